Source: an optimization exercise on an open RTL-to-GDS flow (aim: small area, a short achievable clock period and few clock cycles per item). Production flows keep margins and buffers that such runs may drop.
RTL that was checked went through simulation tests only; none was proved equivalent to the original.
The runs stand in the order in which they began. Some may have run side by side, so a run need not build on the results above it, and the first need not be the original design.
The series may have gaps, and a smaller design here may also do less where the tests do not look.
The RTL of run 1 was laid out without a check of its function.

===== flow/run.sh =====
#!/bin/bash
# synth_recipe.tcl (not shown) runs the flow's synth.tcl, then flattens the netlist and writes it again
# the make line also repeats each setting of config.mk as NAME=value (left out here)
make -C /OpenROAD-flow-scripts/flow DESIGN_CONFIG=/design/flow/config.mk WORK_HOME=/design/flow/orfs CLKGATE_MAP_FILE= SYNTH_SCRIPT=/design/flow/synth_recipe.tcl finish

===== flow/config.mk =====
export PLATFORM = sky130hd
export DESIGN_NAME = llnn_wrapper
export DESIGN_NICKNAME = llnn_wrapper
export VERILOG_FILES = /design/flow/design.v
export SDC_FILE = /design/flow/constraint.sdc
export NUM_CORES = 4
export LEC_CHECK = 0
export CAP_MARGIN = 20
export CORE_MARGIN = 2
export CORE_UTILIZATION = 40
export SLEW_MARGIN = 20

===== flow/constraint.sdc =====
create_clock -name core_clock -period 20.0 [get_ports {clk}]
set_input_delay 4.0000 -clock core_clock [delete_from_list [all_inputs] [get_ports {clk}]]
set_output_delay 4.0000 -clock core_clock [all_outputs]
set_load 0.01 [all_outputs]

===== flow/design.v =====
module SoftLUT5 (
    input logic clk,
    input  logic [4:0] lut_in,
    output logic       lut_out,
    input  logic cfg_ce,
    input  logic cfg_data,
    output logic cfg_out
);
  logic [31:0] init_reg;
  assign lut_out = init_reg[lut_in];
  assign cfg_out = init_reg[31];
  always_ff @(posedge clk) begin
    if (cfg_ce) begin
      init_reg <= {init_reg[30:0], cfg_data};
    end
  end
endmodule
module axi_lut_ctrl #(
    parameter TOTAL_GATES = 1512,
    parameter NET_INPUTS = 400,
    parameter NET_OUTPUTS = 4,
    parameter ADDR_W = 16,
    parameter DATA_W = 32,
    parameter GATE_SEL_W = (TOTAL_GATES > 1) ? $clog2(TOTAL_GATES) : 1
) (
    input logic S_AXI_ACLK,
    input logic S_AXI_ARESETN,
    input  logic [ADDR_W-1:0] S_AXI_AWADDR,
    input  logic S_AXI_AWVALID,
    output logic S_AXI_AWREADY,
    input  logic [DATA_W-1:0] S_AXI_WDATA,
    input  logic [3:0] S_AXI_WSTRB,
    input  logic S_AXI_WVALID,
    output logic S_AXI_WREADY,
    output logic [1:0] S_AXI_BRESP,
    output logic S_AXI_BVALID,
    input  logic S_AXI_BREADY,
    input  logic [ADDR_W-1:0] S_AXI_ARADDR,
    input  logic S_AXI_ARVALID,
    output logic S_AXI_ARREADY,
    output logic [DATA_W-1:0] S_AXI_RDATA,
    output logic [1:0] S_AXI_RRESP,
    output logic S_AXI_RVALID,
    input  logic S_AXI_RREADY,
    output logic [GATE_SEL_W-1:0] cfg_gate_sel,
    output logic cfg_ce,
    output logic cfg_data,
    output logic [NET_INPUTS-1:0] net_i,
    input  logic [NET_OUTPUTS-1:0] net_o
);
  localparam NUM_INPUT_WORDS = (NET_INPUTS + 31) / 32;
  localparam [ADDR_W-1:0] ADDR_INPUT_BASE = ADDR_W'(16'h9000);
  localparam [ADDR_W-1:0] ADDR_OUTPUT     = ADDR_INPUT_BASE + ADDR_W'(NUM_INPUT_WORDS * 4);
  logic [DATA_W-1:0] input_regs [NUM_INPUT_WORDS];
  genvar gi;
  generate
    for (gi = 0; gi < NUM_INPUT_WORDS; gi++) begin : pack_input
      if ((gi + 1) * 32 <= NET_INPUTS) begin
        assign net_i[gi*32+:32] = input_regs[gi];
      end else begin
        assign net_i[NET_INPUTS-1 : gi*32] = input_regs[gi][NET_INPUTS-1-gi*32:0];
      end
    end
  endgenerate
  typedef enum logic [1:0] { IDLE, SHIFTING, RESPOND } cfg_state_t;
  cfg_state_t cfg_state;
  logic [DATA_W-1:0] shift_reg;
  logic [5:0] bit_cnt;
  logic [GATE_SEL_W-1:0] gate_sel_r;
  assign cfg_gate_sel = gate_sel_r;
  assign cfg_data     = shift_reg[31];             
  assign cfg_ce       = (cfg_state == SHIFTING);
  logic s_axi_awready_reg;
  logic s_axi_wready_reg;
  logic s_axi_bvalid_reg;
  logic aw_captured;
  logic w_captured;
  logic [ADDR_W-1:0] aw_addr_latched;
  logic [DATA_W-1:0] w_data_latched;
  assign S_AXI_AWREADY = s_axi_awready_reg;
  assign S_AXI_WREADY  = s_axi_wready_reg;
  assign S_AXI_BRESP   = 2'b00;
  assign S_AXI_BVALID  = s_axi_bvalid_reg;
  wire wr_addr_is_gate  = (aw_addr_latched < ADDR_W'(16'h8000));
  wire wr_addr_is_input = (aw_addr_latched >= ADDR_INPUT_BASE)
                        && (aw_addr_latched <  ADDR_OUTPUT);
  always_ff @(posedge S_AXI_ACLK) begin
    if (!S_AXI_ARESETN) begin
      s_axi_awready_reg <= 1'b0;
      s_axi_wready_reg  <= 1'b0;
      s_axi_bvalid_reg  <= 1'b0;
      aw_captured        <= 1'b0;
      w_captured         <= 1'b0;
      cfg_state          <= IDLE;
      bit_cnt            <= '0;
      shift_reg          <= '0;
      gate_sel_r         <= '0;
      for (int i = 0; i < NUM_INPUT_WORDS; i++) input_regs[i] <= '0;
    end else begin
      if (S_AXI_AWVALID && !aw_captured) begin
        s_axi_awready_reg <= 1'b1;
        aw_addr_latched   <= S_AXI_AWADDR;
        aw_captured       <= 1'b1;
      end else begin
        s_axi_awready_reg <= 1'b0;
      end
      if (S_AXI_WVALID && !w_captured) begin
        s_axi_wready_reg <= 1'b1;
        w_data_latched   <= S_AXI_WDATA;
        w_captured       <= 1'b1;
      end else begin
        s_axi_wready_reg <= 1'b0;
      end
      if (s_axi_bvalid_reg && S_AXI_BREADY) begin
        s_axi_bvalid_reg <= 1'b0;
      end
      case (cfg_state)
        IDLE: begin
          if (aw_captured && w_captured && !s_axi_bvalid_reg) begin
            if (wr_addr_is_gate) begin
              gate_sel_r       <= aw_addr_latched[GATE_SEL_W+1:2];
              shift_reg        <= w_data_latched;
              bit_cnt          <= '0;
              cfg_state        <= SHIFTING;
              aw_captured      <= 1'b0;
              w_captured       <= 1'b0;
            end else begin
              if (wr_addr_is_input) begin
                input_regs[(aw_addr_latched - ADDR_INPUT_BASE) >> 2] <= w_data_latched;
              end
              s_axi_bvalid_reg <= 1'b1;
              aw_captured      <= 1'b0;
              w_captured       <= 1'b0;
            end
          end
        end
        SHIFTING: begin
          shift_reg <= {shift_reg[DATA_W-2:0], 1'b0};   
          bit_cnt   <= bit_cnt + 1'b1;
          if (bit_cnt == 6'd31) begin
            cfg_state <= RESPOND;
          end
        end
        RESPOND: begin
          s_axi_bvalid_reg <= 1'b1;
          cfg_state        <= IDLE;
        end
        default: cfg_state <= IDLE;
      endcase
    end
  end
  logic s_axi_arready_reg, s_axi_arready_next;
  logic s_axi_rvalid_reg, s_axi_rvalid_next;
  logic [DATA_W-1:0] s_axi_rdata_reg;
  logic mem_rd_en;
  assign S_AXI_ARREADY = s_axi_arready_reg;
  assign S_AXI_RVALID  = s_axi_rvalid_reg;
  assign S_AXI_RDATA   = s_axi_rdata_reg;
  assign S_AXI_RRESP   = 2'b00;
  always_comb begin
    mem_rd_en = 1'b0;
    s_axi_arready_next = 1'b0;
    s_axi_rvalid_next  = s_axi_rvalid_reg && !S_AXI_RREADY;
    if (S_AXI_ARVALID
        && (!S_AXI_RVALID || S_AXI_RREADY)
        && (!s_axi_arready_reg)) begin
      s_axi_arready_next = 1'b1;
      s_axi_rvalid_next  = 1'b1;
      mem_rd_en           = 1'b1;
    end
  end
  always_ff @(posedge S_AXI_ACLK) begin
    s_axi_arready_reg <= s_axi_arready_next;
    s_axi_rvalid_reg  <= s_axi_rvalid_next;
    if (mem_rd_en) begin
      if (S_AXI_ARADDR == ADDR_W'(16'h8000)) begin
        s_axi_rdata_reg <= {31'b0, (cfg_state != IDLE)};
      end else if (S_AXI_ARADDR == ADDR_W'(16'h8004)) begin
        s_axi_rdata_reg <= TOTAL_GATES;
      end else if (S_AXI_ARADDR >= ADDR_INPUT_BASE && S_AXI_ARADDR < ADDR_OUTPUT) begin
        s_axi_rdata_reg <= input_regs[(S_AXI_ARADDR - ADDR_INPUT_BASE) >> 2];
      end else if (S_AXI_ARADDR == ADDR_OUTPUT) begin
        s_axi_rdata_reg <= {{(DATA_W - NET_OUTPUTS){1'b0}}, net_o};
      end else begin
        s_axi_rdata_reg <= 32'hDEAD_BEEF;
      end
    end
    if (!S_AXI_ARESETN) begin
      s_axi_arready_reg <= 1'b0;
      s_axi_rvalid_reg  <= 1'b0;
      s_axi_rdata_reg   <= '0;
    end
  end
endmodule
module comparator (
	input  logic [3:0] in1,
	input  logic [3:0] in2,
	output logic [3:0] max,
	output logic       idx
);
	always_comb begin
		if (in1 >= in2) begin
			idx = 1'b0;
			max = in1;
		end else begin
			idx = 1'b1;
			max = in2;
		end
	end
endmodule : comparator
module layer0 (
	input  logic             clk,
	input  logic [399:0] in,
	output logic [127:0]  out,
	input  logic [7:0]   cfg_gate_sel,
	input  logic             cfg_ce,
	input  logic             cfg_data
);
	localparam NET_INPUTS      = 400;
	localparam L0_NEURONS     = 128;
	localparam L1_NEURONS     = 80;
	localparam CLASS_OUTS      = 8;
	localparam NET_OUTPUT_BITS = 4;
	localparam TOTAL_GATES     = 208;
	localparam L0_GATE_BASE    = 0;
	localparam L1_GATE_BASE    = 128;
	localparam GATE_SEL_W      = $clog2(TOTAL_GATES);
	wire [L0_NEURONS-1:0] local_ce;
	genvar g;
	generate
		for (g = 0; g < L0_NEURONS; g = g + 1) begin : ce_decode
			assign local_ce[g] = cfg_ce & (cfg_gate_sel == L0_GATE_BASE + g);
		end
	endgenerate
	logic [4:0] lut_in_0;
	assign lut_in_0[4] = in[149];
	assign lut_in_0[3] = in[304];
	assign lut_in_0[2] = in[230];
	assign lut_in_0[1] = in[130];
	assign lut_in_0[0] = in[29];
	SoftLUT5 slut_0 (
		.clk      (clk),
		.lut_in   (lut_in_0),
		.lut_out  (out[0]),
		.cfg_ce   (local_ce[0]),
		.cfg_data (cfg_data),
		.cfg_out  ()   
	);
	logic [4:0] lut_in_1;
	assign lut_in_1[4] = in[187];
	assign lut_in_1[3] = in[120];
	assign lut_in_1[2] = in[24];
	assign lut_in_1[1] = in[281];
	assign lut_in_1[0] = in[242];
	SoftLUT5 slut_1 (
		.clk      (clk),
		.lut_in   (lut_in_1),
		.lut_out  (out[1]),
		.cfg_ce   (local_ce[1]),
		.cfg_data (cfg_data),
		.cfg_out  ()   
	);
	logic [4:0] lut_in_2;
	assign lut_in_2[4] = in[277];
	assign lut_in_2[3] = in[76];
	assign lut_in_2[2] = in[81];
	assign lut_in_2[1] = in[128];
	assign lut_in_2[0] = in[84];
	SoftLUT5 slut_2 (
		.clk      (clk),
		.lut_in   (lut_in_2),
		.lut_out  (out[2]),
		.cfg_ce   (local_ce[2]),
		.cfg_data (cfg_data),
		.cfg_out  ()   
	);
	logic [4:0] lut_in_3;
	assign lut_in_3[4] = in[194];
	assign lut_in_3[3] = in[312];
	assign lut_in_3[2] = in[274];
	assign lut_in_3[1] = in[316];
	assign lut_in_3[0] = in[28];
	SoftLUT5 slut_3 (
		.clk      (clk),
		.lut_in   (lut_in_3),
		.lut_out  (out[3]),
		.cfg_ce   (local_ce[3]),
		.cfg_data (cfg_data),
		.cfg_out  ()   
	);
	logic [4:0] lut_in_4;
	assign lut_in_4[4] = in[58];
	assign lut_in_4[3] = in[148];
	assign lut_in_4[2] = in[188];
	assign lut_in_4[1] = in[182];
	assign lut_in_4[0] = in[229];
	SoftLUT5 slut_4 (
		.clk      (clk),
		.lut_in   (lut_in_4),
		.lut_out  (out[4]),
		.cfg_ce   (local_ce[4]),
		.cfg_data (cfg_data),
		.cfg_out  ()   
	);
	logic [4:0] lut_in_5;
	assign lut_in_5[4] = in[94];
	assign lut_in_5[3] = in[248];
	assign lut_in_5[2] = in[283];
	assign lut_in_5[1] = in[129];
	assign lut_in_5[0] = in[108];
	SoftLUT5 slut_5 (
		.clk      (clk),
		.lut_in   (lut_in_5),
		.lut_out  (out[5]),
		.cfg_ce   (local_ce[5]),
		.cfg_data (cfg_data),
		.cfg_out  ()   
	);
	logic [4:0] lut_in_6;
	assign lut_in_6[4] = in[170];
	assign lut_in_6[3] = in[142];
	assign lut_in_6[2] = in[137];
	assign lut_in_6[1] = in[69];
	assign lut_in_6[0] = in[87];
	SoftLUT5 slut_6 (
		.clk      (clk),
		.lut_in   (lut_in_6),
		.lut_out  (out[6]),
		.cfg_ce   (local_ce[6]),
		.cfg_data (cfg_data),
		.cfg_out  ()   
	);
	logic [4:0] lut_in_7;
	assign lut_in_7[4] = in[371];
	assign lut_in_7[3] = in[333];
	assign lut_in_7[2] = in[199];
	assign lut_in_7[1] = in[80];
	assign lut_in_7[0] = in[150];
	SoftLUT5 slut_7 (
		.clk      (clk),
		.lut_in   (lut_in_7),
		.lut_out  (out[7]),
		.cfg_ce   (local_ce[7]),
		.cfg_data (cfg_data),
		.cfg_out  ()   
	);
	logic [4:0] lut_in_8;
	assign lut_in_8[4] = in[240];
	assign lut_in_8[3] = in[261];
	assign lut_in_8[2] = in[268];
	assign lut_in_8[1] = in[251];
	assign lut_in_8[0] = in[377];
	SoftLUT5 slut_8 (
		.clk      (clk),
		.lut_in   (lut_in_8),
		.lut_out  (out[8]),
		.cfg_ce   (local_ce[8]),
		.cfg_data (cfg_data),
		.cfg_out  ()   
	);
	logic [4:0] lut_in_9;
	assign lut_in_9[4] = in[320];
	assign lut_in_9[3] = in[339];
	assign lut_in_9[2] = in[282];
	assign lut_in_9[1] = in[205];
	assign lut_in_9[0] = in[358];
	SoftLUT5 slut_9 (
		.clk      (clk),
		.lut_in   (lut_in_9),
		.lut_out  (out[9]),
		.cfg_ce   (local_ce[9]),
		.cfg_data (cfg_data),
		.cfg_out  ()   
	);
	logic [4:0] lut_in_10;
	assign lut_in_10[4] = in[56];
	assign lut_in_10[3] = in[236];
	assign lut_in_10[2] = in[127];
	assign lut_in_10[1] = in[386];
	assign lut_in_10[0] = in[250];
	SoftLUT5 slut_10 (
		.clk      (clk),
		.lut_in   (lut_in_10),
		.lut_out  (out[10]),
		.cfg_ce   (local_ce[10]),
		.cfg_data (cfg_data),
		.cfg_out  ()   
	);
	logic [4:0] lut_in_11;
	assign lut_in_11[4] = in[147];
	assign lut_in_11[3] = in[11];
	assign lut_in_11[2] = in[50];
	assign lut_in_11[1] = in[155];
	assign lut_in_11[0] = in[305];
	SoftLUT5 slut_11 (
		.clk      (clk),
		.lut_in   (lut_in_11),
		.lut_out  (out[11]),
		.cfg_ce   (local_ce[11]),
		.cfg_data (cfg_data),
		.cfg_out  ()   
	);
	logic [4:0] lut_in_12;
	assign lut_in_12[4] = in[369];
	assign lut_in_12[3] = in[168];
	assign lut_in_12[2] = in[368];
	assign lut_in_12[1] = in[212];
	assign lut_in_12[0] = in[120];
	SoftLUT5 slut_12 (
		.clk      (clk),
		.lut_in   (lut_in_12),
		.lut_out  (out[12]),
		.cfg_ce   (local_ce[12]),
		.cfg_data (cfg_data),
		.cfg_out  ()   
	);
	logic [4:0] lut_in_13;
	assign lut_in_13[4] = in[32];
	assign lut_in_13[3] = in[332];
	assign lut_in_13[2] = in[361];
	assign lut_in_13[1] = in[179];
	assign lut_in_13[0] = in[35];
	SoftLUT5 slut_13 (
		.clk      (clk),
		.lut_in   (lut_in_13),
		.lut_out  (out[13]),
		.cfg_ce   (local_ce[13]),
		.cfg_data (cfg_data),
		.cfg_out  ()   
	);
	logic [4:0] lut_in_14;
	assign lut_in_14[4] = in[357];
	assign lut_in_14[3] = in[370];
	assign lut_in_14[2] = in[258];
	assign lut_in_14[1] = in[189];
	assign lut_in_14[0] = in[173];
	SoftLUT5 slut_14 (
		.clk      (clk),
		.lut_in   (lut_in_14),
		.lut_out  (out[14]),
		.cfg_ce   (local_ce[14]),
		.cfg_data (cfg_data),
		.cfg_out  ()   
	);
	logic [4:0] lut_in_15;
	assign lut_in_15[4] = in[58];
	assign lut_in_15[3] = in[305];
	assign lut_in_15[2] = in[0];
	assign lut_in_15[1] = in[101];
	assign lut_in_15[0] = in[343];
	SoftLUT5 slut_15 (
		.clk      (clk),
		.lut_in   (lut_in_15),
		.lut_out  (out[15]),
		.cfg_ce   (local_ce[15]),
		.cfg_data (cfg_data),
		.cfg_out  ()   
	);
	logic [4:0] lut_in_16;
	assign lut_in_16[4] = in[34];
	assign lut_in_16[3] = in[172];
	assign lut_in_16[2] = in[97];
	assign lut_in_16[1] = in[308];
	assign lut_in_16[0] = in[213];
	SoftLUT5 slut_16 (
		.clk      (clk),
		.lut_in   (lut_in_16),
		.lut_out  (out[16]),
		.cfg_ce   (local_ce[16]),
		.cfg_data (cfg_data),
		.cfg_out  ()   
	);
	logic [4:0] lut_in_17;
	assign lut_in_17[4] = in[150];
	assign lut_in_17[3] = in[288];
	assign lut_in_17[2] = in[320];
	assign lut_in_17[1] = in[299];
	assign lut_in_17[0] = in[109];
	SoftLUT5 slut_17 (
		.clk      (clk),
		.lut_in   (lut_in_17),
		.lut_out  (out[17]),
		.cfg_ce   (local_ce[17]),
		.cfg_data (cfg_data),
		.cfg_out  ()   
	);
	logic [4:0] lut_in_18;
	assign lut_in_18[4] = in[264];
	assign lut_in_18[3] = in[330];
	assign lut_in_18[2] = in[179];
	assign lut_in_18[1] = in[6];
	assign lut_in_18[0] = in[204];
	SoftLUT5 slut_18 (
		.clk      (clk),
		.lut_in   (lut_in_18),
		.lut_out  (out[18]),
		.cfg_ce   (local_ce[18]),
		.cfg_data (cfg_data),
		.cfg_out  ()   
	);
	logic [4:0] lut_in_19;
	assign lut_in_19[4] = in[243];
	assign lut_in_19[3] = in[104];
	assign lut_in_19[2] = in[114];
	assign lut_in_19[1] = in[13];
	assign lut_in_19[0] = in[391];
	SoftLUT5 slut_19 (
		.clk      (clk),
		.lut_in   (lut_in_19),
		.lut_out  (out[19]),
		.cfg_ce   (local_ce[19]),
		.cfg_data (cfg_data),
		.cfg_out  ()   
	);
	logic [4:0] lut_in_20;
	assign lut_in_20[4] = in[294];
	assign lut_in_20[3] = in[384];
	assign lut_in_20[2] = in[362];
	assign lut_in_20[1] = in[208];
	assign lut_in_20[0] = in[285];
	SoftLUT5 slut_20 (
		.clk      (clk),
		.lut_in   (lut_in_20),
		.lut_out  (out[20]),
		.cfg_ce   (local_ce[20]),
		.cfg_data (cfg_data),
		.cfg_out  ()   
	);
	logic [4:0] lut_in_21;
	assign lut_in_21[4] = in[331];
	assign lut_in_21[3] = in[257];
	assign lut_in_21[2] = in[316];
	assign lut_in_21[1] = in[226];
	assign lut_in_21[0] = in[279];
	SoftLUT5 slut_21 (
		.clk      (clk),
		.lut_in   (lut_in_21),
		.lut_out  (out[21]),
		.cfg_ce   (local_ce[21]),
		.cfg_data (cfg_data),
		.cfg_out  ()   
	);
	logic [4:0] lut_in_22;
	assign lut_in_22[4] = in[373];
	assign lut_in_22[3] = in[247];
	assign lut_in_22[2] = in[358];
	assign lut_in_22[1] = in[212];
	assign lut_in_22[0] = in[93];
	SoftLUT5 slut_22 (
		.clk      (clk),
		.lut_in   (lut_in_22),
		.lut_out  (out[22]),
		.cfg_ce   (local_ce[22]),
		.cfg_data (cfg_data),
		.cfg_out  ()   
	);
	logic [4:0] lut_in_23;
	assign lut_in_23[4] = in[2];
	assign lut_in_23[3] = in[167];
	assign lut_in_23[2] = in[47];
	assign lut_in_23[1] = in[344];
	assign lut_in_23[0] = in[238];
	SoftLUT5 slut_23 (
		.clk      (clk),
		.lut_in   (lut_in_23),
		.lut_out  (out[23]),
		.cfg_ce   (local_ce[23]),
		.cfg_data (cfg_data),
		.cfg_out  ()   
	);
	logic [4:0] lut_in_24;
	assign lut_in_24[4] = in[347];
	assign lut_in_24[3] = in[387];
	assign lut_in_24[2] = in[39];
	assign lut_in_24[1] = in[286];
	assign lut_in_24[0] = in[4];
	SoftLUT5 slut_24 (
		.clk      (clk),
		.lut_in   (lut_in_24),
		.lut_out  (out[24]),
		.cfg_ce   (local_ce[24]),
		.cfg_data (cfg_data),
		.cfg_out  ()   
	);
	logic [4:0] lut_in_25;
	assign lut_in_25[4] = in[208];
	assign lut_in_25[3] = in[259];
	assign lut_in_25[2] = in[37];
	assign lut_in_25[1] = in[99];
	assign lut_in_25[0] = in[26];
	SoftLUT5 slut_25 (
		.clk      (clk),
		.lut_in   (lut_in_25),
		.lut_out  (out[25]),
		.cfg_ce   (local_ce[25]),
		.cfg_data (cfg_data),
		.cfg_out  ()   
	);
	logic [4:0] lut_in_26;
	assign lut_in_26[4] = in[363];
	assign lut_in_26[3] = in[105];
	assign lut_in_26[2] = in[141];
	assign lut_in_26[1] = in[232];
	assign lut_in_26[0] = in[234];
	SoftLUT5 slut_26 (
		.clk      (clk),
		.lut_in   (lut_in_26),
		.lut_out  (out[26]),
		.cfg_ce   (local_ce[26]),
		.cfg_data (cfg_data),
		.cfg_out  ()   
	);
	logic [4:0] lut_in_27;
	assign lut_in_27[4] = in[399];
	assign lut_in_27[3] = in[45];
	assign lut_in_27[2] = in[130];
	assign lut_in_27[1] = in[12];
	assign lut_in_27[0] = in[139];
	SoftLUT5 slut_27 (
		.clk      (clk),
		.lut_in   (lut_in_27),
		.lut_out  (out[27]),
		.cfg_ce   (local_ce[27]),
		.cfg_data (cfg_data),
		.cfg_out  ()   
	);
	logic [4:0] lut_in_28;
	assign lut_in_28[4] = in[180];
	assign lut_in_28[3] = in[322];
	assign lut_in_28[2] = in[17];
	assign lut_in_28[1] = in[18];
	assign lut_in_28[0] = in[30];
	SoftLUT5 slut_28 (
		.clk      (clk),
		.lut_in   (lut_in_28),
		.lut_out  (out[28]),
		.cfg_ce   (local_ce[28]),
		.cfg_data (cfg_data),
		.cfg_out  ()   
	);
	logic [4:0] lut_in_29;
	assign lut_in_29[4] = in[239];
	assign lut_in_29[3] = in[51];
	assign lut_in_29[2] = in[39];
	assign lut_in_29[1] = in[25];
	assign lut_in_29[0] = in[225];
	SoftLUT5 slut_29 (
		.clk      (clk),
		.lut_in   (lut_in_29),
		.lut_out  (out[29]),
		.cfg_ce   (local_ce[29]),
		.cfg_data (cfg_data),
		.cfg_out  ()   
	);
	logic [4:0] lut_in_30;
	assign lut_in_30[4] = in[324];
	assign lut_in_30[3] = in[145];
	assign lut_in_30[2] = in[211];
	assign lut_in_30[1] = in[173];
	assign lut_in_30[0] = in[93];
	SoftLUT5 slut_30 (
		.clk      (clk),
		.lut_in   (lut_in_30),
		.lut_out  (out[30]),
		.cfg_ce   (local_ce[30]),
		.cfg_data (cfg_data),
		.cfg_out  ()   
	);
	logic [4:0] lut_in_31;
	assign lut_in_31[4] = in[90];
	assign lut_in_31[3] = in[3];
	assign lut_in_31[2] = in[386];
	assign lut_in_31[1] = in[92];
	assign lut_in_31[0] = in[218];
	SoftLUT5 slut_31 (
		.clk      (clk),
		.lut_in   (lut_in_31),
		.lut_out  (out[31]),
		.cfg_ce   (local_ce[31]),
		.cfg_data (cfg_data),
		.cfg_out  ()   
	);
	logic [4:0] lut_in_32;
	assign lut_in_32[4] = in[119];
	assign lut_in_32[3] = in[280];
	assign lut_in_32[2] = in[272];
	assign lut_in_32[1] = in[149];
	assign lut_in_32[0] = in[22];
	SoftLUT5 slut_32 (
		.clk      (clk),
		.lut_in   (lut_in_32),
		.lut_out  (out[32]),
		.cfg_ce   (local_ce[32]),
		.cfg_data (cfg_data),
		.cfg_out  ()   
	);
	logic [4:0] lut_in_33;
	assign lut_in_33[4] = in[253];
	assign lut_in_33[3] = in[143];
	assign lut_in_33[2] = in[385];
	assign lut_in_33[1] = in[169];
	assign lut_in_33[0] = in[156];
	SoftLUT5 slut_33 (
		.clk      (clk),
		.lut_in   (lut_in_33),
		.lut_out  (out[33]),
		.cfg_ce   (local_ce[33]),
		.cfg_data (cfg_data),
		.cfg_out  ()   
	);
	logic [4:0] lut_in_34;
	assign lut_in_34[4] = in[91];
	assign lut_in_34[3] = in[385];
	assign lut_in_34[2] = in[256];
	assign lut_in_34[1] = in[317];
	assign lut_in_34[0] = in[217];
	SoftLUT5 slut_34 (
		.clk      (clk),
		.lut_in   (lut_in_34),
		.lut_out  (out[34]),
		.cfg_ce   (local_ce[34]),
		.cfg_data (cfg_data),
		.cfg_out  ()   
	);
	logic [4:0] lut_in_35;
	assign lut_in_35[4] = in[334];
	assign lut_in_35[3] = in[210];
	assign lut_in_35[2] = in[285];
	assign lut_in_35[1] = in[191];
	assign lut_in_35[0] = in[336];
	SoftLUT5 slut_35 (
		.clk      (clk),
		.lut_in   (lut_in_35),
		.lut_out  (out[35]),
		.cfg_ce   (local_ce[35]),
		.cfg_data (cfg_data),
		.cfg_out  ()   
	);
	logic [4:0] lut_in_36;
	assign lut_in_36[4] = in[125];
	assign lut_in_36[3] = in[313];
	assign lut_in_36[2] = in[222];
	assign lut_in_36[1] = in[152];
	assign lut_in_36[0] = in[190];
	SoftLUT5 slut_36 (
		.clk      (clk),
		.lut_in   (lut_in_36),
		.lut_out  (out[36]),
		.cfg_ce   (local_ce[36]),
		.cfg_data (cfg_data),
		.cfg_out  ()   
	);
	logic [4:0] lut_in_37;
	assign lut_in_37[4] = in[338];
	assign lut_in_37[3] = in[389];
	assign lut_in_37[2] = in[183];
	assign lut_in_37[1] = in[273];
	assign lut_in_37[0] = in[109];
	SoftLUT5 slut_37 (
		.clk      (clk),
		.lut_in   (lut_in_37),
		.lut_out  (out[37]),
		.cfg_ce   (local_ce[37]),
		.cfg_data (cfg_data),
		.cfg_out  ()   
	);
	logic [4:0] lut_in_38;
	assign lut_in_38[4] = in[95];
	assign lut_in_38[3] = in[375];
	assign lut_in_38[2] = in[273];
	assign lut_in_38[1] = in[233];
	assign lut_in_38[0] = in[246];
	SoftLUT5 slut_38 (
		.clk      (clk),
		.lut_in   (lut_in_38),
		.lut_out  (out[38]),
		.cfg_ce   (local_ce[38]),
		.cfg_data (cfg_data),
		.cfg_out  ()   
	);
	logic [4:0] lut_in_39;
	assign lut_in_39[4] = in[50];
	assign lut_in_39[3] = in[390];
	assign lut_in_39[2] = in[155];
	assign lut_in_39[1] = in[233];
	assign lut_in_39[0] = in[275];
	SoftLUT5 slut_39 (
		.clk      (clk),
		.lut_in   (lut_in_39),
		.lut_out  (out[39]),
		.cfg_ce   (local_ce[39]),
		.cfg_data (cfg_data),
		.cfg_out  ()   
	);
	logic [4:0] lut_in_40;
	assign lut_in_40[4] = in[346];
	assign lut_in_40[3] = in[237];
	assign lut_in_40[2] = in[202];
	assign lut_in_40[1] = in[62];
	assign lut_in_40[0] = in[111];
	SoftLUT5 slut_40 (
		.clk      (clk),
		.lut_in   (lut_in_40),
		.lut_out  (out[40]),
		.cfg_ce   (local_ce[40]),
		.cfg_data (cfg_data),
		.cfg_out  ()   
	);
	logic [4:0] lut_in_41;
	assign lut_in_41[4] = in[140];
	assign lut_in_41[3] = in[97];
	assign lut_in_41[2] = in[332];
	assign lut_in_41[1] = in[271];
	assign lut_in_41[0] = in[217];
	SoftLUT5 slut_41 (
		.clk      (clk),
		.lut_in   (lut_in_41),
		.lut_out  (out[41]),
		.cfg_ce   (local_ce[41]),
		.cfg_data (cfg_data),
		.cfg_out  ()   
	);
	logic [4:0] lut_in_42;
	assign lut_in_42[4] = in[237];
	assign lut_in_42[3] = in[252];
	assign lut_in_42[2] = in[148];
	assign lut_in_42[1] = in[103];
	assign lut_in_42[0] = in[106];
	SoftLUT5 slut_42 (
		.clk      (clk),
		.lut_in   (lut_in_42),
		.lut_out  (out[42]),
		.cfg_ce   (local_ce[42]),
		.cfg_data (cfg_data),
		.cfg_out  ()   
	);
	logic [4:0] lut_in_43;
	assign lut_in_43[4] = in[207];
	assign lut_in_43[3] = in[194];
	assign lut_in_43[2] = in[321];
	assign lut_in_43[1] = in[55];
	assign lut_in_43[0] = in[8];
	SoftLUT5 slut_43 (
		.clk      (clk),
		.lut_in   (lut_in_43),
		.lut_out  (out[43]),
		.cfg_ce   (local_ce[43]),
		.cfg_data (cfg_data),
		.cfg_out  ()   
	);
	logic [4:0] lut_in_44;
	assign lut_in_44[4] = in[26];
	assign lut_in_44[3] = in[190];
	assign lut_in_44[2] = in[14];
	assign lut_in_44[1] = in[159];
	assign lut_in_44[0] = in[132];
	SoftLUT5 slut_44 (
		.clk      (clk),
		.lut_in   (lut_in_44),
		.lut_out  (out[44]),
		.cfg_ce   (local_ce[44]),
		.cfg_data (cfg_data),
		.cfg_out  ()   
	);
	logic [4:0] lut_in_45;
	assign lut_in_45[4] = in[199];
	assign lut_in_45[3] = in[315];
	assign lut_in_45[2] = in[55];
	assign lut_in_45[1] = in[319];
	assign lut_in_45[0] = in[145];
	SoftLUT5 slut_45 (
		.clk      (clk),
		.lut_in   (lut_in_45),
		.lut_out  (out[45]),
		.cfg_ce   (local_ce[45]),
		.cfg_data (cfg_data),
		.cfg_out  ()   
	);
	logic [4:0] lut_in_46;
	assign lut_in_46[4] = in[154];
	assign lut_in_46[3] = in[203];
	assign lut_in_46[2] = in[158];
	assign lut_in_46[1] = in[18];
	assign lut_in_46[0] = in[94];
	SoftLUT5 slut_46 (
		.clk      (clk),
		.lut_in   (lut_in_46),
		.lut_out  (out[46]),
		.cfg_ce   (local_ce[46]),
		.cfg_data (cfg_data),
		.cfg_out  ()   
	);
	logic [4:0] lut_in_47;
	assign lut_in_47[4] = in[340];
	assign lut_in_47[3] = in[248];
	assign lut_in_47[2] = in[89];
	assign lut_in_47[1] = in[59];
	assign lut_in_47[0] = in[227];
	SoftLUT5 slut_47 (
		.clk      (clk),
		.lut_in   (lut_in_47),
		.lut_out  (out[47]),
		.cfg_ce   (local_ce[47]),
		.cfg_data (cfg_data),
		.cfg_out  ()   
	);
	logic [4:0] lut_in_48;
	assign lut_in_48[4] = in[146];
	assign lut_in_48[3] = in[244];
	assign lut_in_48[2] = in[220];
	assign lut_in_48[1] = in[298];
	assign lut_in_48[0] = in[378];
	SoftLUT5 slut_48 (
		.clk      (clk),
		.lut_in   (lut_in_48),
		.lut_out  (out[48]),
		.cfg_ce   (local_ce[48]),
		.cfg_data (cfg_data),
		.cfg_out  ()   
	);
	logic [4:0] lut_in_49;
	assign lut_in_49[4] = in[49];
	assign lut_in_49[3] = in[170];
	assign lut_in_49[2] = in[178];
	assign lut_in_49[1] = in[5];
	assign lut_in_49[0] = in[69];
	SoftLUT5 slut_49 (
		.clk      (clk),
		.lut_in   (lut_in_49),
		.lut_out  (out[49]),
		.cfg_ce   (local_ce[49]),
		.cfg_data (cfg_data),
		.cfg_out  ()   
	);
	logic [4:0] lut_in_50;
	assign lut_in_50[4] = in[48];
	assign lut_in_50[3] = in[68];
	assign lut_in_50[2] = in[89];
	assign lut_in_50[1] = in[214];
	assign lut_in_50[0] = in[158];
	SoftLUT5 slut_50 (
		.clk      (clk),
		.lut_in   (lut_in_50),
		.lut_out  (out[50]),
		.cfg_ce   (local_ce[50]),
		.cfg_data (cfg_data),
		.cfg_out  ()   
	);
	logic [4:0] lut_in_51;
	assign lut_in_51[4] = in[15];
	assign lut_in_51[3] = in[304];
	assign lut_in_51[2] = in[134];
	assign lut_in_51[1] = in[195];
	assign lut_in_51[0] = in[110];
	SoftLUT5 slut_51 (
		.clk      (clk),
		.lut_in   (lut_in_51),
		.lut_out  (out[51]),
		.cfg_ce   (local_ce[51]),
		.cfg_data (cfg_data),
		.cfg_out  ()   
	);
	logic [4:0] lut_in_52;
	assign lut_in_52[4] = in[63];
	assign lut_in_52[3] = in[271];
	assign lut_in_52[2] = in[330];
	assign lut_in_52[1] = in[42];
	assign lut_in_52[0] = in[394];
	SoftLUT5 slut_52 (
		.clk      (clk),
		.lut_in   (lut_in_52),
		.lut_out  (out[52]),
		.cfg_ce   (local_ce[52]),
		.cfg_data (cfg_data),
		.cfg_out  ()   
	);
	logic [4:0] lut_in_53;
	assign lut_in_53[4] = in[395];
	assign lut_in_53[3] = in[226];
	assign lut_in_53[2] = in[160];
	assign lut_in_53[1] = in[27];
	assign lut_in_53[0] = in[280];
	SoftLUT5 slut_53 (
		.clk      (clk),
		.lut_in   (lut_in_53),
		.lut_out  (out[53]),
		.cfg_ce   (local_ce[53]),
		.cfg_data (cfg_data),
		.cfg_out  ()   
	);
	logic [4:0] lut_in_54;
	assign lut_in_54[4] = in[328];
	assign lut_in_54[3] = in[128];
	assign lut_in_54[2] = in[19];
	assign lut_in_54[1] = in[151];
	assign lut_in_54[0] = in[143];
	SoftLUT5 slut_54 (
		.clk      (clk),
		.lut_in   (lut_in_54),
		.lut_out  (out[54]),
		.cfg_ce   (local_ce[54]),
		.cfg_data (cfg_data),
		.cfg_out  ()   
	);
	logic [4:0] lut_in_55;
	assign lut_in_55[4] = in[21];
	assign lut_in_55[3] = in[326];
	assign lut_in_55[2] = in[157];
	assign lut_in_55[1] = in[191];
	assign lut_in_55[0] = in[59];
	SoftLUT5 slut_55 (
		.clk      (clk),
		.lut_in   (lut_in_55),
		.lut_out  (out[55]),
		.cfg_ce   (local_ce[55]),
		.cfg_data (cfg_data),
		.cfg_out  ()   
	);
	logic [4:0] lut_in_56;
	assign lut_in_56[4] = in[181];
	assign lut_in_56[3] = in[291];
	assign lut_in_56[2] = in[241];
	assign lut_in_56[1] = in[27];
	assign lut_in_56[0] = in[344];
	SoftLUT5 slut_56 (
		.clk      (clk),
		.lut_in   (lut_in_56),
		.lut_out  (out[56]),
		.cfg_ce   (local_ce[56]),
		.cfg_data (cfg_data),
		.cfg_out  ()   
	);
	logic [4:0] lut_in_57;
	assign lut_in_57[4] = in[323];
	assign lut_in_57[3] = in[103];
	assign lut_in_57[2] = in[392];
	assign lut_in_57[1] = in[383];
	assign lut_in_57[0] = in[342];
	SoftLUT5 slut_57 (
		.clk      (clk),
		.lut_in   (lut_in_57),
		.lut_out  (out[57]),
		.cfg_ce   (local_ce[57]),
		.cfg_data (cfg_data),
		.cfg_out  ()   
	);
	logic [4:0] lut_in_58;
	assign lut_in_58[4] = in[235];
	assign lut_in_58[3] = in[392];
	assign lut_in_58[2] = in[88];
	assign lut_in_58[1] = in[362];
	assign lut_in_58[0] = in[33];
	SoftLUT5 slut_58 (
		.clk      (clk),
		.lut_in   (lut_in_58),
		.lut_out  (out[58]),
		.cfg_ce   (local_ce[58]),
		.cfg_data (cfg_data),
		.cfg_out  ()   
	);
	logic [4:0] lut_in_59;
	assign lut_in_59[4] = in[7];
	assign lut_in_59[3] = in[228];
	assign lut_in_59[2] = in[46];
	assign lut_in_59[1] = in[174];
	assign lut_in_59[0] = in[1];
	SoftLUT5 slut_59 (
		.clk      (clk),
		.lut_in   (lut_in_59),
		.lut_out  (out[59]),
		.cfg_ce   (local_ce[59]),
		.cfg_data (cfg_data),
		.cfg_out  ()   
	);
	logic [4:0] lut_in_60;
	assign lut_in_60[4] = in[335];
	assign lut_in_60[3] = in[12];
	assign lut_in_60[2] = in[61];
	assign lut_in_60[1] = in[325];
	assign lut_in_60[0] = in[177];
	SoftLUT5 slut_60 (
		.clk      (clk),
		.lut_in   (lut_in_60),
		.lut_out  (out[60]),
		.cfg_ce   (local_ce[60]),
		.cfg_data (cfg_data),
		.cfg_out  ()   
	);
	logic [4:0] lut_in_61;
	assign lut_in_61[4] = in[369];
	assign lut_in_61[3] = in[303];
	assign lut_in_61[2] = in[48];
	assign lut_in_61[1] = in[31];
	assign lut_in_61[0] = in[376];
	SoftLUT5 slut_61 (
		.clk      (clk),
		.lut_in   (lut_in_61),
		.lut_out  (out[61]),
		.cfg_ce   (local_ce[61]),
		.cfg_data (cfg_data),
		.cfg_out  ()   
	);
	logic [4:0] lut_in_62;
	assign lut_in_62[4] = in[254];
	assign lut_in_62[3] = in[287];
	assign lut_in_62[2] = in[14];
	assign lut_in_62[1] = in[359];
	assign lut_in_62[0] = in[107];
	SoftLUT5 slut_62 (
		.clk      (clk),
		.lut_in   (lut_in_62),
		.lut_out  (out[62]),
		.cfg_ce   (local_ce[62]),
		.cfg_data (cfg_data),
		.cfg_out  ()   
	);
	logic [4:0] lut_in_63;
	assign lut_in_63[4] = in[169];
	assign lut_in_63[3] = in[232];
	assign lut_in_63[2] = in[116];
	assign lut_in_63[1] = in[300];
	assign lut_in_63[0] = in[307];
	SoftLUT5 slut_63 (
		.clk      (clk),
		.lut_in   (lut_in_63),
		.lut_out  (out[63]),
		.cfg_ce   (local_ce[63]),
		.cfg_data (cfg_data),
		.cfg_out  ()   
	);
	logic [4:0] lut_in_64;
	assign lut_in_64[4] = in[30];
	assign lut_in_64[3] = in[67];
	assign lut_in_64[2] = in[6];
	assign lut_in_64[1] = in[33];
	assign lut_in_64[0] = in[126];
	SoftLUT5 slut_64 (
		.clk      (clk),
		.lut_in   (lut_in_64),
		.lut_out  (out[64]),
		.cfg_ce   (local_ce[64]),
		.cfg_data (cfg_data),
		.cfg_out  ()   
	);
	logic [4:0] lut_in_65;
	assign lut_in_65[4] = in[390];
	assign lut_in_65[3] = in[265];
	assign lut_in_65[2] = in[105];
	assign lut_in_65[1] = in[171];
	assign lut_in_65[0] = in[262];
	SoftLUT5 slut_65 (
		.clk      (clk),
		.lut_in   (lut_in_65),
		.lut_out  (out[65]),
		.cfg_ce   (local_ce[65]),
		.cfg_data (cfg_data),
		.cfg_out  ()   
	);
	logic [4:0] lut_in_66;
	assign lut_in_66[4] = in[70];
	assign lut_in_66[3] = in[380];
	assign lut_in_66[2] = in[54];
	assign lut_in_66[1] = in[54];
	assign lut_in_66[0] = in[124];
	SoftLUT5 slut_66 (
		.clk      (clk),
		.lut_in   (lut_in_66),
		.lut_out  (out[66]),
		.cfg_ce   (local_ce[66]),
		.cfg_data (cfg_data),
		.cfg_out  ()   
	);
	logic [4:0] lut_in_67;
	assign lut_in_67[4] = in[216];
	assign lut_in_67[3] = in[378];
	assign lut_in_67[2] = in[329];
	assign lut_in_67[1] = in[317];
	assign lut_in_67[0] = in[90];
	SoftLUT5 slut_67 (
		.clk      (clk),
		.lut_in   (lut_in_67),
		.lut_out  (out[67]),
		.cfg_ce   (local_ce[67]),
		.cfg_data (cfg_data),
		.cfg_out  ()   
	);
	logic [4:0] lut_in_68;
	assign lut_in_68[4] = in[294];
	assign lut_in_68[3] = in[37];
	assign lut_in_68[2] = in[188];
	assign lut_in_68[1] = in[314];
	assign lut_in_68[0] = in[133];
	SoftLUT5 slut_68 (
		.clk      (clk),
		.lut_in   (lut_in_68),
		.lut_out  (out[68]),
		.cfg_ce   (local_ce[68]),
		.cfg_data (cfg_data),
		.cfg_out  ()   
	);
	logic [4:0] lut_in_69;
	assign lut_in_69[4] = in[380];
	assign lut_in_69[3] = in[366];
	assign lut_in_69[2] = in[297];
	assign lut_in_69[1] = in[387];
	assign lut_in_69[0] = in[79];
	SoftLUT5 slut_69 (
		.clk      (clk),
		.lut_in   (lut_in_69),
		.lut_out  (out[69]),
		.cfg_ce   (local_ce[69]),
		.cfg_data (cfg_data),
		.cfg_out  ()   
	);
	logic [4:0] lut_in_70;
	assign lut_in_70[4] = in[19];
	assign lut_in_70[3] = in[308];
	assign lut_in_70[2] = in[175];
	assign lut_in_70[1] = in[57];
	assign lut_in_70[0] = in[343];
	SoftLUT5 slut_70 (
		.clk      (clk),
		.lut_in   (lut_in_70),
		.lut_out  (out[70]),
		.cfg_ce   (local_ce[70]),
		.cfg_data (cfg_data),
		.cfg_out  ()   
	);
	logic [4:0] lut_in_71;
	assign lut_in_71[4] = in[210];
	assign lut_in_71[3] = in[38];
	assign lut_in_71[2] = in[309];
	assign lut_in_71[1] = in[372];
	assign lut_in_71[0] = in[52];
	SoftLUT5 slut_71 (
		.clk      (clk),
		.lut_in   (lut_in_71),
		.lut_out  (out[71]),
		.cfg_ce   (local_ce[71]),
		.cfg_data (cfg_data),
		.cfg_out  ()   
	);
	logic [4:0] lut_in_72;
	assign lut_in_72[4] = in[267];
	assign lut_in_72[3] = in[85];
	assign lut_in_72[2] = in[108];
	assign lut_in_72[1] = in[270];
	assign lut_in_72[0] = in[151];
	SoftLUT5 slut_72 (
		.clk      (clk),
		.lut_in   (lut_in_72),
		.lut_out  (out[72]),
		.cfg_ce   (local_ce[72]),
		.cfg_data (cfg_data),
		.cfg_out  ()   
	);
	logic [4:0] lut_in_73;
	assign lut_in_73[4] = in[342];
	assign lut_in_73[3] = in[91];
	assign lut_in_73[2] = in[382];
	assign lut_in_73[1] = in[28];
	assign lut_in_73[0] = in[98];
	SoftLUT5 slut_73 (
		.clk      (clk),
		.lut_in   (lut_in_73),
		.lut_out  (out[73]),
		.cfg_ce   (local_ce[73]),
		.cfg_data (cfg_data),
		.cfg_out  ()   
	);
	logic [4:0] lut_in_74;
	assign lut_in_74[4] = in[38];
	assign lut_in_74[3] = in[178];
	assign lut_in_74[2] = in[259];
	assign lut_in_74[1] = in[7];
	assign lut_in_74[0] = in[284];
	SoftLUT5 slut_74 (
		.clk      (clk),
		.lut_in   (lut_in_74),
		.lut_out  (out[74]),
		.cfg_ce   (local_ce[74]),
		.cfg_data (cfg_data),
		.cfg_out  ()   
	);
	logic [4:0] lut_in_75;
	assign lut_in_75[4] = in[2];
	assign lut_in_75[3] = in[219];
	assign lut_in_75[2] = in[60];
	assign lut_in_75[1] = in[396];
	assign lut_in_75[0] = in[289];
	SoftLUT5 slut_75 (
		.clk      (clk),
		.lut_in   (lut_in_75),
		.lut_out  (out[75]),
		.cfg_ce   (local_ce[75]),
		.cfg_data (cfg_data),
		.cfg_out  ()   
	);
	logic [4:0] lut_in_76;
	assign lut_in_76[4] = in[43];
	assign lut_in_76[3] = in[83];
	assign lut_in_76[2] = in[281];
	assign lut_in_76[1] = in[206];
	assign lut_in_76[0] = in[345];
	SoftLUT5 slut_76 (
		.clk      (clk),
		.lut_in   (lut_in_76),
		.lut_out  (out[76]),
		.cfg_ce   (local_ce[76]),
		.cfg_data (cfg_data),
		.cfg_out  ()   
	);
	logic [4:0] lut_in_77;
	assign lut_in_77[4] = in[197];
	assign lut_in_77[3] = in[76];
	assign lut_in_77[2] = in[244];
	assign lut_in_77[1] = in[324];
	assign lut_in_77[0] = in[224];
	SoftLUT5 slut_77 (
		.clk      (clk),
		.lut_in   (lut_in_77),
		.lut_out  (out[77]),
		.cfg_ce   (local_ce[77]),
		.cfg_data (cfg_data),
		.cfg_out  ()   
	);
	logic [4:0] lut_in_78;
	assign lut_in_78[4] = in[75];
	assign lut_in_78[3] = in[311];
	assign lut_in_78[2] = in[40];
	assign lut_in_78[1] = in[202];
	assign lut_in_78[0] = in[125];
	SoftLUT5 slut_78 (
		.clk      (clk),
		.lut_in   (lut_in_78),
		.lut_out  (out[78]),
		.cfg_ce   (local_ce[78]),
		.cfg_data (cfg_data),
		.cfg_out  ()   
	);
	logic [4:0] lut_in_79;
	assign lut_in_79[4] = in[0];
	assign lut_in_79[3] = in[260];
	assign lut_in_79[2] = in[345];
	assign lut_in_79[1] = in[198];
	assign lut_in_79[0] = in[131];
	SoftLUT5 slut_79 (
		.clk      (clk),
		.lut_in   (lut_in_79),
		.lut_out  (out[79]),
		.cfg_ce   (local_ce[79]),
		.cfg_data (cfg_data),
		.cfg_out  ()   
	);
	logic [4:0] lut_in_80;
	assign lut_in_80[4] = in[114];
	assign lut_in_80[3] = in[382];
	assign lut_in_80[2] = in[302];
	assign lut_in_80[1] = in[192];
	assign lut_in_80[0] = in[161];
	SoftLUT5 slut_80 (
		.clk      (clk),
		.lut_in   (lut_in_80),
		.lut_out  (out[80]),
		.cfg_ce   (local_ce[80]),
		.cfg_data (cfg_data),
		.cfg_out  ()   
	);
	logic [4:0] lut_in_81;
	assign lut_in_81[4] = in[221];
	assign lut_in_81[3] = in[171];
	assign lut_in_81[2] = in[377];
	assign lut_in_81[1] = in[201];
	assign lut_in_81[0] = in[201];
	SoftLUT5 slut_81 (
		.clk      (clk),
		.lut_in   (lut_in_81),
		.lut_out  (out[81]),
		.cfg_ce   (local_ce[81]),
		.cfg_data (cfg_data),
		.cfg_out  ()   
	);
	logic [4:0] lut_in_82;
	assign lut_in_82[4] = in[63];
	assign lut_in_82[3] = in[186];
	assign lut_in_82[2] = in[379];
	assign lut_in_82[1] = in[117];
	assign lut_in_82[0] = in[182];
	SoftLUT5 slut_82 (
		.clk      (clk),
		.lut_in   (lut_in_82),
		.lut_out  (out[82]),
		.cfg_ce   (local_ce[82]),
		.cfg_data (cfg_data),
		.cfg_out  ()   
	);
	logic [4:0] lut_in_83;
	assign lut_in_83[4] = in[57];
	assign lut_in_83[3] = in[337];
	assign lut_in_83[2] = in[200];
	assign lut_in_83[1] = in[34];
	assign lut_in_83[0] = in[274];
	SoftLUT5 slut_83 (
		.clk      (clk),
		.lut_in   (lut_in_83),
		.lut_out  (out[83]),
		.cfg_ce   (local_ce[83]),
		.cfg_data (cfg_data),
		.cfg_out  ()   
	);
	logic [4:0] lut_in_84;
	assign lut_in_84[4] = in[360];
	assign lut_in_84[3] = in[166];
	assign lut_in_84[2] = in[136];
	assign lut_in_84[1] = in[47];
	assign lut_in_84[0] = in[162];
	SoftLUT5 slut_84 (
		.clk      (clk),
		.lut_in   (lut_in_84),
		.lut_out  (out[84]),
		.cfg_ce   (local_ce[84]),
		.cfg_data (cfg_data),
		.cfg_out  ()   
	);
	logic [4:0] lut_in_85;
	assign lut_in_85[4] = in[86];
	assign lut_in_85[3] = in[96];
	assign lut_in_85[2] = in[266];
	assign lut_in_85[1] = in[352];
	assign lut_in_85[0] = in[256];
	SoftLUT5 slut_85 (
		.clk      (clk),
		.lut_in   (lut_in_85),
		.lut_out  (out[85]),
		.cfg_ce   (local_ce[85]),
		.cfg_data (cfg_data),
		.cfg_out  ()   
	);
	logic [4:0] lut_in_86;
	assign lut_in_86[4] = in[291];
	assign lut_in_86[3] = in[220];
	assign lut_in_86[2] = in[181];
	assign lut_in_86[1] = in[364];
	assign lut_in_86[0] = in[219];
	SoftLUT5 slut_86 (
		.clk      (clk),
		.lut_in   (lut_in_86),
		.lut_out  (out[86]),
		.cfg_ce   (local_ce[86]),
		.cfg_data (cfg_data),
		.cfg_out  ()   
	);
	logic [4:0] lut_in_87;
	assign lut_in_87[4] = in[198];
	assign lut_in_87[3] = in[193];
	assign lut_in_87[2] = in[135];
	assign lut_in_87[1] = in[336];
	assign lut_in_87[0] = in[261];
	SoftLUT5 slut_87 (
		.clk      (clk),
		.lut_in   (lut_in_87),
		.lut_out  (out[87]),
		.cfg_ce   (local_ce[87]),
		.cfg_data (cfg_data),
		.cfg_out  ()   
	);
	logic [4:0] lut_in_88;
	assign lut_in_88[4] = in[350];
	assign lut_in_88[3] = in[242];
	assign lut_in_88[2] = in[85];
	assign lut_in_88[1] = in[264];
	assign lut_in_88[0] = in[165];
	SoftLUT5 slut_88 (
		.clk      (clk),
		.lut_in   (lut_in_88),
		.lut_out  (out[88]),
		.cfg_ce   (local_ce[88]),
		.cfg_data (cfg_data),
		.cfg_out  ()   
	);
	logic [4:0] lut_in_89;
	assign lut_in_89[4] = in[355];
	assign lut_in_89[3] = in[5];
	assign lut_in_89[2] = in[23];
	assign lut_in_89[1] = in[250];
	assign lut_in_89[0] = in[180];
	SoftLUT5 slut_89 (
		.clk      (clk),
		.lut_in   (lut_in_89),
		.lut_out  (out[89]),
		.cfg_ce   (local_ce[89]),
		.cfg_data (cfg_data),
		.cfg_out  ()   
	);
	logic [4:0] lut_in_90;
	assign lut_in_90[4] = in[365];
	assign lut_in_90[3] = in[138];
	assign lut_in_90[2] = in[353];
	assign lut_in_90[1] = in[25];
	assign lut_in_90[0] = in[240];
	SoftLUT5 slut_90 (
		.clk      (clk),
		.lut_in   (lut_in_90),
		.lut_out  (out[90]),
		.cfg_ce   (local_ce[90]),
		.cfg_data (cfg_data),
		.cfg_out  ()   
	);
	logic [4:0] lut_in_91;
	assign lut_in_91[4] = in[367];
	assign lut_in_91[3] = in[349];
	assign lut_in_91[2] = in[3];
	assign lut_in_91[1] = in[122];
	assign lut_in_91[0] = in[310];
	SoftLUT5 slut_91 (
		.clk      (clk),
		.lut_in   (lut_in_91),
		.lut_out  (out[91]),
		.cfg_ce   (local_ce[91]),
		.cfg_data (cfg_data),
		.cfg_out  ()   
	);
	logic [4:0] lut_in_92;
	assign lut_in_92[4] = in[189];
	assign lut_in_92[3] = in[118];
	assign lut_in_92[2] = in[290];
	assign lut_in_92[1] = in[129];
	assign lut_in_92[0] = in[35];
	SoftLUT5 slut_92 (
		.clk      (clk),
		.lut_in   (lut_in_92),
		.lut_out  (out[92]),
		.cfg_ce   (local_ce[92]),
		.cfg_data (cfg_data),
		.cfg_out  ()   
	);
	logic [4:0] lut_in_93;
	assign lut_in_93[4] = in[84];
	assign lut_in_93[3] = in[381];
	assign lut_in_93[2] = in[200];
	assign lut_in_93[1] = in[4];
	assign lut_in_93[0] = in[278];
	SoftLUT5 slut_93 (
		.clk      (clk),
		.lut_in   (lut_in_93),
		.lut_out  (out[93]),
		.cfg_ce   (local_ce[93]),
		.cfg_data (cfg_data),
		.cfg_out  ()   
	);
	logic [4:0] lut_in_94;
	assign lut_in_94[4] = in[110];
	assign lut_in_94[3] = in[360];
	assign lut_in_94[2] = in[147];
	assign lut_in_94[1] = in[132];
	assign lut_in_94[0] = in[185];
	SoftLUT5 slut_94 (
		.clk      (clk),
		.lut_in   (lut_in_94),
		.lut_out  (out[94]),
		.cfg_ce   (local_ce[94]),
		.cfg_data (cfg_data),
		.cfg_out  ()   
	);
	logic [4:0] lut_in_95;
	assign lut_in_95[4] = in[206];
	assign lut_in_95[3] = in[36];
	assign lut_in_95[2] = in[74];
	assign lut_in_95[1] = in[258];
	assign lut_in_95[0] = in[82];
	SoftLUT5 slut_95 (
		.clk      (clk),
		.lut_in   (lut_in_95),
		.lut_out  (out[95]),
		.cfg_ce   (local_ce[95]),
		.cfg_data (cfg_data),
		.cfg_out  ()   
	);
	logic [4:0] lut_in_96;
	assign lut_in_96[4] = in[207];
	assign lut_in_96[3] = in[71];
	assign lut_in_96[2] = in[302];
	assign lut_in_96[1] = in[372];
	assign lut_in_96[0] = in[53];
	SoftLUT5 slut_96 (
		.clk      (clk),
		.lut_in   (lut_in_96),
		.lut_out  (out[96]),
		.cfg_ce   (local_ce[96]),
		.cfg_data (cfg_data),
		.cfg_out  ()   
	);
	logic [4:0] lut_in_97;
	assign lut_in_97[4] = in[221];
	assign lut_in_97[3] = in[119];
	assign lut_in_97[2] = in[301];
	assign lut_in_97[1] = in[255];
	assign lut_in_97[0] = in[255];
	SoftLUT5 slut_97 (
		.clk      (clk),
		.lut_in   (lut_in_97),
		.lut_out  (out[97]),
		.cfg_ce   (local_ce[97]),
		.cfg_data (cfg_data),
		.cfg_out  ()   
	);
	logic [4:0] lut_in_98;
	assign lut_in_98[4] = in[325];
	assign lut_in_98[3] = in[163];
	assign lut_in_98[2] = in[284];
	assign lut_in_98[1] = in[87];
	assign lut_in_98[0] = in[279];
	SoftLUT5 slut_98 (
		.clk      (clk),
		.lut_in   (lut_in_98),
		.lut_out  (out[98]),
		.cfg_ce   (local_ce[98]),
		.cfg_data (cfg_data),
		.cfg_out  ()   
	);
	logic [4:0] lut_in_99;
	assign lut_in_99[4] = in[293];
	assign lut_in_99[3] = in[229];
	assign lut_in_99[2] = in[396];
	assign lut_in_99[1] = in[276];
	assign lut_in_99[0] = in[313];
	SoftLUT5 slut_99 (
		.clk      (clk),
		.lut_in   (lut_in_99),
		.lut_out  (out[99]),
		.cfg_ce   (local_ce[99]),
		.cfg_data (cfg_data),
		.cfg_out  ()   
	);
	logic [4:0] lut_in_100;
	assign lut_in_100[4] = in[32];
	assign lut_in_100[3] = in[73];
	assign lut_in_100[2] = in[269];
	assign lut_in_100[1] = in[287];
	assign lut_in_100[0] = in[56];
	SoftLUT5 slut_100 (
		.clk      (clk),
		.lut_in   (lut_in_100),
		.lut_out  (out[100]),
		.cfg_ce   (local_ce[100]),
		.cfg_data (cfg_data),
		.cfg_out  ()   
	);
	logic [4:0] lut_in_101;
	assign lut_in_101[4] = in[374];
	assign lut_in_101[3] = in[215];
	assign lut_in_101[2] = in[333];
	assign lut_in_101[1] = in[357];
	assign lut_in_101[0] = in[292];
	SoftLUT5 slut_101 (
		.clk      (clk),
		.lut_in   (lut_in_101),
		.lut_out  (out[101]),
		.cfg_ce   (local_ce[101]),
		.cfg_data (cfg_data),
		.cfg_out  ()   
	);
	logic [4:0] lut_in_102;
	assign lut_in_102[4] = in[245];
	assign lut_in_102[3] = in[10];
	assign lut_in_102[2] = in[153];
	assign lut_in_102[1] = in[203];
	assign lut_in_102[0] = in[228];
	SoftLUT5 slut_102 (
		.clk      (clk),
		.lut_in   (lut_in_102),
		.lut_out  (out[102]),
		.cfg_ce   (local_ce[102]),
		.cfg_data (cfg_data),
		.cfg_out  ()   
	);
	logic [4:0] lut_in_103;
	assign lut_in_103[4] = in[21];
	assign lut_in_103[3] = in[373];
	assign lut_in_103[2] = in[78];
	assign lut_in_103[1] = in[397];
	assign lut_in_103[0] = in[68];
	SoftLUT5 slut_103 (
		.clk      (clk),
		.lut_in   (lut_in_103),
		.lut_out  (out[103]),
		.cfg_ce   (local_ce[103]),
		.cfg_data (cfg_data),
		.cfg_out  ()   
	);
	logic [4:0] lut_in_104;
	assign lut_in_104[4] = in[296];
	assign lut_in_104[3] = in[154];
	assign lut_in_104[2] = in[353];
	assign lut_in_104[1] = in[157];
	assign lut_in_104[0] = in[152];
	SoftLUT5 slut_104 (
		.clk      (clk),
		.lut_in   (lut_in_104),
		.lut_out  (out[104]),
		.cfg_ce   (local_ce[104]),
		.cfg_data (cfg_data),
		.cfg_out  ()   
	);
	logic [4:0] lut_in_105;
	assign lut_in_105[4] = in[142];
	assign lut_in_105[3] = in[146];
	assign lut_in_105[2] = in[160];
	assign lut_in_105[1] = in[44];
	assign lut_in_105[0] = in[126];
	SoftLUT5 slut_105 (
		.clk      (clk),
		.lut_in   (lut_in_105),
		.lut_out  (out[105]),
		.cfg_ce   (local_ce[105]),
		.cfg_data (cfg_data),
		.cfg_out  ()   
	);
	logic [4:0] lut_in_106;
	assign lut_in_106[4] = in[183];
	assign lut_in_106[3] = in[67];
	assign lut_in_106[2] = in[92];
	assign lut_in_106[1] = in[234];
	assign lut_in_106[0] = in[398];
	SoftLUT5 slut_106 (
		.clk      (clk),
		.lut_in   (lut_in_106),
		.lut_out  (out[106]),
		.cfg_ce   (local_ce[106]),
		.cfg_data (cfg_data),
		.cfg_out  ()   
	);
	logic [4:0] lut_in_107;
	assign lut_in_107[4] = in[112];
	assign lut_in_107[3] = in[117];
	assign lut_in_107[2] = in[77];
	assign lut_in_107[1] = in[100];
	assign lut_in_107[0] = in[45];
	SoftLUT5 slut_107 (
		.clk      (clk),
		.lut_in   (lut_in_107),
		.lut_out  (out[107]),
		.cfg_ce   (local_ce[107]),
		.cfg_data (cfg_data),
		.cfg_out  ()   
	);
	logic [4:0] lut_in_108;
	assign lut_in_108[4] = in[223];
	assign lut_in_108[3] = in[303];
	assign lut_in_108[2] = in[139];
	assign lut_in_108[1] = in[113];
	assign lut_in_108[0] = in[51];
	SoftLUT5 slut_108 (
		.clk      (clk),
		.lut_in   (lut_in_108),
		.lut_out  (out[108]),
		.cfg_ce   (local_ce[108]),
		.cfg_data (cfg_data),
		.cfg_out  ()   
	);
	logic [4:0] lut_in_109;
	assign lut_in_109[4] = in[329];
	assign lut_in_109[3] = in[339];
	assign lut_in_109[2] = in[196];
	assign lut_in_109[1] = in[41];
	assign lut_in_109[0] = in[1];
	SoftLUT5 slut_109 (
		.clk      (clk),
		.lut_in   (lut_in_109),
		.lut_out  (out[109]),
		.cfg_ce   (local_ce[109]),
		.cfg_data (cfg_data),
		.cfg_out  ()   
	);
	logic [4:0] lut_in_110;
	assign lut_in_110[4] = in[215];
	assign lut_in_110[3] = in[9];
	assign lut_in_110[2] = in[300];
	assign lut_in_110[1] = in[121];
	assign lut_in_110[0] = in[375];
	SoftLUT5 slut_110 (
		.clk      (clk),
		.lut_in   (lut_in_110),
		.lut_out  (out[110]),
		.cfg_ce   (local_ce[110]),
		.cfg_data (cfg_data),
		.cfg_out  ()   
	);
	logic [4:0] lut_in_111;
	assign lut_in_111[4] = in[327];
	assign lut_in_111[3] = in[65];
	assign lut_in_111[2] = in[231];
	assign lut_in_111[1] = in[222];
	assign lut_in_111[0] = in[64];
	SoftLUT5 slut_111 (
		.clk      (clk),
		.lut_in   (lut_in_111),
		.lut_out  (out[111]),
		.cfg_ce   (local_ce[111]),
		.cfg_data (cfg_data),
		.cfg_out  ()   
	);
	logic [4:0] lut_in_112;
	assign lut_in_112[4] = in[72];
	assign lut_in_112[3] = in[184];
	assign lut_in_112[2] = in[319];
	assign lut_in_112[1] = in[249];
	assign lut_in_112[0] = in[15];
	SoftLUT5 slut_112 (
		.clk      (clk),
		.lut_in   (lut_in_112),
		.lut_out  (out[112]),
		.cfg_ce   (local_ce[112]),
		.cfg_data (cfg_data),
		.cfg_out  ()   
	);
	logic [4:0] lut_in_113;
	assign lut_in_113[4] = in[352];
	assign lut_in_113[3] = in[318];
	assign lut_in_113[2] = in[246];
	assign lut_in_113[1] = in[395];
	assign lut_in_113[0] = in[351];
	SoftLUT5 slut_113 (
		.clk      (clk),
		.lut_in   (lut_in_113),
		.lut_out  (out[113]),
		.cfg_ce   (local_ce[113]),
		.cfg_data (cfg_data),
		.cfg_out  ()   
	);
	logic [4:0] lut_in_114;
	assign lut_in_114[4] = in[66];
	assign lut_in_114[3] = in[205];
	assign lut_in_114[2] = in[394];
	assign lut_in_114[1] = in[289];
	assign lut_in_114[0] = in[185];
	SoftLUT5 slut_114 (
		.clk      (clk),
		.lut_in   (lut_in_114),
		.lut_out  (out[114]),
		.cfg_ce   (local_ce[114]),
		.cfg_data (cfg_data),
		.cfg_out  ()   
	);
	logic [4:0] lut_in_115;
	assign lut_in_115[4] = in[17];
	assign lut_in_115[3] = in[23];
	assign lut_in_115[2] = in[209];
	assign lut_in_115[1] = in[275];
	assign lut_in_115[0] = in[133];
	SoftLUT5 slut_115 (
		.clk      (clk),
		.lut_in   (lut_in_115),
		.lut_out  (out[115]),
		.cfg_ce   (local_ce[115]),
		.cfg_data (cfg_data),
		.cfg_out  ()   
	);
	logic [4:0] lut_in_116;
	assign lut_in_116[4] = in[346];
	assign lut_in_116[3] = in[36];
	assign lut_in_116[2] = in[295];
	assign lut_in_116[1] = in[370];
	assign lut_in_116[0] = in[298];
	SoftLUT5 slut_116 (
		.clk      (clk),
		.lut_in   (lut_in_116),
		.lut_out  (out[116]),
		.cfg_ce   (local_ce[116]),
		.cfg_data (cfg_data),
		.cfg_out  ()   
	);
	logic [4:0] lut_in_117;
	assign lut_in_117[4] = in[81];
	assign lut_in_117[3] = in[135];
	assign lut_in_117[2] = in[230];
	assign lut_in_117[1] = in[338];
	assign lut_in_117[0] = in[348];
	SoftLUT5 slut_117 (
		.clk      (clk),
		.lut_in   (lut_in_117),
		.lut_out  (out[117]),
		.cfg_ce   (local_ce[117]),
		.cfg_data (cfg_data),
		.cfg_out  ()   
	);
	logic [4:0] lut_in_118;
	assign lut_in_118[4] = in[144];
	assign lut_in_118[3] = in[282];
	assign lut_in_118[2] = in[388];
	assign lut_in_118[1] = in[399];
	assign lut_in_118[0] = in[350];
	SoftLUT5 slut_118 (
		.clk      (clk),
		.lut_in   (lut_in_118),
		.lut_out  (out[118]),
		.cfg_ce   (local_ce[118]),
		.cfg_data (cfg_data),
		.cfg_out  ()   
	);
	logic [4:0] lut_in_119;
	assign lut_in_119[4] = in[266];
	assign lut_in_119[3] = in[296];
	assign lut_in_119[2] = in[162];
	assign lut_in_119[1] = in[239];
	assign lut_in_119[0] = in[20];
	SoftLUT5 slut_119 (
		.clk      (clk),
		.lut_in   (lut_in_119),
		.lut_out  (out[119]),
		.cfg_ce   (local_ce[119]),
		.cfg_data (cfg_data),
		.cfg_out  ()   
	);
	logic [4:0] lut_in_120;
	assign lut_in_120[4] = in[398];
	assign lut_in_120[3] = in[115];
	assign lut_in_120[2] = in[176];
	assign lut_in_120[1] = in[127];
	assign lut_in_120[0] = in[61];
	SoftLUT5 slut_120 (
		.clk      (clk),
		.lut_in   (lut_in_120),
		.lut_out  (out[120]),
		.cfg_ce   (local_ce[120]),
		.cfg_data (cfg_data),
		.cfg_out  ()   
	);
	logic [4:0] lut_in_121;
	assign lut_in_121[4] = in[306];
	assign lut_in_121[3] = in[86];
	assign lut_in_121[2] = in[70];
	assign lut_in_121[1] = in[49];
	assign lut_in_121[0] = in[16];
	SoftLUT5 slut_121 (
		.clk      (clk),
		.lut_in   (lut_in_121),
		.lut_out  (out[121]),
		.cfg_ce   (local_ce[121]),
		.cfg_data (cfg_data),
		.cfg_out  ()   
	);
	logic [4:0] lut_in_122;
	assign lut_in_122[4] = in[116];
	assign lut_in_122[3] = in[253];
	assign lut_in_122[2] = in[231];
	assign lut_in_122[1] = in[354];
	assign lut_in_122[0] = in[161];
	SoftLUT5 slut_122 (
		.clk      (clk),
		.lut_in   (lut_in_122),
		.lut_out  (out[122]),
		.cfg_ce   (local_ce[122]),
		.cfg_data (cfg_data),
		.cfg_out  ()   
	);
	logic [4:0] lut_in_123;
	assign lut_in_123[4] = in[164];
	assign lut_in_123[3] = in[277];
	assign lut_in_123[2] = in[66];
	assign lut_in_123[1] = in[365];
	assign lut_in_123[0] = in[384];
	SoftLUT5 slut_123 (
		.clk      (clk),
		.lut_in   (lut_in_123),
		.lut_out  (out[123]),
		.cfg_ce   (local_ce[123]),
		.cfg_data (cfg_data),
		.cfg_out  ()   
	);
	logic [4:0] lut_in_124;
	assign lut_in_124[4] = in[388];
	assign lut_in_124[3] = in[341];
	assign lut_in_124[2] = in[102];
	assign lut_in_124[1] = in[356];
	assign lut_in_124[0] = in[263];
	SoftLUT5 slut_124 (
		.clk      (clk),
		.lut_in   (lut_in_124),
		.lut_out  (out[124]),
		.cfg_ce   (local_ce[124]),
		.cfg_data (cfg_data),
		.cfg_out  ()   
	);
	logic [4:0] lut_in_125;
	assign lut_in_125[4] = in[123];
	assign lut_in_125[3] = in[24];
	assign lut_in_125[2] = in[29];
	assign lut_in_125[1] = in[374];
	assign lut_in_125[0] = in[321];
	SoftLUT5 slut_125 (
		.clk      (clk),
		.lut_in   (lut_in_125),
		.lut_out  (out[125]),
		.cfg_ce   (local_ce[125]),
		.cfg_data (cfg_data),
		.cfg_out  ()   
	);
	logic [4:0] lut_in_126;
	assign lut_in_126[4] = in[269];
	assign lut_in_126[3] = in[327];
	assign lut_in_126[2] = in[168];
	assign lut_in_126[1] = in[393];
	assign lut_in_126[0] = in[31];
	SoftLUT5 slut_126 (
		.clk      (clk),
		.lut_in   (lut_in_126),
		.lut_out  (out[126]),
		.cfg_ce   (local_ce[126]),
		.cfg_data (cfg_data),
		.cfg_out  ()   
	);
	logic [4:0] lut_in_127;
	assign lut_in_127[4] = in[262];
	assign lut_in_127[3] = in[301];
	assign lut_in_127[2] = in[286];
	assign lut_in_127[1] = in[137];
	assign lut_in_127[0] = in[299];
	SoftLUT5 slut_127 (
		.clk      (clk),
		.lut_in   (lut_in_127),
		.lut_out  (out[127]),
		.cfg_ce   (local_ce[127]),
		.cfg_data (cfg_data),
		.cfg_out  ()   
	);
endmodule : layer0
module layer1 (
	input  logic             clk,
	input  logic [127:0] in,
	output logic [79:0]  out,
	input  logic [7:0]   cfg_gate_sel,
	input  logic             cfg_ce,
	input  logic             cfg_data
);
	localparam NET_INPUTS      = 400;
	localparam L0_NEURONS     = 128;
	localparam L1_NEURONS     = 80;
	localparam CLASS_OUTS      = 8;
	localparam NET_OUTPUT_BITS = 4;
	localparam TOTAL_GATES     = 208;
	localparam L0_GATE_BASE    = 0;
	localparam L1_GATE_BASE    = 128;
	localparam GATE_SEL_W      = $clog2(TOTAL_GATES);
	wire [L1_NEURONS-1:0] local_ce;
	genvar g;
	generate
		for (g = 0; g < L1_NEURONS; g = g + 1) begin : ce_decode
			assign local_ce[g] = cfg_ce & (cfg_gate_sel == L1_GATE_BASE + g);
		end
	endgenerate
	logic [4:0] lut_in_0;
	assign lut_in_0[4] = in[114];
	assign lut_in_0[3] = in[84];
	assign lut_in_0[2] = in[71];
	assign lut_in_0[1] = in[62];
	assign lut_in_0[0] = in[7];
	SoftLUT5 slut_0 (
		.clk      (clk),
		.lut_in   (lut_in_0),
		.lut_out  (out[0]),
		.cfg_ce   (local_ce[0]),
		.cfg_data (cfg_data),
		.cfg_out  ()   
	);
	logic [4:0] lut_in_1;
	assign lut_in_1[4] = in[39];
	assign lut_in_1[3] = in[3];
	assign lut_in_1[2] = in[6];
	assign lut_in_1[1] = in[38];
	assign lut_in_1[0] = in[53];
	SoftLUT5 slut_1 (
		.clk      (clk),
		.lut_in   (lut_in_1),
		.lut_out  (out[1]),
		.cfg_ce   (local_ce[1]),
		.cfg_data (cfg_data),
		.cfg_out  ()   
	);
	logic [4:0] lut_in_2;
	assign lut_in_2[4] = in[50];
	assign lut_in_2[3] = in[76];
	assign lut_in_2[2] = in[67];
	assign lut_in_2[1] = in[4];
	assign lut_in_2[0] = in[8];
	SoftLUT5 slut_2 (
		.clk      (clk),
		.lut_in   (lut_in_2),
		.lut_out  (out[2]),
		.cfg_ce   (local_ce[2]),
		.cfg_data (cfg_data),
		.cfg_out  ()   
	);
	logic [4:0] lut_in_3;
	assign lut_in_3[4] = in[10];
	assign lut_in_3[3] = in[36];
	assign lut_in_3[2] = in[34];
	assign lut_in_3[1] = in[95];
	assign lut_in_3[0] = in[71];
	SoftLUT5 slut_3 (
		.clk      (clk),
		.lut_in   (lut_in_3),
		.lut_out  (out[3]),
		.cfg_ce   (local_ce[3]),
		.cfg_data (cfg_data),
		.cfg_out  ()   
	);
	logic [4:0] lut_in_4;
	assign lut_in_4[4] = in[27];
	assign lut_in_4[3] = in[47];
	assign lut_in_4[2] = in[26];
	assign lut_in_4[1] = in[27];
	assign lut_in_4[0] = in[108];
	SoftLUT5 slut_4 (
		.clk      (clk),
		.lut_in   (lut_in_4),
		.lut_out  (out[4]),
		.cfg_ce   (local_ce[4]),
		.cfg_data (cfg_data),
		.cfg_out  ()   
	);
	logic [4:0] lut_in_5;
	assign lut_in_5[4] = in[26];
	assign lut_in_5[3] = in[34];
	assign lut_in_5[2] = in[22];
	assign lut_in_5[1] = in[24];
	assign lut_in_5[0] = in[29];
	SoftLUT5 slut_5 (
		.clk      (clk),
		.lut_in   (lut_in_5),
		.lut_out  (out[5]),
		.cfg_ce   (local_ce[5]),
		.cfg_data (cfg_data),
		.cfg_out  ()   
	);
	logic [4:0] lut_in_6;
	assign lut_in_6[4] = in[86];
	assign lut_in_6[3] = in[100];
	assign lut_in_6[2] = in[116];
	assign lut_in_6[1] = in[12];
	assign lut_in_6[0] = in[30];
	SoftLUT5 slut_6 (
		.clk      (clk),
		.lut_in   (lut_in_6),
		.lut_out  (out[6]),
		.cfg_ce   (local_ce[6]),
		.cfg_data (cfg_data),
		.cfg_out  ()   
	);
	logic [4:0] lut_in_7;
	assign lut_in_7[4] = in[1];
	assign lut_in_7[3] = in[54];
	assign lut_in_7[2] = in[14];
	assign lut_in_7[1] = in[28];
	assign lut_in_7[0] = in[17];
	SoftLUT5 slut_7 (
		.clk      (clk),
		.lut_in   (lut_in_7),
		.lut_out  (out[7]),
		.cfg_ce   (local_ce[7]),
		.cfg_data (cfg_data),
		.cfg_out  ()   
	);
	logic [4:0] lut_in_8;
	assign lut_in_8[4] = in[8];
	assign lut_in_8[3] = in[56];
	assign lut_in_8[2] = in[123];
	assign lut_in_8[1] = in[64];
	assign lut_in_8[0] = in[21];
	SoftLUT5 slut_8 (
		.clk      (clk),
		.lut_in   (lut_in_8),
		.lut_out  (out[8]),
		.cfg_ce   (local_ce[8]),
		.cfg_data (cfg_data),
		.cfg_out  ()   
	);
	logic [4:0] lut_in_9;
	assign lut_in_9[4] = in[98];
	assign lut_in_9[3] = in[117];
	assign lut_in_9[2] = in[72];
	assign lut_in_9[1] = in[57];
	assign lut_in_9[0] = in[22];
	SoftLUT5 slut_9 (
		.clk      (clk),
		.lut_in   (lut_in_9),
		.lut_out  (out[9]),
		.cfg_ce   (local_ce[9]),
		.cfg_data (cfg_data),
		.cfg_out  ()   
	);
	logic [4:0] lut_in_10;
	assign lut_in_10[4] = in[91];
	assign lut_in_10[3] = in[121];
	assign lut_in_10[2] = in[65];
	assign lut_in_10[1] = in[92];
	assign lut_in_10[0] = in[103];
	SoftLUT5 slut_10 (
		.clk      (clk),
		.lut_in   (lut_in_10),
		.lut_out  (out[10]),
		.cfg_ce   (local_ce[10]),
		.cfg_data (cfg_data),
		.cfg_out  ()   
	);
	logic [4:0] lut_in_11;
	assign lut_in_11[4] = in[23];
	assign lut_in_11[3] = in[94];
	assign lut_in_11[2] = in[41];
	assign lut_in_11[1] = in[77];
	assign lut_in_11[0] = in[16];
	SoftLUT5 slut_11 (
		.clk      (clk),
		.lut_in   (lut_in_11),
		.lut_out  (out[11]),
		.cfg_ce   (local_ce[11]),
		.cfg_data (cfg_data),
		.cfg_out  ()   
	);
	logic [4:0] lut_in_12;
	assign lut_in_12[4] = in[17];
	assign lut_in_12[3] = in[53];
	assign lut_in_12[2] = in[94];
	assign lut_in_12[1] = in[42];
	assign lut_in_12[0] = in[2];
	SoftLUT5 slut_12 (
		.clk      (clk),
		.lut_in   (lut_in_12),
		.lut_out  (out[12]),
		.cfg_ce   (local_ce[12]),
		.cfg_data (cfg_data),
		.cfg_out  ()   
	);
	logic [4:0] lut_in_13;
	assign lut_in_13[4] = in[21];
	assign lut_in_13[3] = in[28];
	assign lut_in_13[2] = in[46];
	assign lut_in_13[1] = in[127];
	assign lut_in_13[0] = in[58];
	SoftLUT5 slut_13 (
		.clk      (clk),
		.lut_in   (lut_in_13),
		.lut_out  (out[13]),
		.cfg_ce   (local_ce[13]),
		.cfg_data (cfg_data),
		.cfg_out  ()   
	);
	logic [4:0] lut_in_14;
	assign lut_in_14[4] = in[124];
	assign lut_in_14[3] = in[117];
	assign lut_in_14[2] = in[14];
	assign lut_in_14[1] = in[58];
	assign lut_in_14[0] = in[36];
	SoftLUT5 slut_14 (
		.clk      (clk),
		.lut_in   (lut_in_14),
		.lut_out  (out[14]),
		.cfg_ce   (local_ce[14]),
		.cfg_data (cfg_data),
		.cfg_out  ()   
	);
	logic [4:0] lut_in_15;
	assign lut_in_15[4] = in[94];
	assign lut_in_15[3] = in[32];
	assign lut_in_15[2] = in[68];
	assign lut_in_15[1] = in[108];
	assign lut_in_15[0] = in[9];
	SoftLUT5 slut_15 (
		.clk      (clk),
		.lut_in   (lut_in_15),
		.lut_out  (out[15]),
		.cfg_ce   (local_ce[15]),
		.cfg_data (cfg_data),
		.cfg_out  ()   
	);
	logic [4:0] lut_in_16;
	assign lut_in_16[4] = in[92];
	assign lut_in_16[3] = in[88];
	assign lut_in_16[2] = in[24];
	assign lut_in_16[1] = in[35];
	assign lut_in_16[0] = in[60];
	SoftLUT5 slut_16 (
		.clk      (clk),
		.lut_in   (lut_in_16),
		.lut_out  (out[16]),
		.cfg_ce   (local_ce[16]),
		.cfg_data (cfg_data),
		.cfg_out  ()   
	);
	logic [4:0] lut_in_17;
	assign lut_in_17[4] = in[71];
	assign lut_in_17[3] = in[91];
	assign lut_in_17[2] = in[49];
	assign lut_in_17[1] = in[90];
	assign lut_in_17[0] = in[6];
	SoftLUT5 slut_17 (
		.clk      (clk),
		.lut_in   (lut_in_17),
		.lut_out  (out[17]),
		.cfg_ce   (local_ce[17]),
		.cfg_data (cfg_data),
		.cfg_out  ()   
	);
	logic [4:0] lut_in_18;
	assign lut_in_18[4] = in[102];
	assign lut_in_18[3] = in[118];
	assign lut_in_18[2] = in[25];
	assign lut_in_18[1] = in[110];
	assign lut_in_18[0] = in[77];
	SoftLUT5 slut_18 (
		.clk      (clk),
		.lut_in   (lut_in_18),
		.lut_out  (out[18]),
		.cfg_ce   (local_ce[18]),
		.cfg_data (cfg_data),
		.cfg_out  ()   
	);
	logic [4:0] lut_in_19;
	assign lut_in_19[4] = in[120];
	assign lut_in_19[3] = in[99];
	assign lut_in_19[2] = in[53];
	assign lut_in_19[1] = in[104];
	assign lut_in_19[0] = in[14];
	SoftLUT5 slut_19 (
		.clk      (clk),
		.lut_in   (lut_in_19),
		.lut_out  (out[19]),
		.cfg_ce   (local_ce[19]),
		.cfg_data (cfg_data),
		.cfg_out  ()   
	);
	logic [4:0] lut_in_20;
	assign lut_in_20[4] = in[89];
	assign lut_in_20[3] = in[15];
	assign lut_in_20[2] = in[84];
	assign lut_in_20[1] = in[65];
	assign lut_in_20[0] = in[75];
	SoftLUT5 slut_20 (
		.clk      (clk),
		.lut_in   (lut_in_20),
		.lut_out  (out[20]),
		.cfg_ce   (local_ce[20]),
		.cfg_data (cfg_data),
		.cfg_out  ()   
	);
	logic [4:0] lut_in_21;
	assign lut_in_21[4] = in[82];
	assign lut_in_21[3] = in[31];
	assign lut_in_21[2] = in[126];
	assign lut_in_21[1] = in[83];
	assign lut_in_21[0] = in[48];
	SoftLUT5 slut_21 (
		.clk      (clk),
		.lut_in   (lut_in_21),
		.lut_out  (out[21]),
		.cfg_ce   (local_ce[21]),
		.cfg_data (cfg_data),
		.cfg_out  ()   
	);
	logic [4:0] lut_in_22;
	assign lut_in_22[4] = in[95];
	assign lut_in_22[3] = in[100];
	assign lut_in_22[2] = in[121];
	assign lut_in_22[1] = in[67];
	assign lut_in_22[0] = in[18];
	SoftLUT5 slut_22 (
		.clk      (clk),
		.lut_in   (lut_in_22),
		.lut_out  (out[22]),
		.cfg_ce   (local_ce[22]),
		.cfg_data (cfg_data),
		.cfg_out  ()   
	);
	logic [4:0] lut_in_23;
	assign lut_in_23[4] = in[51];
	assign lut_in_23[3] = in[95];
	assign lut_in_23[2] = in[109];
	assign lut_in_23[1] = in[40];
	assign lut_in_23[0] = in[107];
	SoftLUT5 slut_23 (
		.clk      (clk),
		.lut_in   (lut_in_23),
		.lut_out  (out[23]),
		.cfg_ce   (local_ce[23]),
		.cfg_data (cfg_data),
		.cfg_out  ()   
	);
	logic [4:0] lut_in_24;
	assign lut_in_24[4] = in[33];
	assign lut_in_24[3] = in[26];
	assign lut_in_24[2] = in[29];
	assign lut_in_24[1] = in[44];
	assign lut_in_24[0] = in[2];
	SoftLUT5 slut_24 (
		.clk      (clk),
		.lut_in   (lut_in_24),
		.lut_out  (out[24]),
		.cfg_ce   (local_ce[24]),
		.cfg_data (cfg_data),
		.cfg_out  ()   
	);
	logic [4:0] lut_in_25;
	assign lut_in_25[4] = in[96];
	assign lut_in_25[3] = in[109];
	assign lut_in_25[2] = in[87];
	assign lut_in_25[1] = in[37];
	assign lut_in_25[0] = in[35];
	SoftLUT5 slut_25 (
		.clk      (clk),
		.lut_in   (lut_in_25),
		.lut_out  (out[25]),
		.cfg_ce   (local_ce[25]),
		.cfg_data (cfg_data),
		.cfg_out  ()   
	);
	logic [4:0] lut_in_26;
	assign lut_in_26[4] = in[97];
	assign lut_in_26[3] = in[1];
	assign lut_in_26[2] = in[102];
	assign lut_in_26[1] = in[70];
	assign lut_in_26[0] = in[7];
	SoftLUT5 slut_26 (
		.clk      (clk),
		.lut_in   (lut_in_26),
		.lut_out  (out[26]),
		.cfg_ce   (local_ce[26]),
		.cfg_data (cfg_data),
		.cfg_out  ()   
	);
	logic [4:0] lut_in_27;
	assign lut_in_27[4] = in[74];
	assign lut_in_27[3] = in[16];
	assign lut_in_27[2] = in[75];
	assign lut_in_27[1] = in[76];
	assign lut_in_27[0] = in[16];
	SoftLUT5 slut_27 (
		.clk      (clk),
		.lut_in   (lut_in_27),
		.lut_out  (out[27]),
		.cfg_ce   (local_ce[27]),
		.cfg_data (cfg_data),
		.cfg_out  ()   
	);
	logic [4:0] lut_in_28;
	assign lut_in_28[4] = in[13];
	assign lut_in_28[3] = in[18];
	assign lut_in_28[2] = in[82];
	assign lut_in_28[1] = in[87];
	assign lut_in_28[0] = in[66];
	SoftLUT5 slut_28 (
		.clk      (clk),
		.lut_in   (lut_in_28),
		.lut_out  (out[28]),
		.cfg_ce   (local_ce[28]),
		.cfg_data (cfg_data),
		.cfg_out  ()   
	);
	logic [4:0] lut_in_29;
	assign lut_in_29[4] = in[34];
	assign lut_in_29[3] = in[61];
	assign lut_in_29[2] = in[79];
	assign lut_in_29[1] = in[118];
	assign lut_in_29[0] = in[2];
	SoftLUT5 slut_29 (
		.clk      (clk),
		.lut_in   (lut_in_29),
		.lut_out  (out[29]),
		.cfg_ce   (local_ce[29]),
		.cfg_data (cfg_data),
		.cfg_out  ()   
	);
	logic [4:0] lut_in_30;
	assign lut_in_30[4] = in[19];
	assign lut_in_30[3] = in[15];
	assign lut_in_30[2] = in[85];
	assign lut_in_30[1] = in[9];
	assign lut_in_30[0] = in[58];
	SoftLUT5 slut_30 (
		.clk      (clk),
		.lut_in   (lut_in_30),
		.lut_out  (out[30]),
		.cfg_ce   (local_ce[30]),
		.cfg_data (cfg_data),
		.cfg_out  ()   
	);
	logic [4:0] lut_in_31;
	assign lut_in_31[4] = in[64];
	assign lut_in_31[3] = in[22];
	assign lut_in_31[2] = in[104];
	assign lut_in_31[1] = in[50];
	assign lut_in_31[0] = in[116];
	SoftLUT5 slut_31 (
		.clk      (clk),
		.lut_in   (lut_in_31),
		.lut_out  (out[31]),
		.cfg_ce   (local_ce[31]),
		.cfg_data (cfg_data),
		.cfg_out  ()   
	);
	logic [4:0] lut_in_32;
	assign lut_in_32[4] = in[119];
	assign lut_in_32[3] = in[55];
	assign lut_in_32[2] = in[118];
	assign lut_in_32[1] = in[5];
	assign lut_in_32[0] = in[61];
	SoftLUT5 slut_32 (
		.clk      (clk),
		.lut_in   (lut_in_32),
		.lut_out  (out[32]),
		.cfg_ce   (local_ce[32]),
		.cfg_data (cfg_data),
		.cfg_out  ()   
	);
	logic [4:0] lut_in_33;
	assign lut_in_33[4] = in[111];
	assign lut_in_33[3] = in[93];
	assign lut_in_33[2] = in[51];
	assign lut_in_33[1] = in[13];
	assign lut_in_33[0] = in[123];
	SoftLUT5 slut_33 (
		.clk      (clk),
		.lut_in   (lut_in_33),
		.lut_out  (out[33]),
		.cfg_ce   (local_ce[33]),
		.cfg_data (cfg_data),
		.cfg_out  ()   
	);
	logic [4:0] lut_in_34;
	assign lut_in_34[4] = in[109];
	assign lut_in_34[3] = in[31];
	assign lut_in_34[2] = in[74];
	assign lut_in_34[1] = in[49];
	assign lut_in_34[0] = in[54];
	SoftLUT5 slut_34 (
		.clk      (clk),
		.lut_in   (lut_in_34),
		.lut_out  (out[34]),
		.cfg_ce   (local_ce[34]),
		.cfg_data (cfg_data),
		.cfg_out  ()   
	);
	logic [4:0] lut_in_35;
	assign lut_in_35[4] = in[76];
	assign lut_in_35[3] = in[113];
	assign lut_in_35[2] = in[105];
	assign lut_in_35[1] = in[89];
	assign lut_in_35[0] = in[7];
	SoftLUT5 slut_35 (
		.clk      (clk),
		.lut_in   (lut_in_35),
		.lut_out  (out[35]),
		.cfg_ce   (local_ce[35]),
		.cfg_data (cfg_data),
		.cfg_out  ()   
	);
	logic [4:0] lut_in_36;
	assign lut_in_36[4] = in[101];
	assign lut_in_36[3] = in[19];
	assign lut_in_36[2] = in[12];
	assign lut_in_36[1] = in[48];
	assign lut_in_36[0] = in[61];
	SoftLUT5 slut_36 (
		.clk      (clk),
		.lut_in   (lut_in_36),
		.lut_out  (out[36]),
		.cfg_ce   (local_ce[36]),
		.cfg_data (cfg_data),
		.cfg_out  ()   
	);
	logic [4:0] lut_in_37;
	assign lut_in_37[4] = in[52];
	assign lut_in_37[3] = in[62];
	assign lut_in_37[2] = in[63];
	assign lut_in_37[1] = in[51];
	assign lut_in_37[0] = in[120];
	SoftLUT5 slut_37 (
		.clk      (clk),
		.lut_in   (lut_in_37),
		.lut_out  (out[37]),
		.cfg_ce   (local_ce[37]),
		.cfg_data (cfg_data),
		.cfg_out  ()   
	);
	logic [4:0] lut_in_38;
	assign lut_in_38[4] = in[48];
	assign lut_in_38[3] = in[0];
	assign lut_in_38[2] = in[100];
	assign lut_in_38[1] = in[97];
	assign lut_in_38[0] = in[101];
	SoftLUT5 slut_38 (
		.clk      (clk),
		.lut_in   (lut_in_38),
		.lut_out  (out[38]),
		.cfg_ce   (local_ce[38]),
		.cfg_data (cfg_data),
		.cfg_out  ()   
	);
	logic [4:0] lut_in_39;
	assign lut_in_39[4] = in[103];
	assign lut_in_39[3] = in[11];
	assign lut_in_39[2] = in[87];
	assign lut_in_39[1] = in[100];
	assign lut_in_39[0] = in[122];
	SoftLUT5 slut_39 (
		.clk      (clk),
		.lut_in   (lut_in_39),
		.lut_out  (out[39]),
		.cfg_ce   (local_ce[39]),
		.cfg_data (cfg_data),
		.cfg_out  ()   
	);
	logic [4:0] lut_in_40;
	assign lut_in_40[4] = in[55];
	assign lut_in_40[3] = in[127];
	assign lut_in_40[2] = in[112];
	assign lut_in_40[1] = in[28];
	assign lut_in_40[0] = in[106];
	SoftLUT5 slut_40 (
		.clk      (clk),
		.lut_in   (lut_in_40),
		.lut_out  (out[40]),
		.cfg_ce   (local_ce[40]),
		.cfg_data (cfg_data),
		.cfg_out  ()   
	);
	logic [4:0] lut_in_41;
	assign lut_in_41[4] = in[107];
	assign lut_in_41[3] = in[43];
	assign lut_in_41[2] = in[56];
	assign lut_in_41[1] = in[57];
	assign lut_in_41[0] = in[116];
	SoftLUT5 slut_41 (
		.clk      (clk),
		.lut_in   (lut_in_41),
		.lut_out  (out[41]),
		.cfg_ce   (local_ce[41]),
		.cfg_data (cfg_data),
		.cfg_out  ()   
	);
	logic [4:0] lut_in_42;
	assign lut_in_42[4] = in[60];
	assign lut_in_42[3] = in[36];
	assign lut_in_42[2] = in[64];
	assign lut_in_42[1] = in[88];
	assign lut_in_42[0] = in[86];
	SoftLUT5 slut_42 (
		.clk      (clk),
		.lut_in   (lut_in_42),
		.lut_out  (out[42]),
		.cfg_ce   (local_ce[42]),
		.cfg_data (cfg_data),
		.cfg_out  ()   
	);
	logic [4:0] lut_in_43;
	assign lut_in_43[4] = in[127];
	assign lut_in_43[3] = in[126];
	assign lut_in_43[2] = in[59];
	assign lut_in_43[1] = in[90];
	assign lut_in_43[0] = in[74];
	SoftLUT5 slut_43 (
		.clk      (clk),
		.lut_in   (lut_in_43),
		.lut_out  (out[43]),
		.cfg_ce   (local_ce[43]),
		.cfg_data (cfg_data),
		.cfg_out  ()   
	);
	logic [4:0] lut_in_44;
	assign lut_in_44[4] = in[73];
	assign lut_in_44[3] = in[69];
	assign lut_in_44[2] = in[52];
	assign lut_in_44[1] = in[124];
	assign lut_in_44[0] = in[59];
	SoftLUT5 slut_44 (
		.clk      (clk),
		.lut_in   (lut_in_44),
		.lut_out  (out[44]),
		.cfg_ce   (local_ce[44]),
		.cfg_data (cfg_data),
		.cfg_out  ()   
	);
	logic [4:0] lut_in_45;
	assign lut_in_45[4] = in[1];
	assign lut_in_45[3] = in[20];
	assign lut_in_45[2] = in[97];
	assign lut_in_45[1] = in[32];
	assign lut_in_45[0] = in[44];
	SoftLUT5 slut_45 (
		.clk      (clk),
		.lut_in   (lut_in_45),
		.lut_out  (out[45]),
		.cfg_ce   (local_ce[45]),
		.cfg_data (cfg_data),
		.cfg_out  ()   
	);
	logic [4:0] lut_in_46;
	assign lut_in_46[4] = in[31];
	assign lut_in_46[3] = in[37];
	assign lut_in_46[2] = in[28];
	assign lut_in_46[1] = in[85];
	assign lut_in_46[0] = in[39];
	SoftLUT5 slut_46 (
		.clk      (clk),
		.lut_in   (lut_in_46),
		.lut_out  (out[46]),
		.cfg_ce   (local_ce[46]),
		.cfg_data (cfg_data),
		.cfg_out  ()   
	);
	logic [4:0] lut_in_47;
	assign lut_in_47[4] = in[67];
	assign lut_in_47[3] = in[45];
	assign lut_in_47[2] = in[38];
	assign lut_in_47[1] = in[119];
	assign lut_in_47[0] = in[125];
	SoftLUT5 slut_47 (
		.clk      (clk),
		.lut_in   (lut_in_47),
		.lut_out  (out[47]),
		.cfg_ce   (local_ce[47]),
		.cfg_data (cfg_data),
		.cfg_out  ()   
	);
	logic [4:0] lut_in_48;
	assign lut_in_48[4] = in[73];
	assign lut_in_48[3] = in[96];
	assign lut_in_48[2] = in[30];
	assign lut_in_48[1] = in[30];
	assign lut_in_48[0] = in[98];
	SoftLUT5 slut_48 (
		.clk      (clk),
		.lut_in   (lut_in_48),
		.lut_out  (out[48]),
		.cfg_ce   (local_ce[48]),
		.cfg_data (cfg_data),
		.cfg_out  ()   
	);
	logic [4:0] lut_in_49;
	assign lut_in_49[4] = in[76];
	assign lut_in_49[3] = in[121];
	assign lut_in_49[2] = in[120];
	assign lut_in_49[1] = in[69];
	assign lut_in_49[0] = in[83];
	SoftLUT5 slut_49 (
		.clk      (clk),
		.lut_in   (lut_in_49),
		.lut_out  (out[49]),
		.cfg_ce   (local_ce[49]),
		.cfg_data (cfg_data),
		.cfg_out  ()   
	);
	logic [4:0] lut_in_50;
	assign lut_in_50[4] = in[122];
	assign lut_in_50[3] = in[104];
	assign lut_in_50[2] = in[123];
	assign lut_in_50[1] = in[112];
	assign lut_in_50[0] = in[105];
	SoftLUT5 slut_50 (
		.clk      (clk),
		.lut_in   (lut_in_50),
		.lut_out  (out[50]),
		.cfg_ce   (local_ce[50]),
		.cfg_data (cfg_data),
		.cfg_out  ()   
	);
	logic [4:0] lut_in_51;
	assign lut_in_51[4] = in[115];
	assign lut_in_51[3] = in[68];
	assign lut_in_51[2] = in[11];
	assign lut_in_51[1] = in[6];
	assign lut_in_51[0] = in[114];
	SoftLUT5 slut_51 (
		.clk      (clk),
		.lut_in   (lut_in_51),
		.lut_out  (out[51]),
		.cfg_ce   (local_ce[51]),
		.cfg_data (cfg_data),
		.cfg_out  ()   
	);
	logic [4:0] lut_in_52;
	assign lut_in_52[4] = in[33];
	assign lut_in_52[3] = in[45];
	assign lut_in_52[2] = in[9];
	assign lut_in_52[1] = in[88];
	assign lut_in_52[0] = in[84];
	SoftLUT5 slut_52 (
		.clk      (clk),
		.lut_in   (lut_in_52),
		.lut_out  (out[52]),
		.cfg_ce   (local_ce[52]),
		.cfg_data (cfg_data),
		.cfg_out  ()   
	);
	logic [4:0] lut_in_53;
	assign lut_in_53[4] = in[115];
	assign lut_in_53[3] = in[83];
	assign lut_in_53[2] = in[106];
	assign lut_in_53[1] = in[83];
	assign lut_in_53[0] = in[94];
	SoftLUT5 slut_53 (
		.clk      (clk),
		.lut_in   (lut_in_53),
		.lut_out  (out[53]),
		.cfg_ce   (local_ce[53]),
		.cfg_data (cfg_data),
		.cfg_out  ()   
	);
	logic [4:0] lut_in_54;
	assign lut_in_54[4] = in[122];
	assign lut_in_54[3] = in[43];
	assign lut_in_54[2] = in[33];
	assign lut_in_54[1] = in[10];
	assign lut_in_54[0] = in[125];
	SoftLUT5 slut_54 (
		.clk      (clk),
		.lut_in   (lut_in_54),
		.lut_out  (out[54]),
		.cfg_ce   (local_ce[54]),
		.cfg_data (cfg_data),
		.cfg_out  ()   
	);
	logic [4:0] lut_in_55;
	assign lut_in_55[4] = in[115];
	assign lut_in_55[3] = in[96];
	assign lut_in_55[2] = in[80];
	assign lut_in_55[1] = in[93];
	assign lut_in_55[0] = in[37];
	SoftLUT5 slut_55 (
		.clk      (clk),
		.lut_in   (lut_in_55),
		.lut_out  (out[55]),
		.cfg_ce   (local_ce[55]),
		.cfg_data (cfg_data),
		.cfg_out  ()   
	);
	logic [4:0] lut_in_56;
	assign lut_in_56[4] = in[81];
	assign lut_in_56[3] = in[70];
	assign lut_in_56[2] = in[113];
	assign lut_in_56[1] = in[39];
	assign lut_in_56[0] = in[38];
	SoftLUT5 slut_56 (
		.clk      (clk),
		.lut_in   (lut_in_56),
		.lut_out  (out[56]),
		.cfg_ce   (local_ce[56]),
		.cfg_data (cfg_data),
		.cfg_out  ()   
	);
	logic [4:0] lut_in_57;
	assign lut_in_57[4] = in[27];
	assign lut_in_57[3] = in[78];
	assign lut_in_57[2] = in[73];
	assign lut_in_57[1] = in[40];
	assign lut_in_57[0] = in[25];
	SoftLUT5 slut_57 (
		.clk      (clk),
		.lut_in   (lut_in_57),
		.lut_out  (out[57]),
		.cfg_ce   (local_ce[57]),
		.cfg_data (cfg_data),
		.cfg_out  ()   
	);
	logic [4:0] lut_in_58;
	assign lut_in_58[4] = in[72];
	assign lut_in_58[3] = in[93];
	assign lut_in_58[2] = in[47];
	assign lut_in_58[1] = in[56];
	assign lut_in_58[0] = in[110];
	SoftLUT5 slut_58 (
		.clk      (clk),
		.lut_in   (lut_in_58),
		.lut_out  (out[58]),
		.cfg_ce   (local_ce[58]),
		.cfg_data (cfg_data),
		.cfg_out  ()   
	);
	logic [4:0] lut_in_59;
	assign lut_in_59[4] = in[43];
	assign lut_in_59[3] = in[4];
	assign lut_in_59[2] = in[35];
	assign lut_in_59[1] = in[99];
	assign lut_in_59[0] = in[77];
	SoftLUT5 slut_59 (
		.clk      (clk),
		.lut_in   (lut_in_59),
		.lut_out  (out[59]),
		.cfg_ce   (local_ce[59]),
		.cfg_data (cfg_data),
		.cfg_out  ()   
	);
	logic [4:0] lut_in_60;
	assign lut_in_60[4] = in[127];
	assign lut_in_60[3] = in[25];
	assign lut_in_60[2] = in[21];
	assign lut_in_60[1] = in[82];
	assign lut_in_60[0] = in[42];
	SoftLUT5 slut_60 (
		.clk      (clk),
		.lut_in   (lut_in_60),
		.lut_out  (out[60]),
		.cfg_ce   (local_ce[60]),
		.cfg_data (cfg_data),
		.cfg_out  ()   
	);
	logic [4:0] lut_in_61;
	assign lut_in_61[4] = in[92];
	assign lut_in_61[3] = in[57];
	assign lut_in_61[2] = in[49];
	assign lut_in_61[1] = in[66];
	assign lut_in_61[0] = in[19];
	SoftLUT5 slut_61 (
		.clk      (clk),
		.lut_in   (lut_in_61),
		.lut_out  (out[61]),
		.cfg_ce   (local_ce[61]),
		.cfg_data (cfg_data),
		.cfg_out  ()   
	);
	logic [4:0] lut_in_62;
	assign lut_in_62[4] = in[79];
	assign lut_in_62[3] = in[65];
	assign lut_in_62[2] = in[113];
	assign lut_in_62[1] = in[79];
	assign lut_in_62[0] = in[17];
	SoftLUT5 slut_62 (
		.clk      (clk),
		.lut_in   (lut_in_62),
		.lut_out  (out[62]),
		.cfg_ce   (local_ce[62]),
		.cfg_data (cfg_data),
		.cfg_out  ()   
	);
	logic [4:0] lut_in_63;
	assign lut_in_63[4] = in[117];
	assign lut_in_63[3] = in[80];
	assign lut_in_63[2] = in[99];
	assign lut_in_63[1] = in[78];
	assign lut_in_63[0] = in[103];
	SoftLUT5 slut_63 (
		.clk      (clk),
		.lut_in   (lut_in_63),
		.lut_out  (out[63]),
		.cfg_ce   (local_ce[63]),
		.cfg_data (cfg_data),
		.cfg_out  ()   
	);
	logic [4:0] lut_in_64;
	assign lut_in_64[4] = in[11];
	assign lut_in_64[3] = in[89];
	assign lut_in_64[2] = in[47];
	assign lut_in_64[1] = in[102];
	assign lut_in_64[0] = in[67];
	SoftLUT5 slut_64 (
		.clk      (clk),
		.lut_in   (lut_in_64),
		.lut_out  (out[64]),
		.cfg_ce   (local_ce[64]),
		.cfg_data (cfg_data),
		.cfg_out  ()   
	);
	logic [4:0] lut_in_65;
	assign lut_in_65[4] = in[70];
	assign lut_in_65[3] = in[18];
	assign lut_in_65[2] = in[63];
	assign lut_in_65[1] = in[91];
	assign lut_in_65[0] = in[29];
	SoftLUT5 slut_65 (
		.clk      (clk),
		.lut_in   (lut_in_65),
		.lut_out  (out[65]),
		.cfg_ce   (local_ce[65]),
		.cfg_data (cfg_data),
		.cfg_out  ()   
	);
	logic [4:0] lut_in_66;
	assign lut_in_66[4] = in[23];
	assign lut_in_66[3] = in[81];
	assign lut_in_66[2] = in[20];
	assign lut_in_66[1] = in[60];
	assign lut_in_66[0] = in[5];
	SoftLUT5 slut_66 (
		.clk      (clk),
		.lut_in   (lut_in_66),
		.lut_out  (out[66]),
		.cfg_ce   (local_ce[66]),
		.cfg_data (cfg_data),
		.cfg_out  ()   
	);
	logic [4:0] lut_in_67;
	assign lut_in_67[4] = in[20];
	assign lut_in_67[3] = in[116];
	assign lut_in_67[2] = in[112];
	assign lut_in_67[1] = in[69];
	assign lut_in_67[0] = in[106];
	SoftLUT5 slut_67 (
		.clk      (clk),
		.lut_in   (lut_in_67),
		.lut_out  (out[67]),
		.cfg_ce   (local_ce[67]),
		.cfg_data (cfg_data),
		.cfg_out  ()   
	);
	logic [4:0] lut_in_68;
	assign lut_in_68[4] = in[25];
	assign lut_in_68[3] = in[59];
	assign lut_in_68[2] = in[80];
	assign lut_in_68[1] = in[85];
	assign lut_in_68[0] = in[111];
	SoftLUT5 slut_68 (
		.clk      (clk),
		.lut_in   (lut_in_68),
		.lut_out  (out[68]),
		.cfg_ce   (local_ce[68]),
		.cfg_data (cfg_data),
		.cfg_out  ()   
	);
	logic [4:0] lut_in_69;
	assign lut_in_69[4] = in[45];
	assign lut_in_69[3] = in[108];
	assign lut_in_69[2] = in[81];
	assign lut_in_69[1] = in[3];
	assign lut_in_69[0] = in[57];
	SoftLUT5 slut_69 (
		.clk      (clk),
		.lut_in   (lut_in_69),
		.lut_out  (out[69]),
		.cfg_ce   (local_ce[69]),
		.cfg_data (cfg_data),
		.cfg_out  ()   
	);
	logic [4:0] lut_in_70;
	assign lut_in_70[4] = in[24];
	assign lut_in_70[3] = in[73];
	assign lut_in_70[2] = in[5];
	assign lut_in_70[1] = in[66];
	assign lut_in_70[0] = in[50];
	SoftLUT5 slut_70 (
		.clk      (clk),
		.lut_in   (lut_in_70),
		.lut_out  (out[70]),
		.cfg_ce   (local_ce[70]),
		.cfg_data (cfg_data),
		.cfg_out  ()   
	);
	logic [4:0] lut_in_71;
	assign lut_in_71[4] = in[110];
	assign lut_in_71[3] = in[119];
	assign lut_in_71[2] = in[78];
	assign lut_in_71[1] = in[107];
	assign lut_in_71[0] = in[40];
	SoftLUT5 slut_71 (
		.clk      (clk),
		.lut_in   (lut_in_71),
		.lut_out  (out[71]),
		.cfg_ce   (local_ce[71]),
		.cfg_data (cfg_data),
		.cfg_out  ()   
	);
	logic [4:0] lut_in_72;
	assign lut_in_72[4] = in[98];
	assign lut_in_72[3] = in[54];
	assign lut_in_72[2] = in[42];
	assign lut_in_72[1] = in[32];
	assign lut_in_72[0] = in[63];
	SoftLUT5 slut_72 (
		.clk      (clk),
		.lut_in   (lut_in_72),
		.lut_out  (out[72]),
		.cfg_ce   (local_ce[72]),
		.cfg_data (cfg_data),
		.cfg_out  ()   
	);
	logic [4:0] lut_in_73;
	assign lut_in_73[4] = in[15];
	assign lut_in_73[3] = in[0];
	assign lut_in_73[2] = in[105];
	assign lut_in_73[1] = in[124];
	assign lut_in_73[0] = in[22];
	SoftLUT5 slut_73 (
		.clk      (clk),
		.lut_in   (lut_in_73),
		.lut_out  (out[73]),
		.cfg_ce   (local_ce[73]),
		.cfg_data (cfg_data),
		.cfg_out  ()   
	);
	logic [4:0] lut_in_74;
	assign lut_in_74[4] = in[10];
	assign lut_in_74[3] = in[114];
	assign lut_in_74[2] = in[68];
	assign lut_in_74[1] = in[90];
	assign lut_in_74[0] = in[44];
	SoftLUT5 slut_74 (
		.clk      (clk),
		.lut_in   (lut_in_74),
		.lut_out  (out[74]),
		.cfg_ce   (local_ce[74]),
		.cfg_data (cfg_data),
		.cfg_out  ()   
	);
	logic [4:0] lut_in_75;
	assign lut_in_75[4] = in[86];
	assign lut_in_75[3] = in[3];
	assign lut_in_75[2] = in[23];
	assign lut_in_75[1] = in[101];
	assign lut_in_75[0] = in[0];
	SoftLUT5 slut_75 (
		.clk      (clk),
		.lut_in   (lut_in_75),
		.lut_out  (out[75]),
		.cfg_ce   (local_ce[75]),
		.cfg_data (cfg_data),
		.cfg_out  ()   
	);
	logic [4:0] lut_in_76;
	assign lut_in_76[4] = in[72];
	assign lut_in_76[3] = in[111];
	assign lut_in_76[2] = in[7];
	assign lut_in_76[1] = in[75];
	assign lut_in_76[0] = in[46];
	SoftLUT5 slut_76 (
		.clk      (clk),
		.lut_in   (lut_in_76),
		.lut_out  (out[76]),
		.cfg_ce   (local_ce[76]),
		.cfg_data (cfg_data),
		.cfg_out  ()   
	);
	logic [4:0] lut_in_77;
	assign lut_in_77[4] = in[13];
	assign lut_in_77[3] = in[41];
	assign lut_in_77[2] = in[69];
	assign lut_in_77[1] = in[55];
	assign lut_in_77[0] = in[12];
	SoftLUT5 slut_77 (
		.clk      (clk),
		.lut_in   (lut_in_77),
		.lut_out  (out[77]),
		.cfg_ce   (local_ce[77]),
		.cfg_data (cfg_data),
		.cfg_out  ()   
	);
	logic [4:0] lut_in_78;
	assign lut_in_78[4] = in[12];
	assign lut_in_78[3] = in[4];
	assign lut_in_78[2] = in[82];
	assign lut_in_78[1] = in[126];
	assign lut_in_78[0] = in[62];
	SoftLUT5 slut_78 (
		.clk      (clk),
		.lut_in   (lut_in_78),
		.lut_out  (out[78]),
		.cfg_ce   (local_ce[78]),
		.cfg_data (cfg_data),
		.cfg_out  ()   
	);
	logic [4:0] lut_in_79;
	assign lut_in_79[4] = in[8];
	assign lut_in_79[3] = in[41];
	assign lut_in_79[2] = in[125];
	assign lut_in_79[1] = in[52];
	assign lut_in_79[0] = in[46];
	SoftLUT5 slut_79 (
		.clk      (clk),
		.lut_in   (lut_in_79),
		.lut_out  (out[79]),
		.cfg_ce   (local_ce[79]),
		.cfg_data (cfg_data),
		.cfg_out  ()   
	);
endmodule : layer1
module top (
	input  logic        clk,
	input  logic        rst_n,
	input  logic [15:0] S_AXI_AWADDR,
	input  logic        S_AXI_AWVALID,
	output logic        S_AXI_AWREADY,
	input  logic [31:0] S_AXI_WDATA,
	input  logic [3:0]  S_AXI_WSTRB,
	input  logic        S_AXI_WVALID,
	output logic        S_AXI_WREADY,
	output logic [1:0]  S_AXI_BRESP,
	output logic        S_AXI_BVALID,
	input  logic        S_AXI_BREADY,
	input  logic [15:0] S_AXI_ARADDR,
	input  logic        S_AXI_ARVALID,
	output logic        S_AXI_ARREADY,
	output logic [31:0] S_AXI_RDATA,
	output logic [1:0]  S_AXI_RRESP,
	output logic        S_AXI_RVALID,
	input  logic        S_AXI_RREADY
);
	localparam NET_INPUTS      = 400;
	localparam L0_NEURONS     = 128;
	localparam L1_NEURONS     = 80;
	localparam CLASS_OUTS      = 8;
	localparam NET_OUTPUT_BITS = 4;
	localparam TOTAL_GATES     = 208;
	localparam L0_GATE_BASE    = 0;
	localparam L1_GATE_BASE    = 128;
	localparam GATE_SEL_W      = $clog2(TOTAL_GATES);
	logic [NET_INPUTS-1:0] NET_I;
	logic [3:0] NET_O;
	logic [GATE_SEL_W-1:0] cfg_gate_sel;
	logic cfg_ce, cfg_data;
	logic [L0_NEURONS-1:0] F_L0;
	logic [L1_NEURONS-1:0] F_L1;
	logic [$clog2(CLASS_OUTS+1)-1:0] C0;
	logic [$clog2(CLASS_OUTS+1)-1:0] C1;
	logic [$clog2(CLASS_OUTS+1)-1:0] C2;
	logic [$clog2(CLASS_OUTS+1)-1:0] C3;
	logic [$clog2(CLASS_OUTS+1)-1:0] C4;
	logic [$clog2(CLASS_OUTS+1)-1:0] C5;
	logic [$clog2(CLASS_OUTS+1)-1:0] C6;
	logic [$clog2(CLASS_OUTS+1)-1:0] C7;
	logic [$clog2(CLASS_OUTS+1)-1:0] C8;
	logic [$clog2(CLASS_OUTS+1)-1:0] C9;
	logic [$clog2(CLASS_OUTS+1)-1:0] max0;
	logic [$clog2(CLASS_OUTS+1)-1:0] max1;
	logic [$clog2(CLASS_OUTS+1)-1:0] max2;
	logic [$clog2(CLASS_OUTS+1)-1:0] max3;
	logic [$clog2(CLASS_OUTS+1)-1:0] max4;
	logic [$clog2(CLASS_OUTS+1)-1:0] max5;
	logic [$clog2(CLASS_OUTS+1)-1:0] max6;
	logic [$clog2(CLASS_OUTS+1)-1:0] max7;
	logic idx0;
	logic idx1;
	logic idx2;
	logic idx3;
	logic idx4;
	logic idx5;
	logic idx6;
	logic idx7;
	logic idx8;
	axi_lut_ctrl #(
		.TOTAL_GATES  (TOTAL_GATES),
		.NET_INPUTS   (NET_INPUTS),
		.NET_OUTPUTS  (4)
	) u_axi_ctrl (
		.S_AXI_ACLK    (clk),
		.S_AXI_ARESETN (rst_n),
		.S_AXI_AWADDR     (S_AXI_AWADDR),
		.S_AXI_AWVALID    (S_AXI_AWVALID),
		.S_AXI_AWREADY    (S_AXI_AWREADY),
		.S_AXI_WDATA      (S_AXI_WDATA),
		.S_AXI_WSTRB      (S_AXI_WSTRB),
		.S_AXI_WVALID     (S_AXI_WVALID),
		.S_AXI_WREADY     (S_AXI_WREADY),
		.S_AXI_BRESP      (S_AXI_BRESP),
		.S_AXI_BVALID     (S_AXI_BVALID),
		.S_AXI_BREADY     (S_AXI_BREADY),
		.S_AXI_ARADDR     (S_AXI_ARADDR),
		.S_AXI_ARVALID    (S_AXI_ARVALID),
		.S_AXI_ARREADY    (S_AXI_ARREADY),
		.S_AXI_RDATA      (S_AXI_RDATA),
		.S_AXI_RRESP      (S_AXI_RRESP),
		.S_AXI_RVALID     (S_AXI_RVALID),
		.S_AXI_RREADY     (S_AXI_RREADY),
		.cfg_gate_sel  (cfg_gate_sel),
		.cfg_ce        (cfg_ce),
		.cfg_data      (cfg_data),
		.net_i         (NET_I),
		.net_o         (NET_O)
	);
	layer0 L0 (
		.clk          (clk),
		.in           (NET_I),
		.out          (F_L0),
		.cfg_gate_sel (cfg_gate_sel),
		.cfg_ce       (cfg_ce),
		.cfg_data     (cfg_data)
	);
	layer1 L1 (
		.clk          (clk),
		.in           (F_L0),
		.out          (F_L1),
		.cfg_gate_sel (cfg_gate_sel),
		.cfg_ce       (cfg_ce),
		.cfg_data     (cfg_data)
	);
	function automatic [$clog2(CLASS_OUTS+1)-1:0] popcount;
		input [7:0] v;
		integer i;
		begin
			popcount = 0;
			for (i = 0; i < 8; i = i + 1)
				popcount = popcount + v[i];
		end
	endfunction
	assign C9 = popcount(F_L1[79:72]);
	assign C8 = popcount(F_L1[71:64]);
	assign C7 = popcount(F_L1[63:56]);
	assign C6 = popcount(F_L1[55:48]);
	assign C5 = popcount(F_L1[47:40]);
	assign C4 = popcount(F_L1[39:32]);
	assign C3 = popcount(F_L1[31:24]);
	assign C2 = popcount(F_L1[23:16]);
	assign C1 = popcount(F_L1[15:8]);
	assign C0 = popcount(F_L1[7:0]);
	comparator CMP0 (
		.in1 (C0),
		.in2 (C1),
		.max (max0),
		.idx (idx0)
	);
	comparator CMP1 (
		.in1 (max0),
		.in2 (C2),
		.max (max1),
		.idx (idx1)
	);
	comparator CMP2 (
		.in1 (max1),
		.in2 (C3),
		.max (max2),
		.idx (idx2)
	);
	comparator CMP3 (
		.in1 (max2),
		.in2 (C4),
		.max (max3),
		.idx (idx3)
	);
	comparator CMP4 (
		.in1 (max3),
		.in2 (C5),
		.max (max4),
		.idx (idx4)
	);
	comparator CMP5 (
		.in1 (max4),
		.in2 (C6),
		.max (max5),
		.idx (idx5)
	);
	comparator CMP6 (
		.in1 (max5),
		.in2 (C7),
		.max (max6),
		.idx (idx6)
	);
	comparator CMP7 (
		.in1 (max6),
		.in2 (C8),
		.max (max7),
		.idx (idx7)
	);
	comparator CMP8 (
		.in1 (max7),
		.in2 (C9),
		.max (),
		.idx (idx8)
	);
	always_comb begin
		NET_O = 4'b1111;
		if (idx0 == 1'b0 && idx1 == 1'b0 && idx2 == 1'b0 && idx3 == 1'b0 && idx4 == 1'b0 && idx5 == 1'b0 && idx6 == 1'b0 && idx7 == 1'b0 && idx8 == 1'b0) NET_O = 4'b0000;
		if (idx0 == 1'b1 && idx1 == 1'b0 && idx2 == 1'b0 && idx3 == 1'b0 && idx4 == 1'b0 && idx5 == 1'b0 && idx6 == 1'b0 && idx7 == 1'b0 && idx8 == 1'b0) NET_O = 4'b0001;
		if (idx1 == 1'b1 && idx2 == 1'b0 && idx3 == 1'b0 && idx4 == 1'b0 && idx5 == 1'b0 && idx6 == 1'b0 && idx7 == 1'b0 && idx8 == 1'b0) NET_O = 4'b0010;
		if (idx2 == 1'b1 && idx3 == 1'b0 && idx4 == 1'b0 && idx5 == 1'b0 && idx6 == 1'b0 && idx7 == 1'b0 && idx8 == 1'b0) NET_O = 4'b0011;
		if (idx3 == 1'b1 && idx4 == 1'b0 && idx5 == 1'b0 && idx6 == 1'b0 && idx7 == 1'b0 && idx8 == 1'b0) NET_O = 4'b0100;
		if (idx4 == 1'b1 && idx5 == 1'b0 && idx6 == 1'b0 && idx7 == 1'b0 && idx8 == 1'b0) NET_O = 4'b0101;
		if (idx5 == 1'b1 && idx6 == 1'b0 && idx7 == 1'b0 && idx8 == 1'b0) NET_O = 4'b0110;
		if (idx6 == 1'b1 && idx7 == 1'b0 && idx8 == 1'b0) NET_O = 4'b0111;
		if (idx7 == 1'b1 && idx8 == 1'b0) NET_O = 4'b1000;
		if (idx8 == 1'b1) NET_O = 4'b1001;
	end
endmodule : top
module llnn_wrapper (
    input  logic        clk,
    input  logic        rst_n,
    input  logic [15:0] S_AXI_AWADDR,
    input  logic        S_AXI_AWVALID,
    output logic        S_AXI_AWREADY,
    input  logic [31:0] S_AXI_WDATA,
    input  logic [3:0]  S_AXI_WSTRB,
    input  logic        S_AXI_WVALID,
    output logic        S_AXI_WREADY,
    output logic [1:0]  S_AXI_BRESP,
    output logic        S_AXI_BVALID,
    input  logic        S_AXI_BREADY,
    input  logic [15:0] S_AXI_ARADDR,
    input  logic        S_AXI_ARVALID,
    output logic        S_AXI_ARREADY,
    output logic [31:0] S_AXI_RDATA,
    output logic [1:0]  S_AXI_RRESP,
    output logic        S_AXI_RVALID,
    input  logic        S_AXI_RREADY
);
    top u_net (
        .clk           (clk),
        .rst_n         (rst_n),
        .S_AXI_AWADDR  (S_AXI_AWADDR),
        .S_AXI_AWVALID (S_AXI_AWVALID),
        .S_AXI_AWREADY (S_AXI_AWREADY),
        .S_AXI_WDATA   (S_AXI_WDATA),
        .S_AXI_WSTRB   (S_AXI_WSTRB),
        .S_AXI_WVALID  (S_AXI_WVALID),
        .S_AXI_WREADY  (S_AXI_WREADY),
        .S_AXI_BRESP   (S_AXI_BRESP),
        .S_AXI_BVALID  (S_AXI_BVALID),
        .S_AXI_BREADY  (S_AXI_BREADY),
        .S_AXI_ARADDR  (S_AXI_ARADDR),
        .S_AXI_ARVALID (S_AXI_ARVALID),
        .S_AXI_ARREADY (S_AXI_ARREADY),
        .S_AXI_RDATA   (S_AXI_RDATA),
        .S_AXI_RRESP   (S_AXI_RRESP),
        .S_AXI_RVALID  (S_AXI_RVALID),
        .S_AXI_RREADY  (S_AXI_RREADY)
    );
endmodule

==> results of run 1 <==
-- cells in the final DEF, fill, tap and decap left out, types with 130 or more instances in the layout --
master / synthesis / routed
clkinv_2: 0 / 130
clkbuf_1: 350 / 149
and3_1: 199 / 198
edfxtp_1: 7208 / 7208
nor2_1: 428 / 215
a21oi_1: 216 / 201
mux2i_1: 1308 / 1284
nor2_2: 0 / 166
mux4_2: 1223 / 1223
o22ai_1: 188 / 188
clkinv_1: 1 / 180
mux2_2: 507 / 507
nand2_1: 329 / 305
buf_4: 68 / 587
and2_1: 231 / 231
nor2b_1: 171 / 168
clkbuf_16: 0 / 731
-- critical path, delay by kind of cell, from the launching register on --
| kind | cells | cell delay, ps |
|---|---|---|
| AO/OA/AOI/OAI | 28 | 6680 |
| XOR/XNOR | 1 | 170 |
| adder cells (fa/ha/maj) | 14 | 4800 |
| buffers and inverters | 5 | 650 |
| flip-flops | 1 | 550 |
| multiplexers | 8 | 2760 |
| AND/OR/NAND/NOR | 21 | 3250 |
-- cells by family after synthesis --
group,synth area share
AO/OA/AOI/OAI,0.02843
XOR/XNOR,0.0003651
adder cells (fa/ha/maj),0.005432
buffers and inverters,0.01357
flip-flops,0.7579
multiplexers,0.1630
other,0.00001303
AND/OR/NAND/NOR,0.03133
-- what timing repair did --
| action | in CTS | in global routing |
|---|---|---|
| endpoints found under the setup margin | 0 | 4 |
| buffers inserted | 0 | 60 |
| gates resized for setup | 0 | 5 |
-- final cells by class --
class,instances,area share
flip-flops and latches,7295,0.6655
multi-input cells,6205,0.2073
clock buffers,890,0.05792
well taps,9546,0.03643
repair buffers,724,0.01868
clock inverters,442,0.01295
inverters,76,0.0008702
diodes,40,0.0003053
-- per-layer routing --
metal,vias to the layer above,wire [um]
met5,-,267
met4,24,42770
met3,1322,79690
met2,7344,335800
met1,77990,326700
li1,60070,-
-- worst max-delay path by stage --
stage / startpoint / end / slack [ps] / cells after the start
floorplan: u_net.u_axi_ctrl.input_regs[12][0] / u_net.u_axi_ctrl.s_axi_rdata_reg[1] / 2750 / 78
global placement: u_net.u_axi_ctrl.input_regs[2][29] / u_net.u_axi_ctrl.s_axi_rdata_reg[0] / 300 / 78
detailed placement: u_net.u_axi_ctrl.input_regs[2][29] / u_net.u_axi_ctrl.s_axi_rdata_reg[0] / 400 / 77
CTS: u_net.u_axi_ctrl.input_regs[2][29] / u_net.u_axi_ctrl.s_axi_rdata_reg[0] / 210 / 77
global route: u_net.u_axi_ctrl.input_regs[2][29] / u_net.u_axi_ctrl.s_axi_rdata_reg[1] / 80 / 79
finish: u_net.u_axi_ctrl.input_regs[2][29] / u_net.u_axi_ctrl.s_axi_rdata_reg[0] / 1000 / 77
-- per-stage QoR --
step	std cells	cell area, um^2	setup slack (ps)	hold WS [ps]
CTS	25110	326900	212.3	362.6
global placement	23770	303500	298.5	400.4
global route	25180	327800	76.41	386.9
finish	25220	327800	1001	363.9
floorplan	14310	288300	2749	400.3
detailed placement	23780	303700	404.9	404.5
==> out/results.txt, run 1 <==
M3 GR Usage: 0.05388
DRC marker count from the first detailed-route iteration: 20670
FMAX: 52.64 MHz
area delta synth->final: 13.87%
reg-to-reg slack, setup: 1000 ps
Post-Syn Area: 0.2879 mm^2
Gate Count Post-Synth: 14220
post-synth top area cell: edfxtp_1
Hold EP: u_net.L0.slut_52.init_reg[15]
Placer Congestion: 0.8896
vias: 146800
Die Y: 852.4 um
warnings from Yosys: 4
crit path kind: flip-flop to flip-flop
io pins: 116
worst hold path type: flip-flop to flip-flop
largest net degree at the start of global routing: 80
reg2reg start: u_net.u_axi_ctrl.input_regs[2][29]
clock sinks: 7295
crit share post-route: 0.9499
skew final: 160.0 ps
Multi-input gate area: 0.06797 mm^2
CTS tree: built
row count: 311
root buf cell: clkbuf_16
Detailed Route WL: 785.2 mm
Syn Area/Cell: 20.25 um^2
Crit path largest cell delay: 550 ps
clk latency of the worst-skew pair: 1210 ps
fraction of layout instances using a drive strength above 1: 0.2403
residual DRC count: 0
EDFF count, synth: 7208
reg2reg end: u_net.u_axi_ctrl.s_axi_rdata_reg[0]
WL/cell: 31.14 um
outcome: complete, no violations
FFs w/ async S/R, synth: 0
PortBufs: 105
Top Usage Layer GRT: met2
#FFs+latches synth: 7295
crit path launch type: flip-flop
worst slew pin tran: 1362 ps
post-synth cell types: 87
Die W: 852.4 um
Arrival @ worst endpoint: 20030 ps
H-Tree Depth: 6
CTS buffer count: 723
core region area: 0.7172 mm^2
setup TNS: 0 ps
Routed Antenna Nets: 0
register with the most flip-flops: u_net.u_axi_ctrl.input_regs
number of global-route vias before repair: 141200
hold depth: 0
Fill cells: 59940
Worst-path clk slew: 60 ps
most frequent cell after synthesis: edfxtp_1
Seq/Total Area, Yosys: 0.7579
drt first pass iters: 8
ranking of synthesized cells by area: edfxtp_1 75%, mux4_2 9.6%, mux2i_1 4.5%, mux2_2 2.0%, dfxtp_1 0.60%
RSZ-0062 raised after global routing: no
CP dominant cell by count: ha_1
final max-slew violation count: 0
post-layout min period: 19000 ps
Largest register FFs: 506
Clock Tree Buf Depth: 4
R2R depth: 77
Die ar.: 0.7266 mm^2
top cell type's share of synthesized area: 0.7518
grt met1 use: 0.2988
Register Area: 0.2182 mm^2
Hold Fails Final Rpt: 0
ys flop type: edfxtp_1
grt met2 use: 0.2996
DPL Wire Length: 530.4 mm
Post-synth top cells: 7208 x edfxtp_1, 1308 x mux2i_1, 1223 x mux4_2
slowest cell on the critical path: edfxtp_1
Hold Buf Count CTS: 0
initial antenna violation count: 91
count of final setup violators: 0
Vias/cell: 5.819
Final Net Count: 15200
worst min-delay path startpoint: u_net.L0.slut_52.init_reg[14]
Max-Slew Margin vs Limit: 0.09205
crit path max fanout: 8
first-pass GRT wire length: 1084 mm
initial cell density of the core: 0.4015
Remaining Overflow, GRT: 0
fin util: 0.4571
GRT Util Overall: 0.2088
CP Data Required Time: 21030 ps
Setup crit end kind: flip-flop
Max Cap Viol: 0
Power of run 1 is not shown: the default activity estimate is doubtful for this run.
--- run 2: outline of the changes from run 1 ---
flow/design.v: 3411 -> 3320 lines; modules unchanged: 1
  SoftLUT5: edited, 17 -> 28 lines
  axi_lut_ctrl: edited, 177 -> 144 lines
  comparator: edited, 16 -> 7 lines
  layer0: edited, 1817 -> 1810 lines, shown in part
  layer1: edited, 1145 -> 1138 lines
  top: edited, 196 -> 150 lines
==> module SoftLUT5 as of run 2 <==
module SoftLUT5 (
    input logic clk,
    input  logic [4:0] lut_in,
    output logic       lut_out,
    input  logic       cfg_ce,
    input  logic [3:0] cfg_data,
    input  logic [6:0] phase    
);
  logic [7:0] ring [4];
  genvar r;
  generate
    for (r = 0; r < 4; r++) begin : rings
      always_ff @(posedge clk) begin
        ring[r] <= {ring[r][6:0], cfg_ce ? cfg_data[r] : ring[r][7]};
      end
    end
  endgenerate
  logic [7:0] col;
  always_comb begin
    for (int j = 0; j < 8; j++) col[j] = ring[lut_in[1:0]][j];
  end
  wire [2:0] b = lut_in[4:2];
  wire [2:0] pos;
  assign pos[0] = b[0] ^ phase[0];
  assign pos[1] = b[1] ^ phase[1 + b[0]];
  assign pos[2] = b[2] ^ phase[3 + b[1:0]];
  assign lut_out = col[pos];
endmodule
==> module axi_lut_ctrl as of run 2 <==
module axi_lut_ctrl #(
    parameter TOTAL_GATES = 1512,
    parameter NET_INPUTS = 400,
    parameter NET_OUTPUTS = 4,
    parameter ADDR_W = 16,
    parameter DATA_W = 32,
    parameter GATE_SEL_W = (TOTAL_GATES > 1) ? $clog2(TOTAL_GATES) : 1
) (
    input logic S_AXI_ACLK,
    input logic S_AXI_ARESETN,
    input  logic [ADDR_W-1:0] S_AXI_AWADDR,
    input  logic S_AXI_AWVALID,
    output logic S_AXI_AWREADY,
    input  logic [DATA_W-1:0] S_AXI_WDATA,
    input  logic [3:0] S_AXI_WSTRB,
    input  logic S_AXI_WVALID,
    output logic S_AXI_WREADY,
    output logic [1:0] S_AXI_BRESP,
    output logic S_AXI_BVALID,
    input  logic S_AXI_BREADY,
    input  logic [ADDR_W-1:0] S_AXI_ARADDR,
    input  logic S_AXI_ARVALID,
    output logic S_AXI_ARREADY,
    output logic [DATA_W-1:0] S_AXI_RDATA,
    output logic [1:0] S_AXI_RRESP,
    output logic S_AXI_RVALID,
    input  logic S_AXI_RREADY,
    output logic [GATE_SEL_W-1:0] cfg_gate_sel,
    output logic cfg_ce,
    output logic [3:0] cfg_data,
    output logic [6:0] phase,
    output logic [NET_INPUTS-1:0] net_i,
    input  logic [NET_OUTPUTS-1:0] net_o
);
  localparam NUM_INPUT_WORDS = (NET_INPUTS + 31) / 32;
  localparam [ADDR_W-1:0] ADDR_INPUT_BASE = ADDR_W'(16'h9000);
  localparam [ADDR_W-1:0] ADDR_OUTPUT     = ADDR_INPUT_BASE + ADDR_W'(NUM_INPUT_WORDS * 4);
  logic [DATA_W-1:0] input_regs [NUM_INPUT_WORDS];
  genvar gi;
  generate
    for (gi = 0; gi < NUM_INPUT_WORDS; gi++) begin : pack_input
      if ((gi + 1) * 32 <= NET_INPUTS) begin
        assign net_i[gi*32+:32] = input_regs[gi];
      end else begin
        assign net_i[NET_INPUTS-1 : gi*32] = input_regs[gi][NET_INPUTS-1-gi*32:0];
      end
    end
  endgenerate
  logic b_pend;                        
  logic shifting;                      
  logic [2:0] bit_cnt;
  logic [DATA_W-1:0] shift_reg;        
  logic [2:0] phase_r;                 
  logic [6:0] phase_d;                 
  logic [GATE_SEL_W-1:0] gate_sel_r;
  wire wr_fire     = S_AXI_AWVALID & S_AXI_WVALID;
  wire wr_is_gate  = ~S_AXI_AWADDR[15];
  wire wr_is_input = (S_AXI_AWADDR >= ADDR_INPUT_BASE) && (S_AXI_AWADDR < ADDR_OUTPUT);
  wire shift_last  = shifting & (bit_cnt == 3'd7);
  assign S_AXI_AWREADY = S_AXI_WVALID;
  assign S_AXI_WREADY  = S_AXI_AWVALID;
  assign S_AXI_BRESP   = 2'b00;
  assign S_AXI_BVALID  = b_pend | (wr_fire & ~wr_is_gate);
  assign cfg_gate_sel = gate_sel_r;
  assign cfg_ce       = shifting;
  assign phase        = phase_d;
  wire [2:0] phase_nx = S_AXI_ARESETN ? phase_r + 1'b1 : 3'd0;
  always_ff @(posedge S_AXI_ACLK) begin
    phase_d <= {phase_nx[2] ^ (phase_nx[1] | phase_nx[0]),
                phase_nx[2] ^ phase_nx[1],
                phase_nx[2] ^ (phase_nx[1] & phase_nx[0]),
                phase_nx[2],
                phase_nx[1] ^ phase_nx[0],
                phase_nx[1],
                phase_nx[0]};
  end
  genvar gr;
  generate
    for (gr = 0; gr < 4; gr++) begin : cfg_bits
      assign cfg_data[gr] = shift_reg[{~phase_r, 2'(gr)}];
    end
  endgenerate
  always_ff @(posedge S_AXI_ACLK) begin
    if (!S_AXI_ARESETN) begin
      b_pend   <= 1'b0;
      shifting <= 1'b0;
      phase_r  <= '0;
    end else begin
      phase_r <= phase_nx;
      b_pend <= (S_AXI_BVALID & ~S_AXI_BREADY) | shift_last;
      if (wr_fire & wr_is_gate) shifting <= 1'b1;
      else if (shift_last)      shifting <= 1'b0;
    end
  end
  always_ff @(posedge S_AXI_ACLK) begin
    if (wr_fire & wr_is_gate) begin
      gate_sel_r <= S_AXI_AWADDR[GATE_SEL_W+1:2];
      shift_reg  <= S_AXI_WDATA;
      bit_cnt    <= '0;
    end else begin
      bit_cnt   <= bit_cnt + 1'b1;
    end
  end
  wire [DATA_W-1:0] in_wdata = S_AXI_WDATA & {DATA_W{S_AXI_ARESETN}};
  wire [3:0] in_widx = S_AXI_AWADDR[5:2];
  generate
    for (gi = 0; gi < NUM_INPUT_WORDS; gi++) begin : in_word
      wire we = (wr_fire & wr_is_input & (in_widx == gi)) | ~S_AXI_ARESETN;
      always_ff @(posedge S_AXI_ACLK) begin
        if (we) input_regs[gi] <= in_wdata;
      end
    end
  endgenerate
  logic s_axi_rvalid_reg;
  logic [DATA_W-1:0] s_axi_rdata_reg;
  assign S_AXI_ARREADY = 1'b1;
  assign S_AXI_RVALID  = s_axi_rvalid_reg;
  assign S_AXI_RDATA   = s_axi_rdata_reg;
  assign S_AXI_RRESP   = 2'b00;
  always_ff @(posedge S_AXI_ACLK) begin
    if (!S_AXI_ARESETN) begin
      s_axi_rvalid_reg <= 1'b0;
    end else if (S_AXI_ARVALID) begin
      s_axi_rvalid_reg <= 1'b1;
    end else if (S_AXI_RREADY) begin
      s_axi_rvalid_reg <= 1'b0;
    end
  end
  always_ff @(posedge S_AXI_ACLK) begin
    if (S_AXI_ARVALID) begin
      if (S_AXI_ARADDR == ADDR_W'(16'h8000)) begin
        s_axi_rdata_reg <= '0;
      end else if (S_AXI_ARADDR == ADDR_W'(16'h8004)) begin
        s_axi_rdata_reg <= TOTAL_GATES;
      end else if (S_AXI_ARADDR >= ADDR_INPUT_BASE && S_AXI_ARADDR < ADDR_OUTPUT) begin
        s_axi_rdata_reg <= input_regs[S_AXI_ARADDR[5:2]];
      end else if (S_AXI_ARADDR == ADDR_OUTPUT) begin
        s_axi_rdata_reg <= {{(DATA_W - NET_OUTPUTS){1'b0}}, net_o};
      end else begin
        s_axi_rdata_reg <= 32'hDEAD_BEEF;
      end
    end
  end
endmodule
==> module comparator as of run 2 <==
module comparator (
	input  logic [7:0] in1,
	input  logic [7:0] in2,
	output logic       gt
);
	assign gt = |(in1 & ~in2);
endmodule : comparator
==> module layer0, changes in run 2, first 70 of 923 lines <==
@@ -5,20 +5,13 @@
 	input  logic [7:0]   cfg_gate_sel,
 	input  logic             cfg_ce,
-	input  logic             cfg_data
+	input  logic [3:0]       cfg_data,
+	input  logic [6:0]       phase
 );
-	localparam NET_INPUTS      = 400;
-	localparam L0_NEURONS     = 128;
-	localparam L1_NEURONS     = 80;
-	localparam CLASS_OUTS      = 8;
-	localparam NET_OUTPUT_BITS = 4;
-	localparam TOTAL_GATES     = 208;
-	localparam L0_GATE_BASE    = 0;
-	localparam L1_GATE_BASE    = 128;
-	localparam GATE_SEL_W      = $clog2(TOTAL_GATES);
-	wire [L0_NEURONS-1:0] local_ce;
+	localparam GATE_BASE = 0;
+	wire [127:0] local_ce;
 	genvar g;
 	generate
-		for (g = 0; g < L0_NEURONS; g = g + 1) begin : ce_decode
-			assign local_ce[g] = cfg_ce & (cfg_gate_sel == L0_GATE_BASE + g);
+		for (g = 0; g < 128; g = g + 1) begin : ce_decode
+			assign local_ce[g] = cfg_ce & (cfg_gate_sel == GATE_BASE + g);
 		end
 	endgenerate
@@ -35,5 +28,5 @@
 		.cfg_ce   (local_ce[0]),
 		.cfg_data (cfg_data),
-		.cfg_out  ()   
+		.phase    (phase)
 	);
 	logic [4:0] lut_in_1;
@@ -49,5 +42,5 @@
 		.cfg_ce   (local_ce[1]),
 		.cfg_data (cfg_data),
-		.cfg_out  ()   
+		.phase    (phase)
 	);
 	logic [4:0] lut_in_2;
@@ -63,5 +56,5 @@
 		.cfg_ce   (local_ce[2]),
 		.cfg_data (cfg_data),
-		.cfg_out  ()   
+		.phase    (phase)
 	);
 	logic [4:0] lut_in_3;
@@ -77,5 +70,5 @@
 		.cfg_ce   (local_ce[3]),
 		.cfg_data (cfg_data),
-		.cfg_out  ()   
+		.phase    (phase)
 	);
 	logic [4:0] lut_in_4;
@@ -91,5 +84,5 @@
 		.cfg_ce   (local_ce[4]),
 		.cfg_data (cfg_data),
-		.cfg_out  ()   
+		.phase    (phase)
 	);
 	logic [4:0] lut_in_5;
@@ -105,5 +98,5 @@
 		.cfg_ce   (local_ce[5]),
 		.cfg_data (cfg_data),
-		.cfg_out  ()   
+		.phase    (phase)
 	);
 	logic [4:0] lut_in_6;
@@ -119,5 +112,5 @@
==> module layer1, changes in run 2 <==
@@ -5,20 +5,13 @@
 	input  logic [7:0]   cfg_gate_sel,
 	input  logic             cfg_ce,
-	input  logic             cfg_data
+	input  logic [3:0]       cfg_data,
+	input  logic [6:0]       phase
 );
-	localparam NET_INPUTS      = 400;
-	localparam L0_NEURONS     = 128;
-	localparam L1_NEURONS     = 80;
-	localparam CLASS_OUTS      = 8;
-	localparam NET_OUTPUT_BITS = 4;
-	localparam TOTAL_GATES     = 208;
-	localparam L0_GATE_BASE    = 0;
-	localparam L1_GATE_BASE    = 128;
-	localparam GATE_SEL_W      = $clog2(TOTAL_GATES);
-	wire [L1_NEURONS-1:0] local_ce;
+	localparam GATE_BASE = 128;
+	wire [79:0] local_ce;
 	genvar g;
 	generate
-		for (g = 0; g < L1_NEURONS; g = g + 1) begin : ce_decode
-			assign local_ce[g] = cfg_ce & (cfg_gate_sel == L1_GATE_BASE + g);
+		for (g = 0; g < 80; g = g + 1) begin : ce_decode
+			assign local_ce[g] = cfg_ce & (cfg_gate_sel == GATE_BASE + g);
 		end
 	endgenerate
@@ -35,5 +28,5 @@
 		.cfg_ce   (local_ce[0]),
 		.cfg_data (cfg_data),
-		.cfg_out  ()   
+		.phase    (phase)
 	);
 	logic [4:0] lut_in_1;
@@ -49,5 +42,5 @@
 		.cfg_ce   (local_ce[1]),
 		.cfg_data (cfg_data),
-		.cfg_out  ()   
+		.phase    (phase)
 	);
 	logic [4:0] lut_in_2;
@@ -63,5 +56,5 @@
 		.cfg_ce   (local_ce[2]),
 		.cfg_data (cfg_data),
-		.cfg_out  ()   
+		.phase    (phase)
 	);
 	logic [4:0] lut_in_3;
@@ -77,5 +70,5 @@
 		.cfg_ce   (local_ce[3]),
 		.cfg_data (cfg_data),
-		.cfg_out  ()   
+		.phase    (phase)
 	);
 	logic [4:0] lut_in_4;
@@ -91,5 +84,5 @@
 		.cfg_ce   (local_ce[4]),
 		.cfg_data (cfg_data),
-		.cfg_out  ()   
+		.phase    (phase)
 	);
 	logic [4:0] lut_in_5;
@@ -105,5 +98,5 @@
 		.cfg_ce   (local_ce[5]),
 		.cfg_data (cfg_data),
-		.cfg_out  ()   
+		.phase    (phase)
 	);
 	logic [4:0] lut_in_6;
@@ -119,5 +112,5 @@
 		.cfg_ce   (local_ce[6]),
 		.cfg_data (cfg_data),
-		.cfg_out  ()   
+		.phase    (phase)
 	);
 	logic [4:0] lut_in_7;
@@ -133,5 +126,5 @@
 		.cfg_ce   (local_ce[7]),
 		.cfg_data (cfg_data),
-		.cfg_out  ()   
+		.phase    (phase)
 	);
 	logic [4:0] lut_in_8;
@@ -147,5 +140,5 @@
 		.cfg_ce   (local_ce[8]),
 		.cfg_data (cfg_data),
-		.cfg_out  ()   
+		.phase    (phase)
 	);
 	logic [4:0] lut_in_9;
@@ -161,5 +154,5 @@
 		.cfg_ce   (local_ce[9]),
 		.cfg_data (cfg_data),
-		.cfg_out  ()   
+		.phase    (phase)
 	);
 	logic [4:0] lut_in_10;
@@ -175,5 +168,5 @@
 		.cfg_ce   (local_ce[10]),
 		.cfg_data (cfg_data),
-		.cfg_out  ()   
+		.phase    (phase)
 	);
 	logic [4:0] lut_in_11;
@@ -189,5 +182,5 @@
 		.cfg_ce   (local_ce[11]),
 		.cfg_data (cfg_data),
-		.cfg_out  ()   
+		.phase    (phase)
 	);
 	logic [4:0] lut_in_12;
@@ -203,5 +196,5 @@
 		.cfg_ce   (local_ce[12]),
 		.cfg_data (cfg_data),
-		.cfg_out  ()   
+		.phase    (phase)
 	);
 	logic [4:0] lut_in_13;
@@ -217,5 +210,5 @@
 		.cfg_ce   (local_ce[13]),
 		.cfg_data (cfg_data),
-		.cfg_out  ()   
+		.phase    (phase)
 	);
 	logic [4:0] lut_in_14;
@@ -231,5 +224,5 @@
 		.cfg_ce   (local_ce[14]),
 		.cfg_data (cfg_data),
-		.cfg_out  ()   
+		.phase    (phase)
 	);
 	logic [4:0] lut_in_15;
@@ -245,5 +238,5 @@
 		.cfg_ce   (local_ce[15]),
 		.cfg_data (cfg_data),
-		.cfg_out  ()   
+		.phase    (phase)
 	);
 	logic [4:0] lut_in_16;
@@ -259,5 +252,5 @@
 		.cfg_ce   (local_ce[16]),
 		.cfg_data (cfg_data),
-		.cfg_out  ()   
+		.phase    (phase)
 	);
 	logic [4:0] lut_in_17;
@@ -273,5 +266,5 @@
 		.cfg_ce   (local_ce[17]),
 		.cfg_data (cfg_data),
-		.cfg_out  ()   
+		.phase    (phase)
 	);
 	logic [4:0] lut_in_18;
@@ -287,5 +280,5 @@
 		.cfg_ce   (local_ce[18]),
 		.cfg_data (cfg_data),
-		.cfg_out  ()   
+		.phase    (phase)
 	);
 	logic [4:0] lut_in_19;
@@ -301,5 +294,5 @@
 		.cfg_ce   (local_ce[19]),
 		.cfg_data (cfg_data),
-		.cfg_out  ()   
+		.phase    (phase)
 	);
 	logic [4:0] lut_in_20;
@@ -315,5 +308,5 @@
 		.cfg_ce   (local_ce[20]),
 		.cfg_data (cfg_data),
-		.cfg_out  ()   
+		.phase    (phase)
 	);
 	logic [4:0] lut_in_21;
@@ -329,5 +322,5 @@
 		.cfg_ce   (local_ce[21]),
 		.cfg_data (cfg_data),
-		.cfg_out  ()   
+		.phase    (phase)
 	);
 	logic [4:0] lut_in_22;
@@ -343,5 +336,5 @@
 		.cfg_ce   (local_ce[22]),
 		.cfg_data (cfg_data),
-		.cfg_out  ()   
+		.phase    (phase)
 	);
 	logic [4:0] lut_in_23;
@@ -357,5 +350,5 @@
 		.cfg_ce   (local_ce[23]),
 		.cfg_data (cfg_data),
-		.cfg_out  ()   
+		.phase    (phase)
 	);
 	logic [4:0] lut_in_24;
@@ -371,5 +364,5 @@
 		.cfg_ce   (local_ce[24]),
 		.cfg_data (cfg_data),
-		.cfg_out  ()   
+		.phase    (phase)
 	);
 	logic [4:0] lut_in_25;
@@ -385,5 +378,5 @@
 		.cfg_ce   (local_ce[25]),
 		.cfg_data (cfg_data),
-		.cfg_out  ()   
+		.phase    (phase)
 	);
 	logic [4:0] lut_in_26;
@@ -399,5 +392,5 @@
 		.cfg_ce   (local_ce[26]),
 		.cfg_data (cfg_data),
-		.cfg_out  ()   
+		.phase    (phase)
 	);
 	logic [4:0] lut_in_27;
@@ -413,5 +406,5 @@
 		.cfg_ce   (local_ce[27]),
 		.cfg_data (cfg_data),
-		.cfg_out  ()   
+		.phase    (phase)
 	);
 	logic [4:0] lut_in_28;
@@ -427,5 +420,5 @@
 		.cfg_ce   (local_ce[28]),
 		.cfg_data (cfg_data),
-		.cfg_out  ()   
+		.phase    (phase)
 	);
 	logic [4:0] lut_in_29;
@@ -441,5 +434,5 @@
 		.cfg_ce   (local_ce[29]),
 		.cfg_data (cfg_data),
-		.cfg_out  ()   
+		.phase    (phase)
 	);
 	logic [4:0] lut_in_30;
@@ -455,5 +448,5 @@
 		.cfg_ce   (local_ce[30]),
 		.cfg_data (cfg_data),
-		.cfg_out  ()   
+		.phase    (phase)
 	);
 	logic [4:0] lut_in_31;
@@ -469,5 +462,5 @@
 		.cfg_ce   (local_ce[31]),
 		.cfg_data (cfg_data),
-		.cfg_out  ()   
+		.phase    (phase)
 	);
 	logic [4:0] lut_in_32;
@@ -483,5 +476,5 @@
 		.cfg_ce   (local_ce[32]),
 		.cfg_data (cfg_data),
-		.cfg_out  ()   
+		.phase    (phase)
 	);
 	logic [4:0] lut_in_33;
@@ -497,5 +490,5 @@
 		.cfg_ce   (local_ce[33]),
 		.cfg_data (cfg_data),
-		.cfg_out  ()   
+		.phase    (phase)
 	);
 	logic [4:0] lut_in_34;
@@ -511,5 +504,5 @@
 		.cfg_ce   (local_ce[34]),
 		.cfg_data (cfg_data),
-		.cfg_out  ()   
+		.phase    (phase)
 	);
 	logic [4:0] lut_in_35;
@@ -525,5 +518,5 @@
 		.cfg_ce   (local_ce[35]),
 		.cfg_data (cfg_data),
-		.cfg_out  ()   
+		.phase    (phase)
 	);
 	logic [4:0] lut_in_36;
@@ -539,5 +532,5 @@
 		.cfg_ce   (local_ce[36]),
 		.cfg_data (cfg_data),
-		.cfg_out  ()   
+		.phase    (phase)
 	);
 	logic [4:0] lut_in_37;
@@ -553,5 +546,5 @@
 		.cfg_ce   (local_ce[37]),
 		.cfg_data (cfg_data),
-		.cfg_out  ()   
+		.phase    (phase)
 	);
 	logic [4:0] lut_in_38;
@@ -567,5 +560,5 @@
 		.cfg_ce   (local_ce[38]),
 		.cfg_data (cfg_data),
-		.cfg_out  ()   
+		.phase    (phase)
 	);
 	logic [4:0] lut_in_39;
@@ -581,5 +574,5 @@
 		.cfg_ce   (local_ce[39]),
 		.cfg_data (cfg_data),
-		.cfg_out  ()   
+		.phase    (phase)
 	);
 	logic [4:0] lut_in_40;
@@ -595,5 +588,5 @@
 		.cfg_ce   (local_ce[40]),
 		.cfg_data (cfg_data),
-		.cfg_out  ()   
+		.phase    (phase)
 	);
 	logic [4:0] lut_in_41;
@@ -609,5 +602,5 @@
 		.cfg_ce   (local_ce[41]),
 		.cfg_data (cfg_data),
-		.cfg_out  ()   
+		.phase    (phase)
 	);
 	logic [4:0] lut_in_42;
@@ -623,5 +616,5 @@
 		.cfg_ce   (local_ce[42]),
 		.cfg_data (cfg_data),
-		.cfg_out  ()   
+		.phase    (phase)
 	);
 	logic [4:0] lut_in_43;
@@ -637,5 +630,5 @@
 		.cfg_ce   (local_ce[43]),
 		.cfg_data (cfg_data),
-		.cfg_out  ()   
+		.phase    (phase)
 	);
 	logic [4:0] lut_in_44;
@@ -651,5 +644,5 @@
 		.cfg_ce   (local_ce[44]),
 		.cfg_data (cfg_data),
-		.cfg_out  ()   
+		.phase    (phase)
 	);
 	logic [4:0] lut_in_45;
@@ -665,5 +658,5 @@
 		.cfg_ce   (local_ce[45]),
 		.cfg_data (cfg_data),
-		.cfg_out  ()   
+		.phase    (phase)
 	);
 	logic [4:0] lut_in_46;
@@ -679,5 +672,5 @@
 		.cfg_ce   (local_ce[46]),
 		.cfg_data (cfg_data),
-		.cfg_out  ()   
+		.phase    (phase)
 	);
 	logic [4:0] lut_in_47;
@@ -693,5 +686,5 @@
 		.cfg_ce   (local_ce[47]),
 		.cfg_data (cfg_data),
-		.cfg_out  ()   
+		.phase    (phase)
 	);
 	logic [4:0] lut_in_48;
@@ -707,5 +700,5 @@
 		.cfg_ce   (local_ce[48]),
 		.cfg_data (cfg_data),
-		.cfg_out  ()   
+		.phase    (phase)
 	);
 	logic [4:0] lut_in_49;
@@ -721,5 +714,5 @@
 		.cfg_ce   (local_ce[49]),
 		.cfg_data (cfg_data),
-		.cfg_out  ()   
+		.phase    (phase)
 	);
 	logic [4:0] lut_in_50;
@@ -735,5 +728,5 @@
 		.cfg_ce   (local_ce[50]),
 		.cfg_data (cfg_data),
-		.cfg_out  ()   
+		.phase    (phase)
 	);
 	logic [4:0] lut_in_51;
@@ -749,5 +742,5 @@
 		.cfg_ce   (local_ce[51]),
 		.cfg_data (cfg_data),
-		.cfg_out  ()   
+		.phase    (phase)
 	);
 	logic [4:0] lut_in_52;
@@ -763,5 +756,5 @@
 		.cfg_ce   (local_ce[52]),
 		.cfg_data (cfg_data),
-		.cfg_out  ()   
+		.phase    (phase)
 	);
 	logic [4:0] lut_in_53;
@@ -777,5 +770,5 @@
 		.cfg_ce   (local_ce[53]),
 		.cfg_data (cfg_data),
-		.cfg_out  ()   
+		.phase    (phase)
 	);
 	logic [4:0] lut_in_54;
@@ -791,5 +784,5 @@
 		.cfg_ce   (local_ce[54]),
 		.cfg_data (cfg_data),
-		.cfg_out  ()   
+		.phase    (phase)
 	);
 	logic [4:0] lut_in_55;
@@ -805,5 +798,5 @@
 		.cfg_ce   (local_ce[55]),
 		.cfg_data (cfg_data),
-		.cfg_out  ()   
+		.phase    (phase)
 	);
 	logic [4:0] lut_in_56;
@@ -819,5 +812,5 @@
 		.cfg_ce   (local_ce[56]),
 		.cfg_data (cfg_data),
-		.cfg_out  ()   
+		.phase    (phase)
 	);
 	logic [4:0] lut_in_57;
@@ -833,5 +826,5 @@
 		.cfg_ce   (local_ce[57]),
 		.cfg_data (cfg_data),
-		.cfg_out  ()   
+		.phase    (phase)
 	);
 	logic [4:0] lut_in_58;
@@ -847,5 +840,5 @@
 		.cfg_ce   (local_ce[58]),
 		.cfg_data (cfg_data),
-		.cfg_out  ()   
+		.phase    (phase)
 	);
 	logic [4:0] lut_in_59;
@@ -861,5 +854,5 @@
 		.cfg_ce   (local_ce[59]),
 		.cfg_data (cfg_data),
-		.cfg_out  ()   
+		.phase    (phase)
 	);
 	logic [4:0] lut_in_60;
@@ -875,5 +868,5 @@
 		.cfg_ce   (local_ce[60]),
 		.cfg_data (cfg_data),
-		.cfg_out  ()   
+		.phase    (phase)
 	);
 	logic [4:0] lut_in_61;
@@ -889,5 +882,5 @@
 		.cfg_ce   (local_ce[61]),
 		.cfg_data (cfg_data),
-		.cfg_out  ()   
+		.phase    (phase)
 	);
 	logic [4:0] lut_in_62;
@@ -903,5 +896,5 @@
 		.cfg_ce   (local_ce[62]),
 		.cfg_data (cfg_data),
-		.cfg_out  ()   
+		.phase    (phase)
 	);
 	logic [4:0] lut_in_63;
@@ -917,5 +910,5 @@
 		.cfg_ce   (local_ce[63]),
 		.cfg_data (cfg_data),
-		.cfg_out  ()   
+		.phase    (phase)
 	);
 	logic [4:0] lut_in_64;
@@ -931,5 +924,5 @@
 		.cfg_ce   (local_ce[64]),
 		.cfg_data (cfg_data),
-		.cfg_out  ()   
+		.phase    (phase)
 	);
 	logic [4:0] lut_in_65;
@@ -945,5 +938,5 @@
 		.cfg_ce   (local_ce[65]),
 		.cfg_data (cfg_data),
-		.cfg_out  ()   
+		.phase    (phase)
 	);
 	logic [4:0] lut_in_66;
@@ -959,5 +952,5 @@
 		.cfg_ce   (local_ce[66]),
 		.cfg_data (cfg_data),
-		.cfg_out  ()   
+		.phase    (phase)
 	);
 	logic [4:0] lut_in_67;
@@ -973,5 +966,5 @@
 		.cfg_ce   (local_ce[67]),
 		.cfg_data (cfg_data),
-		.cfg_out  ()   
+		.phase    (phase)
 	);
 	logic [4:0] lut_in_68;
@@ -987,5 +980,5 @@
 		.cfg_ce   (local_ce[68]),
 		.cfg_data (cfg_data),
-		.cfg_out  ()   
+		.phase    (phase)
 	);
 	logic [4:0] lut_in_69;
@@ -1001,5 +994,5 @@
 		.cfg_ce   (local_ce[69]),
 		.cfg_data (cfg_data),
-		.cfg_out  ()   
+		.phase    (phase)
 	);
 	logic [4:0] lut_in_70;
@@ -1015,5 +1008,5 @@
 		.cfg_ce   (local_ce[70]),
 		.cfg_data (cfg_data),
-		.cfg_out  ()   
+		.phase    (phase)
 	);
 	logic [4:0] lut_in_71;
@@ -1029,5 +1022,5 @@
 		.cfg_ce   (local_ce[71]),
 		.cfg_data (cfg_data),
-		.cfg_out  ()   
+		.phase    (phase)
 	);
 	logic [4:0] lut_in_72;
@@ -1043,5 +1036,5 @@
 		.cfg_ce   (local_ce[72]),
 		.cfg_data (cfg_data),
-		.cfg_out  ()   
+		.phase    (phase)
 	);
 	logic [4:0] lut_in_73;
@@ -1057,5 +1050,5 @@
 		.cfg_ce   (local_ce[73]),
 		.cfg_data (cfg_data),
-		.cfg_out  ()   
+		.phase    (phase)
 	);
 	logic [4:0] lut_in_74;
@@ -1071,5 +1064,5 @@
 		.cfg_ce   (local_ce[74]),
 		.cfg_data (cfg_data),
-		.cfg_out  ()   
+		.phase    (phase)
 	);
 	logic [4:0] lut_in_75;
@@ -1085,5 +1078,5 @@
 		.cfg_ce   (local_ce[75]),
 		.cfg_data (cfg_data),
-		.cfg_out  ()   
+		.phase    (phase)
 	);
 	logic [4:0] lut_in_76;
@@ -1099,5 +1092,5 @@
 		.cfg_ce   (local_ce[76]),
 		.cfg_data (cfg_data),
-		.cfg_out  ()   
+		.phase    (phase)
 	);
 	logic [4:0] lut_in_77;
@@ -1113,5 +1106,5 @@
 		.cfg_ce   (local_ce[77]),
 		.cfg_data (cfg_data),
-		.cfg_out  ()   
+		.phase    (phase)
 	);
 	logic [4:0] lut_in_78;
@@ -1127,5 +1120,5 @@
 		.cfg_ce   (local_ce[78]),
 		.cfg_data (cfg_data),
-		.cfg_out  ()   
+		.phase    (phase)
 	);
 	logic [4:0] lut_in_79;
@@ -1141,5 +1134,5 @@
 		.cfg_ce   (local_ce[79]),
 		.cfg_data (cfg_data),
-		.cfg_out  ()   
+		.phase    (phase)
 	);
 endmodule : layer1
==> module top as of run 2 <==
module top (
	input  logic        clk,
	input  logic        rst_n,
	input  logic [15:0] S_AXI_AWADDR,
	input  logic        S_AXI_AWVALID,
	output logic        S_AXI_AWREADY,
	input  logic [31:0] S_AXI_WDATA,
	input  logic [3:0]  S_AXI_WSTRB,
	input  logic        S_AXI_WVALID,
	output logic        S_AXI_WREADY,
	output logic [1:0]  S_AXI_BRESP,
	output logic        S_AXI_BVALID,
	input  logic        S_AXI_BREADY,
	input  logic [15:0] S_AXI_ARADDR,
	input  logic        S_AXI_ARVALID,
	output logic        S_AXI_ARREADY,
	output logic [31:0] S_AXI_RDATA,
	output logic [1:0]  S_AXI_RRESP,
	output logic        S_AXI_RVALID,
	input  logic        S_AXI_RREADY
);
	localparam NET_INPUTS      = 400;
	localparam L0_NEURONS     = 128;
	localparam L1_NEURONS     = 80;
	localparam CLASS_OUTS      = 8;
	localparam NET_OUTPUT_BITS = 4;
	localparam TOTAL_GATES     = 208;
	localparam L0_GATE_BASE    = 0;
	localparam L1_GATE_BASE    = 128;
	localparam GATE_SEL_W      = $clog2(TOTAL_GATES);
	logic [NET_INPUTS-1:0] NET_I;
	logic [3:0] NET_O;
	logic [GATE_SEL_W-1:0] cfg_gate_sel;
	logic cfg_ce;
	logic [3:0] cfg_data;
	logic [6:0] phase;
	logic [L0_NEURONS-1:0] F_L0;
	logic [L1_NEURONS-1:0] F_L1;
	axi_lut_ctrl #(
		.TOTAL_GATES  (TOTAL_GATES),
		.NET_INPUTS   (NET_INPUTS),
		.NET_OUTPUTS  (4)
	) u_axi_ctrl (
		.S_AXI_ACLK    (clk),
		.S_AXI_ARESETN (rst_n),
		.S_AXI_AWADDR     (S_AXI_AWADDR),
		.S_AXI_AWVALID    (S_AXI_AWVALID),
		.S_AXI_AWREADY    (S_AXI_AWREADY),
		.S_AXI_WDATA      (S_AXI_WDATA),
		.S_AXI_WSTRB      (S_AXI_WSTRB),
		.S_AXI_WVALID     (S_AXI_WVALID),
		.S_AXI_WREADY     (S_AXI_WREADY),
		.S_AXI_BRESP      (S_AXI_BRESP),
		.S_AXI_BVALID     (S_AXI_BVALID),
		.S_AXI_BREADY     (S_AXI_BREADY),
		.S_AXI_ARADDR     (S_AXI_ARADDR),
		.S_AXI_ARVALID    (S_AXI_ARVALID),
		.S_AXI_ARREADY    (S_AXI_ARREADY),
		.S_AXI_RDATA      (S_AXI_RDATA),
		.S_AXI_RRESP      (S_AXI_RRESP),
		.S_AXI_RVALID     (S_AXI_RVALID),
		.S_AXI_RREADY     (S_AXI_RREADY),
		.cfg_gate_sel  (cfg_gate_sel),
		.cfg_ce        (cfg_ce),
		.cfg_data      (cfg_data),
		.phase         (phase),
		.net_i         (NET_I),
		.net_o         (NET_O)
	);
	layer0 L0 (
		.clk          (clk),
		.in           (NET_I),
		.out          (F_L0),
		.cfg_gate_sel (cfg_gate_sel),
		.cfg_ce       (cfg_ce),
		.cfg_data     (cfg_data),
		.phase        (phase)
	);
	layer1 L1 (
		.clk          (clk),
		.in           (F_L0),
		.out          (F_L1),
		.cfg_gate_sel (cfg_gate_sel),
		.cfg_ce       (cfg_ce),
		.cfg_data     (cfg_data),
		.phase        (phase)
	);
	function automatic [7:0] therm8;
		input [7:0] v;
		logic [7:0] s;
		logic hi, lo;
		begin
			s = v;
			hi = s[0] | s[2]; lo = s[0] & s[2]; s[0] = hi; s[2] = lo;
			hi = s[1] | s[3]; lo = s[1] & s[3]; s[1] = hi; s[3] = lo;
			hi = s[4] | s[6]; lo = s[4] & s[6]; s[4] = hi; s[6] = lo;
			hi = s[5] | s[7]; lo = s[5] & s[7]; s[5] = hi; s[7] = lo;
			hi = s[0] | s[4]; lo = s[0] & s[4]; s[0] = hi; s[4] = lo;
			hi = s[1] | s[5]; lo = s[1] & s[5]; s[1] = hi; s[5] = lo;
			hi = s[2] | s[6]; lo = s[2] & s[6]; s[2] = hi; s[6] = lo;
			hi = s[3] | s[7]; lo = s[3] & s[7]; s[3] = hi; s[7] = lo;
			hi = s[0] | s[1]; lo = s[0] & s[1]; s[0] = hi; s[1] = lo;
			hi = s[2] | s[3]; lo = s[2] & s[3]; s[2] = hi; s[3] = lo;
			hi = s[4] | s[5]; lo = s[4] & s[5]; s[4] = hi; s[5] = lo;
			hi = s[6] | s[7]; lo = s[6] & s[7]; s[6] = hi; s[7] = lo;
			hi = s[2] | s[4]; lo = s[2] & s[4]; s[2] = hi; s[4] = lo;
			hi = s[3] | s[5]; lo = s[3] & s[5]; s[3] = hi; s[5] = lo;
			hi = s[1] | s[4]; lo = s[1] & s[4]; s[1] = hi; s[4] = lo;
			hi = s[3] | s[6]; lo = s[3] & s[6]; s[3] = hi; s[6] = lo;
			hi = s[1] | s[2]; lo = s[1] & s[2]; s[1] = hi; s[2] = lo;
			hi = s[3] | s[4]; lo = s[3] & s[4]; s[3] = hi; s[4] = lo;
			hi = s[5] | s[6]; lo = s[5] & s[6]; s[5] = hi; s[6] = lo;
			therm8 = s;
		end
	endfunction
	logic [7:0] T [10];
	genvar gc;
	generate
		for (gc = 0; gc < 10; gc = gc + 1) begin : cnt
			assign T[gc] = therm8(F_L1[8*gc +: 8]);
		end
	endgenerate
	logic [9:0] gt [10];
	genvar gk, gj;
	generate
		for (gk = 0; gk < 10; gk = gk + 1) begin : cmp_k
			for (gj = 0; gj < 10; gj = gj + 1) begin : cmp_j
				if (gj < gk) begin : lower
					comparator CMP (.in1(T[gk]), .in2(T[gj]), .gt(gt[gk][gj]));
				end else begin : none
					assign gt[gk][gj] = 1'b0;
				end
			end
		end
	endgenerate
	logic [9:0] win;
	always_comb begin
		for (int k = 0; k < 10; k++) begin
			win[k] = 1'b1;
			for (int j = 0; j < 10; j++) begin
				if (j < k) win[k] = win[k] & gt[k][j];
				else if (j > k) win[k] = win[k] & ~gt[j][k];
			end
		end
	end
	assign NET_O[0] = win[1] | win[3] | win[5] | win[7] | win[9];
	assign NET_O[1] = win[2] | win[3] | win[6] | win[7];
	assign NET_O[2] = win[4] | win[5] | win[6] | win[7];
	assign NET_O[3] = win[8] | win[9];
endmodule : top
==> run 2 against run 1 <==
  * Still clean
  * Sequential share of layout area decreased by 14 points
  * Area after synthesis decreased by 15%
  * Non-clock buffer count decreased by 85
  * Clock skew decreased by 86 ps
  * Critical path depth decreased by 55
  * Final area decreased by 14%
==> out/results.txt, run 2 <==
crit-path cells: buf_4, buf_4, buf_4, xnor2_1, mux2i_1, o221ai_1, a41oi_1, nand2_1, xnor2_1, a211o_1, nand4_1, inv_1, nor2_1, o21ai_0, nand2_1, maj3_1, a22o_1, nor4_1, nand3_1, nor4_2, a41oi_1, a41oi_1
hold depth: 0 (unchanged)
Largest register FFs: 416 (was 506)
Seq/Total Area, Yosys: 0.6005 (was 0.7579)
Detailed Route WL: 878.7 mm (was 785.2 mm)
warnings from Yosys: 9 (was 4)
worst min-delay path startpoint: u_net.L0.slut_44.ring[0][6] (was u_net.L0.slut_52.init_reg[14])
Clock Tree Buf Depth: 4 (unchanged)
reg2reg start: u_net.u_axi_ctrl.phase_d[0] (was u_net.u_axi_ctrl.input_regs[2][29])
Final WS setup: 8705 ps (was 1001 ps)
Placer Congestion: 0.9790 (was 0.8896)
dpl ws: 9071 ps (was 404.9 ps)
setup TNS: 0 ps (unchanged)
Post-Syn Area: 0.2458 mm^2 (was 0.2879 mm^2)
DPL Wire Length: 625.0 mm (was 530.4 mm)
drt first pass iters: 9 (was 8)
fraction of layout instances using a drive strength above 1: 0.1570 (was 0.2403)
Post-synth top cells: 6640 x dfxtp_1, 1584 x mux2i_1, 1385 x nand2_1 (was 7208 x edfxtp_1, 1308 x mux2i_1, 1223 x mux4_2)
residual DRC count: 0 (unchanged)
crit path max fanout: 40 (was 8)
Hold Buf Count CTS: 0 (unchanged)
EDFF count, synth: 488 (was 7208)
crit path kind: flip-flop to flip-flop (unchanged)
ranking of synthesized cells by area: dfxtp_1 54%, mux2i_1 6.5%, mux4_2 6.3%, edfxtp_1 6.0%, mux2_2 2.7% (was edfxtp_1 75%, mux4_2 9.6%, mux2i_1 4.5%, mux2_2 2.0%, dfxtp_1 0.60%)
WL/cell: 29.92 um (was 31.14 um)
slowest cell on the critical path: buf_4 (was edfxtp_1)
area delta synth->final: 14.78% (was 13.87%)
Gates resized, CTS repair: 0 (unchanged)
CP Data Required Time: 20890 ps (was 21030 ps)
post-synth top area cell: dfxtp_1 (was edfxtp_1)
ys flop type: dfxtp_1 (was edfxtp_1)
Post-Synth Adder-Cell Area: 0.0008248 (was 0.005432)
Final Net Count: 20740 (was 15200)
post-synth cell types: 121 (was 87)
register with the most flip-flops: u_net.u_axi_ctrl.input_regs (unchanged)
outcome: complete, no violations (unchanged)
FFs w/ async S/R, synth: 0 (unchanged)
Routed Antenna Nets: 0 (unchanged)
Die ar.: 0.6207 mm^2 (was 0.7266 mm^2)
clk latency of the worst-skew pair: 1150 ps (was 1210 ps)
root buf cell: clkbuf_16 (unchanged)
leading cell type in the layout, fill and taps excluded: dfxtp_1 (was edfxtp_1)
skew final: 74.09 ps (was 160.0 ps)
Post-CTS Setup Inserts: 0 (unchanged)
Syn Area/Cell: 12.04 um^2 (was 20.25 um^2)
Vias/cell: 5.805 (was 5.819)
top cell type's share of synthesized area: 0.5409 (was 0.7518)
final max-slew violation count: 0 (unchanged)
CTS tree: built (unchanged)
Hold Fails Final Rpt: 0 (unchanged)
Post-Synth XOR/XNOR Area: 0.02710 (was 0.0003651)
FMAX: 88.54 MHz (was 52.64 MHz)
critical path launch point: u_net.u_axi_ctrl.phase_d[0] (was u_net.u_axi_ctrl.input_regs[2][29])
worst hold slack: 290.9 ps (was 363.9 ps)
mux cell area share after synthesis: 0.1546 (was 0.1630)
Gate Count Post-Synth: 20420 (was 14220)
Post-Synth Simple-Gate Area: 0.08204 (was 0.03133)
clock sinks: 7128 (was 7295)
core region area: 0.6115 mm^2 (was 0.7172 mm^2)
worst slew pin tran: 1430 ps (was 1362 ps)
GRT Util Overall: 0.2713 (was 0.2088)
PortBufs: 104 (was 105)
DRC marker count from the first detailed-route iteration: 20190 (was 20670)
Crit path largest cell delay: 760 ps (was 550 ps)
post-layout min period: 11290 ps (was 19000 ps)
Max-Slew Margin vs Limit: 0.04688 (was 0.09205)
H-Tree Depth: 6 (unchanged)
worst hold path type: flip-flop to flip-flop (unchanged)
row count: 287 (was 311)
RSZ-0062 raised after global routing: no (unchanged)
CTS buffer count: 693 (was 723)
Die Y: 787.8 um (was 852.4 um)
first-pass GRT wire length: 1214 mm (was 1084 mm)
Die W: 787.8 um (was 852.4 um)
R2R depth: 22 (was 77)
crit share post-route: 0.5647 (was 0.9499)
Arrival @ worst endpoint: 12180 ps (was 20030 ps)
Fill cells: 54720 (was 59940)
Compound-Gate Fraction of Synth Area: 0.1136 (was 0.02843)
number of global-route vias before repair: 161800 (was 141200)
Max Cap Viol: 0 (unchanged)
count of final setup violators: 0 (unchanged)
Setup crit end kind: flip-flop (unchanged)
initial cell density of the core: 0.4019 (was 0.4015)
most frequent cell after synthesis: dfxtp_1 (was edfxtp_1)
most frequent cells in the layout: 6633 x dfxtp_1, 1562 x mux2i_1, 1371 x nand2_1, 1245 x nor2_1, 1070 x a21oi_1 (was 7208 x edfxtp_1, 1284 x mux2i_1, 1223 x mux4_2, 731 x clkbuf_16, 587 x buf_4)
initial antenna violation count: 66 (was 91)
#FFs+latches synth: 7128 (was 7295)
io pins: 116 (unchanged)
crit path launch type: flip-flop (unchanged)
vias: 170500 (was 146800)
Worst-path clk slew: 60 ps (about the same)
Remaining Overflow, GRT: 0 (unchanged)
largest net degree at the start of global routing: 81 (was 80)
largest family of logic cells by synthesized area: multiplexers (unchanged)
run 2: final timing paths:
kind                            slack, ps                                   to
worst min-delay path                  290          u_net.L0.slut_44.ring[0][7]
worst min register to register        290          u_net.L0.slut_44.ring[0][7]
worst max register to register       8710  u_net.u_axi_ctrl.s_axi_rdata_reg[2]
worst max-delay path                 8710  u_net.u_axi_ctrl.s_axi_rdata_reg[2]
run 2: final cells by class:
type / instances / area (um^2) / area share
antenna: 39 / 97.59 / 0.0003460
clock buffer: 993 / 20080 / 0.07118
sequential: 7128 / 147600 / 0.5233
clock inverter: 273 / 3885 / 0.01377
multi-input combinational: 12010 / 94350 / 0.3345
timing repair buffer: 639 / 5215 / 0.01849
tap: 8092 / 10120 / 0.03589
inverter: 187 / 709.4 / 0.002515
run 2: cells by family after synthesis:
family | after synthesis
flops | 7128
buf+inv | 1276
xor+xnor | 726
other cells | 2
simple gates | 4345
fa+ha+maj | 19
compound gates | 4055
mux | 2864
run 2: per-stage QoR:
| step | utilization | instances | area [um^2] |
|---|---|---|---|
| global route | 0.4611 | 29330 | 282000 |
| finish | 0.4612 | 29370 | 282100 |
| CTS | 0.4608 | 29320 | 281800 |
| global placement | 0.4215 | 28050 | 257800 |
| floorplan | - | 20420 | 245800 |
| detailed placement | 0.4216 | 28050 | 257800 |
run 2: metal layers:
metal / track usage / part of all wire / up-vias
met5: 0 / 0.00033 / -
met4: 0.1664 / 0.073 / 44
met3: 0.07429 / 0.10 / 2052
met2: 0.3973 / 0.42 / 8356
met1: 0.3561 / 0.41 / 84830
li1: - / - / 75190
run 2: critical path, delay by kind of cell (launching register included):
kind | cells | cell delay, ps
AO/OA/AOI/OAI | 7 | 2750
multiplexers | 1 | 270
flip-flops | 1 | 680
AND/OR/NAND/NOR | 7 | 3470
XOR/XNOR | 2 | 820
buffers and inverters | 4 | 2350
adder cells (fa/ha/maj) | 1 | 510
Testbench counts for the RTL of run 2, summed over its fixed seeds: cycles 5,760, inferences 384.
Power of run 2 is not shown: the default activity estimate is doubtful for this run.
==> run 3, diff against run 2 <==
--- a/flow/design.v
+++ b/flow/design.v
@@ -65,11 +65,12 @@
   localparam [ADDR_W-1:0] ADDR_OUTPUT     = ADDR_INPUT_BASE + ADDR_W'(NUM_INPUT_WORDS * 4);
   logic [DATA_W-1:0] input_regs [NUM_INPUT_WORDS];
+  logic [DATA_W-1:0] input_next [NUM_INPUT_WORDS];
   genvar gi;
   generate
     for (gi = 0; gi < NUM_INPUT_WORDS; gi++) begin : pack_input
       if ((gi + 1) * 32 <= NET_INPUTS) begin
-        assign net_i[gi*32+:32] = input_regs[gi];
+        assign net_i[gi*32+:32] = input_next[gi];
       end else begin
-        assign net_i[NET_INPUTS-1 : gi*32] = input_regs[gi][NET_INPUTS-1-gi*32:0];
+        assign net_i[NET_INPUTS-1 : gi*32] = input_next[gi][NET_INPUTS-1-gi*32:0];
       end
     end
@@ -84,5 +85,4 @@
   wire wr_fire     = S_AXI_AWVALID & S_AXI_WVALID;
   wire wr_is_gate  = ~S_AXI_AWADDR[15];
-  wire wr_is_input = (S_AXI_AWADDR >= ADDR_INPUT_BASE) && (S_AXI_AWADDR < ADDR_OUTPUT);
   wire shift_last  = shifting & (bit_cnt == 3'd7);
   assign S_AXI_AWREADY = S_AXI_WVALID;
@@ -132,9 +132,11 @@
   wire [DATA_W-1:0] in_wdata = S_AXI_WDATA & {DATA_W{S_AXI_ARESETN}};
   wire [3:0] in_widx = S_AXI_AWADDR[5:2];
+  wire wr_in_region = (S_AXI_AWADDR[15:6] == 10'(16'h9000 >> 6));
   generate
     for (gi = 0; gi < NUM_INPUT_WORDS; gi++) begin : in_word
-      wire we = (wr_fire & wr_is_input & (in_widx == gi)) | ~S_AXI_ARESETN;
+      wire we = (wr_fire & wr_in_region & (in_widx == gi)) | ~S_AXI_ARESETN;
+      assign input_next[gi] = (in_wdata & {DATA_W{we}}) | (input_regs[gi] & {DATA_W{~we}});
       always_ff @(posedge S_AXI_ACLK) begin
-        if (we) input_regs[gi] <= in_wdata;
+        input_regs[gi] <= input_next[gi];
       end
     end
@@ -3162,5 +3164,6 @@
 	logic [3:0] cfg_data;
 	logic [6:0] phase;
-	logic [L0_NEURONS-1:0] F_L0;
+	logic [L0_NEURONS-1:0] F_L0;      
+	logic [L0_NEURONS-1:0] F_L0_q;    
 	logic [L1_NEURONS-1:0] F_L1;
 	axi_lut_ctrl #(
@@ -3206,5 +3209,5 @@
 	layer1 L1 (
 		.clk          (clk),
-		.in           (F_L0),
+		.in           (F_L0_q),
 		.out          (F_L1),
 		.cfg_gate_sel (cfg_gate_sel),
@@ -3213,4 +3216,5 @@
 		.phase        (phase)
 	);
+	always_ff @(posedge clk) F_L0_q <= F_L0;
 	function automatic [7:0] therm8;
 		input [7:0] v;
==> flow/flow/run.sh (new file) <==
#!/bin/bash
# The standard layout (standard.sh: the unchanged standard synthesis, then
# ORFS through finish) with two changes to how the layout is optimised:
#  * the port buffers inserted before global placement are
#    sky130_fd_sc_hd__buf_4 instead of the default pick (a delay buffer,
#    clkdlybuf4s50_1, ~0.5 ns each on every input-to-output path);
#  * repair_timing aims for 11.5 ns of setup slack on the 20 ns clock (the
#    design's paths are ~8.5 ns long; with the default margin nothing on them
#    is ever sized for speed);
#  * clock tree synthesis clusters flip-flops up to 60 um across (30 at most
#    per leaf buffer) and inserts no dummy loads, for a smaller clock tree.
# The clock, its period and every constraint are the standard flow's own.
set -euo pipefail
cd "$(dirname "$0")/.."
bash standard.sh "BUFFER_PORTS_ARGS=-buffer_cell sky130_fd_sc_hd__buf_4" \
  "SETUP_SLACK_MARGIN=11.5" \
  "CTS_ARGS=-sink_clustering_enable -repair_clock_nets -dont_use_dummy_load -sink_clustering_size 30 -sink_clustering_max_diameter 60" \
  finish > flow_make.log 2>&1
==> flow/standard.sh (new file) <==
#!/bin/bash
# synth_recipe.tcl (not shown) runs the flow's synth.tcl, then flattens the netlist and writes it again
# the make line also repeats each setting of config.mk as NAME=value (left out here)
make -C /OpenROAD-flow-scripts/flow DESIGN_CONFIG=/design/flow/config.mk WORK_HOME=/design/flow/orfs CLKGATE_MAP_FILE= SYNTH_SCRIPT=/design/flow/synth_recipe.tcl "${@:-finish}"
--- a/flow/config.mk
+++ b/flow/config.mk
@@ -8,4 +8,4 @@
 export CAP_MARGIN = 20
 export CORE_MARGIN = 2
-export CORE_UTILIZATION = 40
+export CORE_UTILIZATION = 60
 export SLEW_MARGIN = 20
removed: flow/run.sh
==> run 3 against run 2 <==
  * Final area shrank 6.0%
  * Die area shrank 34%
  * Critical endpoint is now u_net.F_L0_q[3]
  * Via count shrank 6.0%
  * Area after synthesis shrank 0.75%
  * The layout now fails its checks (antenna rules)
  * Global-route usage grew 11 points
  * Critical path depth shrank 7
  * Register-to-register slack gained 2900 ps
  * Worst hold slack lost 59 ps
  * Non-clock buffer count grew 61
  * Count of clock-buffer cells in the layout shrank 526
  * Worst setup slack gained 2700 ps
==> out/results.txt, run 3 <==
outcome: complete, but fails checks (was complete, no violations)
Failed Checks: antenna rules
R2R depth: 16 (was 22)
Die ar.: 0.4116 mm^2 (was 0.6207 mm^2)
crit path launch type: input port (was flip-flop)
CP Data Required Time: 20790 ps (was 20890 ps)
fraction of layout instances using a drive strength above 1: 0.1369 (was 0.1570)
worst hold path type: flip-flop to flip-flop (unchanged)
most frequent cells in the layout: 7135 x dfxtp_1, 2304 x mux2i_1, 1985 x nand2_1, 1030 x nor2_1, 933 x a21oi_1 (was 6633 x dfxtp_1, 1562 x mux2i_1, 1371 x nand2_1, 1245 x nor2_1, 1070 x a21oi_1)
area delta synth->final: 8.759% (was 14.78%)
clk latency of the worst-skew pair: 1060 ps (was 1150 ps)
FFs w/ async S/R, synth: 0 (unchanged)
Clock Tree Buf Depth: 4 (unchanged)
Routed Antenna Nets: 1 (was 0)
count of final setup violators: 0 (unchanged)
final max-slew violation count: 0 (unchanged)
Largest register FFs: 400 (was 416)
top cell type's share of synthesized area: 0.5883 (was 0.5409)
#FFs+latches synth: 7256 (was 7128)
clock sinks: 7256 (was 7128)
DRC marker count from the first detailed-route iteration: 17620 (was 20190)
residual DRC count: 0 (unchanged)
initial antenna violation count: 111 (was 66)
number of global-route vias before repair: 153200 (was 161800)
H-Tree Depth: 5 (was 6)
Arrival @ worst endpoint: 9430 ps (was 12180 ps)
PortBufs: 104 (unchanged)
Placer Congestion: 1.024 (was 0.9790)
crit-path cells: buf_4, or4_1, nor4_2, buf_4, and2_1, nand2_1, nor2_4, buf_6, nand2_1, a21boi_1, mux2_2, o21ai_0, xor2_1, mux2_2, o21ai_1 (was buf_4, buf_4, buf_4, xnor2_1, mux2i_1, o221ai_1, a41oi_1, nand2_1, xnor2_1, a211o_1, nand4_1, inv_1, nor2_1, o21ai_0, nand2_1, maj3_1, a22o_1, nor4_1, nand3_1, nor4_2, a41oi_1, a41oi_1)
DPL Wire Length: 557.7 mm (was 625.0 mm)
CTS tree: built (unchanged)
Final Net Count: 20430 (was 20740)
setup TNS: 0 ps (unchanged)
Post-Syn Area: 0.2439 mm^2 (was 0.2458 mm^2)
Syn Area/Cell: 12.02 um^2 (was 12.04 um^2)
crit path max fanout: 24 (was 40)
core region area: 0.4055 mm^2 (was 0.6115 mm^2)
Hold Buf Count CTS: 0 (unchanged)
Gate Count Post-Synth: 20300 (was 20420)
worst slew pin tran: 1427 ps (was 1430 ps)
Die W: 641.6 um (was 787.8 um)
Setup crit end kind: flip-flop (unchanged)
Die Y: 641.6 um (was 787.8 um)
fin util: 0.6542 (was 0.4612)
WL/cell: 30.72 um (was 29.92 um)
Detailed Route WL: 795.0 mm (was 878.7 mm)
RSZ-0062 raised after global routing: no (unchanged)
ys flop type: dfxtp_1 (unchanged)
Max-Slew Margin vs Limit: 0.04014 (was 0.04688)
leading cell type in the layout, fill and taps excluded: dfxtp_1 (unchanged)
EDFF count, synth: 88 (was 488)
root buf cell: clkbuf_16 (unchanged)
ranking of synthesized cells by area: dfxtp_1 59%, mux2i_1 9.5%, mux4_2 7.5%, nand2_1 3.1%, a21oi_1 1.9% (was dfxtp_1 54%, mux2i_1 6.5%, mux4_2 6.3%, edfxtp_1 6.0%, mux2_2 2.7%)
Vias/cell: 6.194 (was 5.805)
post-synth cell types: 116 (was 121)
register with the most flip-flops: u_net.u_axi_ctrl.input_regs (unchanged)
warnings from Yosys: 10 (was 9)
io pins: 116 (unchanged)
crit share post-route: 0.4318 (was 0.5647)
largest net degree at the start of global routing: 125 (was 81)
Crit path largest cell delay: 850 ps (was 760 ps)
Hold Fails Final Rpt: 0 (unchanged)
first-pass GRT wire length: 1105 mm (was 1214 mm)
CTS buffer count: 467 (was 693)
most frequent cell after synthesis: dfxtp_1 (unchanged)
Seq/Total Area, Yosys: 0.5992 (was 0.6005)
GRT Util Overall: 0.3776 (was 0.2713)
row count: 234 (was 287)
crit path kind: input port to flip-flop (was flip-flop to flip-flop)
Max Cap Viol: 0 (unchanged)
Worst-path clk slew: 80 ps (was 60 ps)
worst hold slack: 231.7 ps (was 290.9 ps)
FMAX: 115.8 MHz (was 88.54 MHz)
Post-synth top cells: 7168 x dfxtp_1, 2309 x mux2i_1, 1997 x nand2_1 (was 6640 x dfxtp_1, 1584 x mux2i_1, 1385 x nand2_1)
post-synth top area cell: dfxtp_1 (unchanged)
hold depth: 0 (unchanged)
drt first pass iters: 10 (was 9)
skew final: 149.9 ps (was 74.09 ps)
slowest cell on the critical path: a21boi_1 (was buf_4)
vias: 160300 (was 170500)
Remaining Overflow, GRT: 0 (unchanged)
Top Registers: u_net.u_axi_ctrl.input_regs (400), u_net.F_L0_q (128)
post-layout min period: 8637 ps (was 11290 ps)
initial cell density of the core: 0.6015 (was 0.4019)
[run 3: final cells by class]
| cell class | count | area, um^2 |
|---|---|---|
| diodes | 102 | 255.2 |
| clock buffers | 467 | 11690 |
| fillers | 31640 | 140200 |
| inverters | 111 | 425.4 |
| multi-input cells | 11810 | 94460 |
| flip-flops and latches | 7256 | 146200 |
| well taps | 5428 | 6792 |
| repair buffers | 700 | 5449 |
| repair inverters | 1 | 5.005 |
[run 3: worst max-delay path: cells and delay by family]
kind	cells	cell delay, ps
muxes	2	790
AOI/OAI and AO/OA	3	1700
and+or+nand+nor	6	1860
xor gates and xnor gates	1	270
buffers and inverters	3	770
[run 3: logic make-up (layout without fill, tap and decap cells)]
kind of cell,count (synthesis),after routing,share of synthesized area
multiplexers,3492,3492,0.1870
buffers and inverters,1236,1279,0.02011
adder cells (fa/ha/maj),20,20,0.0008721
AO/OA/AOI/OAI,3670,3671,0.09800
AND/OR/NAND/NOR,3956,3956,0.06967
flip-flops,7256,7256,0.5992
XOR/XNOR,667,667,0.02514
other,2,107,0.00003079
[run 3: path summary, 6_finish.rpt]
check	startpoint	to	slack (ps)
max	S_AXI_AWADDR[11]	u_net.F_L0_q[3]	11360
min	u_net.L1.slut_62.ring[1][2]	u_net.L1.slut_62.ring[1][3]	230
max reg2reg	u_net.u_axi_ctrl.phase_d[0]	u_net.u_axi_ctrl.s_axi_rdata_reg[2]	11640
min reg2reg	u_net.L1.slut_62.ring[1][2]	u_net.L1.slut_62.ring[1][3]	230
[run 3: per-layer routing]
metal | global-route usage | part of all wire
met1 | 0.4832 | 0.40
met2 | 0.5681 | 0.43
met3 | 0.08953 | 0.089
met4 | 0.2587 | 0.081
met5 | 0 | 0.00088
[run 3: timing repair]
action	4_1_cts	5_1_grt
setup endpoints to repair	6	34
pin swaps	1	3
hold endpoints to repair	0	0
resized for setup	5	22
buffers inserted	0	5
cloned	0	2
[run 3: stage by stage]
step | area (um^2) | setup WS, ps | std cells
floorplan | 243900 | 11790 | 20300
global placement | 252900 | 10150 | 25300
detailed placement | 253000 | 10060 | 25300
CTS | 264700 | 11410 | 25760
global route | 265100 | 11480 | 25790
finish | 265300 | 11360 | 25880
Testbench counts for the RTL of run 3, summed over its fixed seeds: cycles 5,760, inferences 384.
Power of run 3 is not shown: the default activity estimate is doubtful for this run.
==> run 4, diff against run 3 <==
--- a/flow/flow/run.sh
+++ b/flow/flow/run.sh
@@ -1,5 +1,5 @@
 #!/bin/bash
 # The standard layout (standard.sh: the unchanged standard synthesis, then
-# ORFS through finish) with two changes to how the layout is optimised:
+# ORFS through finish) with these changes to how the layout is optimised:
 #  * the port buffers inserted before global placement are
 #    sky130_fd_sc_hd__buf_4 instead of the default pick (a delay buffer,
--- a/flow/config.mk
+++ b/flow/config.mk
@@ -6,6 +6,6 @@
 export NUM_CORES = 4
 export LEC_CHECK = 0
-export CAP_MARGIN = 20
+export CAP_MARGIN = 35
 export CORE_MARGIN = 2
 export CORE_UTILIZATION = 60
-export SLEW_MARGIN = 20
+export SLEW_MARGIN = 35
==> run 4 against run 3 <==
  * Now clean on timing, DRC and antenna
  * Final cell count is essentially flat
  * Count of clock-buffer cells in the layout grew 4
  * Sequential share of layout area shrank 0.16 points
  * Final area grew 0.31%
  * Worst hold slack gained 0.66 ps
  * Critical path depth is the same
  * First-iteration DRC count shrank 2.4%
  * Area after synthesis is the same
  * Flip-flop and latch count is the same
  * Worst setup slack gained 66 ps
  * Core utilization grew 0.20 points
==> out/results.txt, run 4 <==
outcome: complete, no violations (was complete, but fails checks)
FFs w/ async S/R, synth: 0 (unchanged)
slowest cell on the critical path: a21boi_1 (unchanged)
top cell type's share of synthesized area: 0.5883 (unchanged)
Hold Fails Final Rpt: 0 (unchanged)
first-pass GRT wire length: 1106 mm (was 1105 mm)
Die W: 641.6 um (unchanged)
Max Cap Viol: 0 (unchanged)
clk latency of the worst-skew pair: 1080 ps (was 1060 ps)
Clock Tree Buf Depth: 4 (unchanged)
worst hold path type: flip-flop to flip-flop (unchanged)
H-Tree Depth: 5 (unchanged)
PortBufs: 104 (unchanged)
row count: 234 (unchanged)
area delta synth->final: 9.095% (was 8.759%)
Crit path largest cell delay: 860 ps (was 850 ps)
R2R depth: 16 (unchanged)
ys flop type: dfxtp_1 (unchanged)
residual DRC count: 0 (unchanged)
Multi-input gate area: 0.09488 mm^2 (was 0.09446 mm^2)
Top Registers: u_net.u_axi_ctrl.input_regs (400), u_net.F_L0_q (128) (unchanged)
final max-slew violation count: 0 (unchanged)
Hold EP: u_net.L1.slut_62.ring[1][3] (unchanged)
DRC marker count from the first detailed-route iteration: 17200 (was 17620)
largest net degree at the start of global routing: 125 (unchanged)
FMAX: 116.7 MHz (was 115.8 MHz)
hold depth: 0 (unchanged)
register with the most flip-flops: u_net.u_axi_ctrl.input_regs (unchanged)
post-layout min period: 8571 ps (was 8637 ps)
Post-Syn Area: 0.2439 mm^2 (unchanged)
skew final: 157.0 ps (was 149.9 ps)
most frequent cells in the layout: 7130 x dfxtp_1, 2304 x mux2i_1, 1984 x nand2_1, 1026 x nor2_1, 927 x a21oi_1 (was 7135 x dfxtp_1, 2304 x mux2i_1, 1985 x nand2_1, 1030 x nor2_1, 933 x a21oi_1)
crit-path cells: buf_4, or4_1, nor4_2, buf_4, nand3_1, nor2_4, buf_4, nand2_1, a21boi_1, mux2i_1, xnor2_1, a211oi_1, a211oi_1, a21oi_1, o21ai_1 (was buf_4, or4_1, nor4_2, buf_4, and2_1, nand2_1, nor2_4, buf_6, nand2_1, a21boi_1, mux2_2, o21ai_0, xor2_1, mux2_2, o21ai_1)
worst slew pin tran: 1116 ps (was 1427 ps)
GRT Util Overall: 0.3778 (was 0.3776)
CTS buffer count: 471 (was 467)
clock sinks: 7256 (unchanged)
RSZ-0062 raised after global routing: yes (was no)
reg2reg end: u_net.u_axi_ctrl.s_axi_rdata_reg[2] (unchanged)
Routed Antenna Nets: 0 (was 1)
number of global-route vias before repair: 153600 (was 153200)
WL/cell: 30.75 um (was 30.72 um)
Remaining Overflow, GRT: 0 (unchanged)
worst min-delay path startpoint: u_net.L1.slut_62.ring[1][2] (unchanged)
EDFF count, synth: 88 (unchanged)
#FFs+latches synth: 7256 (unchanged)
crit path launch type: input port (unchanged)
CP Data Required Time: 20870 ps (was 20790 ps)
Gate Count Post-Synth: 20300 (unchanged)
initial antenna violation count: 111 (unchanged)
count of final setup violators: 0 (unchanged)
warnings from Yosys: 10 (unchanged)
Die ar.: 0.4116 mm^2 (unchanged)
Seq/Total Area, Yosys: 0.5992 (unchanged)
Max-Slew Margin vs Limit: 0.2541 (was 0.04014)
CTS tree: built (unchanged)
leading cell type in the layout, fill and taps excluded: dfxtp_1 (unchanged)
Syn Area/Cell: 12.02 um^2 (unchanged)
root buf cell: clkbuf_16 (unchanged)
Die Y: 641.6 um (unchanged)
Final Net Count: 20440 (was 20430)
post-synth cell types: 116 (unchanged)
CP dominant cell by count: buf_4
vias: 160600 (was 160300)
Fill cells: 31390 (was 31640)
Register Area: 0.1462 mm^2 (about the same)
fraction of layout instances using a drive strength above 1: 0.1409 (was 0.1369)
Largest register FFs: 400 (unchanged)
core region area: 0.4055 mm^2 (unchanged)
setup TNS: 0 ps (unchanged)
reg-to-reg slack, setup: 11730 ps (was 11640 ps)
io pins: 116 (unchanged)
DPL Wire Length: 558.4 mm (was 557.7 mm)
crit path max fanout: 29 (was 24)
drt first pass iters: 8 (was 10)
Arrival @ worst endpoint: 9440 ps (was 9430 ps)
Worst-path clk slew: 90 ps (was 80 ps)
crit share post-route: 0.4285 (was 0.4318)
Post-synth top cells: 7168 x dfxtp_1, 2309 x mux2i_1, 1997 x nand2_1 (unchanged)
initial cell density of the core: 0.6015 (unchanged)
Detailed Route WL: 796.5 mm (was 795.0 mm)
post-synth top area cell: dfxtp_1 (unchanged)
Setup crit end kind: flip-flop (unchanged)
Vias/cell: 6.201 (was 6.194)
most frequent cell after synthesis: dfxtp_1 (unchanged)
Placer Congestion: 1.024 (unchanged)
reg2reg start: u_net.u_axi_ctrl.phase_d[0] (unchanged)
ranking of synthesized cells by area: dfxtp_1 59%, mux2i_1 9.5%, mux4_2 7.5%, nand2_1 3.1%, a21oi_1 1.9% (unchanged)
crit path kind: input port to flip-flop (unchanged)
==> run 4: cell counts after synthesis <==
Identical to the previous run, type by type.
==> run 4: metrics by stage <==
stage                       util  hold WS, ps  setup slack, ps  std cells  instance area [um^2]
after floorplan                -        322.4            11790      20300                243900
after global placement    0.6237        324.9            10150      25300                252900
after detailed placement  0.6258        328.1            10060      25310                253800
after CTS                 0.6549        212.9            11520      25780                265600
after global routing      0.6556        221.5            11480      25800                265800
final                     0.6562        232.4            11430      25900                266100
==> run 4: worst max-delay path: cells and delay by family <==
kind                   cells  cell delay [ps]
XOR/XNOR                   1              540
buffers and inverters      3             1040
multiplexers               1              220
AO/OA/AOI/OAI              5             1940
AND/OR/NAND/NOR            5             1620
==> run 4: worst max-delay path by stage <==
stage / depth (start not counted) / startpoint / slack [ps] / endpoint
after floorplan: 2 / S_AXI_AWADDR[15] / 11790 / S_AXI_BVALID
after global placement: 15 / S_AXI_AWADDR[11] / 10150 / u_net.F_L0_q[88]
after detailed placement: 17 / S_AXI_AWADDR[11] / 10060 / u_net.F_L0_q[105]
after CTS: 4 / S_AXI_AWADDR[15] / 11520 / S_AXI_BVALID
after global routing: 16 / u_net.u_axi_ctrl.phase_d[0] / 11480 / u_net.u_axi_ctrl.s_axi_rdata_reg[2]
final: 15 / S_AXI_AWADDR[11] / 11430 / u_net.F_L0_q[58]
==> run 4: area by class of cell <==
class                           instances  area share
Antenna cell                          112    0.001053
Clock buffer                          471     0.04430
Inverter                              111    0.001594
Multi-Input combinational cell      11810      0.3566
Sequential cell                      7256      0.5495
Tap cell                             5428     0.02552
Timing Repair Buffer                  711     0.02143
Timing Repair inverter                  1  0.00001881
==> run 4: cells by family after synthesis <==
group                    synth area share
adder cells (fa/ha/maj)         0.0008721
XOR/XNOR                          0.02514
buffers and inverters             0.02011
AND/OR/NAND/NOR                   0.06967
other                          0.00003079
multiplexers                       0.1870
flip-flops                         0.5992
AO/OA/AOI/OAI                     0.09800
==> run 4: repair_timing <==
item                       CTS  global route
resized for setup            2             8
pin swaps                    1             1
cloned                       0             1
setup endpoints to repair    3            13
hold buffers                 0             0
buffers inserted             1             5
==> run 4: metal layers <==
metal | up-vias | wire length (um) | GRT usage
met3 | 2013 | 71720 | 0.09363
met4 | 54 | 64730 | 0.2604
met5 | - | 343 | 0
met2 | 6833 | 341700 | 0.5667
met1 | 79490 | 318000 | 0.4816
li1 | 72210 | - | -
Power of run 4 is not shown: the default activity estimate is doubtful for this run.
==> run 5, diff against run 4 <==
--- a/flow/design.v
+++ b/flow/design.v
@@ -133,16 +133,24 @@
   wire [3:0] in_widx = S_AXI_AWADDR[5:2];
   wire wr_in_region = (S_AXI_AWADDR[15:6] == 10'(16'h9000 >> 6));
+  wire wr_is_input  = wr_in_region & (in_widx < 4'(NUM_INPUT_WORDS));
   generate
     for (gi = 0; gi < NUM_INPUT_WORDS; gi++) begin : in_word
       wire we = (wr_fire & wr_in_region & (in_widx == gi)) | ~S_AXI_ARESETN;
-      assign input_next[gi] = (in_wdata & {DATA_W{we}}) | (input_regs[gi] & {DATA_W{~we}});
+      wire we_l0 = wr_fire & (in_widx == gi);
       always_ff @(posedge S_AXI_ACLK) begin
-        input_regs[gi] <= input_next[gi];
+        input_regs[gi] <= (in_wdata & {DATA_W{we}}) | (input_regs[gi] & {DATA_W{~we}});
       end
+      assign input_next[gi] = we_l0 ? S_AXI_WDATA : input_regs[gi];
     end
   endgenerate
   logic s_axi_rvalid_reg;
   logic [DATA_W-1:0] s_axi_rdata_reg;
-  assign S_AXI_ARREADY = 1'b1;
+  logic ar_block;                      
+  wire  rd_fire = S_AXI_ARVALID & ~ar_block;
+  always_ff @(posedge S_AXI_ACLK) begin
+    if (!S_AXI_ARESETN) ar_block <= 1'b0;
+    else                ar_block <= wr_fire & ~wr_is_input;
+  end
+  assign S_AXI_ARREADY = ~ar_block;
   assign S_AXI_RVALID  = s_axi_rvalid_reg;
   assign S_AXI_RDATA   = s_axi_rdata_reg;
@@ -151,5 +159,5 @@
     if (!S_AXI_ARESETN) begin
       s_axi_rvalid_reg <= 1'b0;
-    end else if (S_AXI_ARVALID) begin
+    end else if (rd_fire) begin
       s_axi_rvalid_reg <= 1'b1;
     end else if (S_AXI_RREADY) begin
@@ -158,5 +166,5 @@
   end
   always_ff @(posedge S_AXI_ACLK) begin
-    if (S_AXI_ARVALID) begin
+    if (rd_fire) begin
       if (S_AXI_ARADDR == ADDR_W'(16'h8000)) begin
         s_axi_rdata_reg <= '0;
==> run 5 against run 4 <==
  * Register-to-register slack improved by 170 ps
  * Worst setup slack better by 41 ps
  * First-iteration DRC count rose by 17%
  * Final cell count decreased by 0.58%
  * Global-route usage grew 1.1 points
  * Flip-flop and latch count rose by 1
  * Area after synthesis grew 0.73%
  * Critical path depth down 11
  * Die area grew 0.72%
==> out/results.txt, run 5 <==
GRT Util Overall: 0.3886 (was 0.3778)
Die Y: 643.9 um (was 641.6 um)
ranking of synthesized cells by area: dfxtp_1 55%, mux4_2 8.2%, mux2i_1 7.2%, edfxtp_1 6.0%, a21oi_1 2.7% (was dfxtp_1 59%, mux2i_1 9.5%, mux4_2 7.5%, nand2_1 3.1%, a21oi_1 1.9%)
Max-Slew Margin vs Limit: 0.2478 (was 0.2541)
Remaining Overflow, GRT: 0 (unchanged)
Setup crit end kind: primary output (was flip-flop)
Die ar.: 0.4146 mm^2 (was 0.4116 mm^2)
WL/cell: 32.04 um (was 30.75 um)
Die W: 643.9 um (was 641.6 um)
crit share post-route: 0.4265 (was 0.4285)
clock sinks: 7257 (was 7256)
crit path max fanout: 2 (was 29)
Fill cells: 31150 (was 31390)
count of final setup violators: 0 (unchanged)
CTS buffer count: 474 (was 471)
top cell type's share of synthesized area: 0.5516 (was 0.5883)
worst hold path type: flip-flop to flip-flop (unchanged)
slowest cell on the critical path: a21o_1 (was a21boi_1)
largest net degree at the start of global routing: 91 (was 125)
M3 GR Usage: 0.09242 (was 0.09363)
final max-slew violation count: 0 (unchanged)
Placer Congestion: 1.024 (about the same)
Hold Fails Final Rpt: 0 (unchanged)
crit path kind: input port to primary output (was input port to flip-flop)
setup TNS: 0 ps (unchanged)
Arrival @ worst endpoint: 4530 ps (was 9440 ps)
grt met1 use: 0.4970 (was 0.4816)
RSZ-0062 raised after global routing: yes (unchanged)
root buf cell: clkbuf_16 (unchanged)
Detailed Route WL: 825.1 mm (was 796.5 mm)
buffers plus inverters on the worst setup path: 2 (was 3)
Post-Syn Area: 0.2457 mm^2 (was 0.2439 mm^2)
Vias/cell: 6.392 (was 6.201)
skew final: 112.1 ps (was 157.0 ps)
fraction of layout instances using a drive strength above 1: 0.1444 (was 0.1409)
Seq/Total Area, Yosys: 0.6112 (was 0.5992)
Gate Count Post-Synth: 20040 (was 20300)
row count: 234 (unchanged)
CP Data Required Time: 16000 ps (was 20870 ps)
Largest register FFs: 128 (was 400)
Clock Tree Buf Depth: 4 (unchanged)
Top Usage Layer GRT: met2 (unchanged)
Hold Buf Count CTS: 0 (unchanged)
number of global-route vias before repair: 156300 (was 153600)
H-Tree Depth: 5 (unchanged)
Top delay family on crit path: buffers and inverters (was compound AO/OA/AOI/OAI gates)
FMAX: 117.2 MHz (was 116.7 MHz)
first-pass GRT wire length: 1147 mm (was 1106 mm)
io pins: 116 (unchanged)
dpl ws: 10720 ps (was 10060 ps)
residual DRC count: 0 (unchanged)
post-synth cell types: 110 (was 116)
worst hold slack: 296.3 ps (was 232.4 ps)
leading cell type in the layout, fill and taps excluded: dfxtp_1 (unchanged)
initial antenna violation count: 104 (was 111)
DRC marker count from the first detailed-route iteration: 20120 (was 17200)
Max Cap Viol: 0 (unchanged)
EDFF count, synth: 488 (was 88)
grt met2 use: 0.5769 (was 0.5667)
#FFs+latches synth: 7257 (was 7256)
worst slew pin tran: 1100 ps (was 1116 ps)
ys flop type: dfxtp_1 (unchanged)
post-synth top area cell: dfxtp_1 (unchanged)
area delta synth->final: 9.293% (was 9.095%)
crit-path cells: buf_6, and2_4, a21o_1, buf_6 (was buf_4, or4_1, nor4_2, buf_4, nand3_1, nor2_4, buf_4, nand2_1, a21boi_1, mux2i_1, xnor2_1, a211oi_1, a211oi_1, a21oi_1, o21ai_1)
FFs w/ async S/R, synth: 0 (unchanged)
warnings from Yosys: 10 (unchanged)
Routed Antenna Nets: 0 (unchanged)
Register Area: 0.1503 mm^2 (was 0.1462 mm^2)
vias: 164600 (was 160600)
Final WS setup: 11470 ps (was 11430 ps)
crit path launch type: input port (unchanged)
core region area: 0.4070 mm^2 (was 0.4055 mm^2)
drt first pass iters: 7 (was 8)
Worst-path clk slew: 70 ps (was 90 ps)
initial cell density of the core: 0.6037 (was 0.6015)
DPL Wire Length: 578.4 mm (was 558.4 mm)
Crit path largest cell delay: 170 ps (was 860 ps)
worst min-delay path startpoint: u_net.L0.slut_75.ring[1][1] (was u_net.L1.slut_62.ring[1][2])
CP dominant cell by count: buf_6 (was buf_4)
Post-synth top cells: 6769 x dfxtp_1, 1778 x mux2i_1, 1515 x nand2_1 (was 7168 x dfxtp_1, 2309 x mux2i_1, 1997 x nand2_1)
most frequent cell after synthesis: dfxtp_1 (unchanged)
most frequent cells in the layout: 6721 x dfxtp_1, 1555 x mux2i_1, 1495 x nand2_1, 1295 x a21oi_1, 1235 x nor2_1 (was 7130 x dfxtp_1, 2304 x mux2i_1, 1984 x nand2_1, 1026 x nor2_1, 927 x a21oi_1)
Multi-input gate area: 0.09335 mm^2 (was 0.09488 mm^2)
CTS tree: built (unchanged)
Final Net Count: 20310 (was 20440)
post-layout min period: 8530 ps (was 8571 ps)
fin util: 0.6598 (was 0.6562)
PortBufs: 105 (was 104)
register with the most flip-flops: u_net.F_L0_q (was u_net.u_axi_ctrl.input_regs)
clk latency of the worst-skew pair: 1110 ps (was 1080 ps)
critical path launch point: S_AXI_WVALID (was S_AXI_AWADDR[11])
Syn Area/Cell: 12.26 um^2 (was 12.02 um^2)
outcome: complete, no violations (unchanged)
reg2reg start: u_net.u_axi_ctrl.phase_d[6] (was u_net.u_axi_ctrl.phase_d[0])
[run 5: cell types whose count changed after synthesis, moves of 208 or more]
| cell | change |
|---|---|
| a21boi_1 | -214 |
| mux2i_1 | -531 |
| edfxtp_1 | +400 |
| nor2_1 | +208 |
| a21oi_1 | +368 |
| nand2_1 | -482 |
| dfxtp_1 | -399 |
[run 5: final cells by class]
cell class / instances / share of cell area
Tap cell: 5428 / 0.02529
Sequential cell: 7257 / 0.5596
Inverter: 119 / 0.001692
Antenna cell: 89 / 0.0008295
Clock buffer: 474 / 0.04418
Timing Repair Buffer: 692 / 0.02073
Multi-Input combinational cell: 11690 / 0.3477
[run 5: cell families after synthesis]
kind of cell | share of synthesized area
other | 0.00001526
AOI/OAI and AO/OA | 0.1051
xor gates and xnor gates | 0.02620
and+or+nand+nor | 0.06877
adders and majority gates | 0.0005806
muxes | 0.1703
DFF | 0.6112
buffers and inverters | 0.01783
[run 5: worst paths after layout]
path	endpoint	slack, ps	depth (start not counted)
setup reg to reg	u_net.u_axi_ctrl.s_axi_rdata_reg[2]	11900	18
hold reg to reg	u_net.L0.slut_75.ring[1][2]	300	0
setup / recovery	S_AXI_BVALID	11470	4
hold / removal	u_net.L0.slut_75.ring[1][2]	300	0
[run 5: through the flow]
step	instances	instance area, um^2
after floorplan	20050	245700
after global placement	25160	255200
after detailed placement	25180	256100
after CTS	25660	268000
after global routing	25680	268300
final	25750	268500
[run 5: per-layer routing]
layer / share of wire / vias up / wire (um)
met5: 0.00061 / - / 504
met1: 0.39 / 81450 / 319800
li1: - / 72810 / -
met2: 0.43 / 8150 / 352300
met3: 0.097 / 2108 / 80130
met4: 0.088 / 62 / 72320
[run 5: what timing repair did]
action	4_1_cts	5_1_grt
buffers inserted	3	0
gates cloned	0	0
pin swaps	2	0
endpoints found under the setup margin	1	1
resized for setup	5	0
Testbench counts for the RTL of run 5, summed over its fixed seeds: cycles 5,760, inferences 384.
Power of run 5 is not shown: the default activity estimate is doubtful for this run.
==> run 6, diff against run 5 <==
--- a/flow/flow/run.sh
+++ b/flow/flow/run.sh
@@ -5,6 +5,6 @@
 #    sky130_fd_sc_hd__buf_4 instead of the default pick (a delay buffer,
 #    clkdlybuf4s50_1, ~0.5 ns each on every input-to-output path);
-#  * repair_timing aims for 11.5 ns of setup slack on the 20 ns clock (the
-#    design's paths are ~8.5 ns long; with the default margin nothing on them
+#  * repair_timing aims for 12 ns of setup slack on the 20 ns clock (the
+#    design's paths are ~8.5 ns long, and routing adds some; with the default margin nothing on them
 #    is ever sized for speed);
 #  * clock tree synthesis clusters flip-flops up to 60 um across (30 at most
@@ -14,5 +14,5 @@
 cd "$(dirname "$0")/.."
 bash standard.sh "BUFFER_PORTS_ARGS=-buffer_cell sky130_fd_sc_hd__buf_4" \
-  "SETUP_SLACK_MARGIN=11.5" \
+  "SETUP_SLACK_MARGIN=12" \
   "CTS_ARGS=-sink_clustering_enable -repair_clock_nets -dont_use_dummy_load -sink_clustering_size 30 -sink_clustering_max_diameter 60" \
   finish > flow_make.log 2>&1
==> run 6 against run 5 <==
  * Largest cell class unchanged
  * Die area stayed put
  * Routed wire length is 0.48% higher
  * Worst hold slack worse by 36 ps
  * Flip-flop and latch count stayed put
  * Synthesized cell count stayed put
  * Final area hardly changed
  * Clock skew is 4.9 ps lower
  * Count of clock-buffer cells in the layout is 7 lower
  * Still clean on timing, DRC and antenna
  * Core utilization hardly changed
  * Global-route usage is 0.31 points higher
  * Critical path depth stayed put
==> out/results.txt, run 6 <==
outcome: complete, no violations (unchanged)
WL/cell: 32.22 um (was 32.04 um)
crit path max fanout: 2 (unchanged)
mux cell area share after synthesis: 0.1703 (unchanged)
drt first pass iters: 9 (was 7)
Setup crit end kind: primary output (unchanged)
# placed instances: 25170 (was 25180)
post-layout min period: 8530 ps (about the same)
post-synth top area cell: dfxtp_1 (unchanged)
crit path kind: input port to primary output (unchanged)
Register Area: 0.1503 mm^2 (about the same)
root buf cell: clkbuf_16 (unchanged)
Gate Count Post-Synth: 20040 (unchanged)
initial antenna violation count: 109 (was 104)
Compound-Gate Fraction of Synth Area: 0.1051 (unchanged)
Final Net Count: 20310 (about the same)
skew final: 107.2 ps (was 112.1 ps)
#FFs+latches synth: 7257 (unchanged)
slowest cell on the critical path: a21o_1 (unchanged)
Post-Synth Adder-Cell Area: 0.0005806 (unchanged)
met3 wire length: 83.28 mm (was 80.13 mm)
row count: 234 (unchanged)
number of global-route vias before repair: 157800 (was 156300)
FFs w/ async S/R, synth: 0 (unchanged)
io pins: 116 (unchanged)
GRT Util Overall: 0.3916 (was 0.3886)
Arrival @ worst endpoint: 4530 ps (about the same)
FMAX: 117.2 MHz (about the same)
Post-Layout Cell Count: 25730 (was 25750)
PortBufs: 105 (unchanged)
Vias/cell: 6.396 (was 6.392)
initial cell density of the core: 0.6037 (unchanged)
warnings from Yosys: 10 (unchanged)
largest net degree at the start of global routing: 85 (was 91)
setup TNS: 0 ps (unchanged)
Post-Synth Simple-Gate Area: 0.06876 (unchanged)
Routed Antenna Nets: 0 (unchanged)
worst slew pin tran: 1134 ps (was 1100 ps)
CTS tree: built (unchanged)
CP Data Required Time: 16000 ps (about the same)
residual DRC count: 0 (unchanged)
Post-Synth XOR/XNOR Area: 0.02620 (unchanged)
Seq/Total Area, Yosys: 0.6112 (unchanged)
Worst-path clk slew: 100 ps (was 70 ps)
Top delay family on crit path: buffers and inverters (unchanged)
Clock Tree Buf Depth: 4 (unchanged)
Die ar.: 0.4146 mm^2 (unchanged)
H-Tree Depth: 5 (unchanged)
vias: 164600 (about the same)
crit path launch type: input port (unchanged)
Die W: 643.9 um (unchanged)
count of final setup violators: 0 (unchanged)
post-synth cell types: 110 (unchanged)
Largest register FFs: 128 (unchanged)
Max-Slew Margin vs Limit: 0.2386 (was 0.2478)
first-pass GRT wire length: 1155 mm (was 1147 mm)
met2 wire len: 353.0 mm (was 352.3 mm)
DRC marker count from the first detailed-route iteration: 19870 (was 20120)
ys flop type: dfxtp_1 (unchanged)
Hold Fails Final Rpt: 0 (unchanged)
Crit path largest cell delay: 170 ps (about the same)
most frequent cell after synthesis: dfxtp_1 (unchanged)
CTS buffer count: 467 (was 474)
crit-path cells: buf_8, and2_4, a21o_1, buf_6 (was buf_6, and2_4, a21o_1, buf_6)
Die Y: 643.9 um (unchanged)
worst hold path type: flip-flop to flip-flop (unchanged)
top cell type's share of synthesized area: 0.5516 (unchanged)
EDFF count, synth: 488 (unchanged)
leading cell type in the layout, fill and taps excluded: dfxtp_1 (unchanged)
Detailed Route WL: 829.0 mm (was 825.1 mm)
highest routed layer: met5 (unchanged)
Remaining Overflow, GRT: 0 (unchanged)
most frequent cells in the layout: 6724 x dfxtp_1, 1557 x mux2i_1, 1494 x nand2_1, 1296 x a21oi_1, 1227 x nor2_1 (was 6721 x dfxtp_1, 1555 x mux2i_1, 1495 x nand2_1, 1295 x a21oi_1, 1235 x nor2_1)
clock sinks: 7257 (unchanged)
DRT met1 WL: 316.1 mm (was 319.8 mm)
final max-slew violation count: 0 (unchanged)
Syn Area/Cell: 12.26 um^2 (unchanged)
Placer Congestion: 1.015 (was 1.024)
Max Cap Viol: 0 (unchanged)
RSZ-0062 raised after global routing: yes (unchanged)
buffers plus inverters on the worst setup path: 2 (unchanged)
fraction of layout instances using a drive strength above 1: 0.1448 (was 0.1444)
Multi-input gate area: 0.09353 mm^2 (was 0.09335 mm^2)
ranking of synthesized cells by area: dfxtp_1 55%, mux4_2 8.2%, mux2i_1 7.2%, edfxtp_1 6.0%, a21oi_1 2.7% (unchanged)
largest family of logic cells by synthesized area: multiplexers (unchanged)
Post-Syn Area: 0.2457 mm^2 (unchanged)
area delta synth->final: 9.298% (was 9.293%)
clk latency of the worst-skew pair: 1090 ps (was 1110 ps)
crit share post-route: 0.4265 (about the same)
Post-synth top cells: 6769 x dfxtp_1, 1778 x mux2i_1, 1515 x nand2_1 (unchanged)
register with the most flip-flops: u_net.F_L0_q (unchanged)
core region area: 0.4070 mm^2 (unchanged)
Fill cells: 31050 (was 31150)
DPL Wire Length: 581.2 mm (was 578.4 mm)
## run 6: path summary, 6_finish.rpt
path	start	end	slack [ps]	cells after the start
setup / recovery	S_AXI_AWVALID	S_AXI_BVALID	11470	4
hold / removal	u_net.L0.slut_68.ring[2][0]	u_net.L0.slut_68.ring[2][1]	260	0
setup reg to reg	u_net.u_axi_ctrl.phase_d[0]	u_net.u_axi_ctrl.s_axi_rdata_reg[2]	12170	18
hold reg to reg	u_net.L0.slut_68.ring[2][0]	u_net.L0.slut_68.ring[2][1]	260	0
## run 6: worst reg2reg max path: stages, from the launching register on
cell and delay, ps:
dfxtp_4 620, buf_12 520, buf_12 550, buf_4 680
xor2_1 640, mux4_2 610, mux2i_1 170, mux2_2 250
o21a_1 330, and3_1 320, a31oi_1 110, o31ai_1 250
o211ai_1 400, a2111oi_0 1010, o2111ai_1 350, nand3_1 170
or3_1 120, nand2_1 50, o311a_1 410
## run 6: repair_timing
item,4_1_cts,5_1_grt
setup buffers,3,2
resized for setup,5,11
pin swaps,3,2
endpoints found under the setup margin,5,12
hold buffers,0,0
## run 6: through the flow
stage | hold WS, ps | setup slack, ps | area, um^2 | util
finish | 260.5 | 11470 | 268500 | 0.6598
global route | 267.2 | 11460 | 268400 | 0.6594
CTS | 275.6 | 11460 | 267900 | 0.6582
detailed placement | 327.1 | 11010 | 256100 | 0.6294
global placement | 324.7 | 10580 | 255100 | 0.6269
floorplan | 322.6 | 11680 | 245700 | -
## run 6: cell type report
class	count	share of cell area
well taps	5428	0.02529
clock buffers	467	0.04352
multi-input cells	11690	0.3483
inverters	119	0.001691
flip-flops and latches	7257	0.5596
diodes	75	0.0006990
repair buffers	694	0.02084
## run 6: cells by family after synthesis
kind of cell	count (synthesis)
xor gates and xnor gates	707
other	1
and+or+nand+nor	3863
buffers and inverters	1100
DFF	7257
muxes	3018
adders and majority gates	13
AOI/OAI and AO/OA	4085
## run 6: routing by layer
| metal | GRT usage | vias to the layer above |
|---|---|---|
| met4 | 0.3033 | 68 |
| met3 | 0.09943 | 2239 |
| met1 | 0.4927 | 81250 |
| met2 | 0.5799 | 8248 |
| li1 | - | 72780 |
| met5 | 0.001388 | - |
Power of run 6 is not shown: the default activity estimate is doubtful for this run.
==> run 7, diff against run 6 <==
--- a/flow/flow/run.sh
+++ b/flow/flow/run.sh
@@ -5,6 +5,6 @@
 #    sky130_fd_sc_hd__buf_4 instead of the default pick (a delay buffer,
 #    clkdlybuf4s50_1, ~0.5 ns each on every input-to-output path);
-#  * repair_timing aims for 12 ns of setup slack on the 20 ns clock (the
-#    design's paths are ~8.5 ns long, and routing adds some; with the default margin nothing on them
+#  * repair_timing aims for 11.5 ns of setup slack on the 20 ns clock (the
+#    design's paths are ~8.5 ns long; with the default margin nothing on them
 #    is ever sized for speed);
 #  * clock tree synthesis clusters flip-flops up to 60 um across (30 at most
@@ -14,5 +14,5 @@
 cd "$(dirname "$0")/.."
 bash standard.sh "BUFFER_PORTS_ARGS=-buffer_cell sky130_fd_sc_hd__buf_4" \
-  "SETUP_SLACK_MARGIN=12" \
+  "SETUP_SLACK_MARGIN=11.5" \
   "CTS_ARGS=-sink_clustering_enable -repair_clock_nets -dont_use_dummy_load -sink_clustering_size 30 -sink_clustering_max_diameter 60" \
   finish > flow_make.log 2>&1
--- a/flow/config.mk
+++ b/flow/config.mk
@@ -8,4 +8,4 @@
 export CAP_MARGIN = 35
 export CORE_MARGIN = 2
-export CORE_UTILIZATION = 60
+export CORE_UTILIZATION = 65
 export SLEW_MARGIN = 35
==> run 7 against run 6 <==
  * Register-to-register slack worse by 90 ps
  * Worst hold slack better by 13 ps
  * Count of clock-buffer cells in the layout is 22 lower
  * Clock skew is 26 ps higher
  * Area after synthesis stayed put
  * Worst setup slack worse by 5.9 ps
  * Global-route usage is 2.4 points higher
  * Non-clock buffer count is 24 lower
  * Die area is 7.6% lower
  * Sequential share of layout area is 0.31 points higher
  * First-iteration DRC count is 0.24% higher
  * Synthesized cell count stayed put
  * Highest routed layer unchanged
==> out/results.txt, run 7 <==
outcome: complete, no violations (unchanged)
drt first pass iters: 9 (unchanged)
EDFF count, synth: 488 (unchanged)
initial antenna violation count: 100 (was 109)
initial cell density of the core: 0.6537 (was 0.6037)
leading cell type in the layout, fill and taps excluded: dfxtp_1 (unchanged)
M3 GR Usage: 0.1369 (was 0.09943)
crit share post-route: 0.4268 (was 0.4265)
skew final: 133.3 ps (was 107.2 ps)
FFs w/ async S/R, synth: 0 (unchanged)
WL/cell: 32.12 um (was 32.22 um)
Die W: 618.8 um (was 643.9 um)
H-Tree Depth: 5 (unchanged)
number of global-route vias before repair: 158000 (was 157800)
vias: 165500 (was 164600)
io pins: 116 (unchanged)
post-synth top area cell: dfxtp_1 (unchanged)
register with the most flip-flops: u_net.F_L0_q (unchanged)
DPL Wire Length: 566.9 mm (was 581.2 mm)
Die Y: 618.8 um (was 643.9 um)
Arrival @ worst endpoint: 4540 ps (was 4530 ps)
Post-Layout Cell Count: 25270 (was 25730)
first-pass GRT wire length: 1131 mm (was 1155 mm)
root buf cell: clkbuf_16 (unchanged)
Routed Antenna Nets: 0 (unchanged)
clock sinks: 7257 (unchanged)
residual DRC count: 0 (unchanged)
Top Usage Layer GRT: met2 (unchanged)
crit path launch type: input port (unchanged)
Gate Count Post-Synth: 20040 (unchanged)
Setup crit end kind: primary output (unchanged)
clk latency of the worst-skew pair: 1060 ps (was 1090 ps)
worst slew pin tran: 1098 ps (was 1134 ps)
area delta synth->final: 8.679% (was 9.298%)
ys flop type: dfxtp_1 (unchanged)
Syn Area/Cell: 12.26 um^2 (unchanged)
RSZ-0062 raised after global routing: yes (unchanged)
Detailed Route WL: 811.7 mm (was 829.0 mm)
post-synth cell types: 110 (unchanged)
Final Net Count: 20260 (was 20310)
crit path kind: input port to primary output (unchanged)
core region area: 0.3758 mm^2 (was 0.4070 mm^2)
CP Data Required Time: 16000 ps (about the same)
Clock Tree Buf Depth: 4 (unchanged)
FMAX: 117.2 MHz (about the same)
Post-synth top cells: 6769 x dfxtp_1, 1778 x mux2i_1, 1515 x nand2_1 (unchanged)
setup TNS: 0 ps (unchanged)
fin util: 0.7104 (was 0.6598)
Max-Slew Margin vs Limit: 0.2616 (was 0.2386)
crit path max fanout: 2 (unchanged)
GRT Util Overall: 0.4160 (was 0.3916)
Die ar.: 0.3829 mm^2 (was 0.4146 mm^2)
fraction of layout instances using a drive strength above 1: 0.1420 (was 0.1448)
PortBufs: 105 (unchanged)
CTS tree: built (unchanged)
Placer Congestion: 1.052 (was 1.015)
# placed instances: 24720 (was 25170)
final max-slew violation count: 0 (unchanged)
Hold Buf Count CTS: 0 (unchanged)
largest net degree at the start of global routing: 97 (was 85)
grt met1 use: 0.5101 (was 0.4927)
DRC marker count from the first detailed-route iteration: 19920 (was 19870)
Remaining Overflow, GRT: 0 (unchanged)
#FFs+latches synth: 7257 (unchanged)
Vias/cell: 6.550 (was 6.396)
most frequent cell after synthesis: dfxtp_1 (unchanged)
top cell type's share of synthesized area: 0.5516 (unchanged)
warnings from Yosys: 10 (unchanged)
Seq/Total Area, Yosys: 0.6112 (unchanged)
ranking of synthesized cells by area: dfxtp_1 55%, mux4_2 8.2%, mux2i_1 7.2%, edfxtp_1 6.0%, a21oi_1 2.7% (unchanged)
post-layout min period: 8536 ps (was 8530 ps)
count of final setup violators: 0 (unchanged)
grt met2 use: 0.6057 (was 0.5799)
most frequent cells in the layout: 6727 x dfxtp_1, 1570 x mux2i_1, 1493 x nand2_1, 1293 x a21oi_1, 1233 x nor2_1 (was 6724 x dfxtp_1, 1557 x mux2i_1, 1494 x nand2_1, 1296 x a21oi_1, 1227 x nor2_1)
Largest register FFs: 128 (unchanged)
Hold Fails Final Rpt: 0 (unchanged)
CTS buffer count: 445 (was 467)
Worst-path clk slew: 110 ps (was 100 ps)
row count: 225 (was 234)
Post-Syn Area: 0.2457 mm^2 (unchanged)
Max Cap Viol: 0 (unchanged)
worst hold path type: flip-flop to flip-flop (unchanged)
[run 7: changes by cell type in the layout (fill, tap and decap cells not counted), moves of 5 or more]
cell       before   now
buf_4         649   628
clkbuf_16     467   446
dfxtp_2        24    34
dfxtp_4        21     8
diode_2        75    96
mux2i_1      1557  1570
mux2i_4        64    50
nor2_1       1227  1233
nor2_2         11     6
o21ai_1        35    28
xnor2_1       488   493
[run 7: cell type report]
class,count,area (um^2)
diodes,96,240.2
clock buffers,445,11140
fillers,26700,108800
inverters,119,454.2
multi-input cells,11690,93300
flip-flops and latches,7257,150200
well taps,4994,6248
repair buffers,670,5383
[run 7: worst paths after layout]
path                                         endpoint  cells past startpoint  slack, ps                         from
setup reg to reg  u_net.u_axi_ctrl.s_axi_rdata_reg[2]                     17      12080  u_net.u_axi_ctrl.phase_d[0]
setup / recovery                         S_AXI_BVALID                      4      11460                 S_AXI_WVALID
hold reg to reg            u_net.L1.slut_0.ring[0][7]                      0        270   u_net.L1.slut_0.ring[0][6]
hold / removal             u_net.L1.slut_0.ring[0][7]                      0        270   u_net.L1.slut_0.ring[0][6]
[run 7: routing by layer]
layer | vias up | part of all wire
met4 | 62 | 0.096
met3 | 2416 | 0.11
met1 | 81420 | 0.37
li1 | 72660 | -
met5 | - | 0.00050
met2 | 8974 | 0.42
[run 7: cells by family (layout without fill, tap and decap cells)]
logic type,after synthesis,after routing,share of synthesized area
adders and majority gates,13,13,0.0005806
other,1,100,0.00001526
DFF,7257,7257,0.6112
AOI/OAI and AO/OA,4085,4085,0.1051
xor gates and xnor gates,707,707,0.02620
buffers and inverters,1100,1234,0.01783
and+or+nand+nor,3863,3863,0.06877
muxes,3018,3018,0.1703
[run 7: per-stage QoR]
| step | hold WS, ps | cell area [um^2] | setup slack (ps) |
|---|---|---|---|
| detailed placement | 328.6 | 255300 | 10530 |
| global route | 282.9 | 266800 | 11450 |
| CTS | 272.7 | 266400 | 11470 |
| global placement | 325.2 | 254400 | 10460 |
| floorplan | 322.6 | 245700 | 11630 |
| finish | 274.0 | 267000 | 11460 |
[run 7: timing repair]
action | in CTS | in global routing
cloned | 0 | 0
setup buffers | 2 | 0
gates resized for setup | 5 | 0
setup endpoints to repair | 1 | 1
pin swaps | 2 | 0
[run 7: worst max-delay path, cell delays in order]
cell    delay, ps
buf_6          90
and2_4        150
a21o_1        170
buf_6         120
Power of run 7 is not shown: the default activity estimate is doubtful for this run.
==> run 8, diff against run 7 <==
--- a/flow/design.v
+++ b/flow/design.v
@@ -16,8 +16,4 @@
     end
   endgenerate
-  logic [7:0] col;
-  always_comb begin
-    for (int j = 0; j < 8; j++) col[j] = ring[lut_in[1:0]][j];
-  end
   wire [2:0] b = lut_in[4:2];
   wire [2:0] pos;
@@ -25,5 +21,14 @@
   assign pos[1] = b[1] ^ phase[1 + b[0]];
   assign pos[2] = b[2] ^ phase[3 + b[1:0]];
-  assign lut_out = col[pos];
+  function automatic logic mux4(input logic [3:0] d, input logic [1:0] s);
+    mux4 = s[1] ? (s[0] ? d[3] : d[2]) : (s[0] ? d[1] : d[0]);
+  endfunction
+  logic [7:0] col;
+  always_comb begin
+    for (int j = 0; j < 8; j++) col[j] = mux4({ring[3][j], ring[2][j], ring[1][j], ring[0][j]}, lut_in[1:0]);
+  end
+  wire lo = mux4(col[3:0], pos[1:0]);
+  wire hi = mux4(col[7:4], pos[1:0]);
+  assign lut_out = pos[2] ? hi : lo;
 endmodule
 module axi_lut_ctrl #(
--- a/flow/config.mk
+++ b/flow/config.mk
@@ -8,4 +8,4 @@
 export CAP_MARGIN = 35
 export CORE_MARGIN = 2
-export CORE_UTILIZATION = 65
+export CORE_UTILIZATION = 60
 export SLEW_MARGIN = 35
==> run 8 against run 7 <==
  * Sequential share of layout area rose by 0.32 points
  * Non-clock buffer count did not move
  * Area after synthesis fell by 1.5%
  * Count of clock-buffer cells in the layout rose by 20
  * Clock skew fell by 30 ps
  * Synthesized cell count fell by 13%
  * Core utilization fell by 5.0 points
  * Critical path depth did not move
  * Final area fell by 0.55%
  * Routed wire length fell by 5.6%
  * Maximum frequency barely moved
==> out/results.txt, run 8 <==
outcome: complete, no violations (unchanged)
CP dominant cell by count: buf_6 (unchanged)
final max-slew violation count: 0 (unchanged)
ranking of synthesized cells by area: dfxtp_1 56%, mux4_2 12%, mux2i_1 10%, edfxtp_1 6.1%, a21oi_1 1.7% (was dfxtp_1 55%, mux4_2 8.2%, mux2i_1 7.2%, edfxtp_1 6.0%, a21oi_1 2.7%)
Largest register FFs: 128 (unchanged)
residual DRC count: 0 (unchanged)
skew final: 103.2 ps (was 133.3 ps)
crit-path cells: buf_6, and2_4, a21o_1, buf_6 (unchanged)
# placed instances: 22540 (was 24720)
count of final setup violators: 0 (unchanged)
first-pass GRT wire length: 1066 mm (was 1131 mm)
worst hold slack: 272.1 ps (was 274.0 ps)
drt first pass iters: 6 (was 9)
critical path launch point: S_AXI_WVALID (unchanged)
Detailed Route WL: 766.4 mm (was 811.7 mm)
fin util: 0.6600 (was 0.7104)
clock sinks: 7257 (unchanged)
worst min-delay path startpoint: u_net.L0.slut_27.ring[1][6] (was u_net.L1.slut_0.ring[0][6])
area delta synth->final: 9.696% (was 8.679%)
PortBufs: 105 (unchanged)
Placer Congestion: 1.038 (was 1.052)
reg2reg start: u_net.u_axi_ctrl.phase_d[0] (unchanged)
initial antenna violation count: 100 (unchanged)
root buf cell: clkbuf_16 (unchanged)
Vias/cell: 6.273 (was 6.550)
GRT Util Overall: 0.3702 (was 0.4160)
Setup crit end kind: primary output (unchanged)
CTS tree: built (unchanged)
crit path kind: input port to primary output (unchanged)
register with the most flip-flops: u_net.F_L0_q (unchanged)
reg-to-reg slack, setup: 11810 ps (was 12080 ps)
row count: 233 (was 225)
Die Y: 639.2 um (was 618.8 um)
ys flop type: dfxtp_1 (unchanged)
io pins: 116 (unchanged)
FMAX: 117.1 MHz (was 117.2 MHz)
Final Net Count: 17800 (was 20260)
crit share post-route: 0.4269 (was 0.4268)
Clock Tree Buf Depth: 4 (unchanged)
FFs w/ async S/R, synth: 0 (unchanged)
reg2reg end: u_net.u_axi_ctrl.s_axi_rdata_reg[2] (unchanged)
Die W: 639.2 um (was 618.8 um)
Max Cap Viol: 0 (unchanged)
crit path launch type: input port (unchanged)
buffers plus inverters on the worst setup path: 2 (unchanged)
post-synth cell types: 107 (was 110)
most frequent cell after synthesis: dfxtp_1 (unchanged)
crit path max fanout: 2 (unchanged)
Gate Count Post-Synth: 17400 (was 20040)
Routed Antenna Nets: 0 (unchanged)
Hold Fails Final Rpt: 0 (unchanged)
Worst-path clk slew: 80 ps (was 110 ps)
DRC marker count from the first detailed-route iteration: 15340 (was 19920)
Syn Area/Cell: 13.92 um^2 (was 12.26 um^2)
R2R depth: 16 (was 17)
RSZ-0062 raised after global routing: yes (unchanged)
Remaining Overflow, GRT: 0 (unchanged)
most frequent cells in the layout: 6714 x dfxtp_1, 2299 x mux2i_1, 1340 x mux4_2, 940 x nor2_1, 816 x a21oi_1 (was 6727 x dfxtp_1, 1570 x mux2i_1, 1493 x nand2_1, 1293 x a21oi_1, 1233 x nor2_1)
largest net degree at the start of global routing: 93 (was 97)
number of global-route vias before repair: 142800 (was 158000)
Post-Layout Cell Count: 23110 (was 25270)
#FFs+latches synth: 7257 (unchanged)
vias: 145000 (was 165500)
leading cell type in the layout, fill and taps excluded: dfxtp_1 (unchanged)
hold depth: 0 (unchanged)
Hold EP: u_net.L0.slut_27.ring[1][7] (was u_net.L1.slut_0.ring[0][7])
Seq/Total Area, Yosys: 0.6203 (was 0.6112)
Arrival @ worst endpoint: 4540 ps (about the same)
warnings from Yosys: 10 (unchanged)
worst slew pin tran: 1115 ps (was 1098 ps)
Max-Slew Margin vs Limit: 0.2552 (was 0.2616)
initial cell density of the core: 0.6017 (was 0.6537)
Die ar.: 0.4085 mm^2 (was 0.3829 mm^2)
worst hold path type: flip-flop to flip-flop (unchanged)
fraction of layout instances using a drive strength above 1: 0.1819 (was 0.1420)
top cell type's share of synthesized area: 0.5598 (was 0.5516)
setup TNS: 0 ps (unchanged)
WL/cell: 33.16 um (was 32.12 um)
EDFF count, synth: 488 (unchanged)
clk latency of the worst-skew pair: 1060 ps (about the same)
CTS buffer count: 465 (was 445)
CP Data Required Time: 16000 ps (about the same)
DPL Wire Length: 541.0 mm (was 566.9 mm)
H-Tree Depth: 5 (unchanged)
post-layout min period: 8537 ps (was 8536 ps)
Hold Buf Count CTS: 0 (unchanged)
post-synth top area cell: dfxtp_1 (unchanged)
Post-Syn Area: 0.2421 mm^2 (was 0.2457 mm^2)
Post-synth top cells: 6769 x dfxtp_1, 2539 x mux2i_1, 1340 x mux4_2 (was 6769 x dfxtp_1, 1778 x mux2i_1, 1515 x nand2_1)
slowest cell on the critical path: a21o_1 (unchanged)
Crit path largest cell delay: 170 ps (about the same)
Top delay family on crit path: buffers and inverters (unchanged)
core region area: 0.4023 mm^2 (was 0.3758 mm^2)
[run 8: cell count changes in the layout (fill, tap and decap cells not counted), moves of 158 or more]
| cell | previous run | this run |
|---|---|---|
| nand2_1 | 1493 | 710 |
| mux2i_1 | 1570 | 2299 |
| a21oi_1 | 1293 | 816 |
| o21ai_0 | 924 | 457 |
| mux4_2 | 890 | 1340 |
| nor2_1 | 1233 | 940 |
| o22ai_1 | 203 | 45 |
[run 8: cell families after synthesis]
group,count (synthesis),share of synthesized area
buf+inv,878,0.01507
xor+xnor,643,0.02485
compound gates,2148,0.05479
mux,4143,0.2422
other cells,1,0.00001549
fa+ha+maj,23,0.001013
flops,7257,0.6203
simple gates,2302,0.04173
[run 8: how the worst max path moves through the flow]
stage | depth (start not counted) | end | slack, ps
2_1_floorplan | 3 | S_AXI_BVALID | 11520
3_3_place_gp | 10 | u_net.F_L0_q[71] | 10630
3_5_place_dp | 10 | u_net.F_L0_q[99] | 10760
4_1_cts | 4 | S_AXI_BVALID | 11460
5_1_grt | 4 | S_AXI_BVALID | 11450
6_report | 4 | S_AXI_BVALID | 11460
[run 8: layer usage]
layer / routed length (um) / GRT usage / up-vias
met1: 303100 / 0.4736 / 73030
met4: 61770 / 0.2496 / 66
met2: 333300 / 0.5576 / 6181
li1: - / - / 63810
met3: 67710 / 0.09314 / 1870
met5: 487 / 0 / -
[run 8: what timing repair did]
item / CTS / global route
gates resized for setup: 5 / 4
buffers inserted: 3 / 0
endpoints found under the setup margin: 1 / 2
pin swaps: 2 / 1
cloned: 0 / 0
[run 8: per-stage QoR]
step / instance area (um^2) / setup WS [ps]
floorplan: 242100 / 11520
global placement: 252000 / 10630
detailed placement: 253400 / 10760
CTS: 265000 / 11460
global route: 265300 / 11450
finish: 265500 / 11460
[run 8: cell type report]
| class | instances | area (um^2) |
|---|---|---|
| antenna | 102 | 255.2 |
| clock buffer | 465 | 11640 |
| fill | 29700 | 136800 |
| inverter | 65 | 244.0 |
| multi-input combinational | 9263 | 90970 |
| sequential | 7257 | 150300 |
| tap | 5287 | 6615 |
| timing repair buffer | 670 | 5540 |
Testbench counts for the RTL of run 8, summed over its fixed seeds: cycles 5,760, inferences 384.
Power of run 8 is not shown: the default activity estimate is doubtful for this run.
==> run 9, diff against run 8 <==
--- a/flow/config.mk
+++ b/flow/config.mk
@@ -8,4 +8,4 @@
 export CAP_MARGIN = 35
 export CORE_MARGIN = 2
-export CORE_UTILIZATION = 60
+export CORE_UTILIZATION = 65
 export SLEW_MARGIN = 35
==> run 9 against run 8 <==
  * Synthesized cell count stayed put
  * Die area is 7.6% lower
  * Final cell count is 1.5% lower
  * Critical path type unchanged
  * Via count is 0.97% higher
  * Still clean on timing, DRC and antenna
  * Maximum frequency is 1.3% lower
==> out/results.txt, run 9 <==
fraction of layout instances using a drive strength above 1: 0.1798 (was 0.1819)
crit path kind: input port to primary output (unchanged)
FFs w/ async S/R, synth: 0 (unchanged)
highest routed layer: met5 (unchanged)
most frequent cells in the layout: 6719 x dfxtp_1, 2310 x mux2i_1, 1340 x mux4_2, 945 x nor2_1, 815 x a21oi_1 (was 6714 x dfxtp_1, 2299 x mux2i_1, 1340 x mux4_2, 940 x nor2_1, 816 x a21oi_1)
worst slew pin tran: 1128 ps (was 1115 ps)
post-synth top area cell: dfxtp_1 (unchanged)
warnings from Yosys: 10 (unchanged)
Placer Congestion: 1.044 (was 1.038)
H-Tree Depth: 5 (unchanged)
Max Cap Viol: 0 (unchanged)
most frequent cell after synthesis: dfxtp_1 (unchanged)
root buf cell: clkbuf_16 (unchanged)
crit path max fanout: 2 (unchanged)
leading cell type in the layout, fill and taps excluded: dfxtp_1 (unchanged)
skew final: 130.5 ps (was 103.2 ps)
first-pass GRT wire length: 1052 mm (was 1066 mm)
fin area: 0.2643 mm^2 (was 0.2655 mm^2)
Die ar.: 0.3773 mm^2 (was 0.4085 mm^2)
reg2reg start: u_net.u_axi_ctrl.phase_d[0] (unchanged)
setup TNS: 0 ps (unchanged)
reg-to-reg slack, setup: 12590 ps (was 11810 ps)
Worst-path clk slew: 110 ps (was 80 ps)
Hold EP: u_net.L0.slut_116.ring[0][3] (was u_net.L0.slut_27.ring[1][7])
post-synth cell types: 107 (unchanged)
post-layout min period: 8647 ps (was 8537 ps)
reg2reg end: u_net.u_axi_ctrl.s_axi_rdata_reg[2] (unchanged)
worst min-delay path startpoint: u_net.L0.slut_116.ring[0][2] (was u_net.L0.slut_27.ring[1][6])
residual DRC count: 0 (unchanged)
initial cell density of the core: 0.6518 (was 0.6017)
# placed instances: 22220 (was 22540)
RSZ-0062 raised after global routing: yes (unchanged)
DRT met1 WL: 287.7 mm (was 303.1 mm)
Routed Antenna Nets: 0 (unchanged)
CP Data Required Time: 16000 ps (about the same)
Die Y: 614.3 um (was 639.2 um)
count of final setup violators: 0 (unchanged)
EDFF count, synth: 488 (unchanged)
Remaining Overflow, GRT: 0 (unchanged)
largest net degree at the start of global routing: 92 (was 93)
Seq/Total Area, Yosys: 0.6203 (unchanged)
PortBufs: 105 (unchanged)
top cell type's share of synthesized area: 0.5598 (unchanged)
Vias/cell: 6.427 (was 6.273)
WL/cell: 33.01 um (was 33.16 um)
#FFs+latches synth: 7257 (unchanged)
io pins: 116 (unchanged)
Hold Fails Final Rpt: 0 (unchanged)
Arrival @ worst endpoint: 4650 ps (was 4540 ps)
register with the most flip-flops: u_net.F_L0_q (unchanged)
area delta synth->final: 9.175% (was 9.696%)
Syn Area/Cell: 13.92 um^2 (unchanged)
final max-slew violation count: 0 (unchanged)
Post-synth top cells: 6769 x dfxtp_1, 2539 x mux2i_1, 1340 x mux4_2 (unchanged)
GRT Util Overall: 0.3919 (was 0.3702)
crit path launch type: input port (unchanged)
clock sinks: 7257 (unchanged)
Detailed Route WL: 751.7 mm (was 766.4 mm)
Largest register FFs: 128 (unchanged)
R2R depth: 17 (was 16)
Hold Buf Count CTS: 0 (unchanged)
CTS buffer count: 447 (was 465)
Clock Tree Buf Depth: 4 (unchanged)
outcome: complete, no violations (unchanged)
met3 wire length: 72.41 mm (was 67.71 mm)
vias: 146400 (was 145000)
placed instance area: 0.2526 mm^2 (was 0.2534 mm^2)
number of global-route vias before repair: 143200 (was 142800)
clk latency of the worst-skew pair: 1080 ps (was 1060 ps)
DRC marker count from the first detailed-route iteration: 16750 (was 15340)
Post-Syn Area: 0.2421 mm^2 (unchanged)
worst hold path type: flip-flop to flip-flop (unchanged)
Max-Slew Margin vs Limit: 0.2482 (was 0.2552)
initial antenna violation count: 94 (was 100)
row count: 224 (was 233)
Post-Layout Cell Count: 22770 (was 23110)
met2 wire len: 324.1 mm (was 333.3 mm)
hold depth: 0 (unchanged)
Setup crit end kind: primary output (unchanged)
FMAX: 115.6 MHz (was 117.1 MHz)
core region area: 0.3714 mm^2 (was 0.4023 mm^2)
Die W: 614.3 um (was 639.2 um)
DPL Wire Length: 528.6 mm (was 541.0 mm)
crit share post-route: 0.4324 (was 0.4269)
ranking of synthesized cells by area: dfxtp_1 56%, mux4_2 12%, mux2i_1 10%, edfxtp_1 6.1%, a21oi_1 1.7% (unchanged)
Gate Count Post-Synth: 17400 (unchanged)
drt first pass iters: 6 (unchanged)
ys flop type: dfxtp_1 (unchanged)
Final Net Count: 17790 (was 17800)
CTS tree: built (unchanged)
-- run 9: cell types whose count changed in the layout (fill, tap and decap cells not counted), moves of 4 or more --
cell	change
clkbuf_16	-18
o21ai_2	-4
mux2i_1	+11
buf_4	+14
nor2_1	+5
mux2i_4	-26
nor2_2	-4
o21ai_0	+6
diode_2	-9
dfxtp_1	+5
buf_8	-11
mux2i_2	+15
-- run 9: area by class of cell --
type	instances	area, um^2
diodes	93	232.7
repair buffers	675	5518
multi-input cells	9263	90610
fillers	25520	107100
well taps	4972	6221
flip-flops and latches	7257	150300
inverters	65	244.0
clock buffers	447	11190
-- run 9: what timing repair did --
item	in CTS	in global routing
resized for setup	5	0
pin swaps	2	1
endpoints found under the setup margin	1	1
setup buffers	3	0
-- run 9: kinds of logic after synthesis --
| family | after synthesis | share of synthesized area |
|---|---|---|
| AOI/OAI and AO/OA | 2148 | 0.05479 |
| and+or+nand+nor | 2302 | 0.04173 |
| buffers and inverters | 878 | 0.01507 |
| xor gates and xnor gates | 643 | 0.02485 |
| muxes | 4143 | 0.2422 |
| other | 1 | 0.00001549 |
| DFF | 7257 | 0.6203 |
| adders and majority gates | 23 | 0.001013 |
-- run 9: worst max-delay path by stage --
stage | from | to | slack (ps)
finish | S_AXI_WVALID | S_AXI_BVALID | 11350
global route | S_AXI_WVALID | S_AXI_BVALID | 11340
CTS | S_AXI_WVALID | S_AXI_BVALID | 11350
detailed placement | S_AXI_AWADDR[4] | u_net.F_L0_q[93] | 11160
global placement | S_AXI_AWADDR[5] | u_net.F_L0_q[9] | 10990
floorplan | S_AXI_AWVALID | S_AXI_BVALID | 11520
-- run 9: critical path, cell delays in order --
cell and delay, ps:
buf_6 90, and2_4 140, buf_6 100, a21o_1 180, buf_6 130
-- run 9: per-layer routing --
metal  vias up  track usage
met5         -            0
met3      2034       0.1006
met4        48       0.2852
met1     73240       0.4997
met2      7247       0.5827
li1      63800            -
-- run 9: stage by stage --
step | worst slack (ps) | hold WS, ps | utilization
CTS | 11350 | 270.7 | 0.7104
detailed placement | 11160 | 329.3 | 0.6802
finish | 11350 | 284.5 | 0.7116
global route | 11340 | 280.8 | 0.7112
global placement | 10990 | 325.0 | 0.6774
floorplan | 11520 | 323.5 | -
Power of run 9 is not shown: the default activity estimate is doubtful for this run.

## separate check: timing with driven ports
How much do the figures lean on ideal ports? The routed layouts below were timed once more, with nothing changed but the port constraints. Step 1: set_driving_cell puts a clkbuf_16 on clk and a buf_2 on each other input, an assumption about the parent block. Step 2 times the ports against the registers' clock, not the clock port: input delays grow and output delays shrink by t, the midpoint of the rising clock arrivals with the driver on. Slacks: ideal ports / drivers / drivers and shift; pairs: ideal ports / drivers.
run	t, ns	slack for setup (ns)	cell pins on the clock port's net
run 1	1.260	1.001 / 1.001 / 1.001	1
run 2	1.252	8.705 / 8.705 / 8.705	1
run 3	1.121	11.364 / 11.460 / 10.339	1
run 4	1.133	11.429 / 11.503 / 10.394	1
run 5	1.152	11.470 / 11.437 / 10.660	1
run 6	1.158	11.470 / 11.430 / 10.905	1
run 7	1.127	11.464 / 11.432 / 10.436	1
run 8	1.159	11.463 / 11.431 / 10.825	1
run 9	1.137	11.353 / 11.321 / 10.821	1
For run 4, which loses most, drivers alone change the setup slack by +0.074 ns; drivers and shift together by -1.035 ns.
